Source: an optimization exercise on an open RTL-to-GDS flow (aim: small area and a short achievable clock period). Production flows keep margins and buffers that such runs may drop.
At most, simulation tests tie the RTL to the original design; equivalence was not proved.
Order is by start time. A run may have started before the one above it ended, and the first run may already hold edits.
The series may have gaps, and a smaller design here may also do less where the tests do not look.
No functional check of the RTL was part of runs 2 to 4.
Power and IR drop assume default switching activity.

`flow/constraint.sdc`:
```
create_clock -name core_clock -period 8.0 [get_ports {clk}]
set_input_delay 1.6000 -clock core_clock [delete_from_list [all_inputs] [get_ports {clk}]]
set_output_delay 1.6000 -clock core_clock [all_outputs]
set_load 0.01 [all_outputs]
```
`flow/run.sh`:
```
#!/bin/bash
# synth_recipe.tcl (not shown) runs the flow's synth.tcl, then flattens the netlist and writes it again
# the make line also repeats each setting of config.mk as NAME=value (left out here)
make -C /OpenROAD-flow-scripts/flow DESIGN_CONFIG=/design/flow/config.mk WORK_HOME=/design/flow/orfs CLKGATE_MAP_FILE= SYNTH_SCRIPT=/design/flow/synth_recipe.tcl finish
```
`flow/config.mk`:
```
export PLATFORM = sky130hd
export DESIGN_NAME = gng_interp
export DESIGN_NICKNAME = gng_interp
export VERILOG_FILES = /design/flow/design.v
export SDC_FILE = /design/flow/constraint.sdc
export NUM_CORES = 4
export LEC_CHECK = 0
export CAP_MARGIN = 20
export CORE_MARGIN = 2
export CORE_UTILIZATION = 40
export SLEW_MARGIN = 20
export SYNTH_MEMORY_MAX_BITS = 16384
```
`flow/design.v`:
```
`timescale 1 ns / 1 ps
module gng_lzd (
    input [60:0] data_in,         
    output [5:0] data_out         
);
wire [63:0] d;
wire p1 [31:0];
wire [31:0] v1;
wire [1:0] p2 [15:0];
wire [15:0] v2;
wire [2:0] p3 [7:0];
wire [7:0] v3;
wire [3:0] p4 [3:0];
wire [3:0] v4;
wire [4:0] p5 [1:0];
wire [1:0] v5;
wire [5:0] p6;
assign d = {data_in, 3'b111};     
assign p1[0 ] = ~d[1 ];
assign p1[1 ] = ~d[3 ];
assign p1[2 ] = ~d[5 ];
assign p1[3 ] = ~d[7 ];
assign p1[4 ] = ~d[9 ];
assign p1[5 ] = ~d[11];
assign p1[6 ] = ~d[13];
assign p1[7 ] = ~d[15];
assign p1[8 ] = ~d[17];
assign p1[9 ] = ~d[19];
assign p1[10] = ~d[21];
assign p1[11] = ~d[23];
assign p1[12] = ~d[25];
assign p1[13] = ~d[27];
assign p1[14] = ~d[29];
assign p1[15] = ~d[31];
assign p1[16] = ~d[33];
assign p1[17] = ~d[35];
assign p1[18] = ~d[37];
assign p1[19] = ~d[39];
assign p1[20] = ~d[41];
assign p1[21] = ~d[43];
assign p1[22] = ~d[45];
assign p1[23] = ~d[47];
assign p1[24] = ~d[49];
assign p1[25] = ~d[51];
assign p1[26] = ~d[53];
assign p1[27] = ~d[55];
assign p1[28] = ~d[57];
assign p1[29] = ~d[59];
assign p1[30] = ~d[61];
assign p1[31] = ~d[63];
assign v1[0 ] = d[0 ] | d[1 ];
assign v1[1 ] = d[2 ] | d[3 ];
assign v1[2 ] = d[4 ] | d[5 ];
assign v1[3 ] = d[6 ] | d[7 ];
assign v1[4 ] = d[8 ] | d[9 ];
assign v1[5 ] = d[10] | d[11];
assign v1[6 ] = d[12] | d[13];
assign v1[7 ] = d[14] | d[15];
assign v1[8 ] = d[16] | d[17];
assign v1[9 ] = d[18] | d[19];
assign v1[10] = d[20] | d[21];
assign v1[11] = d[22] | d[23];
assign v1[12] = d[24] | d[25];
assign v1[13] = d[26] | d[27];
assign v1[14] = d[28] | d[29];
assign v1[15] = d[30] | d[31];
assign v1[16] = d[32] | d[33];
assign v1[17] = d[34] | d[35];
assign v1[18] = d[36] | d[37];
assign v1[19] = d[38] | d[39];
assign v1[20] = d[40] | d[41];
assign v1[21] = d[42] | d[43];
assign v1[22] = d[44] | d[45];
assign v1[23] = d[46] | d[47];
assign v1[24] = d[48] | d[49];
assign v1[25] = d[50] | d[51];
assign v1[26] = d[52] | d[53];
assign v1[27] = d[54] | d[55];
assign v1[28] = d[56] | d[57];
assign v1[29] = d[58] | d[59];
assign v1[30] = d[60] | d[61];
assign v1[31] = d[62] | d[63];
assign p2[0 ] = {~v1[1 ], (v1[1 ] ? p1[1 ] : p1[0 ])};
assign p2[1 ] = {~v1[3 ], (v1[3 ] ? p1[3 ] : p1[2 ])};
assign p2[2 ] = {~v1[5 ], (v1[5 ] ? p1[5 ] : p1[4 ])};
assign p2[3 ] = {~v1[7 ], (v1[7 ] ? p1[7 ] : p1[6 ])};
assign p2[4 ] = {~v1[9 ], (v1[9 ] ? p1[9 ] : p1[8 ])};
assign p2[5 ] = {~v1[11], (v1[11] ? p1[11] : p1[10])};
assign p2[6 ] = {~v1[13], (v1[13] ? p1[13] : p1[12])};
assign p2[7 ] = {~v1[15], (v1[15] ? p1[15] : p1[14])};
assign p2[8 ] = {~v1[17], (v1[17] ? p1[17] : p1[16])};
assign p2[9 ] = {~v1[19], (v1[19] ? p1[19] : p1[18])};
assign p2[10] = {~v1[21], (v1[21] ? p1[21] : p1[20])};
assign p2[11] = {~v1[23], (v1[23] ? p1[23] : p1[22])};
assign p2[12] = {~v1[25], (v1[25] ? p1[25] : p1[24])};
assign p2[13] = {~v1[27], (v1[27] ? p1[27] : p1[26])};
assign p2[14] = {~v1[29], (v1[29] ? p1[29] : p1[28])};
assign p2[15] = {~v1[31], (v1[31] ? p1[31] : p1[30])};
assign v2[0 ] = v1[1 ] | v1[0 ];
assign v2[1 ] = v1[3 ] | v1[2 ];
assign v2[2 ] = v1[5 ] | v1[4 ];
assign v2[3 ] = v1[7 ] | v1[6 ];
assign v2[4 ] = v1[9 ] | v1[8 ];
assign v2[5 ] = v1[11] | v1[10];
assign v2[6 ] = v1[13] | v1[12];
assign v2[7 ] = v1[15] | v1[14];
assign v2[8 ] = v1[17] | v1[16];
assign v2[9 ] = v1[19] | v1[18];
assign v2[10] = v1[21] | v1[20];
assign v2[11] = v1[23] | v1[22];
assign v2[12] = v1[25] | v1[24];
assign v2[13] = v1[27] | v1[26];
assign v2[14] = v1[29] | v1[28];
assign v2[15] = v1[31] | v1[30];
assign p3[0] = {~v2[1 ], (v2[1 ] ? p2[1 ] : p2[0 ])};
assign p3[1] = {~v2[3 ], (v2[3 ] ? p2[3 ] : p2[2 ])};
assign p3[2] = {~v2[5 ], (v2[5 ] ? p2[5 ] : p2[4 ])};
assign p3[3] = {~v2[7 ], (v2[7 ] ? p2[7 ] : p2[6 ])};
assign p3[4] = {~v2[9 ], (v2[9 ] ? p2[9 ] : p2[8 ])};
assign p3[5] = {~v2[11], (v2[11] ? p2[11] : p2[10])};
assign p3[6] = {~v2[13], (v2[13] ? p2[13] : p2[12])};
assign p3[7] = {~v2[15], (v2[15] ? p2[15] : p2[14])};
assign v3[0] = v2[1 ] | v2[0 ];
assign v3[1] = v2[3 ] | v2[2 ];
assign v3[2] = v2[5 ] | v2[4 ];
assign v3[3] = v2[7 ] | v2[6 ];
assign v3[4] = v2[9 ] | v2[8 ];
assign v3[5] = v2[11] | v2[10];
assign v3[6] = v2[13] | v2[12];
assign v3[7] = v2[15] | v2[14];
assign p4[0] = {~v3[1], (v3[1] ? p3[1] : p3[0])};
assign p4[1] = {~v3[3], (v3[3] ? p3[3] : p3[2])};
assign p4[2] = {~v3[5], (v3[5] ? p3[5] : p3[4])};
assign p4[3] = {~v3[7], (v3[7] ? p3[7] : p3[6])};
assign v4[0] = v3[1] | v3[0];
assign v4[1] = v3[3] | v3[2];
assign v4[2] = v3[5] | v3[4];
assign v4[3] = v3[7] | v3[6];
assign p5[0] = {~v4[1], (v4[1] ? p4[1] : p4[0])};
assign p5[1] = {~v4[3], (v4[3] ? p4[3] : p4[2])};
assign v5[0] = v4[1] | v4[0];
assign v5[1] = v4[3] | v4[2];
assign p6 = {~v5[1], (v5[1] ? p5[1] : p5[0])};
assign data_out = p6;
endmodule
`timescale 1 ns / 1 ps
module gng_coef (
    input clk,                     
    input [7:0] addr,              
    output reg [17:0] c0,          
    output reg [17:0] c1,          
    output reg [16:0] c2           
);
reg [52:0] d;     
always @ (*) begin
    case (addr)
        8'd0  : d = 53'b000010101100101001_100110111110001110_10100011110000000;
        8'd1  : d = 53'b000001111101000111_101001011111011001_01011111011110011;
        8'd2  : d = 53'b000001010001100100_101010111101101110_00110010101000000;
        8'd3  : d = 53'b000000101000010001_101011101111111001_00001111111010011;
        8'd4  : d = 53'b000100100110011110_101100101100100010_10101101110011100;
        8'd5  : d = 53'b000100000010100011_101111010111110111_01110101000001100;
        8'd6  : d = 53'b000011100011000111_110001001011101011_01010011011010011;
        8'd7  : d = 53'b000011000110110001_110010011110011100_00111101101011001;
        8'd8  : d = 53'b000110001000101110_101111110110101010_10100011001000110;
        8'd9  : d = 53'b000101101010111101_110010010111100001_01101111010111011;
        8'd10 : d = 53'b000101010001011010_110100000101110001_01010000111111000;
        8'd11 : d = 53'b000100111010110110_110101010110001001_00111101100100011;
        8'd12 : d = 53'b000111011100110110_110001111001100101_10010111001100011;
        8'd13 : d = 53'b000111000010111111_110100001110101001_01100111010010101;
        8'd14 : d = 53'b000110101101000010_110101110100111010_01001011010000101;
        8'd15 : d = 53'b000110011001110111_110110111111100110_00111001011001010;
        8'd16 : d = 53'b001000100111011000_110011010110100101_10001100100110110;
        8'd17 : d = 53'b001000010000010000_110101100001001100_01011111111010010;
        8'd18 : d = 53'b000111111100110010_110111000000001000_01000101110011111;
        8'd19 : d = 53'b000111101011110111_111000000101011011_00110101001101001;
        8'd20 : d = 53'b001001101010111000_110100011100101111_10000011100100011;
        8'd21 : d = 53'b001001010101110100_110110011110011100_01011001100101001;
        8'd22 : d = 53'b001001000100001010_110111110111000110_01000001000110100;
        8'd23 : d = 53'b001000110100111000_111000110111101101_00110001100011100;
        8'd24 : d = 53'b001010101000111110_110101010011111110_01111011110111110;
        8'd25 : d = 53'b001010010101100000_110111001110000100_01010100001100011;
        8'd26 : d = 53'b001010000101010000_111000100001011001_00111101000110010;
        8'd27 : d = 53'b001001110111001111_111001011110000001_00101110011100100;
        8'd28 : d = 53'b001011100010101101_110110000000110101_01110101010001000;
        8'd29 : d = 53'b001011010000100011_110111110100011001_01001111100101010;
        8'd30 : d = 53'b001011000001011011_111001000011001010_00111001101011010;
        8'd31 : d = 53'b001010110100011010_111001111100011001_00101011110010110;
        8'd32 : d = 53'b001100011000111001_110110100110001001_01101111100010101;
        8'd33 : d = 53'b001100000111110011_111000010100000101_01001011100110010;
        8'd34 : d = 53'b001011111001100110_111001011110111001_00110110101110100;
        8'd35 : d = 53'b001011101101011011_111010010101001100_00101001100000110;
        8'd36 : d = 53'b001101001100000100_110111000101110100_01101010100010001;
        8'd37 : d = 53'b001100111011111001_111000101110110010_01001000000111110;
        8'd38 : d = 53'b001100101110011110_111001110110001010_00110100001010001;
        8'd39 : d = 53'b001100100010111110_111010101001111011_00100111100001111;
        8'd40 : d = 53'b001101111100101100_110111100001000101_01100110000110111;
        8'd41 : d = 53'b001101101101010011_111001000101101101_01000101000011110;
        8'd42 : d = 53'b001101100000100011_111010001010000011_00110001111001101;
        8'd43 : d = 53'b001101010101101000_111010111011100011_00100101110010101;
        8'd44 : d = 53'b001110101011000101_110111111000111001_01100010001010110;
        8'd45 : d = 53'b001110011100011000_111001011001101000_01000010010101101;
        8'd46 : d = 53'b001110010000001101_111010011011010001_00101111111001101;
        8'd47 : d = 53'b001110000101110011_111011001010110011_00100100010000001;
        8'd48 : d = 53'b001111010111100001_111000001101111010_01011110101000100;
        8'd49 : d = 53'b001111001001011011_111001101011001001_00111111111001110;
        8'd50 : d = 53'b001110111101110000_111010101010011000_00101110000111001;
        8'd51 : d = 53'b001110110011110011_111011011000001000_00100010111000010;
        8'd52 : d = 53'b010000000010001111_111000100000100111_01011011011100010;
        8'd53 : d = 53'b001111110100101011_111001111010101101_00111101101101001;
        8'd54 : d = 53'b001111101001011101_111010110111110001_00101100100000001;
        8'd55 : d = 53'b001111011111111001_111011100011111010_00100001101001010;
        8'd56 : d = 53'b010000101011011010_111000110001011010_01011000100010101;
        8'd57 : d = 53'b010000011110010100_111010001000101001_00111011101101101;
        8'd58 : d = 53'b010000010011100000_111011000011101110_00101011000010110;
        8'd59 : d = 53'b010000001010010010_111011101110011011_00100000100001110;
        8'd60 : d = 53'b010001010011001011_111001000000100110_01010101111001000;
        8'd61 : d = 53'b010001000110100001_111010010101001110_00111001111001011;
        8'd62 : d = 53'b010000111100000101_111011001110100000_00101001101101110;
        8'd63 : d = 53'b010000110011001011_111011110111111001_00011111100000110;
        8'd64 : d = 53'b010001111001101011_111001001110011010_01010011011101011;
        8'd65 : d = 53'b010001101101011010_111010100000101000_00111000001110110;
        8'd66 : d = 53'b010001100011010011_111011011000010001_00101000011111111;
        8'd67 : d = 53'b010001011010101100_111100000000011100_00011110100101010;
        8'd68 : d = 53'b010010011111000010_111001011011000010_01010001001101111;
        8'd69 : d = 53'b010010010011001000_111010101011000011_00110110101100101;
        8'd70 : d = 53'b010010001001010100_111011100001001011_00100111011000011;
        8'd71 : d = 53'b010010000000111110_111100001000001111_00011101101110101;
        8'd72 : d = 53'b010011000011010100_111001100110101010_01001111001001001;
        8'd73 : d = 53'b010010110111110000_111010110100101000_00110101010001111;
        8'd74 : d = 53'b010010101110001110_111011101001010101_00100110010110010;
        8'd75 : d = 53'b010010100110000111_111100001111011000_00011100111100001;
        8'd76 : d = 53'b010011100110101001_111001110001011000_01001101001101110;
        8'd77 : d = 53'b010011011011011000_111010111101011100_00110011111101110;
        8'd78 : d = 53'b010011010010000110_111011110000110110_00100101011000111;
        8'd79 : d = 53'b010011001010001101_111100010101111100_00011100001101100;
        8'd80 : d = 53'b010100001001000100_111001111011010100_01001011011010110;
        8'd81 : d = 53'b010011111110000101_111011000101100111_00110010101111010;
        8'd82 : d = 53'b010011110101000010_111011110111110011_00100100011111111;
        8'd83 : d = 53'b010011101101010110_111100011100000001_00011011100010000;
        8'd84 : d = 53'b010100101010101001_111010000100100011_01001001101111010;
        8'd85 : d = 53'b010100011111111011_111011001101001100_00110001100110000;
        8'd86 : d = 53'b010100010111000110_111011111110010000_00100011101010101;
        8'd87 : d = 53'b010100001111100110_111100100001101001_00011010111001100;
        8'd88 : d = 53'b010101001011011100_111010001101001011_01001000001010100;
        8'd89 : d = 53'b010101000000111110_111011010100010000_00110000100001100;
        8'd90 : d = 53'b010100111000010110_111100000100010001_00100010111000110;
        8'd91 : d = 53'b010100110001000001_111100100110111000_00011010010011100;
        8'd92 : d = 53'b010101101011100000_111010010101001111_01000110101011110;
        8'd93 : d = 53'b010101100001010001_111011011010111000_00101111100001000;
        8'd94 : d = 53'b010101011000110110_111100001001111000_00100010001010000;
        8'd95 : d = 53'b010101010001101011_111100101011110001_00011001110000000;
        8'd96 : d = 53'b010110001010111001_111010011100110100_01000101010010101;
        8'd97 : d = 53'b010110000000110111_111011100001000100_00101110100100011;
        8'd98 : d = 53'b010101111000101000_111100001111001001_00100001011110000;
        8'd99 : d = 53'b010101110001100111_111100110000010110_00011001001110100;
        8'd100: d = 53'b010110101001101001_111010100011111100_01000011111110011;
        8'd101: d = 53'b010110011111110100_111011100110111001_00101101101011001;
        8'd102: d = 53'b010110010111101111_111100010100000101_00100000110100100;
        8'd103: d = 53'b010110010000111000_111100110100101001_00011000101111000;
        8'd104: d = 53'b010111000111110010_111010101010101010_01000010101110101;
        8'd105: d = 53'b010110111110001010_111011101100011001_00101100110101000;
        8'd106: d = 53'b010110110110001111_111100011000101111_00100000001101010;
        8'd107: d = 53'b010110101111100000_111100111000101100_00011000010001010;
        8'd108: d = 53'b010111100101010111_111010110001000000_01000001100011001;
        8'd109: d = 53'b010111011011111010_111011110001100101_00101100000001110;
        8'd110: d = 53'b010111010100001000_111100011101001000_00011111101000001;
        8'd111: d = 53'b010111001101100010_111100111100100000_00010111110101000;
        8'd112: d = 53'b011000000010011001_111010110111000001_01000000011011011;
        8'd113: d = 53'b010111111001000111_111011110110011111_00101011010001001;
        8'd114: d = 53'b010111110001011110_111100100001010011_00011111000100111;
        8'd115: d = 53'b010111101011000000_111101000000000111_00010111011010010;
        8'd116: d = 53'b011000011110111010_111010111100101110_00111111010111001;
        8'd117: d = 53'b011000010101110010_111011111011001001_00101010100010111;
        8'd118: d = 53'b011000001110010011_111100100101001111_00011110100011011;
        8'd119: d = 53'b011000000111111011_111101000011100010_00010111000000111;
        8'd120: d = 53'b011000111010111100_111011000010001010_00111110010110001;
        8'd121: d = 53'b011000110001111110_111011111111100100_00101001110110111;
        8'd122: d = 53'b011000101010100111_111100101000111110_00011110000011100;
        8'd123: d = 53'b011000100100010110_111101000110110010_00010110101000110;
        8'd124: d = 53'b011001010110100001_111011000111010100_00111101011000001;
        8'd125: d = 53'b011001001101101100_111100000011110001_00101001001100110;
        8'd126: d = 53'b011001000110011100_111100101100100010_00011101100101001;
        8'd127: d = 53'b011001000000010011_111101001001111000_00010110010001110;
        8'd128: d = 53'b011001110001101001_111011001100001111_00111100011100111;
        8'd129: d = 53'b011001101000111101_111100000111110010_00101000100100101;
        8'd130: d = 53'b011001100001110101_111100101111111011_00011101001000001;
        8'd131: d = 53'b011001011011110010_111101001100110100_00010101111011110;
        8'd132: d = 53'b011010001100010110_111011010000111100_00111011100100001;
        8'd133: d = 53'b011010000011110011_111100001011100111_00100111111110010;
        8'd134: d = 53'b011001111100110010_111100110011001001_00011100101100011;
        8'd135: d = 53'b011001110110110101_111101001111100111_00010101100110101;
        8'd136: d = 53'b011010100110101010_111011010101011011_00111010101101111;
        8'd137: d = 53'b011010011110001111_111100001111010001_00100111011001101;
        8'd138: d = 53'b011010010111010101_111100110110001111_00011100010001111;
        8'd139: d = 53'b011010010001011101_111101010010010010_00010101010010101;
        8'd140: d = 53'b011011000000100101_111011011001101110_00111001111001110;
        8'd141: d = 53'b011010111000010010_111100010010110001_00100110110110011;
        8'd142: d = 53'b011010110001011110_111100111001001100_00011011111000011;
        8'd143: d = 53'b011010101011101100_111101010100110110_00010100111111010;
        8'd144: d = 53'b011011011010001001_111011011101110110_00111001000111110;
        8'd145: d = 53'b011011010001111101_111100010110000111_00100110010100100;
        8'd146: d = 53'b011011001011001111_111100111100000001_00011011100000000;
        8'd147: d = 53'b011011000101100010_111101010111010011_00010100101100111;
        8'd148: d = 53'b011011110011010110_111011100001110011_00111000010111101;
        8'd149: d = 53'b011011101011010001_111100011001010101_00100101110100000;
        8'd150: d = 53'b011011100100101001_111100111110101111_00011011001000100;
        8'd151: d = 53'b011011011111000010_111101011001101010_00010100011011000;
        8'd152: d = 53'b011100001100001101_111011100101100111_00110111101001100;
        8'd153: d = 53'b011100000100001111_111100011100011011_00100101010100110;
        8'd154: d = 53'b011011111101101101_111101000001010110_00011010110001111;
        8'd155: d = 53'b011011111000001010_111101011011111010_00010100001010000;
        8'd156: d = 53'b011100100100110000_111011101001010001_00110110111100111;
        8'd157: d = 53'b011100011100111000_111100011111011001_00100100110110110;
        8'd158: d = 53'b011100010110011100_111101000011110110_00011010011100010;
        8'd159: d = 53'b011100010000111110_111101011110000101_00010011111001101;
        8'd160: d = 53'b011100111100111110_111011101100110010_00110110010010000;
        8'd161: d = 53'b011100110101001101_111100100010001111_00100100011001110;
        8'd162: d = 53'b011100101110110110_111101000110010000_00011010000111010;
        8'd163: d = 53'b011100101001011100_111101100000001010_00010011101001110;
        8'd164: d = 53'b011101010100111001_111011110000001011_00110101101000101;
        8'd165: d = 53'b011101001101001110_111100100101000000_00100011111101110;
        8'd166: d = 53'b011101000110111100_111101001000100101_00011001110011001;
        8'd167: d = 53'b011101000001100111_111101100010001010_00010011011010100;
        8'd168: d = 53'b011101101100100001_111011110011011100_00110101000000101;
        8'd169: d = 53'b011101100100111101_111100100111101001_00100011100010111;
        8'd170: d = 53'b011101011110101111_111101001010110100_00011001011111101;
        8'd171: d = 53'b011101011001011110_111101100100000110_00010011001011110;
        8'd172: d = 53'b011110000011111000_111011110110100110_00110100011010000;
        8'd173: d = 53'b011101111100011001_111100101010001101_00100011001000110;
        8'd174: d = 53'b011101110110010000_111101001100111110_00011001001100111;
        8'd175: d = 53'b011101110001000011_111101100101111110_00010010111101101;
        8'd176: d = 53'b011110011010111101_111011111001101001_00110011110100110;
        8'd177: d = 53'b011110010011100100_111100101100101011_00100010101111100;
        8'd178: d = 53'b011110001101011111_111101001111000011_00011000111010110;
        8'd179: d = 53'b011110001000010110_111101100111110001_00010010101111111;
        8'd180: d = 53'b011110110001110001_111011111100100101_00110011010000101;
        8'd181: d = 53'b011110101010011101_111100101111000100_00100010010111001;
        8'd182: d = 53'b011110100100011101_111101010001000100_00011000101001001;
        8'd183: d = 53'b011110011111011000_111101101001100000_00010010100010100;
        8'd184: d = 53'b011111001000010110_111011111111011011_00110010101101101;
        8'd185: d = 53'b011111000001000111_111100110001011000_00100001111111101;
        8'd186: d = 53'b011110111011001011_111101010011000000_00011000011000001;
        8'd187: d = 53'b011110110110001001_111101101011001100_00010010010101110;
        8'd188: d = 53'b011111011110101010_111100000010001100_00110010001011110;
        8'd189: d = 53'b011111010111100000_111100110011100111_00100001101000110;
        8'd190: d = 53'b011111010001101001_111101010100111001_00011000000111101;
        8'd191: d = 53'b011111001100101010_111101101100110100_00010010001001010;
        8'd192: d = 53'b011111110100101111_111100000100110111_00110001101011000;
        8'd193: d = 53'b011111101101101010_111100110101110010_00100001010010101;
        8'd194: d = 53'b011111100111110111_111101010110101101_00010111110111110;
        8'd195: d = 53'b011111100010111100_111101101110011001_00010001111101010;
        8'd196: d = 53'b100000001010100110_111100000111011101_00110001001011010;
        8'd197: d = 53'b100000000011100101_111100110111111000_00100000111101010;
        8'd198: d = 53'b011111111101110110_111101011000011110_00010111101000010;
        8'd199: d = 53'b011111111000111110_111101101111111010_00010001110001100;
        8'd200: d = 53'b100000100000001110_111100001001111101_00110000101100101;
        8'd201: d = 53'b100000011001010010_111100111001111010_00100000101000100;
        8'd202: d = 53'b100000010011100110_111101011010001100_00010111011001011;
        8'd203: d = 53'b100000001110110010_111101110001011001_00010001100110010;
        8'd204: d = 53'b100000110101101001_111100001100011001_00110000001111001;
        8'd205: d = 53'b100000101110110001_111100111011111000_00100000010100101;
        8'd206: d = 53'b100000101001001001_111101011011110110_00010111001011000;
        8'd207: d = 53'b100000100100011000_111101110010110101_00010001011011011;
        8'd208: d = 53'b100001001010110110_111100001110110000_00101111110011010;
        8'd209: d = 53'b100001000100000010_111100111101110011_00100000000001101;
        8'd210: d = 53'b100000111110011110_111101011101011101_00010110111101010;
        8'd211: d = 53'b100000111001101111_111101110100001110_00010001010001000;
        8'd212: d = 53'b100001011111110110_111100010001000010_00101111011001100;
        8'd213: d = 53'b100001011001000111_111100111111101001_00011111101111111;
        8'd214: d = 53'b100001010011100101_111101011111000001_00010110110000010;
        8'd215: d = 53'b100001001110111010_111101110101100100_00010001000111001;
        8'd216: d = 53'b100001110100101001_111100010011001110_00101111000011000;
        8'd217: d = 53'b100001101101111110_111101000001011100_00011111100000001;
        8'd218: d = 53'b100001101000100000_111101100000100010_00010110100100101;
        8'd219: d = 53'b100001100011110111_111101110110111000_00010000111110001;
        8'd220: d = 53'b100010001001010000_111100010101010100_00101110110010010;
        8'd221: d = 53'b100010000010101001_111101000011001010_00011111010011101;
        8'd222: d = 53'b100001111101001110_111101100001111111_00010110011011000;
        8'd223: d = 53'b100001111000101000_111101111000001001_00010000110110100;
        8'd224: d = 53'b100010011101101011_111100010111010010_00101110101100100;
        8'd225: d = 53'b100010010111000111_111101000100110010_00011111001101001;
        8'd226: d = 53'b100010010001110000_111101100011011000_00010110010101000;
        8'd227: d = 53'b100010001101001101_111101111001010110_00010000110001010;
        8'd228: d = 53'b100010110001111010_111100011001000101_00101110111011101;
        8'd229: d = 53'b100010101011011010_111101000110010011_00011111010010001;
        8'd230: d = 53'b100010100110000110_111101100100101100_00010110010110000;
        8'd231: d = 53'b100010100001100101_111101111010100000_00010000110000101;
        8'd232: d = 53'b100011000101111110_111100011010100111_00101111110100001;
        8'd233: d = 53'b100010111111100010_111101000111101011_00011111101101110;
        8'd234: d = 53'b100010111010010000_111101100101111001_00010110100100111;
        8'd235: d = 53'b100010110101110010_111101111011100101_00010000111001000;
        8'd236: d = 53'b100011011001110111_111100101000100000_00000000000000000;
        8'd237: d = 53'b100011010011011110_111101010001001010_00000000000000000;
        8'd238: d = 53'b100011001110010000_111101101100110110_00000000000000000;
        8'd239: d = 53'b100011001001110100_111110000000111011_00000000000000000;
        8'd240: d = 53'b100011101101100101_000000000000000000_00000000000000000;
        8'd241: d = 53'b100011100111010000_000000000000000000_00000000000000000;
        8'd242: d = 53'b100011100010000100_000000000000000000_00000000000000000;
        8'd243: d = 53'b100011011101101011_000000000000000000_00000000000000000;
        8'd244: d = 53'b100100100111110000_000000000000000000_00000000000000000;
        8'd245: d = 53'b100100010100100001_000000000000000000_00000000000000000;
        8'd246: d = 53'b100100000001001000_000000000000000000_00000000000000000;
        8'd247: d = 53'b100011110101101101_000000000000000000_00000000000000000;
        default: d = 53'd0;
    endcase
end
always @ (posedge clk) begin
    c0 <= d[52:35];
    c1 <= d[34:17];
    c2 <= d[16:0];
end
endmodule
`timescale 1 ns / 1 ps
module gng_smul_16_18_sadd_37 (
    input clk,                   
    input [15:0] a,              
    input [17:0] b,              
    input [36:0] c,              
    output [37:0] p              
);
reg signed [15:0] a_reg;
reg signed [17:0] b_reg;
reg signed [36:0] c_reg;
reg signed [33:0] prod;
wire signed [37:0] sum;
reg [37:0] result;
always @ (posedge clk) begin
    a_reg <= a;
    b_reg <= b;
    c_reg <= c;
end
always @ (posedge clk) begin
    prod <= a_reg * b_reg;
end
assign sum = c_reg + prod;
always @ (posedge clk) begin
    result <= sum;
end
assign p = result;
endmodule
`timescale 1 ns / 1 ps
module gng_smul_16_18 (
    input clk,                   
    input [15:0] a,              
    input [17:0] b,              
    output [33:0] p              
);
reg signed [15:0] a_reg;
reg signed [17:0] b_reg;
reg signed [33:0] prod;
always @ (posedge clk) begin
    a_reg <= a;
    b_reg <= b;
end
always @ (posedge clk) begin
    prod <= a_reg * b_reg;
end
assign p = prod;
endmodule
`timescale 1 ns / 1 ps
module gng_interp (
    input clk,                     
    input rstn,                    
    input valid_in,                
    input [63:0] data_in,          
    output reg valid_out,          
    output reg [15:0] data_out     
);
wire [5:0] num_lzd;
reg [5:0] num_lzd_r;
reg [14:0] mask;
reg [1:0] offset;
wire [7:0] addr;
wire [17:0] c0;     
wire [17:0] c1;     
wire [16:0] c2;     
reg [14:0] x;       
reg [14:0] x_r1, x_r2, x_r3, x_r4;    
reg [17:0] c1_r1;     
wire [37:0] sum1;     
wire [17:0] sum1_new;     
wire [33:0] mul1;     
wire signed [13:0] mul1_new;     
reg [17:0] c0_r1, c0_r2, c0_r3, c0_r4, c0_r5;    
reg signed [18:0] sum2;     
reg [14:0] sum2_rnd;     
reg [8:0] sign_r;
reg [8:0] valid_in_r;
gng_lzd u_gng_lzd (
    .data_in(data_in[63:3]),
    .data_out(num_lzd)
);
always @ (posedge clk) begin
    if (!rstn)
        num_lzd_r <= 6'd0;
    else
        num_lzd_r <= num_lzd;
end
always @ (posedge clk) begin
    if (!rstn)
        mask <= 15'b111111111111111;
    else begin
        case (num_lzd_r)
            6'd61:   mask <= 15'b111111111111111;
            6'd60:   mask <= 15'b011111111111111;
            6'd59:   mask <= 15'b101111111111111;
            6'd58:   mask <= 15'b110111111111111;
            6'd57:   mask <= 15'b111011111111111;
            6'd56:   mask <= 15'b111101111111111;
            6'd55:   mask <= 15'b111110111111111;
            6'd54:   mask <= 15'b111111011111111;
            6'd53:   mask <= 15'b111111101111111;
            6'd52:   mask <= 15'b111111110111111;
            6'd51:   mask <= 15'b111111111011111;
            6'd50:   mask <= 15'b111111111101111;
            6'd49:   mask <= 15'b111111111110111;
            6'd48:   mask <= 15'b111111111111011;
            6'd47:   mask <= 15'b111111111111101;
            6'd46:   mask <= 15'b111111111111110;
            default: mask <= 15'b111111111111111;
        endcase
    end
end
always @ (posedge clk) begin
    if (!rstn)
        offset <= 2'd0;
    else
        offset <= {data_in[1], data_in[2]};
end
assign addr = {num_lzd_r, offset};
gng_coef u_gng_coef (
    .clk(clk),
    .addr(addr),
    .c0(c0),
    .c1(c1),
    .c2(c2)
);
always @ (posedge clk) begin
    if (!rstn)
        x <= 15'd0;
    else
        x <= {data_in[3], data_in[4], data_in[5], data_in[6], data_in[7],
              data_in[8], data_in[9], data_in[10], data_in[11], data_in[12],
              data_in[13], data_in[14], data_in[15], data_in[16], data_in[17]};
end
always @ (posedge clk) begin
    x_r1 <= x & mask;
    x_r2 <= x_r1;
    x_r3 <= x_r2;
    x_r4 <= x_r3;
end
always @ (posedge clk) begin
    c1_r1 <= c1;
end
always @ (posedge clk) begin
    c0_r1 <= c0;
    c0_r2 <= c0_r1;
    c0_r3 <= c0_r2;
    c0_r4 <= c0_r3;
    c0_r5 <= c0_r4;
end
always @ (posedge clk) begin
    sign_r <= {sign_r[7:0], data_in[0]};
end
always @ (posedge clk) begin
    if (!rstn)
        valid_in_r <= 9'd0;
    else
        valid_in_r <= {valid_in_r[7:0], valid_in};
end
gng_smul_16_18_sadd_37 u_gng_smul_16_18_sadd_37 (
    .clk(clk),
    .a({1'b0, x_r1}),
    .b({1'b0, c2}),
    .c({c1_r1, 19'd0}),
    .p(sum1)
);
assign sum1_new = sum1[37:20];
gng_smul_16_18 u_gng_smul_16_18 (
    .clk(clk),
    .a({1'b0, x_r4}),
    .b(sum1_new),
    .p(mul1)
);
assign mul1_new = mul1[32:19];
always @ (posedge clk) begin
    sum2 <= $signed({1'b0, c0_r5}) + mul1_new;
end
always @ (posedge clk) begin
    sum2_rnd <= sum2[17:3] + sum2[2];
end
always @ (posedge clk) begin
    if (!rstn)
        valid_out <= 1'b0;
    else
        valid_out <= valid_in_r[8];
end
always @ (posedge clk) begin
    if (!rstn)
        data_out <= 16'd0;
    else if (sign_r[8])
        data_out <= {1'b1, ~sum2_rnd} + 1'b1;
    else
        data_out <= {1'b0, sum2_rnd};
end
endmodule
```
==> results of run 1 <==
-- where the power goes --
| part | switching (mW) | internal, mW | leakage [nW] |
|---|---|---|---|
| Sequential | 0.499 | 2.69 | 3.66 |
| Combinational | 6.65 | 4.73 | 14.7 |
| Clock | 0.949 | 1.40 | 0.812 |
| Total | 8.10 | 8.82 | 19.2 |
-- routing by layer --
layer  track usage  wire length, um  up-vias
met5       0.00236              129        -
met4         0.320            20700       16
met3         0.170            26100     1036
met2         0.592            87500     2946
met1         0.499            80100    19300
li1              -                -    16100
-- layout make-up --
class	count	area, sq um	share of cell area
Inverter	551	2070	0.0465
Antenna cell	29	72.6	0.00163
Sequential cell	438	8790	0.198
Clock buffer	55	1280	0.0287
Tap cell	1298	1620	0.0365
Timing Repair Buffer	228	2010	0.0452
Clock inverter	30	405	0.00911
Multi-Input combinational cell	3513	28200	0.635
-- Yosys cell counts, types with 91 or more instances --
cell	instances	area (sq um)
clkbuf_1	258	968
fa_1	460	9210
o21ai_0	291	1460
a21oi_1	294	1470
and2_1	340	2130
dfxtp_1	438	8770
nand2_1	563	2110
nand3_1	92	460
inv_1	545	2050
nor3_1	91	455
ha_1	226	2830
nor2_1	287	1080
-- kinds of logic after synthesis --
kind of cell	Yosys count	share of synthesized area
multiplexers	26	0.0108
AND/OR/NAND/NOR	1546	0.182
XOR/XNOR	96	0.0209
buffers and inverters	904	0.0857
adder cells (fa/ha/maj)	686	0.299
AO/OA/AOI/OAI	1159	0.184
flip-flops	438	0.217
-- worst max-delay path: cells and delay by family (launching register included) --
family                   cells  cell delay, ns
AO/OA/AOI/OAI                6            1.67
adder cells (fa/ha/maj)      7            3.37
AND/OR/NAND/NOR              2            0.28
XOR/XNOR                     1            0.14
flip-flops                   1            0.80
buffers and inverters        6            0.44
-- path summary, 6_finish.rpt --
| kind | start | endpoint | slack [ns] |
|---|---|---|---|
| hold reg to reg | c0_r1[7]$_DFF_P_ | c0_r2[7]$_DFF_P_ | 0.31 |
| setup reg to reg | u_gng_smul_16_18.a_reg[7]$_DFF_P_ | u_gng_smul_16_18.prod[32]$_DFF_P_ | 1.23 |
| hold / removal | c0_r1[7]$_DFF_P_ | c0_r2[7]$_DFF_P_ | 0.31 |
| setup / recovery | u_gng_smul_16_18.a_reg[7]$_DFF_P_ | u_gng_smul_16_18.prod[32]$_DFF_P_ | 1.23 |
-- stage by stage --
stage               worst slack (ns)  std cells  utilization
finish                          1.23       6142        0.445
global route                   0.812       6116        0.444
CTS                             1.20       6107        0.443
detailed placement              1.24       6022        0.426
global placement                1.22       6022        0.426
floorplan                       1.89       4855            -
==> impl_results.md, run 1 <==
- Status: timing/DRC/antenna clean
- Clock buffer count from CTS: 47
- Least-Margin Pin Slew: 1.29 ns
- Worst-path fanout max: 18
- Most frequent cells in the layout: nand2_1, inv_1, fa_1
- Number of port buffers: 83
- Fin Clk Skew: around 0.027 ns
- Synth async-reset ratio: 0
- MaxCap Viol Count: 0
- Starting density of the core: 0.403
- Max H-tree Level: 2
- RSZ-0062 raised after global routing: false
- Post-synth EDFFs: 0
- Worst min path class: reg2reg
- Routed WL per cell: roughly 35 um
- Synth Warn #: 5
- Min Hold Slack: about 0.31 ns
- Cell repeated most along the worst path: fa_1
- Overall Global Routing Usage: 0.416
- Setup TNS Final: 0 ns
- Fill count: roughly 10,000
- Tmin final: 6.77 ns
- Deepest clock path buffer count: 3
- Vias per inst: 6.42
- Commonest non-fill, non-tap cell in the layout: nand2_1
- Worst path required time: 8.52 ns
- Worst-skew pair later-pin latency: 0.60 ns
- Setup crit end kind: flip-flop
- Global-route wire length before repair: 302 mm
- Slew Viols, Final: 0
- Mapped Area: 40,300 sq um
- Vias in the first global route: 38,600
- Drt first pass iters: 7
- Top FF cell, synth: dfxtp_1
- Static leakage: 19.2 nW
- Max incr delay on CP: 0.80 ns
- CTS tree: done
- Post-synthesis sequential area ratio: 0.217
- Synth Register Bits: 438
- Largest net degree at the start of global routing: 114
- Setup violations, final: 0
- Routed WL: 215 mm
- Power consumption: ~17 mW
- Initial antenna violation count: 37
- Slew HR: 0.138
- PD cells: roughly 380 nW/um^2
- Synthesized net count: 5,608
- Crit share post-route: 0.846
- Core Region: approximately 100,000 sq um
- Chip height: 321 um
- Slowest stage cell on the critical path: dfxtp_1
- Drt drc: 0
- Worst reg-to-reg path cell count: 22
- Cts hold-fix bufs: 0
- Fraction of layout instances using a drive strength above 1: 0.0694
- Hold Fails Final Rpt: 0
- Worst setup SP type: flip-flop
- Setup bufs post-CTS: 0
- Cell Rows: 116
- P&R area growth vs syn: 10.4%
- Crit-path cells: nand2_1, fa_1, inv_1, fa_1, inv_1, fa_1, inv_1, fa_1, fa_1, inv_1, fa_1, inv_1, ha_1, nand3_1, o221ai_1, a2111oi_2, a211oi_1, buf_4, o31ai_2, o211ai_1, a21oi_1, xnor2_1
- Fin nets: 5,532
- Post-cts resize count: 0
- Worst vdd ir: 0.679 mV
- Root buf cell: clkbuf_16
- DR vias: 39,400
- Aggregate global routing overflow: 0
- Post-synth cell types: 83
- DRT antenna net count: 0
- Number of DRC markers in iteration 0: 5,291
- Crit Path Class: reg2reg
- Post-DP HPWL: ~150 mm
- Placer Congestion: 1.16
- Avg Cell Area, Syn: 8.30 sq um
- Boundary Pins: 84
- Worst Hold Depth: 0
- Die area: 103,000 sq um
- Fin area: 44,500 sq um
- Critical path arrival: 7.29 ns
- Syn Inst Count: 4,855
- Placed inst area: approximately 43,000 sq um
- Die W: 321 um
- Clk slew on worst S/H paths: 0.07 ns
- Max Fclk: 0.148 GHz
- Clock Sink Count: 438
==> inputs of run 2 (changes only) <==
==> flow/design.v (replaced) <==
`timescale 1 ns / 1 ps
module gng_lzd (
    input [60:0] data_in,         
    output [5:0] data_out         
);
wire [63:0] d;
wire p1 [31:0];
wire [31:0] v1;
wire [1:0] p2 [15:0];
wire [15:0] v2;
wire [2:0] p3 [7:0];
wire [7:0] v3;
wire [3:0] p4 [3:0];
wire [3:0] v4;
wire [4:0] p5 [1:0];
wire [1:0] v5;
wire [5:0] p6;
assign d = {data_in, 3'b111};     
assign p1[0 ] = ~d[1 ];
assign p1[1 ] = ~d[3 ];
assign p1[2 ] = ~d[5 ];
assign p1[3 ] = ~d[7 ];
assign p1[4 ] = ~d[9 ];
assign p1[5 ] = ~d[11];
assign p1[6 ] = ~d[13];
assign p1[7 ] = ~d[15];
assign p1[8 ] = ~d[17];
assign p1[9 ] = ~d[19];
assign p1[10] = ~d[21];
assign p1[11] = ~d[23];
assign p1[12] = ~d[25];
assign p1[13] = ~d[27];
assign p1[14] = ~d[29];
assign p1[15] = ~d[31];
assign p1[16] = ~d[33];
assign p1[17] = ~d[35];
assign p1[18] = ~d[37];
assign p1[19] = ~d[39];
assign p1[20] = ~d[41];
assign p1[21] = ~d[43];
assign p1[22] = ~d[45];
assign p1[23] = ~d[47];
assign p1[24] = ~d[49];
assign p1[25] = ~d[51];
assign p1[26] = ~d[53];
assign p1[27] = ~d[55];
assign p1[28] = ~d[57];
assign p1[29] = ~d[59];
assign p1[30] = ~d[61];
assign p1[31] = ~d[63];
assign v1[0 ] = d[0 ] | d[1 ];
assign v1[1 ] = d[2 ] | d[3 ];
assign v1[2 ] = d[4 ] | d[5 ];
assign v1[3 ] = d[6 ] | d[7 ];
assign v1[4 ] = d[8 ] | d[9 ];
assign v1[5 ] = d[10] | d[11];
assign v1[6 ] = d[12] | d[13];
assign v1[7 ] = d[14] | d[15];
assign v1[8 ] = d[16] | d[17];
assign v1[9 ] = d[18] | d[19];
assign v1[10] = d[20] | d[21];
assign v1[11] = d[22] | d[23];
assign v1[12] = d[24] | d[25];
assign v1[13] = d[26] | d[27];
assign v1[14] = d[28] | d[29];
assign v1[15] = d[30] | d[31];
assign v1[16] = d[32] | d[33];
assign v1[17] = d[34] | d[35];
assign v1[18] = d[36] | d[37];
assign v1[19] = d[38] | d[39];
assign v1[20] = d[40] | d[41];
assign v1[21] = d[42] | d[43];
assign v1[22] = d[44] | d[45];
assign v1[23] = d[46] | d[47];
assign v1[24] = d[48] | d[49];
assign v1[25] = d[50] | d[51];
assign v1[26] = d[52] | d[53];
assign v1[27] = d[54] | d[55];
assign v1[28] = d[56] | d[57];
assign v1[29] = d[58] | d[59];
assign v1[30] = d[60] | d[61];
assign v1[31] = d[62] | d[63];
assign p2[0 ] = {~v1[1 ], (v1[1 ] ? p1[1 ] : p1[0 ])};
assign p2[1 ] = {~v1[3 ], (v1[3 ] ? p1[3 ] : p1[2 ])};
assign p2[2 ] = {~v1[5 ], (v1[5 ] ? p1[5 ] : p1[4 ])};
assign p2[3 ] = {~v1[7 ], (v1[7 ] ? p1[7 ] : p1[6 ])};
assign p2[4 ] = {~v1[9 ], (v1[9 ] ? p1[9 ] : p1[8 ])};
assign p2[5 ] = {~v1[11], (v1[11] ? p1[11] : p1[10])};
assign p2[6 ] = {~v1[13], (v1[13] ? p1[13] : p1[12])};
assign p2[7 ] = {~v1[15], (v1[15] ? p1[15] : p1[14])};
assign p2[8 ] = {~v1[17], (v1[17] ? p1[17] : p1[16])};
assign p2[9 ] = {~v1[19], (v1[19] ? p1[19] : p1[18])};
assign p2[10] = {~v1[21], (v1[21] ? p1[21] : p1[20])};
assign p2[11] = {~v1[23], (v1[23] ? p1[23] : p1[22])};
assign p2[12] = {~v1[25], (v1[25] ? p1[25] : p1[24])};
assign p2[13] = {~v1[27], (v1[27] ? p1[27] : p1[26])};
assign p2[14] = {~v1[29], (v1[29] ? p1[29] : p1[28])};
assign p2[15] = {~v1[31], (v1[31] ? p1[31] : p1[30])};
assign v2[0 ] = v1[1 ] | v1[0 ];
assign v2[1 ] = v1[3 ] | v1[2 ];
assign v2[2 ] = v1[5 ] | v1[4 ];
assign v2[3 ] = v1[7 ] | v1[6 ];
assign v2[4 ] = v1[9 ] | v1[8 ];
assign v2[5 ] = v1[11] | v1[10];
assign v2[6 ] = v1[13] | v1[12];
assign v2[7 ] = v1[15] | v1[14];
assign v2[8 ] = v1[17] | v1[16];
assign v2[9 ] = v1[19] | v1[18];
assign v2[10] = v1[21] | v1[20];
assign v2[11] = v1[23] | v1[22];
assign v2[12] = v1[25] | v1[24];
assign v2[13] = v1[27] | v1[26];
assign v2[14] = v1[29] | v1[28];
assign v2[15] = v1[31] | v1[30];
assign p3[0] = {~v2[1 ], (v2[1 ] ? p2[1 ] : p2[0 ])};
assign p3[1] = {~v2[3 ], (v2[3 ] ? p2[3 ] : p2[2 ])};
assign p3[2] = {~v2[5 ], (v2[5 ] ? p2[5 ] : p2[4 ])};
assign p3[3] = {~v2[7 ], (v2[7 ] ? p2[7 ] : p2[6 ])};
assign p3[4] = {~v2[9 ], (v2[9 ] ? p2[9 ] : p2[8 ])};
assign p3[5] = {~v2[11], (v2[11] ? p2[11] : p2[10])};
assign p3[6] = {~v2[13], (v2[13] ? p2[13] : p2[12])};
assign p3[7] = {~v2[15], (v2[15] ? p2[15] : p2[14])};
assign v3[0] = v2[1 ] | v2[0 ];
assign v3[1] = v2[3 ] | v2[2 ];
assign v3[2] = v2[5 ] | v2[4 ];
assign v3[3] = v2[7 ] | v2[6 ];
assign v3[4] = v2[9 ] | v2[8 ];
assign v3[5] = v2[11] | v2[10];
assign v3[6] = v2[13] | v2[12];
assign v3[7] = v2[15] | v2[14];
assign p4[0] = {~v3[1], (v3[1] ? p3[1] : p3[0])};
assign p4[1] = {~v3[3], (v3[3] ? p3[3] : p3[2])};
assign p4[2] = {~v3[5], (v3[5] ? p3[5] : p3[4])};
assign p4[3] = {~v3[7], (v3[7] ? p3[7] : p3[6])};
assign v4[0] = v3[1] | v3[0];
assign v4[1] = v3[3] | v3[2];
assign v4[2] = v3[5] | v3[4];
assign v4[3] = v3[7] | v3[6];
assign p5[0] = {~v4[1], (v4[1] ? p4[1] : p4[0])};
assign p5[1] = {~v4[3], (v4[3] ? p4[3] : p4[2])};
assign v5[0] = v4[1] | v4[0];
assign v5[1] = v4[3] | v4[2];
assign p6 = {~v5[1], (v5[1] ? p5[1] : p5[0])};
assign data_out = p6;
endmodule
`timescale 1 ns / 1 ps
module gng_coef_c2 (
    input [7:0] addr,
    output reg [16:0] d
);
always @ (*) begin
    case (addr)
        8'd0: d = 17'd83840;
        8'd1: d = 17'd48883;
        8'd2: d = 17'd25920;
        8'd3: d = 17'd8147;
        8'd4: d = 17'd88988;
        8'd5: d = 17'd59916;
        8'd6: d = 17'd42707;
        8'd7: d = 17'd31577;
        8'd8: d = 17'd83526;
        8'd9: d = 17'd57019;
        8'd10: d = 17'd41464;
        8'd11: d = 17'd31523;
        8'd12: d = 17'd77411;
        8'd13: d = 17'd52885;
        8'd14: d = 17'd38533;
        8'd15: d = 17'd29386;
        8'd16: d = 17'd71990;
        8'd17: d = 17'd49106;
        8'd18: d = 17'd35743;
        8'd19: d = 17'd27241;
        8'd20: d = 17'd67363;
        8'd21: d = 17'd45865;
        8'd22: d = 17'd33332;
        8'd23: d = 17'd25372;
        8'd24: d = 17'd63422;
        8'd25: d = 17'd43107;
        8'd26: d = 17'd31282;
        8'd27: d = 17'd23780;
        8'd28: d = 17'd60040;
        8'd29: d = 17'd40746;
        8'd30: d = 17'd29530;
        8'd31: d = 17'd22422;
        8'd32: d = 17'd57109;
        8'd33: d = 17'd38706;
        8'd34: d = 17'd28020;
        8'd35: d = 17'd21254;
        8'd36: d = 17'd54545;
        8'd37: d = 17'd36926;
        8'd38: d = 17'd26705;
        8'd39: d = 17'd20239;
        8'd40: d = 17'd52279;
        8'd41: d = 17'd35358;
        8'd42: d = 17'd25549;
        8'd43: d = 17'd19349;
        8'd44: d = 17'd50262;
        8'd45: d = 17'd33965;
        8'd46: d = 17'd24525;
        8'd47: d = 17'd18561;
        8'd48: d = 17'd48452;
        8'd49: d = 17'd32718;
        8'd50: d = 17'd23609;
        8'd51: d = 17'd17858;
        8'd52: d = 17'd46818;
        8'd53: d = 17'd31593;
        8'd54: d = 17'd22785;
        8'd55: d = 17'd17226;
        8'd56: d = 17'd45333;
        8'd57: d = 17'd30573;
        8'd58: d = 17'd22038;
        8'd59: d = 17'd16654;
        8'd60: d = 17'd43976;
        8'd61: d = 17'd29643;
        8'd62: d = 17'd21358;
        8'd63: d = 17'd16134;
        8'd64: d = 17'd42731;
        8'd65: d = 17'd28790;
        8'd66: d = 17'd20735;
        8'd67: d = 17'd15658;
        8'd68: d = 17'd41583;
        8'd69: d = 17'd28005;
        8'd70: d = 17'd20163;
        8'd71: d = 17'd15221;
        8'd72: d = 17'd40521;
        8'd73: d = 17'd27279;
        8'd74: d = 17'd19634;
        8'd75: d = 17'd14817;
        8'd76: d = 17'd39534;
        8'd77: d = 17'd26606;
        8'd78: d = 17'd19143;
        8'd79: d = 17'd14444;
        8'd80: d = 17'd38614;
        8'd81: d = 17'd25978;
        8'd82: d = 17'd18687;
        8'd83: d = 17'd14096;
        8'd84: d = 17'd37754;
        8'd85: d = 17'd25392;
        8'd86: d = 17'd18261;
        8'd87: d = 17'd13772;
        8'd88: d = 17'd36948;
        8'd89: d = 17'd24844;
        8'd90: d = 17'd17862;
        8'd91: d = 17'd13468;
        8'd92: d = 17'd36190;
        8'd93: d = 17'd24328;
        8'd94: d = 17'd17488;
        8'd95: d = 17'd13184;
        8'd96: d = 17'd35477;
        8'd97: d = 17'd23843;
        8'd98: d = 17'd17136;
        8'd99: d = 17'd12916;
        8'd100: d = 17'd34803;
        8'd101: d = 17'd23385;
        8'd102: d = 17'd16804;
        8'd103: d = 17'd12664;
        8'd104: d = 17'd34165;
        8'd105: d = 17'd22952;
        8'd106: d = 17'd16490;
        8'd107: d = 17'd12426;
        8'd108: d = 17'd33561;
        8'd109: d = 17'd22542;
        8'd110: d = 17'd16193;
        8'd111: d = 17'd12200;
        8'd112: d = 17'd32987;
        8'd113: d = 17'd22153;
        8'd114: d = 17'd15911;
        8'd115: d = 17'd11986;
        8'd116: d = 17'd32441;
        8'd117: d = 17'd21783;
        8'd118: d = 17'd15643;
        8'd119: d = 17'd11783;
        8'd120: d = 17'd31921;
        8'd121: d = 17'd21431;
        8'd122: d = 17'd15388;
        8'd123: d = 17'd11590;
        8'd124: d = 17'd31425;
        8'd125: d = 17'd21094;
        8'd126: d = 17'd15145;
        8'd127: d = 17'd11406;
        8'd128: d = 17'd30951;
        8'd129: d = 17'd20773;
        8'd130: d = 17'd14913;
        8'd131: d = 17'd11230;
        8'd132: d = 17'd30497;
        8'd133: d = 17'd20466;
        8'd134: d = 17'd14691;
        8'd135: d = 17'd11061;
        8'd136: d = 17'd30063;
        8'd137: d = 17'd20173;
        8'd138: d = 17'd14479;
        8'd139: d = 17'd10901;
        8'd140: d = 17'd29646;
        8'd141: d = 17'd19891;
        8'd142: d = 17'd14275;
        8'd143: d = 17'd10746;
        8'd144: d = 17'd29246;
        8'd145: d = 17'd19620;
        8'd146: d = 17'd14080;
        8'd147: d = 17'd10599;
        8'd148: d = 17'd28861;
        8'd149: d = 17'd19360;
        8'd150: d = 17'd13892;
        8'd151: d = 17'd10456;
        8'd152: d = 17'd28492;
        8'd153: d = 17'd19110;
        8'd154: d = 17'd13711;
        8'd155: d = 17'd10320;
        8'd156: d = 17'd28135;
        8'd157: d = 17'd18870;
        8'd158: d = 17'd13538;
        8'd159: d = 17'd10189;
        8'd160: d = 17'd27792;
        8'd161: d = 17'd18638;
        8'd162: d = 17'd13370;
        8'd163: d = 17'd10062;
        8'd164: d = 17'd27461;
        8'd165: d = 17'd18414;
        8'd166: d = 17'd13209;
        8'd167: d = 17'd9940;
        8'd168: d = 17'd27141;
        8'd169: d = 17'd18199;
        8'd170: d = 17'd13053;
        8'd171: d = 17'd9822;
        8'd172: d = 17'd26832;
        8'd173: d = 17'd17990;
        8'd174: d = 17'd12903;
        8'd175: d = 17'd9709;
        8'd176: d = 17'd26534;
        8'd177: d = 17'd17788;
        8'd178: d = 17'd12758;
        8'd179: d = 17'd9599;
        8'd180: d = 17'd26245;
        8'd181: d = 17'd17593;
        8'd182: d = 17'd12617;
        8'd183: d = 17'd9492;
        8'd184: d = 17'd25965;
        8'd185: d = 17'd17405;
        8'd186: d = 17'd12481;
        8'd187: d = 17'd9390;
        8'd188: d = 17'd25694;
        8'd189: d = 17'd17222;
        8'd190: d = 17'd12349;
        8'd191: d = 17'd9290;
        8'd192: d = 17'd25432;
        8'd193: d = 17'd17045;
        8'd194: d = 17'd12222;
        8'd195: d = 17'd9194;
        8'd196: d = 17'd25178;
        8'd197: d = 17'd16874;
        8'd198: d = 17'd12098;
        8'd199: d = 17'd9100;
        8'd200: d = 17'd24933;
        8'd201: d = 17'd16708;
        8'd202: d = 17'd11979;
        8'd203: d = 17'd9010;
        8'd204: d = 17'd24697;
        8'd205: d = 17'd16549;
        8'd206: d = 17'd11864;
        8'd207: d = 17'd8923;
        8'd208: d = 17'd24474;
        8'd209: d = 17'd16397;
        8'd210: d = 17'd11754;
        8'd211: d = 17'd8840;
        8'd212: d = 17'd24268;
        8'd213: d = 17'd16255;
        8'd214: d = 17'd11650;
        8'd215: d = 17'd8761;
        8'd216: d = 17'd24088;
        8'd217: d = 17'd16129;
        8'd218: d = 17'd11557;
        8'd219: d = 17'd8689;
        8'd220: d = 17'd23954;
        8'd221: d = 17'd16029;
        8'd222: d = 17'd11480;
        8'd223: d = 17'd8628;
        8'd224: d = 17'd23908;
        8'd225: d = 17'd15977;
        8'd226: d = 17'd11432;
        8'd227: d = 17'd8586;
        8'd228: d = 17'd24029;
        8'd229: d = 17'd16017;
        8'd230: d = 17'd11440;
        8'd231: d = 17'd8581;
        8'd232: d = 17'd24481;
        8'd233: d = 17'd16238;
        8'd234: d = 17'd11559;
        8'd235: d = 17'd8648;
        8'd236: d = 17'd0;
        8'd237: d = 17'd0;
        8'd238: d = 17'd0;
        8'd239: d = 17'd0;
        8'd240: d = 17'd0;
        8'd241: d = 17'd0;
        8'd242: d = 17'd0;
        8'd243: d = 17'd0;
        8'd244: d = 17'd0;
        8'd245: d = 17'd0;
        8'd246: d = 17'd0;
        8'd247: d = 17'd0;
        default: d = 17'd0;
    endcase
end
endmodule
module gng_coef_k1 (
    input [7:0] addr,
    output reg [16:0] d
);
always @ (*) begin
    case (addr)
        8'd0: d = 17'd102514;
        8'd1: d = 17'd92199;
        8'd2: d = 17'd86162;
        8'd3: d = 17'd82951;
        8'd4: d = 17'd79070;
        8'd5: d = 17'd68105;
        8'd6: d = 17'd60693;
        8'd7: d = 17'd55396;
        8'd8: d = 17'd66134;
        8'd9: d = 17'd55839;
        8'd10: d = 17'd48783;
        8'd11: d = 17'd43639;
        8'd12: d = 17'd57755;
        8'd13: d = 17'd48215;
        8'd14: d = 17'd41670;
        8'd15: d = 17'd36890;
        8'd16: d = 17'd51803;
        8'd17: d = 17'd42932;
        8'd18: d = 17'd36856;
        8'd19: d = 17'd32421;
        8'd20: d = 17'd47313;
        8'd21: d = 17'd39012;
        8'd22: d = 17'd33338;
        8'd23: d = 17'd29203;
        8'd24: d = 17'd43778;
        8'd25: d = 17'd35964;
        8'd26: d = 17'd30631;
        8'd27: d = 17'd26751;
        8'd28: d = 17'd40907;
        8'd29: d = 17'd33511;
        8'd30: d = 17'd28470;
        8'd31: d = 17'd24807;
        8'd32: d = 17'd38519;
        8'd33: d = 17'd31483;
        8'd34: d = 17'd26695;
        8'd35: d = 17'd23220;
        8'd36: d = 17'd36492;
        8'd37: d = 17'd29774;
        8'd38: d = 17'd25206;
        8'd39: d = 17'd21893;
        8'd40: d = 17'd34747;
        8'd41: d = 17'd28307;
        8'd42: d = 17'd23933;
        8'd43: d = 17'd20765;
        8'd44: d = 17'd33223;
        8'd45: d = 17'd27032;
        8'd46: d = 17'd22831;
        8'd47: d = 17'd19789;
        8'd48: d = 17'd31878;
        8'd49: d = 17'd25911;
        8'd50: d = 17'd21864;
        8'd51: d = 17'd18936;
        8'd52: d = 17'd30681;
        8'd53: d = 17'd24915;
        8'd54: d = 17'd21007;
        8'd55: d = 17'd18182;
        8'd56: d = 17'd29606;
        8'd57: d = 17'd24023;
        8'd58: d = 17'd20242;
        8'd59: d = 17'd17509;
        8'd60: d = 17'd28634;
        8'd61: d = 17'd23218;
        8'd62: d = 17'd19552;
        8'd63: d = 17'd16903;
        8'd64: d = 17'd27750;
        8'd65: d = 17'd22488;
        8'd66: d = 17'd18927;
        8'd67: d = 17'd16356;
        8'd68: d = 17'd26942;
        8'd69: d = 17'd21821;
        8'd70: d = 17'd18357;
        8'd71: d = 17'd15857;
        8'd72: d = 17'd26198;
        8'd73: d = 17'd21208;
        8'd74: d = 17'd17835;
        8'd75: d = 17'd15400;
        8'd76: d = 17'd25512;
        8'd77: d = 17'd20644;
        8'd78: d = 17'd17354;
        8'd79: d = 17'd14980;
        8'd80: d = 17'd24876;
        8'd81: d = 17'd20121;
        8'd82: d = 17'd16909;
        8'd83: d = 17'd14591;
        8'd84: d = 17'd24285;
        8'd85: d = 17'd19636;
        8'd86: d = 17'd16496;
        8'd87: d = 17'd14231;
        8'd88: d = 17'd23733;
        8'd89: d = 17'd19184;
        8'd90: d = 17'd16111;
        8'd91: d = 17'd13896;
        8'd92: d = 17'd23217;
        8'd93: d = 17'd18760;
        8'd94: d = 17'd15752;
        8'd95: d = 17'd13583;
        8'd96: d = 17'd22732;
        8'd97: d = 17'd18364;
        8'd98: d = 17'd15415;
        8'd99: d = 17'd13290;
        8'd100: d = 17'd22276;
        8'd101: d = 17'd17991;
        8'd102: d = 17'd15099;
        8'd103: d = 17'd13015;
        8'd104: d = 17'd21846;
        8'd105: d = 17'd17639;
        8'd106: d = 17'd14801;
        8'd107: d = 17'd12756;
        8'd108: d = 17'd21440;
        8'd109: d = 17'd17307;
        8'd110: d = 17'd14520;
        8'd111: d = 17'd12512;
        8'd112: d = 17'd21055;
        8'd113: d = 17'd16993;
        8'd114: d = 17'd14253;
        8'd115: d = 17'd12281;
        8'd116: d = 17'd20690;
        8'd117: d = 17'd16695;
        8'd118: d = 17'd14001;
        8'd119: d = 17'd12062;
        8'd120: d = 17'd20342;
        8'd121: d = 17'd16412;
        8'd122: d = 17'd13762;
        8'd123: d = 17'd11854;
        8'd124: d = 17'd20012;
        8'd125: d = 17'd16143;
        8'd126: d = 17'd13534;
        8'd127: d = 17'd11656;
        8'd128: d = 17'd19697;
        8'd129: d = 17'd15886;
        8'd130: d = 17'd13317;
        8'd131: d = 17'd11468;
        8'd132: d = 17'd19396;
        8'd133: d = 17'd15641;
        8'd134: d = 17'd13111;
        8'd135: d = 17'd11289;
        8'd136: d = 17'd19109;
        8'd137: d = 17'd15407;
        8'd138: d = 17'd12913;
        8'd139: d = 17'd11118;
        8'd140: d = 17'd18834;
        8'd141: d = 17'd15183;
        8'd142: d = 17'd12724;
        8'd143: d = 17'd10954;
        8'd144: d = 17'd18570;
        8'd145: d = 17'd14969;
        8'd146: d = 17'd12543;
        8'd147: d = 17'd10797;
        8'd148: d = 17'd18317;
        8'd149: d = 17'd14763;
        8'd150: d = 17'd12369;
        8'd151: d = 17'd10646;
        8'd152: d = 17'd18073;
        8'd153: d = 17'd14565;
        8'd154: d = 17'd12202;
        8'd155: d = 17'd10502;
        8'd156: d = 17'd17839;
        8'd157: d = 17'd14375;
        8'd158: d = 17'd12042;
        8'd159: d = 17'd10363;
        8'd160: d = 17'd17614;
        8'd161: d = 17'd14193;
        8'd162: d = 17'd11888;
        8'd163: d = 17'd10230;
        8'd164: d = 17'd17397;
        8'd165: d = 17'd14016;
        8'd166: d = 17'd11739;
        8'd167: d = 17'd10102;
        8'd168: d = 17'd17188;
        8'd169: d = 17'd13847;
        8'd170: d = 17'd11596;
        8'd171: d = 17'd9978;
        8'd172: d = 17'd16986;
        8'd173: d = 17'd13683;
        8'd174: d = 17'd11458;
        8'd175: d = 17'd9858;
        8'd176: d = 17'd16791;
        8'd177: d = 17'd13525;
        8'd178: d = 17'd11325;
        8'd179: d = 17'd9743;
        8'd180: d = 17'd16603;
        8'd181: d = 17'd13372;
        8'd182: d = 17'd11196;
        8'd183: d = 17'd9632;
        8'd184: d = 17'd16421;
        8'd185: d = 17'd13224;
        8'd186: d = 17'd11072;
        8'd187: d = 17'd9524;
        8'd188: d = 17'd16244;
        8'd189: d = 17'd13081;
        8'd190: d = 17'd10951;
        8'd191: d = 17'd9420;
        8'd192: d = 17'd16073;
        8'd193: d = 17'd12942;
        8'd194: d = 17'd10835;
        8'd195: d = 17'd9319;
        8'd196: d = 17'd15907;
        8'd197: d = 17'd12808;
        8'd198: d = 17'd10722;
        8'd199: d = 17'd9222;
        8'd200: d = 17'd15747;
        8'd201: d = 17'd12678;
        8'd202: d = 17'd10612;
        8'd203: d = 17'd9127;
        8'd204: d = 17'd15591;
        8'd205: d = 17'd12552;
        8'd206: d = 17'd10506;
        8'd207: d = 17'd9035;
        8'd208: d = 17'd15440;
        8'd209: d = 17'd12429;
        8'd210: d = 17'd10403;
        8'd211: d = 17'd8946;
        8'd212: d = 17'd15294;
        8'd213: d = 17'd12311;
        8'd214: d = 17'd10303;
        8'd215: d = 17'd8860;
        8'd216: d = 17'd15154;
        8'd217: d = 17'd12196;
        8'd218: d = 17'd10206;
        8'd219: d = 17'd8776;
        8'd220: d = 17'd15020;
        8'd221: d = 17'd12086;
        8'd222: d = 17'd10113;
        8'd223: d = 17'd8695;
        8'd224: d = 17'd14894;
        8'd225: d = 17'd11982;
        8'd226: d = 17'd10024;
        8'd227: d = 17'd8618;
        8'd228: d = 17'd14779;
        8'd229: d = 17'd11885;
        8'd230: d = 17'd9940;
        8'd231: d = 17'd8544;
        8'd232: d = 17'd14681;
        8'd233: d = 17'd11797;
        8'd234: d = 17'd9863;
        8'd235: d = 17'd8475;
        8'd236: d = 17'd13792;
        8'd237: d = 17'd11190;
        8'd238: d = 17'd9418;
        8'd239: d = 17'd8133;
        8'd240: d = 17'd0;
        8'd241: d = 17'd0;
        8'd242: d = 17'd0;
        8'd243: d = 17'd0;
        8'd244: d = 17'd0;
        8'd245: d = 17'd0;
        8'd246: d = 17'd0;
        8'd247: d = 17'd0;
        default: d = 17'd0;
    endcase
end
endmodule
module gng_coef_c0 (
    input [7:0] addr,
    output reg [17:0] d
);
always @ (*) begin
    case (addr)
        8'd0: d = 18'd11053;
        8'd1: d = 18'd8011;
        8'd2: d = 18'd5224;
        8'd3: d = 18'd2581;
        8'd4: d = 18'd18850;
        8'd5: d = 18'd16551;
        8'd6: d = 18'd14539;
        8'd7: d = 18'd12725;
        8'd8: d = 18'd25138;
        8'd9: d = 18'd23233;
        8'd10: d = 18'd21598;
        8'd11: d = 18'd20154;
        8'd12: d = 18'd30522;
        8'd13: d = 18'd28867;
        8'd14: d = 18'd27462;
        8'd15: d = 18'd26235;
        8'd16: d = 18'd35292;
        8'd17: d = 18'd33812;
        8'd18: d = 18'd32566;
        8'd19: d = 18'd31483;
        8'd20: d = 18'd39612;
        8'd21: d = 18'd38264;
        8'd22: d = 18'd37134;
        8'd23: d = 18'd36156;
        8'd24: d = 18'd43586;
        8'd25: d = 18'd42340;
        8'd26: d = 18'd41300;
        8'd27: d = 18'd40403;
        8'd28: d = 18'd47281;
        8'd29: d = 18'd46119;
        8'd30: d = 18'd45151;
        8'd31: d = 18'd44318;
        8'd32: d = 18'd50749;
        8'd33: d = 18'd49655;
        8'd34: d = 18'd48746;
        8'd35: d = 18'd47967;
        8'd36: d = 18'd54024;
        8'd37: d = 18'd52989;
        8'd38: d = 18'd52130;
        8'd39: d = 18'd51394;
        8'd40: d = 18'd57136;
        8'd41: d = 18'd56151;
        8'd42: d = 18'd55335;
        8'd43: d = 18'd54636;
        8'd44: d = 18'd60105;
        8'd45: d = 18'd59164;
        8'd46: d = 18'd58385;
        8'd47: d = 18'd57719;
        8'd48: d = 18'd62949;
        8'd49: d = 18'd62047;
        8'd50: d = 18'd61300;
        8'd51: d = 18'd60663;
        8'd52: d = 18'd65683;
        8'd53: d = 18'd64815;
        8'd54: d = 18'd64097;
        8'd55: d = 18'd63485;
        8'd56: d = 18'd68318;
        8'd57: d = 18'd67480;
        8'd58: d = 18'd66788;
        8'd59: d = 18'd66198;
        8'd60: d = 18'd70863;
        8'd61: d = 18'd70053;
        8'd62: d = 18'd69385;
        8'd63: d = 18'd68815;
        8'd64: d = 18'd73327;
        8'd65: d = 18'd72542;
        8'd66: d = 18'd71895;
        8'd67: d = 18'd71344;
        8'd68: d = 18'd75718;
        8'd69: d = 18'd74956;
        8'd70: d = 18'd74328;
        8'd71: d = 18'd73794;
        8'd72: d = 18'd78040;
        8'd73: d = 18'd77300;
        8'd74: d = 18'd76690;
        8'd75: d = 18'd76171;
        8'd76: d = 18'd80301;
        8'd77: d = 18'd79580;
        8'd78: d = 18'd78986;
        8'd79: d = 18'd78481;
        8'd80: d = 18'd82504;
        8'd81: d = 18'd81801;
        8'd82: d = 18'd81222;
        8'd83: d = 18'd80730;
        8'd84: d = 18'd84653;
        8'd85: d = 18'd83967;
        8'd86: d = 18'd83402;
        8'd87: d = 18'd82922;
        8'd88: d = 18'd86752;
        8'd89: d = 18'd86082;
        8'd90: d = 18'd85530;
        8'd91: d = 18'd85061;
        8'd92: d = 18'd88804;
        8'd93: d = 18'd88149;
        8'd94: d = 18'd87610;
        8'd95: d = 18'd87151;
        8'd96: d = 18'd90813;
        8'd97: d = 18'd90171;
        8'd98: d = 18'd89644;
        8'd99: d = 18'd89195;
        8'd100: d = 18'd92781;
        8'd101: d = 18'd92152;
        8'd102: d = 18'd91635;
        8'd103: d = 18'd91196;
        8'd104: d = 18'd94710;
        8'd105: d = 18'd94094;
        8'd106: d = 18'd93587;
        8'd107: d = 18'd93156;
        8'd108: d = 18'd96603;
        8'd109: d = 18'd95998;
        8'd110: d = 18'd95500;
        8'd111: d = 18'd95078;
        8'd112: d = 18'd98461;
        8'd113: d = 18'd97867;
        8'd114: d = 18'd97378;
        8'd115: d = 18'd96964;
        8'd116: d = 18'd100286;
        8'd117: d = 18'd99702;
        8'd118: d = 18'd99223;
        8'd119: d = 18'd98815;
        8'd120: d = 18'd102080;
        8'd121: d = 18'd101506;
        8'd122: d = 18'd101035;
        8'd123: d = 18'd100634;
        8'd124: d = 18'd103845;
        8'd125: d = 18'd103280;
        8'd126: d = 18'd102816;
        8'd127: d = 18'd102423;
        8'd128: d = 18'd105581;
        8'd129: d = 18'd105025;
        8'd130: d = 18'd104569;
        8'd131: d = 18'd104182;
        8'd132: d = 18'd107290;
        8'd133: d = 18'd106743;
        8'd134: d = 18'd106294;
        8'd135: d = 18'd105913;
        8'd136: d = 18'd108974;
        8'd137: d = 18'd108435;
        8'd138: d = 18'd107993;
        8'd139: d = 18'd107617;
        8'd140: d = 18'd110633;
        8'd141: d = 18'd110102;
        8'd142: d = 18'd109666;
        8'd143: d = 18'd109296;
        8'd144: d = 18'd112269;
        8'd145: d = 18'd111745;
        8'd146: d = 18'd111315;
        8'd147: d = 18'd110950;
        8'd148: d = 18'd113882;
        8'd149: d = 18'd113365;
        8'd150: d = 18'd112941;
        8'd151: d = 18'd112582;
        8'd152: d = 18'd115473;
        8'd153: d = 18'd114963;
        8'd154: d = 18'd114545;
        8'd155: d = 18'd114190;
        8'd156: d = 18'd117044;
        8'd157: d = 18'd116540;
        8'd158: d = 18'd116128;
        8'd159: d = 18'd115778;
        8'd160: d = 18'd118594;
        8'd161: d = 18'd118097;
        8'd162: d = 18'd117690;
        8'd163: d = 18'd117344;
        8'd164: d = 18'd120125;
        8'd165: d = 18'd119634;
        8'd166: d = 18'd119232;
        8'd167: d = 18'd118891;
        8'd168: d = 18'd121637;
        8'd169: d = 18'd121153;
        8'd170: d = 18'd120755;
        8'd171: d = 18'd120418;
        8'd172: d = 18'd123132;
        8'd173: d = 18'd122653;
        8'd174: d = 18'd122260;
        8'd175: d = 18'd121927;
        8'd176: d = 18'd124609;
        8'd177: d = 18'd124136;
        8'd178: d = 18'd123747;
        8'd179: d = 18'd123418;
        8'd180: d = 18'd126069;
        8'd181: d = 18'd125601;
        8'd182: d = 18'd125217;
        8'd183: d = 18'd124892;
        8'd184: d = 18'd127514;
        8'd185: d = 18'd127051;
        8'd186: d = 18'd126671;
        8'd187: d = 18'd126349;
        8'd188: d = 18'd128942;
        8'd189: d = 18'd128484;
        8'd190: d = 18'd128109;
        8'd191: d = 18'd127790;
        8'd192: d = 18'd130355;
        8'd193: d = 18'd129902;
        8'd194: d = 18'd129531;
        8'd195: d = 18'd129216;
        8'd196: d = 18'd131754;
        8'd197: d = 18'd131305;
        8'd198: d = 18'd130938;
        8'd199: d = 18'd130626;
        8'd200: d = 18'd133138;
        8'd201: d = 18'd132694;
        8'd202: d = 18'd132330;
        8'd203: d = 18'd132022;
        8'd204: d = 18'd134509;
        8'd205: d = 18'd134069;
        8'd206: d = 18'd133709;
        8'd207: d = 18'd133404;
        8'd208: d = 18'd135866;
        8'd209: d = 18'd135430;
        8'd210: d = 18'd135074;
        8'd211: d = 18'd134771;
        8'd212: d = 18'd137210;
        8'd213: d = 18'd136779;
        8'd214: d = 18'd136425;
        8'd215: d = 18'd136126;
        8'd216: d = 18'd138541;
        8'd217: d = 18'd138114;
        8'd218: d = 18'd137764;
        8'd219: d = 18'd137467;
        8'd220: d = 18'd139860;
        8'd221: d = 18'd139437;
        8'd222: d = 18'd139090;
        8'd223: d = 18'd138796;
        8'd224: d = 18'd141167;
        8'd225: d = 18'd140747;
        8'd226: d = 18'd140404;
        8'd227: d = 18'd140113;
        8'd228: d = 18'd142462;
        8'd229: d = 18'd142046;
        8'd230: d = 18'd141706;
        8'd231: d = 18'd141417;
        8'd232: d = 18'd143746;
        8'd233: d = 18'd143334;
        8'd234: d = 18'd142996;
        8'd235: d = 18'd142710;
        8'd236: d = 18'd145019;
        8'd237: d = 18'd144610;
        8'd238: d = 18'd144276;
        8'd239: d = 18'd143992;
        8'd240: d = 18'd146281;
        8'd241: d = 18'd145876;
        8'd242: d = 18'd145544;
        8'd243: d = 18'd145263;
        8'd244: d = 18'd150004;
        8'd245: d = 18'd148773;
        8'd246: d = 18'd147532;
        8'd247: d = 18'd146801;
        default: d = 18'd0;
    endcase
end
endmodule
`timescale 1 ns / 1 ps
module gng_interp (
    input clk,
    input rstn,
    input valid_in,
    input [63:0] data_in,
    output reg valid_out,
    output reg [15:0] data_out
);
reg [63:0] d0;
reg v0, rf0;
always @ (posedge clk) begin
    d0 <= data_in;
    v0 <= valid_in & rstn;
    rf0 <= rstn;
end
wire [5:0] lzd0;
gng_lzd u_lzd (.data_in(d0[63:3]), .data_out(lzd0));
wire [14:0] x0 = {d0[3], d0[4], d0[5], d0[6], d0[7], d0[8], d0[9], d0[10],
                  d0[11], d0[12], d0[13], d0[14], d0[15], d0[16], d0[17]};
reg [5:0] lzd1;
reg [1:0] off1;
reg [14:0] x1;
reg s1, v1;
wire [14:0] clr1 = (lzd1 >= 6'd46 && lzd1 <= 6'd60) ? (15'd1 << (lzd1 - 6'd46)) : 15'd0;
always @ (posedge clk) begin
    lzd1 <= rf0 ? lzd0 : 6'd0;
    off1 <= {d0[1], d0[2]};
    x1 <= x0 & ~clr1;
    s1 <= d0[0];
    v1 <= rstn & v0;
end
wire [7:0] a1 = {lzd1, off1};
wire [16:0] c2_1;
gng_coef_c2 u_c2 (.addr(a1), .d(c2_1));
reg [16:0] c2_2;
reg [7:0] a2;
reg [14:0] x2;
reg s2, v2;
always @ (posedge clk) begin
    c2_2 <= c2_1; a2 <= a1; x2 <= x1; s2 <= s1; v2 <= rstn & v1;
end
wire [16:0] k1_2;
gng_coef_k1 u_k1 (.addr(a2), .d(k1_2));
wire [35:0] t1 = {k1_2, 19'h7ffff} + 36'h80000 - x2 * c2_2;
reg [15:0] u3;
reg [7:0] a3;
reg [14:0] x3;
reg s3, v3;
always @ (posedge clk) begin
    u3 <= t1[35:20]; a3 <= a2; x3 <= x2; s3 <= s2; v3 <= rstn & v2;
end
wire [17:0] c0_3;
gng_coef_c0 u_c0 (.addr(a3), .d(c0_3));
wire [36:0] t2 = {c0_3, 19'd0} - x3 * u3;
reg [14:0] r4;
reg s4, v4;
always @ (posedge clk) begin
    r4 <= t2[36:22]; s4 <= s3; v4 <= rstn & v3;
end
reg [15:0] o5, o6, o7, o8;
reg v5, v6, v7, v8;
always @ (posedge clk) begin
    o5 <= s4 ? -{1'b0, r4} : {1'b0, r4};
    o6 <= o5; o7 <= o6; o8 <= o7; data_out <= o8;
    v5 <= rstn & v4; v6 <= rstn & v5; v7 <= rstn & v6; v8 <= rstn & v7;
    valid_out <= rstn & v8;
end
endmodule
--- a/flow/config.mk
+++ b/flow/config.mk
@@ -5,6 +5,7 @@
 export SDC_FILE = /design/flow/constraint.sdc
 export NUM_CORES = 4
 export LEC_CHECK = 0
+export ABC_AREA = 1
 export CAP_MARGIN = 20
 export CORE_MARGIN = 2
 export CORE_UTILIZATION = 40
==> impl_results.md, run 2 <==
- Status: timing/DRC/antenna clean (unchanged)
- Number of port buffers: 83 (unchanged)
- DRT antenna net count: 0 (unchanged)
- Routed WL: 198 mm (was 215 mm)
- Clock buffer count from CTS: 37 (was 47)
- Top cells by area, synth: fa_1, dfxtp_1, nand2_1 (was fa_1, dfxtp_1, ha_1)
- Setup crit end kind: flip-flop (unchanged)
- Fin nets: 6,139 (was 5,532)
- Root buf cell: clkbuf_16 (unchanged)
- MaxCap Viol Count: 0 (unchanged)
- CTS tree: done (unchanged)
- Multi-input logic area: 26,300 sq um (was 28,200 sq um)
- Most frequent cells in the layout: nand2_1, inv_1, fa_1 (unchanged)
- Setup bufs post-CTS: 0 (unchanged)
- DP Cell Count: 6,605 (was 6,022)
- Critical path arrival: 6.33 ns (was 7.29 ns)
- Clock Sink Count: 303 (was 438)
- Die area: 96,000 sq um (was 103,000 sq um)
- Aggregate global routing overflow: 0 (unchanged)
- Min Hold Slack: 0.323 ns (was 0.307 ns)
- Deepest clock path buffer count: 3 (unchanged)
- Most common cell in the netlist: nand2_1 (unchanged)
- Vias in the first global route: 39,600 (was 38,600)
- Core Region: 93,000 sq um (was 100,000 sq um)
- Fraction of layout instances using a drive strength above 1: 0.0371 (was 0.0694)
- Synth async-reset ratio: 0 (unchanged)
- Drt drc: 0 (unchanged)
- Commonest cells post-synth: nand2_1, inv_1, fa_1 (unchanged)
- Crit share post-route: 0.730 (was 0.846)
- Placer Congestion: 1.15 (was 1.16)
- Overall Global Routing Usage: 0.412 (was 0.416)
- Worst-path fanout max: 18 (unchanged)
- Setup TNS Final: 0 ns (unchanged)
- Worst min path class: reg2reg (unchanged)
- Synth Warn #: 5 (unchanged)
- Register area: 6080 sq um (was 8790 sq um)
- Least-Margin Pin Slew: 1.19 ns (was 1.29 ns)
- Routed WL per cell: 29.7 um (was 34.9 um)
- Initial antenna violation count: 19 (was 37)
- Post-synth cell types: 58 (was 83)
- RSZ-0062 raised after global routing: false (unchanged)
- Slew Viols, Final: 0 (unchanged)
- Commonest non-fill, non-tap cell in the layout: nand2_1 (unchanged)
- Max Fclk: 0.171 GHz (was 0.148 GHz)
- Die W: 310 um (was 321 um)
- Avg Cell Area, Syn: 6.87 sq um (was 8.30 sq um)
- Number of DRC markers in iteration 0: 5,331 (was 5,291)
- Worst path required time: 8.49 ns (was 8.52 ns)
- Crit Path Class: reg2reg (unchanged)
- Placed inst area: 39,200 sq um (was 42,600 sq um)
- Cell Rows: 112 (was 116)
- Fin area: 40,600 sq um (was 44,500 sq um)
- Post-synthesis sequential area ratio: 0.162 (was 0.217)
- Post-synth EDFFs: 0 (unchanged)
- Largest net degree at the start of global routing: 93 (was 114)
- DR vias: 39,600 (was 39,400)
- Worst setup SP type: flip-flop (unchanged)
- Mapped Area: 37,400 sq um (was 40,300 sq um)
- Chip height: 310 um (was 321 um)
- Largest area contributor in the netlist: fa_1 (unchanged)
- Top cell type's share of synthesized area: 0.225 (was 0.228)
- Register bank with the most flops: d0
- Max H-tree Level: 2 (unchanged)
- Worst-skew pair later-pin latency: 0.62 ns (was 0.60 ns)
- Synth Register Bits: 303 (was 438)
- Syn Inst Count: 5,448 (was 4,855)
- Synthesized net count: 6,197 (was 5,608)
- Global-route wire length before repair: 282 mm (was 302 mm)
- Tmin final: 5.84 ns (was 6.77 ns)
- Post-DP HPWL: 150 mm (was 153 mm)
- Fill count: 9,867 (was 10,000)
- Hold Fails Final Rpt: 0 (unchanged)
- Number of flip-flops in the largest register: 64
- Fin Clk Skew: 0.0221 ns (was 0.0270 ns)
- Top FF cell, synth: dfxtp_1 (unchanged)
- Setup violations, final: 0 (unchanged)
- Clk slew on worst S/H paths: 0.06 ns (was 0.07 ns)
- Boundary Pins: 84 (unchanged)
- Cts hold-fix bufs: 0 (unchanged)
- Starting density of the core: 0.402 (was 0.403)
- P&R area growth vs syn: 8.55% (was 10.4%)
- Drt first pass iters: 7 (unchanged)
- Post-cts resize count: 0 (unchanged)
- Vias per inst: 5.93 (was 6.42)
- Slew HR: 0.200 (was 0.138)
- Non-Filler Instances: 6,688 (was 6,142)
==> run 2: critical path, stage by stage (launching register included) <==
cell	delay, ns
dfxtp_1	0.92
nand2_1	0.19
fa_1	0.57
inv_1	0.05
fa_1	0.50
inv_1	0.05
fa_1	0.56
fa_1	0.44
fa_1	0.52
fa_1	0.42
ha_1	0.36
a21oi_1	0.22
inv_1	0.06
a31oi_1	0.29
o21ai_0	0.14
inv_1	0.10
nor2_1	0.05
nor2_1	0.11
nand2_1	0.07
nand2_1	0.05
nand2_1	0.05
==> run 2: layout make-up <==
cell class                      count  share of cell area
Clock inverter                     25             0.00893
Timing Repair Buffer              140              0.0319
Sequential cell                   303               0.150
Antenna cell                       15            0.000924
Multi-Input combinational cell   3842               0.647
Inverter                         1066              0.0986
Clock buffer                       43              0.0241
Tap cell                         1254              0.0386
==> run 2: kinds of logic after synthesis <==
| logic type | share of synthesized area |
|---|---|
| AOI/OAI and AO/OA | 0.141 |
| and+or+nand+nor | 0.243 |
| buffers and inverters | 0.135 |
| DFF | 0.162 |
| adders and majority gates | 0.312 |
| xor gates and xnor gates | 0.00679 |
==> run 2: per-layer routing <==
layer,track usage,up-vias,wire length [um]
met3,0.139,705,23600
met2,0.617,2583,83500
met5,0,-,75
met1,0.508,19400,76400
met4,0.260,10,14800
li1,-,17000,-
==> run 2: through the flow <==
step / setup WS, ns / util
floorplan: 2.70 / -
global placement: 2.28 / 0.422
detailed placement: 2.21 / 0.422
CTS: 2.21 / 0.436
global route: 1.82 / 0.436
finish: 2.16 / 0.437
==> run 2: path summary, 6_finish.rpt <==
kind / cells after the start / from / slack [ns] / to
setup / recovery: 20 / x2[6]$_DFF_P_ / 2.16 / u3[14]$_DFF_P_
hold reg to reg: 0 / x1[11]$_DFF_P_ / 0.32 / x2[11]$_DFF_P_
setup reg to reg: 20 / x2[6]$_DFF_P_ / 2.16 / u3[14]$_DFF_P_
hold / removal: 0 / x1[11]$_DFF_P_ / 0.32 / x2[11]$_DFF_P_
Power of run 2 is left out: the tool's default activity adds up to more than one toggle a clock period on the data nets, which glitch-free logic cannot reach.
==> run 3: too many edits to list; what changed since run 2 <==
flow/design.v: 989 -> 7240 lines; modules unchanged: 1
  gng_coef: new, 5657 lines, shown in part
  gng_interp: edited, 68 -> 1436 lines, not shown
  removed: gng_coef_c2, gng_coef_k1, gng_coef_c0
==> module gng_coef as of run 3, first 116 of 5657 lines <==
module gng_coef(addr, c2, k1, c0);
  input [7:0] addr;
  wire [7:0] addr;
  output [16:0] c2;
  wire [16:0] c2;
  output [16:0] k1;
  wire [16:0] k1;
  output [17:0] c0;
  wire [17:0] c0;
  wire _3028_;
  wire _3029_;
  wire _3030_;
  wire _3031_;
  wire _3032_;
  wire _3033_;
  wire _3034_;
  wire _3035_;
  wire _3036_;
  wire _3037_;
  wire _3038_;
  wire _3039_;
  wire _3040_;
  wire _3041_;
  wire _3042_;
  wire _3043_;
  wire _3044_;
  wire _3045_;
  wire _3046_;
  wire _3047_;
  wire _3048_;
  wire _3049_;
  wire _3050_;
  wire _3051_;
  wire _3052_;
  wire _3053_;
  wire _3054_;
  wire _3055_;
  wire _3056_;
  wire _3057_;
  wire _3058_;
  wire _3059_;
  wire _3060_;
  wire _3061_;
  wire _3062_;
  wire _3063_;
  wire _3064_;
  wire _3065_;
  wire _3066_;
  wire _3067_;
  wire _3068_;
  wire _3069_;
  wire _3070_;
  wire _3071_;
  wire _3072_;
  wire _3073_;
  wire _3074_;
  wire _3075_;
  wire _3076_;
  wire _3077_;
  wire _3078_;
  wire _3079_;
  wire _3080_;
  wire _3081_;
  wire _3082_;
  wire _3083_;
  wire _3084_;
  wire _3085_;
  wire _3086_;
  wire _3087_;
  wire _3088_;
  wire _3089_;
  wire _3090_;
  wire _3091_;
  wire _3092_;
  wire _3093_;
  wire _3094_;
  wire _3095_;
  wire _3096_;
  wire _3097_;
  wire _3098_;
  wire _3099_;
  wire _3100_;
  wire _3101_;
  wire _3102_;
  wire _3103_;
  wire _3104_;
  wire _3105_;
  wire _3106_;
  wire _3107_;
  wire _3108_;
  wire _3109_;
  wire _3110_;
  wire _3111_;
  wire _3112_;
  wire _3113_;
  wire _3114_;
  wire _3115_;
  wire _3116_;
  wire _3117_;
  wire _3118_;
  wire _3119_;
  wire _3120_;
  wire _3121_;
  wire _3122_;
  wire _3123_;
  wire _3124_;
  wire _3125_;
  wire _3126_;
  wire _3127_;
  wire _3128_;
  wire _3129_;
  wire _3130_;
  wire _3131_;
  wire _3132_;
  wire _3133_;
  wire _3134_;
==> impl_results.md, run 3 <==
- Status: timing/DRC/antenna clean (unchanged)
- Worst-skew pair later-pin latency: 0.63 ns (was 0.62 ns)
- Post-synth cell types: 52 (was 58)
- Worst path required time: 8.54 ns (was 8.49 ns)
- Adder-cell share of the synthesized area: 0.186 (was 0.312)
- DRT antenna net count: 0 (unchanged)
- Post-synth EDFFs: 0 (unchanged)
- Cts hold-fix bufs: 0 (unchanged)
- Top cell type's share of synthesized area: 0.277 (was 0.225)
- Multiplexer share of the synthesized area: 0.000360 (was 0)
- Critical path arrival: 5.24 ns (was 6.33 ns)
- Syn Inst Count: 4,195 (was 5,448)
- Fin area: 35,000 sq um (was 40,600 sq um)
- Least-Margin Pin Slew: 1.31 ns (was 1.19 ns)
- Number of port buffers: 83 (unchanged)
- Boundary Pins: 84 (unchanged)
- Post-cts resize count: 0 (unchanged)
- Max Fclk: 0.212 GHz (was 0.171 GHz)
- Drt first pass iters: 10 (was 7)
- Final worst setup slack: 3.29 ns (was 2.16 ns)
- Initial antenna violation count: 28 (was 19)
- Clock Sink Count: 433 (was 303)
- Min Hold Slack: 0.299 ns (was 0.323 ns)
- Crit-path cells: clkinv_2, nor2_4, inv_1, nor2_1, nand3b_1, nand4_1, nand2_1, a21oi_1 (was nand2_1, fa_1, inv_1, fa_1, inv_1, fa_1, fa_1, fa_1, fa_1, ha_1, a21oi_1, inv_1, a31oi_1, o21ai_0, inv_1, nor2_1, nor2_1, nand2_1, nand2_1, nand2_1)
- Global-route wire length before repair: 273 mm (was 282 mm)
- Fin nets: 4,623 (was 6,139)
- Largest area contributor in the netlist: dfxtp_1 (was fa_1)
- Post-DP HPWL: 149 mm (was 150 mm)
- Synth Warn #: 2 (was 5)
- PD cells: 367 nW/um^2
- Synth Area in Simple Gates: 0.204 (was 0.243)
- Core Region: 77,500 sq um (was 93,000 sq um)
- Setup bufs post-CTS: 0 (unchanged)
- Slew Viols, Final: 0 (unchanged)
- Commonest cells post-synth: nand2_1, inv_1, dfxtp_1 (was nand2_1, inv_1, fa_1)
- Combinational fraction of design power: 0.559
- Synth async-reset ratio: 0 (unchanged)
- Synth Register Bits: 433 (was 303)
- Most frequent cells in the layout: nand2_1, inv_1, dfxtp_1 (was nand2_1, inv_1, fa_1)
- Vias per inst: 6.63 (was 5.93)
- Vias in the first global route: 34,000 (was 39,600)
- Clock power share: 0.186
- Tmin final: 4.71 ns (was 5.84 ns)
- Fin Clk Skew: 0.0297 ns (was 0.0221 ns)
- DR vias: 35,200 (was 39,600)
- NetSw: 5.78 mW
- Placement Setup Slack: 3.83 ns (was 2.21 ns)
- Post-synthesis sequential area ratio: 0.277 (was 0.162)
- Setup TNS Final: 0 ns (unchanged)
- Deepest clock path buffer count: 3 (unchanged)
- Overall Global Routing Usage: 0.488 (was 0.412)
- Clock buffer count from CTS: 49 (was 37)
- Most common cell in the netlist: nand2_1 (unchanged)
- Starting density of the core: 0.404 (was 0.402)
- Worst-path fanout max: 23 (was 18)
- Slowest stage cell on the critical path: dfxtp_2 (was dfxtp_1)
- Aggregate global routing overflow: 0 (unchanged)
- Placed inst area: 33,300 sq um (was 39,200 sq um)
- MaxCap Viol Count: 0 (unchanged)
- Drt drc: 0 (unchanged)
- Commonest non-fill, non-tap cell in the layout: nand2_1 (unchanged)
- Mapped Area: 31,300 sq um (was 37,400 sq um)
- Sw Ratio: 0.450
- Pint: 7.06 mW
- P&R area growth vs syn: 11.8% (was 8.55%)
- Largest family of logic cells by synthesized area: simple AND/OR/NAND/NOR gates (was adder cells)
- Max H-tree Level: 2 (unchanged)
- DP Cell Count: 5,204 (was 6,605)
- Max incr delay on CP: 0.84 ns (was 0.92 ns)
- RSZ-0062 raised after global routing: false (unchanged)
- Core Util, Final: 0.452 (was 0.437)
- Crit share post-route: 0.588 (was 0.730)
- CTS tree: done (unchanged)
- Largest net degree at the start of global routing: 83 (was 93)
- Clk slew on worst S/H paths: 0.06 ns (about the same)
- Number of DRC markers in iteration 0: 5,762 (was 5,331)
- Cell Rows: 102 (was 112)
- CP Launch Point: a0[5]$_SDFF_PN0_ (was x2[6]$_DFF_P_)
- Worst vdd ir: 0.255 mV
- Routed WL: 202 mm (was 198 mm)
- Xor-xnor portion of the synthesized cell area: 0.0752 (was 0.00679)
- Setup violations, final: 0 (unchanged)
- Die area: 80,500 sq um (was 96,000 sq um)
- Setup crit end kind: flip-flop (unchanged)
- Hold path start: bx2[7]$_DFF_P_ (was x1[11]$_DFF_P_)
- Hold Fails Final Rpt: 0 (unchanged)
- Chip height: 284 um (was 310 um)
- Routed WL per cell: 38.0 um (was 29.7 um)
- Slew HR: 0.119 (was 0.200)
- Power consumption: 12.8 mW
- Seq pwr share: 0.255
- Fraction of layout instances using a drive strength above 1: 0.0539 (was 0.0371)
- Die W: 284 um (was 310 um)
- Crit Path Class: reg2reg (unchanged)
- Worst min path class: reg2reg (unchanged)
- Synthesized net count: 4,603 (was 6,197)
- Non-Filler Instances: 5,306 (was 6,688)
- Static leakage: ~17 nW
- Top cells by area, synth: dfxtp_1, fa_1, nand2_1 (was fa_1, dfxtp_1, nand2_1)
- Top FF cell, synth: dfxtp_1 (unchanged)
- Reg2reg start: a0[5]$_SDFF_PN0_ (was x2[6]$_DFF_P_)
- Root buf cell: clkbuf_16 (unchanged)
- Placer Congestion: 1.18 (was 1.15)
- Avg Cell Area, Syn: 7.46 sq um (was 6.87 sq um)
- Worst setup SP type: flip-flop (unchanged)
- Synth Area in Compound Gates: 0.160 (was 0.141)
==> run 3: path summary, 6_finish.rpt <==
| path | endpoint | slack [ns] | cells past startpoint |
|---|---|---|---|
| setup reg to reg | c2_1[11]$_DFF_P_ | 3.29 | 8 |
| hold / removal | bx3[7]$_DFF_P_ | 0.30 | 0 |
| hold reg to reg | bx3[7]$_DFF_P_ | 0.30 | 0 |
| setup / recovery | c2_1[11]$_DFF_P_ | 3.29 | 8 |
==> run 3: cell families after synthesis <==
family	after synthesis
and+or+nand+nor	1524
AOI/OAI and AO/OA	842
buffers and inverters	785
DFF	433
adders and majority gates	341
xor gates and xnor gates	269
muxes	1
==> run 3: layer usage <==
metal	GRT usage	up-vias	wire length (um)
met3	0.268	933	33400
met4	0.294	30	15700
met1	0.603	17000	76100
met5	0.0173	-	315
li1	-	13900	-
met2	0.654	3340	76300
==> run 3: worst max-delay path: cells and delay by family (launching register included) <==
family                 cells  cell delay [ns]
AO/OA/AOI/OAI              1             0.18
buffers and inverters      2             1.38
flip-flops                 1             0.84
AND/OR/NAND/NOR            5             2.15
==> run 3: final cells by class <==
cell class	count	area, sq um
fillers	7728	42500
multi-input cells	2977	19600
flip-flops and latches	433	8670
inverters	588	2210
repair buffers	166	1480
clock buffers	60	1350
well taps	1040	1300
clock inverters	27	329
diodes	15	37.5
==> run 3: power groups by stage <==
stage	sequential, mW	clock (mW)	combinational, mW
CTS	3.26	2.40	7.03
global placement	3.25	0	6.55
detailed placement	3.28	0	6.87
floorplan	3.15	0	4.77
global route	3.31	2.48	8.01
finish	3.27	2.38	7.18
==> inputs of run 4 (changes only) <==
--- a/flow/design.v
+++ b/flow/design.v
@@ -6221,339 +6221,339 @@
 wire t1_c377 = (t1_b132 & t1_b149) | (t1_b132 & k1_1[10]) | (t1_b149 & k1_1[10]);
 wire t1_s378 = t1_b133 ^ t1_b150;
 wire t1_c379 = t1_b133 & t1_b150;
-wire t1_s380 = t1_b1 ^ bx1[2];
-wire t1_c381 = t1_b1 & bx1[2];
-wire t1_s382 = t1_b2 ^ 1'b1;
-wire t1_c383 = t1_b2 & 1'b1;
-wire t1_s384 = t1_s322 ^ bx1[5] ^ 1'b1;
-wire t1_c385 = (t1_s322 & bx1[5]) | (t1_s322 & 1'b1) | (bx1[5] & 1'b1);
-wire t1_s386 = t1_s324 ^ 1'b1 ^ t1_c323;
-wire t1_c387 = (t1_s324 & 1'b1) | (t1_s324 & t1_c323) | (1'b1 & t1_c323);
-wire t1_s388 = t1_s326 ^ 1'b1 ^ t1_c325;
-wire t1_c389 = (t1_s326 & 1'b1) | (t1_s326 & t1_c325) | (1'b1 & t1_c325);
-wire t1_s390 = t1_s328 ^ t1_c231 ^ t1_c327;
-wire t1_c391 = (t1_s328 & t1_c231) | (t1_s328 & t1_c327) | (t1_c231 & t1_c327);
-wire t1_s392 = t1_s330 ^ t1_c233 ^ t1_c329;
-wire t1_c393 = (t1_s330 & t1_c233) | (t1_s330 & t1_c329) | (t1_c233 & t1_c329);
-wire t1_s394 = t1_s332 ^ t1_c237 ^ t1_c331;
-wire t1_c395 = (t1_s332 & t1_c237) | (t1_s332 & t1_c331) | (t1_c237 & t1_c331);
-wire t1_s396 = t1_s334 ^ t1_c241 ^ t1_c333;
-wire t1_c397 = (t1_s334 & t1_c241) | (t1_s334 & t1_c333) | (t1_c241 & t1_c333);
-wire t1_s398 = t1_s336 ^ t1_c245 ^ t1_c335;
-wire t1_c399 = (t1_s336 & t1_c245) | (t1_s336 & t1_c335) | (t1_c245 & t1_c335);
-wire t1_s400 = t1_s338 ^ t1_c249 ^ t1_c337;
-wire t1_c401 = (t1_s338 & t1_c249) | (t1_s338 & t1_c337) | (t1_c249 & t1_c337);
-wire t1_s402 = t1_s340 ^ t1_c253 ^ t1_c339;
-wire t1_c403 = (t1_s340 & t1_c253) | (t1_s340 & t1_c339) | (t1_c253 & t1_c339);
-wire t1_s404 = t1_s342 ^ t1_c257 ^ t1_c341;
-wire t1_c405 = (t1_s342 & t1_c257) | (t1_s342 & t1_c341) | (t1_c257 & t1_c341);
-wire t1_s406 = t1_s344 ^ t1_c261 ^ t1_c343;
-wire t1_c407 = (t1_s344 & t1_c261) | (t1_s344 & t1_c343) | (t1_c261 & t1_c343);
-wire t1_s408 = t1_s346 ^ t1_c265 ^ t1_c345;
-wire t1_c409 = (t1_s346 & t1_c265) | (t1_s346 & t1_c345) | (t1_c265 & t1_c345);
-wire t1_s410 = t1_s348 ^ t1_c269 ^ t1_c347;
-wire t1_c411 = (t1_s348 & t1_c269) | (t1_s348 & t1_c347) | (t1_c269 & t1_c347);
-wire t1_s412 = t1_s350 ^ t1_c273 ^ t1_c349;
-wire t1_c413 = (t1_s350 & t1_c273) | (t1_s350 & t1_c349) | (t1_c273 & t1_c349);
-wire t1_s414 = t1_s352 ^ t1_c277 ^ t1_c351;
-wire t1_c415 = (t1_s352 & t1_c277) | (t1_s352 & t1_c351) | (t1_c277 & t1_c351);
-wire t1_s416 = t1_s354 ^ t1_c281 ^ t1_c353;
-wire t1_c417 = (t1_s354 & t1_c281) | (t1_s354 & t1_c353) | (t1_c281 & t1_c353);
-wire t1_s418 = t1_s356 ^ t1_c285 ^ t1_c355;
-wire t1_c419 = (t1_s356 & t1_c285) | (t1_s356 & t1_c355) | (t1_c285 & t1_c355);
-wire t1_s420 = t1_s358 ^ t1_c289 ^ t1_c357;
-wire t1_c421 = (t1_s358 & t1_c289) | (t1_s358 & t1_c357) | (t1_c289 & t1_c357);
-wire t1_s422 = t1_s360 ^ t1_c293 ^ t1_c359;
-wire t1_c423 = (t1_s360 & t1_c293) | (t1_s360 & t1_c359) | (t1_c293 & t1_c359);
-wire t1_s424 = t1_s362 ^ t1_c297 ^ t1_c361;
-wire t1_c425 = (t1_s362 & t1_c297) | (t1_s362 & t1_c361) | (t1_c297 & t1_c361);
-wire t1_s426 = t1_s364 ^ t1_c301 ^ t1_c363;
-wire t1_c427 = (t1_s364 & t1_c301) | (t1_s364 & t1_c363) | (t1_c301 & t1_c363);
-wire t1_s428 = t1_s366 ^ t1_c305 ^ t1_c365;
-wire t1_c429 = (t1_s366 & t1_c305) | (t1_s366 & t1_c365) | (t1_c305 & t1_c365);
-wire t1_s430 = t1_s368 ^ t1_c309 ^ t1_c367;
-wire t1_c431 = (t1_s368 & t1_c309) | (t1_s368 & t1_c367) | (t1_c309 & t1_c367);
-wire t1_s432 = t1_s370 ^ t1_c313 ^ t1_c369;
-wire t1_c433 = (t1_s370 & t1_c313) | (t1_s370 & t1_c369) | (t1_c313 & t1_c369);
-wire t1_s434 = t1_s372 ^ t1_c317 ^ t1_c371;
-wire t1_c435 = (t1_s372 & t1_c317) | (t1_s372 & t1_c371) | (t1_c317 & t1_c371);
-wire t1_s436 = t1_s374 ^ t1_c319 ^ t1_c373;
-wire t1_c437 = (t1_s374 & t1_c319) | (t1_s374 & t1_c373) | (t1_c319 & t1_c373);
-wire t1_s438 = t1_s376 ^ t1_c321 ^ t1_c375;
-wire t1_c439 = (t1_s376 & t1_c321) | (t1_s376 & t1_c375) | (t1_c321 & t1_c375);
-wire t1_s440 = t1_s378 ^ k1_1[11] ^ t1_c377;
-wire t1_c441 = (t1_s378 & k1_1[11]) | (t1_s378 & t1_c377) | (k1_1[11] & t1_c377);
-wire t1_s442 = t1_b151 ^ k1_1[12] ^ t1_c379;
-wire t1_c443 = (t1_b151 & k1_1[12]) | (t1_b151 & t1_c379) | (k1_1[12] & t1_c379);
-reg [67:0] cs1_2;
+reg [93:0] cs1_2;
 reg [17:0] c0_2;
 reg [22:0] bx2;
 reg s2, v2;
 always @ (posedge clk) begin
-    cs1_2 <= {k1_1[16], k1_1[15], k1_1[14], t1_c443, k1_1[13], t1_c441, t1_s442, t1_c439, t1_s440, t1_c437, t1_s438, t1_c435, t1_s436, t1_c433, t1_s434, t1_c431, t1_s432, t1_c429, t1_s430, t1_c427, t1_s428, t1_c425, t1_s426, t1_c423, t1_s424, t1_c421, t1_s422, t1_c419, t1_s420, t1_c417, t1_s418, t1_c415, t1_s416, t1_c413, t1_s414, t1_c411, t1_s412, t1_c409, t1_s410, t1_c407, t1_s408, t1_c405, t1_s406, t1_c403, t1_s404, t1_c401, t1_s402, t1_c399, t1_s400, t1_c397, t1_s398, t1_c395, t1_s396, t1_c393, t1_s394, t1_c391, t1_s392, t1_c389, t1_s390, t1_c387, t1_s388, t1_c385, t1_s386, t1_c383, t1_s384, t1_c381, t1_s382, t1_s380};
+    cs1_2 <= {k1_1[16], k1_1[15], k1_1[14], k1_1[13], t1_c379, k1_1[12], t1_b151, t1_c377, k1_1[11], t1_s378, t1_c375, t1_c321, t1_s376, t1_c373, t1_c319, t1_s374, t1_c371, t1_c317, t1_s372, t1_c369, t1_c313, t1_s370, t1_c367, t1_c309, t1_s368, t1_c365, t1_c305, t1_s366, t1_c363, t1_c301, t1_s364, t1_c361, t1_c297, t1_s362, t1_c359, t1_c293, t1_s360, t1_c357, t1_c289, t1_s358, t1_c355, t1_c285, t1_s356, t1_c353, t1_c281, t1_s354, t1_c351, t1_c277, t1_s352, t1_c349, t1_c273, t1_s350, t1_c347, t1_c269, t1_s348, t1_c345, t1_c265, t1_s346, t1_c343, t1_c261, t1_s344, t1_c341, t1_c257, t1_s342, t1_c339, t1_c253, t1_s340, t1_c337, t1_c249, t1_s338, t1_c335, t1_c245, t1_s336, t1_c333, t1_c241, t1_s334, t1_c331, t1_c237, t1_s332, t1_c329, t1_c233, t1_s330, t1_c327, t1_c231, t1_s328, t1_c325, t1_s326, t1_c323, t1_s324, bx1[5], t1_s322, t1_b2, bx1[2], t1_b1};
     c0_2 <= c0_1;
     bx2 <= bx1;
     s2 <= s1;
     v2 <= rstn & v1;
 end
-wire t1b_g1 = cs1_2[0] & 1'b1;
-wire t1b_p2 = cs1_2[0] ^ 1'b1;
-wire t1b_g3 = cs1_2[1] & cs1_2[2];
-wire t1b_p4 = cs1_2[1] ^ cs1_2[2];
-wire t1b_g5 = cs1_2[3] & cs1_2[4];
-wire t1b_p6 = cs1_2[3] ^ cs1_2[4];
-wire t1b_g7 = cs1_2[5] & cs1_2[6];
-wire t1b_p8 = cs1_2[5] ^ cs1_2[6];
-wire t1b_g9 = cs1_2[7] & cs1_2[8];
-wire t1b_p10 = cs1_2[7] ^ cs1_2[8];
-wire t1b_g11 = cs1_2[9] & cs1_2[10];
-wire t1b_p12 = cs1_2[9] ^ cs1_2[10];
-wire t1b_g13 = cs1_2[11] & cs1_2[12];
-wire t1b_p14 = cs1_2[11] ^ cs1_2[12];
-wire t1b_g15 = cs1_2[13] & cs1_2[14];
-wire t1b_p16 = cs1_2[13] ^ cs1_2[14];
-wire t1b_g17 = cs1_2[15] & cs1_2[16];
-wire t1b_p18 = cs1_2[15] ^ cs1_2[16];
-wire t1b_g19 = cs1_2[17] & cs1_2[18];
-wire t1b_p20 = cs1_2[17] ^ cs1_2[18];
-wire t1b_g21 = cs1_2[19] & cs1_2[20];
-wire t1b_p22 = cs1_2[19] ^ cs1_2[20];
-wire t1b_g23 = cs1_2[21] & cs1_2[22];
-wire t1b_p24 = cs1_2[21] ^ cs1_2[22];
-wire t1b_g25 = cs1_2[23] & cs1_2[24];
-wire t1b_p26 = cs1_2[23] ^ cs1_2[24];
-wire t1b_g27 = cs1_2[25] & cs1_2[26];
-wire t1b_p28 = cs1_2[25] ^ cs1_2[26];
-wire t1b_g29 = cs1_2[27] & cs1_2[28];
-wire t1b_p30 = cs1_2[27] ^ cs1_2[28];
-wire t1b_g31 = cs1_2[29] & cs1_2[30];
-wire t1b_p32 = cs1_2[29] ^ cs1_2[30];
-wire t1b_g33 = cs1_2[31] & cs1_2[32];
-wire t1b_p34 = cs1_2[31] ^ cs1_2[32];
-wire t1b_g35 = cs1_2[33] & cs1_2[34];
-wire t1b_p36 = cs1_2[33] ^ cs1_2[34];
-wire t1b_g37 = cs1_2[35] & cs1_2[36];
-wire t1b_p38 = cs1_2[35] ^ cs1_2[36];
-wire t1b_g39 = cs1_2[37] & cs1_2[38];
-wire t1b_p40 = cs1_2[37] ^ cs1_2[38];
-wire t1b_g41 = cs1_2[39] & cs1_2[40];
-wire t1b_p42 = cs1_2[39] ^ cs1_2[40];
-wire t1b_g43 = cs1_2[41] & cs1_2[42];
-wire t1b_p44 = cs1_2[41] ^ cs1_2[42];
-wire t1b_g45 = cs1_2[43] & cs1_2[44];
-wire t1b_p46 = cs1_2[43] ^ cs1_2[44];
-wire t1b_g47 = cs1_2[45] & cs1_2[46];
-wire t1b_p48 = cs1_2[45] ^ cs1_2[46];
-wire t1b_g49 = cs1_2[47] & cs1_2[48];
-wire t1b_p50 = cs1_2[47] ^ cs1_2[48];
-wire t1b_g51 = cs1_2[49] & cs1_2[50];
-wire t1b_p52 = cs1_2[49] ^ cs1_2[50];
-wire t1b_g53 = cs1_2[51] & cs1_2[52];
-wire t1b_p54 = cs1_2[51] ^ cs1_2[52];
-wire t1b_g55 = cs1_2[53] & cs1_2[54];
-wire t1b_p56 = cs1_2[53] ^ cs1_2[54];
-wire t1b_g57 = cs1_2[55] & cs1_2[56];
-wire t1b_p58 = cs1_2[55] ^ cs1_2[56];
-wire t1b_g59 = cs1_2[57] & cs1_2[58];
-wire t1b_p60 = cs1_2[57] ^ cs1_2[58];
-wire t1b_g61 = cs1_2[59] & cs1_2[60];
-wire t1b_p62 = cs1_2[59] ^ cs1_2[60];
-wire t1b_g63 = cs1_2[61] & cs1_2[62];
-wire t1b_p64 = cs1_2[61] ^ cs1_2[62];
-wire t1b_g65 = cs1_2[63] & cs1_2[64];
-wire t1b_p66 = cs1_2[63] ^ cs1_2[64];
-wire t1b_G67 = t1b_g3 | (t1b_p4 & t1b_g1);
-wire t1b_P68 = t1b_p4 & t1b_p2;
-wire t1b_G69 = t1b_g7 | (t1b_p8 & t1b_g5);
-wire t1b_P70 = t1b_p8 & t1b_p6;
-wire t1b_G71 = t1b_g11 | (t1b_p12 & t1b_g9);
-wire t1b_P72 = t1b_p12 & t1b_p10;
-wire t1b_G73 = t1b_g15 | (t1b_p16 & t1b_g13);
-wire t1b_P74 = t1b_p16 & t1b_p14;
-wire t1b_G75 = t1b_g19 | (t1b_p20 & t1b_g17);
-wire t1b_P76 = t1b_p20 & t1b_p18;
-wire t1b_G77 = t1b_g23 | (t1b_p24 & t1b_g21);
-wire t1b_P78 = t1b_p24 & t1b_p22;
-wire t1b_G79 = t1b_g27 | (t1b_p28 & t1b_g25);
-wire t1b_P80 = t1b_p28 & t1b_p26;
-wire t1b_G81 = t1b_g31 | (t1b_p32 & t1b_g29);
-wire t1b_P82 = t1b_p32 & t1b_p30;
-wire t1b_G83 = t1b_g35 | (t1b_p36 & t1b_g33);
-wire t1b_P84 = t1b_p36 & t1b_p34;
-wire t1b_G85 = t1b_g39 | (t1b_p40 & t1b_g37);
-wire t1b_P86 = t1b_p40 & t1b_p38;
-wire t1b_G87 = t1b_g43 | (t1b_p44 & t1b_g41);
-wire t1b_P88 = t1b_p44 & t1b_p42;
-wire t1b_G89 = t1b_g47 | (t1b_p48 & t1b_g45);
-wire t1b_P90 = t1b_p48 & t1b_p46;
-wire t1b_G91 = t1b_g51 | (t1b_p52 & t1b_g49);
-wire t1b_P92 = t1b_p52 & t1b_p50;
-wire t1b_G93 = t1b_g55 | (t1b_p56 & t1b_g53);
-wire t1b_P94 = t1b_p56 & t1b_p54;
-wire t1b_G95 = t1b_g59 | (t1b_p60 & t1b_g57);
-wire t1b_P96 = t1b_p60 & t1b_p58;
-wire t1b_G97 = t1b_g63 | (t1b_p64 & t1b_g61);
-wire t1b_P98 = t1b_p64 & t1b_p62;
-wire t1b_G99 = cs1_2[65] & t1b_g65;
-wire t1b_P100 = cs1_2[65] & t1b_p66;
-wire t1b_P101 = cs1_2[67] & cs1_2[66];
-wire t1b_G102 = t1b_g5 | (t1b_p6 & t1b_G67);
-wire t1b_P103 = t1b_p6 & t1b_P68;
-wire t1b_G104 = t1b_G69 | (t1b_P70 & t1b_G67);
-wire t1b_P105 = t1b_P70 & t1b_P68;
-wire t1b_G106 = t1b_g13 | (t1b_p14 & t1b_G71);
-wire t1b_P107 = t1b_p14 & t1b_P72;
-wire t1b_G108 = t1b_G73 | (t1b_P74 & t1b_G71);
-wire t1b_P109 = t1b_P74 & t1b_P72;
-wire t1b_G110 = t1b_g21 | (t1b_p22 & t1b_G75);
-wire t1b_P111 = t1b_p22 & t1b_P76;
-wire t1b_G112 = t1b_G77 | (t1b_P78 & t1b_G75);
-wire t1b_P113 = t1b_P78 & t1b_P76;
-wire t1b_G114 = t1b_g29 | (t1b_p30 & t1b_G79);
-wire t1b_P115 = t1b_p30 & t1b_P80;
-wire t1b_G116 = t1b_G81 | (t1b_P82 & t1b_G79);
-wire t1b_P117 = t1b_P82 & t1b_P80;
-wire t1b_G118 = t1b_g37 | (t1b_p38 & t1b_G83);
-wire t1b_P119 = t1b_p38 & t1b_P84;
-wire t1b_G120 = t1b_G85 | (t1b_P86 & t1b_G83);
-wire t1b_P121 = t1b_P86 & t1b_P84;
-wire t1b_G122 = t1b_g45 | (t1b_p46 & t1b_G87);
-wire t1b_P123 = t1b_p46 & t1b_P88;
-wire t1b_G124 = t1b_G89 | (t1b_P90 & t1b_G87);
-wire t1b_P125 = t1b_P90 & t1b_P88;
-wire t1b_G126 = t1b_g53 | (t1b_p54 & t1b_G91);
-wire t1b_P127 = t1b_p54 & t1b_P92;
-wire t1b_G128 = t1b_G93 | (t1b_P94 & t1b_G91);
-wire t1b_P129 = t1b_P94 & t1b_P92;
-wire t1b_G130 = t1b_g61 | (t1b_p62 & t1b_G95);
-wire t1b_P131 = t1b_p62 & t1b_P96;
-wire t1b_G132 = t1b_G97 | (t1b_P98 & t1b_G95);
-wire t1b_P133 = t1b_P98 & t1b_P96;
-wire t1b_G134 = cs1_2[66] & t1b_G99;
-wire t1b_P135 = cs1_2[66] & t1b_P100;
-wire t1b_G136 = t1b_P101 & t1b_G99;
-wire t1b_P137 = t1b_P101 & t1b_P100;
-wire t1b_G138 = t1b_g9 | (t1b_p10 & t1b_G104);
-wire t1b_P139 = t1b_p10 & t1b_P105;
-wire t1b_G140 = t1b_G71 | (t1b_P72 & t1b_G104);
-wire t1b_P141 = t1b_P72 & t1b_P105;
-wire t1b_G142 = t1b_G106 | (t1b_P107 & t1b_G104);
-wire t1b_P143 = t1b_P107 & t1b_P105;
-wire t1b_G144 = t1b_G108 | (t1b_P109 & t1b_G104);
-wire t1b_P145 = t1b_P109 & t1b_P105;
-wire t1b_G146 = t1b_g25 | (t1b_p26 & t1b_G112);
-wire t1b_P147 = t1b_p26 & t1b_P113;
-wire t1b_G148 = t1b_G79 | (t1b_P80 & t1b_G112);
-wire t1b_P149 = t1b_P80 & t1b_P113;
-wire t1b_G150 = t1b_G114 | (t1b_P115 & t1b_G112);
-wire t1b_P151 = t1b_P115 & t1b_P113;
-wire t1b_G152 = t1b_G116 | (t1b_P117 & t1b_G112);
-wire t1b_P153 = t1b_P117 & t1b_P113;
-wire t1b_G154 = t1b_g41 | (t1b_p42 & t1b_G120);
-wire t1b_P155 = t1b_p42 & t1b_P121;
-wire t1b_G156 = t1b_G87 | (t1b_P88 & t1b_G120);
-wire t1b_P157 = t1b_P88 & t1b_P121;
-wire t1b_G158 = t1b_G122 | (t1b_P123 & t1b_G120);
-wire t1b_P159 = t1b_P123 & t1b_P121;
-wire t1b_G160 = t1b_G124 | (t1b_P125 & t1b_G120);
-wire t1b_P161 = t1b_P125 & t1b_P121;
-wire t1b_G162 = t1b_g57 | (t1b_p58 & t1b_G128);
-wire t1b_P163 = t1b_p58 & t1b_P129;
-wire t1b_G164 = t1b_G95 | (t1b_P96 & t1b_G128);
-wire t1b_P165 = t1b_P96 & t1b_P129;
-wire t1b_G166 = t1b_G130 | (t1b_P131 & t1b_G128);
-wire t1b_P167 = t1b_P131 & t1b_P129;
-wire t1b_G168 = t1b_G132 | (t1b_P133 & t1b_G128);
-wire t1b_P169 = t1b_P133 & t1b_P129;
-wire t1b_G170 = t1b_g17 | (t1b_p18 & t1b_G144);
-wire t1b_P171 = t1b_p18 & t1b_P145;
-wire t1b_G172 = t1b_G75 | (t1b_P76 & t1b_G144);
-wire t1b_P173 = t1b_P76 & t1b_P145;
-wire t1b_G174 = t1b_G110 | (t1b_P111 & t1b_G144);
-wire t1b_P175 = t1b_P111 & t1b_P145;
-wire t1b_G176 = t1b_G112 | (t1b_P113 & t1b_G144);
-wire t1b_P177 = t1b_P113 & t1b_P145;
-wire t1b_G178 = t1b_G146 | (t1b_P147 & t1b_G144);
-wire t1b_P179 = t1b_P147 & t1b_P145;
-wire t1b_G180 = t1b_G148 | (t1b_P149 & t1b_G144);
-wire t1b_P181 = t1b_P149 & t1b_P145;
-wire t1b_G182 = t1b_G150 | (t1b_P151 & t1b_G144);
-wire t1b_P183 = t1b_P151 & t1b_P145;
-wire t1b_G184 = t1b_G152 | (t1b_P153 & t1b_G144);
-wire t1b_P185 = t1b_P153 & t1b_P145;
-wire t1b_G186 = t1b_g49 | (t1b_p50 & t1b_G160);
-wire t1b_P187 = t1b_p50 & t1b_P161;
-wire t1b_G188 = t1b_G91 | (t1b_P92 & t1b_G160);
-wire t1b_P189 = t1b_P92 & t1b_P161;
-wire t1b_G190 = t1b_G126 | (t1b_P127 & t1b_G160);
-wire t1b_P191 = t1b_P127 & t1b_P161;
-wire t1b_G192 = t1b_G128 | (t1b_P129 & t1b_G160);
-wire t1b_P193 = t1b_P129 & t1b_P161;
-wire t1b_G194 = t1b_G162 | (t1b_P163 & t1b_G160);
-wire t1b_P195 = t1b_P163 & t1b_P161;
-wire t1b_G196 = t1b_G164 | (t1b_P165 & t1b_G160);
-wire t1b_P197 = t1b_P165 & t1b_P161;
-wire t1b_G198 = t1b_G166 | (t1b_P167 & t1b_G160);
-wire t1b_P199 = t1b_P167 & t1b_P161;
-wire t1b_G200 = t1b_G168 | (t1b_P169 & t1b_G160);
-wire t1b_P201 = t1b_P169 & t1b_P161;
-wire t1b_G202 = t1b_g33 | (t1b_p34 & t1b_G184);
-wire t1b_P203 = t1b_p34 & t1b_P185;
-wire t1b_G204 = t1b_G83 | (t1b_P84 & t1b_G184);
-wire t1b_P205 = t1b_P84 & t1b_P185;
-wire t1b_G206 = t1b_G118 | (t1b_P119 & t1b_G184);
-wire t1b_P207 = t1b_P119 & t1b_P185;
-wire t1b_G208 = t1b_G120 | (t1b_P121 & t1b_G184);
-wire t1b_P209 = t1b_P121 & t1b_P185;
-wire t1b_G210 = t1b_G154 | (t1b_P155 & t1b_G184);
-wire t1b_P211 = t1b_P155 & t1b_P185;
-wire t1b_G212 = t1b_G156 | (t1b_P157 & t1b_G184);
-wire t1b_P213 = t1b_P157 & t1b_P185;
-wire t1b_G214 = t1b_G158 | (t1b_P159 & t1b_G184);
-wire t1b_P215 = t1b_P159 & t1b_P185;
-wire t1b_G216 = t1b_G160 | (t1b_P161 & t1b_G184);
-wire t1b_P217 = t1b_P161 & t1b_P185;
-wire t1b_G218 = t1b_G186 | (t1b_P187 & t1b_G184);
-wire t1b_P219 = t1b_P187 & t1b_P185;
-wire t1b_G220 = t1b_G188 | (t1b_P189 & t1b_G184);
-wire t1b_P221 = t1b_P189 & t1b_P185;
-wire t1b_G222 = t1b_G190 | (t1b_P191 & t1b_G184);
-wire t1b_P223 = t1b_P191 & t1b_P185;
-wire t1b_G224 = t1b_G192 | (t1b_P193 & t1b_G184);
-wire t1b_P225 = t1b_P193 & t1b_P185;
-wire t1b_G226 = t1b_G194 | (t1b_P195 & t1b_G184);
-wire t1b_P227 = t1b_P195 & t1b_P185;
-wire t1b_G228 = t1b_G196 | (t1b_P197 & t1b_G184);
-wire t1b_P229 = t1b_P197 & t1b_P185;
-wire t1b_G230 = t1b_G198 | (t1b_P199 & t1b_G184);
-wire t1b_P231 = t1b_P199 & t1b_P185;
-wire t1b_G232 = t1b_G200 | (t1b_P201 & t1b_G184);
-wire t1b_P233 = t1b_P201 & t1b_P185;
-wire t1b_G234 = t1b_g65 | (t1b_p66 & t1b_G232);
-wire t1b_P235 = t1b_p66 & t1b_P233;
-wire t1b_G236 = t1b_G99 | (t1b_P100 & t1b_G232);
-wire t1b_P237 = t1b_P100 & t1b_P233;
-wire t1b_G238 = t1b_G134 | (t1b_P135 & t1b_G232);
-wire t1b_P239 = t1b_P135 & t1b_P233;
-wire t1b_G240 = t1b_G136 | (t1b_P137 & t1b_G232);
-wire t1b_P241 = t1b_P137 & t1b_P233;
-wire t1b_S242 = t1b_p42 ^ t1b_G208;
-wire t1b_S243 = t1b_p44 ^ t1b_G210;
-wire t1b_S244 = t1b_p46 ^ t1b_G212;
-wire t1b_S245 = t1b_p48 ^ t1b_G214;
-wire t1b_S246 = t1b_p50 ^ t1b_G216;
-wire t1b_S247 = t1b_p52 ^ t1b_G218;
-wire t1b_S248 = t1b_p54 ^ t1b_G220;
-wire t1b_S249 = t1b_p56 ^ t1b_G222;
-wire t1b_S250 = t1b_p58 ^ t1b_G224;
-wire t1b_S251 = t1b_p60 ^ t1b_G226;
-wire t1b_S252 = t1b_p62 ^ t1b_G228;
-wire t1b_S253 = t1b_p64 ^ t1b_G230;
-wire t1b_S254 = t1b_p66 ^ t1b_G232;
-wire t1b_S255 = cs1_2[65] ^ t1b_G234;
-wire t1b_S256 = cs1_2[66] ^ t1b_G236;
-wire t1b_S257 = cs1_2[67] ^ t1b_G238;
-wire [15:0] u2 = {t1b_S257, t1b_S256, t1b_S255, t1b_S254, t1b_S253, t1b_S252, t1b_S251, t1b_S250, t1b_S249, t1b_S248, t1b_S247, t1b_S246, t1b_S245, t1b_S244, t1b_S243, t1b_S242};
+wire t1b_s1 = cs1_2[0] ^ cs1_2[1];
+wire t1b_c2 = cs1_2[0] & cs1_2[1];
+wire t1b_s3 = cs1_2[2] ^ 1'b1;
+wire t1b_c4 = cs1_2[2] & 1'b1;
+wire t1b_s5 = cs1_2[3] ^ cs1_2[4] ^ 1'b1;
+wire t1b_c6 = (cs1_2[3] & cs1_2[4]) | (cs1_2[3] & 1'b1) | (cs1_2[4] & 1'b1);
+wire t1b_s7 = cs1_2[5] ^ cs1_2[6] ^ 1'b1;
+wire t1b_c8 = (cs1_2[5] & cs1_2[6]) | (cs1_2[5] & 1'b1) | (cs1_2[6] & 1'b1);
+wire t1b_s9 = cs1_2[7] ^ cs1_2[8] ^ 1'b1;
+wire t1b_c10 = (cs1_2[7] & cs1_2[8]) | (cs1_2[7] & 1'b1) | (cs1_2[8] & 1'b1);
+wire t1b_s11 = cs1_2[9] ^ cs1_2[10] ^ cs1_2[11];
+wire t1b_c12 = (cs1_2[9] & cs1_2[10]) | (cs1_2[9] & cs1_2[11]) | (cs1_2[10] & cs1_2[11]);
+wire t1b_s13 = cs1_2[12] ^ cs1_2[13] ^ cs1_2[14];
+wire t1b_c14 = (cs1_2[12] & cs1_2[13]) | (cs1_2[12] & cs1_2[14]) | (cs1_2[13] & cs1_2[14]);
+wire t1b_s15 = cs1_2[15] ^ cs1_2[16] ^ cs1_2[17];
+wire t1b_c16 = (cs1_2[15] & cs1_2[16]) | (cs1_2[15] & cs1_2[17]) | (cs1_2[16] & cs1_2[17]);
+wire t1b_s17 = cs1_2[18] ^ cs1_2[19] ^ cs1_2[20];
+wire t1b_c18 = (cs1_2[18] & cs1_2[19]) | (cs1_2[18] & cs1_2[20]) | (cs1_2[19] & cs1_2[20]);
+wire t1b_s19 = cs1_2[21] ^ cs1_2[22] ^ cs1_2[23];
+wire t1b_c20 = (cs1_2[21] & cs1_2[22]) | (cs1_2[21] & cs1_2[23]) | (cs1_2[22] & cs1_2[23]);
+wire t1b_s21 = cs1_2[24] ^ cs1_2[25] ^ cs1_2[26];
+wire t1b_c22 = (cs1_2[24] & cs1_2[25]) | (cs1_2[24] & cs1_2[26]) | (cs1_2[25] & cs1_2[26]);
+wire t1b_s23 = cs1_2[27] ^ cs1_2[28] ^ cs1_2[29];
+wire t1b_c24 = (cs1_2[27] & cs1_2[28]) | (cs1_2[27] & cs1_2[29]) | (cs1_2[28] & cs1_2[29]);
+wire t1b_s25 = cs1_2[30] ^ cs1_2[31] ^ cs1_2[32];
+wire t1b_c26 = (cs1_2[30] & cs1_2[31]) | (cs1_2[30] & cs1_2[32]) | (cs1_2[31] & cs1_2[32]);
+wire t1b_s27 = cs1_2[33] ^ cs1_2[34] ^ cs1_2[35];
+wire t1b_c28 = (cs1_2[33] & cs1_2[34]) | (cs1_2[33] & cs1_2[35]) | (cs1_2[34] & cs1_2[35]);
+wire t1b_s29 = cs1_2[36] ^ cs1_2[37] ^ cs1_2[38];
+wire t1b_c30 = (cs1_2[36] & cs1_2[37]) | (cs1_2[36] & cs1_2[38]) | (cs1_2[37] & cs1_2[38]);
+wire t1b_s31 = cs1_2[39] ^ cs1_2[40] ^ cs1_2[41];
+wire t1b_c32 = (cs1_2[39] & cs1_2[40]) | (cs1_2[39] & cs1_2[41]) | (cs1_2[40] & cs1_2[41]);
+wire t1b_s33 = cs1_2[42] ^ cs1_2[43] ^ cs1_2[44];
+wire t1b_c34 = (cs1_2[42] & cs1_2[43]) | (cs1_2[42] & cs1_2[44]) | (cs1_2[43] & cs1_2[44]);
+wire t1b_s35 = cs1_2[45] ^ cs1_2[46] ^ cs1_2[47];
+wire t1b_c36 = (cs1_2[45] & cs1_2[46]) | (cs1_2[45] & cs1_2[47]) | (cs1_2[46] & cs1_2[47]);
+wire t1b_s37 = cs1_2[48] ^ cs1_2[49] ^ cs1_2[50];
+wire t1b_c38 = (cs1_2[48] & cs1_2[49]) | (cs1_2[48] & cs1_2[50]) | (cs1_2[49] & cs1_2[50]);
+wire t1b_s39 = cs1_2[51] ^ cs1_2[52] ^ cs1_2[53];
+wire t1b_c40 = (cs1_2[51] & cs1_2[52]) | (cs1_2[51] & cs1_2[53]) | (cs1_2[52] & cs1_2[53]);
+wire t1b_s41 = cs1_2[54] ^ cs1_2[55] ^ cs1_2[56];
+wire t1b_c42 = (cs1_2[54] & cs1_2[55]) | (cs1_2[54] & cs1_2[56]) | (cs1_2[55] & cs1_2[56]);
+wire t1b_s43 = cs1_2[57] ^ cs1_2[58] ^ cs1_2[59];
+wire t1b_c44 = (cs1_2[57] & cs1_2[58]) | (cs1_2[57] & cs1_2[59]) | (cs1_2[58] & cs1_2[59]);
+wire t1b_s45 = cs1_2[60] ^ cs1_2[61] ^ cs1_2[62];
+wire t1b_c46 = (cs1_2[60] & cs1_2[61]) | (cs1_2[60] & cs1_2[62]) | (cs1_2[61] & cs1_2[62]);
+wire t1b_s47 = cs1_2[63] ^ cs1_2[64] ^ cs1_2[65];
+wire t1b_c48 = (cs1_2[63] & cs1_2[64]) | (cs1_2[63] & cs1_2[65]) | (cs1_2[64] & cs1_2[65]);
+wire t1b_s49 = cs1_2[66] ^ cs1_2[67] ^ cs1_2[68];
+wire t1b_c50 = (cs1_2[66] & cs1_2[67]) | (cs1_2[66] & cs1_2[68]) | (cs1_2[67] & cs1_2[68]);
+wire t1b_s51 = cs1_2[69] ^ cs1_2[70] ^ cs1_2[71];
+wire t1b_c52 = (cs1_2[69] & cs1_2[70]) | (cs1_2[69] & cs1_2[71]) | (cs1_2[70] & cs1_2[71]);
+wire t1b_s53 = cs1_2[72] ^ cs1_2[73] ^ cs1_2[74];
+wire t1b_c54 = (cs1_2[72] & cs1_2[73]) | (cs1_2[72] & cs1_2[74]) | (cs1_2[73] & cs1_2[74]);
+wire t1b_s55 = cs1_2[75] ^ cs1_2[76] ^ cs1_2[77];
+wire t1b_c56 = (cs1_2[75] & cs1_2[76]) | (cs1_2[75] & cs1_2[77]) | (cs1_2[76] & cs1_2[77]);
+wire t1b_s57 = cs1_2[78] ^ cs1_2[79] ^ cs1_2[80];
+wire t1b_c58 = (cs1_2[78] & cs1_2[79]) | (cs1_2[78] & cs1_2[80]) | (cs1_2[79] & cs1_2[80]);
+wire t1b_s59 = cs1_2[81] ^ cs1_2[82] ^ cs1_2[83];
+wire t1b_c60 = (cs1_2[81] & cs1_2[82]) | (cs1_2[81] & cs1_2[83]) | (cs1_2[82] & cs1_2[83]);
+wire t1b_s61 = cs1_2[84] ^ cs1_2[85] ^ cs1_2[86];
+wire t1b_c62 = (cs1_2[84] & cs1_2[85]) | (cs1_2[84] & cs1_2[86]) | (cs1_2[85] & cs1_2[86]);
+wire t1b_s63 = cs1_2[87] ^ cs1_2[88] ^ cs1_2[89];
+wire t1b_c64 = (cs1_2[87] & cs1_2[88]) | (cs1_2[87] & cs1_2[89]) | (cs1_2[88] & cs1_2[89]);
+wire t1b_g65 = t1b_s1 & 1'b1;
+wire t1b_p66 = t1b_s1 ^ 1'b1;
+wire t1b_g67 = t1b_s3 & t1b_c2;
+wire t1b_p68 = t1b_s3 ^ t1b_c2;
+wire t1b_g69 = t1b_s5 & t1b_c4;
+wire t1b_p70 = t1b_s5 ^ t1b_c4;
+wire t1b_g71 = t1b_s7 & t1b_c6;
+wire t1b_p72 = t1b_s7 ^ t1b_c6;
+wire t1b_g73 = t1b_s9 & t1b_c8;
+wire t1b_p74 = t1b_s9 ^ t1b_c8;
+wire t1b_g75 = t1b_s11 & t1b_c10;
+wire t1b_p76 = t1b_s11 ^ t1b_c10;
+wire t1b_g77 = t1b_s13 & t1b_c12;
+wire t1b_p78 = t1b_s13 ^ t1b_c12;
+wire t1b_g79 = t1b_s15 & t1b_c14;
+wire t1b_p80 = t1b_s15 ^ t1b_c14;
+wire t1b_g81 = t1b_s17 & t1b_c16;
+wire t1b_p82 = t1b_s17 ^ t1b_c16;
+wire t1b_g83 = t1b_s19 & t1b_c18;
+wire t1b_p84 = t1b_s19 ^ t1b_c18;
+wire t1b_g85 = t1b_s21 & t1b_c20;
+wire t1b_p86 = t1b_s21 ^ t1b_c20;
+wire t1b_g87 = t1b_s23 & t1b_c22;
+wire t1b_p88 = t1b_s23 ^ t1b_c22;
+wire t1b_g89 = t1b_s25 & t1b_c24;
+wire t1b_p90 = t1b_s25 ^ t1b_c24;
+wire t1b_g91 = t1b_s27 & t1b_c26;
+wire t1b_p92 = t1b_s27 ^ t1b_c26;
+wire t1b_g93 = t1b_s29 & t1b_c28;
+wire t1b_p94 = t1b_s29 ^ t1b_c28;
+wire t1b_g95 = t1b_s31 & t1b_c30;
+wire t1b_p96 = t1b_s31 ^ t1b_c30;
+wire t1b_g97 = t1b_s33 & t1b_c32;
+wire t1b_p98 = t1b_s33 ^ t1b_c32;
+wire t1b_g99 = t1b_s35 & t1b_c34;
+wire t1b_p100 = t1b_s35 ^ t1b_c34;
+wire t1b_g101 = t1b_s37 & t1b_c36;
+wire t1b_p102 = t1b_s37 ^ t1b_c36;
+wire t1b_g103 = t1b_s39 & t1b_c38;
+wire t1b_p104 = t1b_s39 ^ t1b_c38;
+wire t1b_g105 = t1b_s41 & t1b_c40;
+wire t1b_p106 = t1b_s41 ^ t1b_c40;
+wire t1b_g107 = t1b_s43 & t1b_c42;
+wire t1b_p108 = t1b_s43 ^ t1b_c42;
+wire t1b_g109 = t1b_s45 & t1b_c44;
+wire t1b_p110 = t1b_s45 ^ t1b_c44;
+wire t1b_g111 = t1b_s47 & t1b_c46;
+wire t1b_p112 = t1b_s47 ^ t1b_c46;
+wire t1b_g113 = t1b_s49 & t1b_c48;
+wire t1b_p114 = t1b_s49 ^ t1b_c48;
+wire t1b_g115 = t1b_s51 & t1b_c50;
+wire t1b_p116 = t1b_s51 ^ t1b_c50;
+wire t1b_g117 = t1b_s53 & t1b_c52;
+wire t1b_p118 = t1b_s53 ^ t1b_c52;
+wire t1b_g119 = t1b_s55 & t1b_c54;
+wire t1b_p120 = t1b_s55 ^ t1b_c54;
+wire t1b_g121 = t1b_s57 & t1b_c56;
+wire t1b_p122 = t1b_s57 ^ t1b_c56;
+wire t1b_g123 = t1b_s59 & t1b_c58;
+wire t1b_p124 = t1b_s59 ^ t1b_c58;
+wire t1b_g125 = t1b_s61 & t1b_c60;
+wire t1b_p126 = t1b_s61 ^ t1b_c60;
+wire t1b_g127 = t1b_s63 & t1b_c62;
+wire t1b_p128 = t1b_s63 ^ t1b_c62;
+wire t1b_g129 = cs1_2[90] & t1b_c64;
+wire t1b_p130 = cs1_2[90] ^ t1b_c64;
+wire t1b_G131 = t1b_g67 | (t1b_p68 & t1b_g65);
+wire t1b_P132 = t1b_p68 & t1b_p66;
+wire t1b_G133 = t1b_g71 | (t1b_p72 & t1b_g69);
+wire t1b_P134 = t1b_p72 & t1b_p70;
+wire t1b_G135 = t1b_g75 | (t1b_p76 & t1b_g73);
+wire t1b_P136 = t1b_p76 & t1b_p74;
+wire t1b_G137 = t1b_g79 | (t1b_p80 & t1b_g77);
+wire t1b_P138 = t1b_p80 & t1b_p78;
+wire t1b_G139 = t1b_g83 | (t1b_p84 & t1b_g81);
+wire t1b_P140 = t1b_p84 & t1b_p82;
+wire t1b_G141 = t1b_g87 | (t1b_p88 & t1b_g85);
+wire t1b_P142 = t1b_p88 & t1b_p86;
+wire t1b_G143 = t1b_g91 | (t1b_p92 & t1b_g89);
+wire t1b_P144 = t1b_p92 & t1b_p90;
+wire t1b_G145 = t1b_g95 | (t1b_p96 & t1b_g93);
+wire t1b_P146 = t1b_p96 & t1b_p94;
+wire t1b_G147 = t1b_g99 | (t1b_p100 & t1b_g97);
+wire t1b_P148 = t1b_p100 & t1b_p98;
+wire t1b_G149 = t1b_g103 | (t1b_p104 & t1b_g101);
+wire t1b_P150 = t1b_p104 & t1b_p102;
+wire t1b_G151 = t1b_g107 | (t1b_p108 & t1b_g105);
+wire t1b_P152 = t1b_p108 & t1b_p106;
+wire t1b_G153 = t1b_g111 | (t1b_p112 & t1b_g109);
+wire t1b_P154 = t1b_p112 & t1b_p110;
+wire t1b_G155 = t1b_g115 | (t1b_p116 & t1b_g113);
+wire t1b_P156 = t1b_p116 & t1b_p114;
+wire t1b_G157 = t1b_g119 | (t1b_p120 & t1b_g117);
+wire t1b_P158 = t1b_p120 & t1b_p118;
+wire t1b_G159 = t1b_g123 | (t1b_p124 & t1b_g121);
+wire t1b_P160 = t1b_p124 & t1b_p122;
+wire t1b_G161 = t1b_g127 | (t1b_p128 & t1b_g125);
+wire t1b_P162 = t1b_p128 & t1b_p126;
+wire t1b_G163 = cs1_2[91] & t1b_g129;
+wire t1b_P164 = cs1_2[91] & t1b_p130;
+wire t1b_P165 = cs1_2[93] & cs1_2[92];
+wire t1b_G166 = t1b_g69 | (t1b_p70 & t1b_G131);
+wire t1b_P167 = t1b_p70 & t1b_P132;
+wire t1b_G168 = t1b_G133 | (t1b_P134 & t1b_G131);
+wire t1b_P169 = t1b_P134 & t1b_P132;
+wire t1b_G170 = t1b_g77 | (t1b_p78 & t1b_G135);
+wire t1b_P171 = t1b_p78 & t1b_P136;
+wire t1b_G172 = t1b_G137 | (t1b_P138 & t1b_G135);
+wire t1b_P173 = t1b_P138 & t1b_P136;
+wire t1b_G174 = t1b_g85 | (t1b_p86 & t1b_G139);
+wire t1b_P175 = t1b_p86 & t1b_P140;
+wire t1b_G176 = t1b_G141 | (t1b_P142 & t1b_G139);
+wire t1b_P177 = t1b_P142 & t1b_P140;
+wire t1b_G178 = t1b_g93 | (t1b_p94 & t1b_G143);
+wire t1b_P179 = t1b_p94 & t1b_P144;
+wire t1b_G180 = t1b_G145 | (t1b_P146 & t1b_G143);
+wire t1b_P181 = t1b_P146 & t1b_P144;
+wire t1b_G182 = t1b_g101 | (t1b_p102 & t1b_G147);
+wire t1b_P183 = t1b_p102 & t1b_P148;
+wire t1b_G184 = t1b_G149 | (t1b_P150 & t1b_G147);
+wire t1b_P185 = t1b_P150 & t1b_P148;
+wire t1b_G186 = t1b_g109 | (t1b_p110 & t1b_G151);
+wire t1b_P187 = t1b_p110 & t1b_P152;
+wire t1b_G188 = t1b_G153 | (t1b_P154 & t1b_G151);
+wire t1b_P189 = t1b_P154 & t1b_P152;
+wire t1b_G190 = t1b_g117 | (t1b_p118 & t1b_G155);
+wire t1b_P191 = t1b_p118 & t1b_P156;
+wire t1b_G192 = t1b_G157 | (t1b_P158 & t1b_G155);
+wire t1b_P193 = t1b_P158 & t1b_P156;
+wire t1b_G194 = t1b_g125 | (t1b_p126 & t1b_G159);
+wire t1b_P195 = t1b_p126 & t1b_P160;
+wire t1b_G196 = t1b_G161 | (t1b_P162 & t1b_G159);
+wire t1b_P197 = t1b_P162 & t1b_P160;
+wire t1b_G198 = cs1_2[92] & t1b_G163;
+wire t1b_P199 = cs1_2[92] & t1b_P164;
+wire t1b_G200 = t1b_P165 & t1b_G163;
+wire t1b_P201 = t1b_P165 & t1b_P164;
+wire t1b_G202 = t1b_g73 | (t1b_p74 & t1b_G168);
+wire t1b_P203 = t1b_p74 & t1b_P169;
+wire t1b_G204 = t1b_G135 | (t1b_P136 & t1b_G168);
+wire t1b_P205 = t1b_P136 & t1b_P169;
+wire t1b_G206 = t1b_G170 | (t1b_P171 & t1b_G168);
+wire t1b_P207 = t1b_P171 & t1b_P169;
+wire t1b_G208 = t1b_G172 | (t1b_P173 & t1b_G168);
+wire t1b_P209 = t1b_P173 & t1b_P169;
+wire t1b_G210 = t1b_g89 | (t1b_p90 & t1b_G176);
+wire t1b_P211 = t1b_p90 & t1b_P177;
+wire t1b_G212 = t1b_G143 | (t1b_P144 & t1b_G176);
+wire t1b_P213 = t1b_P144 & t1b_P177;
+wire t1b_G214 = t1b_G178 | (t1b_P179 & t1b_G176);
+wire t1b_P215 = t1b_P179 & t1b_P177;
+wire t1b_G216 = t1b_G180 | (t1b_P181 & t1b_G176);
+wire t1b_P217 = t1b_P181 & t1b_P177;
+wire t1b_G218 = t1b_g105 | (t1b_p106 & t1b_G184);
+wire t1b_P219 = t1b_p106 & t1b_P185;
+wire t1b_G220 = t1b_G151 | (t1b_P152 & t1b_G184);
+wire t1b_P221 = t1b_P152 & t1b_P185;
+wire t1b_G222 = t1b_G186 | (t1b_P187 & t1b_G184);
+wire t1b_P223 = t1b_P187 & t1b_P185;
+wire t1b_G224 = t1b_G188 | (t1b_P189 & t1b_G184);
+wire t1b_P225 = t1b_P189 & t1b_P185;
+wire t1b_G226 = t1b_g121 | (t1b_p122 & t1b_G192);
+wire t1b_P227 = t1b_p122 & t1b_P193;
+wire t1b_G228 = t1b_G159 | (t1b_P160 & t1b_G192);
+wire t1b_P229 = t1b_P160 & t1b_P193;
+wire t1b_G230 = t1b_G194 | (t1b_P195 & t1b_G192);
+wire t1b_P231 = t1b_P195 & t1b_P193;
+wire t1b_G232 = t1b_G196 | (t1b_P197 & t1b_G192);
+wire t1b_P233 = t1b_P197 & t1b_P193;
+wire t1b_G234 = t1b_g81 | (t1b_p82 & t1b_G208);
+wire t1b_P235 = t1b_p82 & t1b_P209;
+wire t1b_G236 = t1b_G139 | (t1b_P140 & t1b_G208);
+wire t1b_P237 = t1b_P140 & t1b_P209;
+wire t1b_G238 = t1b_G174 | (t1b_P175 & t1b_G208);
+wire t1b_P239 = t1b_P175 & t1b_P209;
+wire t1b_G240 = t1b_G176 | (t1b_P177 & t1b_G208);
+wire t1b_P241 = t1b_P177 & t1b_P209;
+wire t1b_G242 = t1b_G210 | (t1b_P211 & t1b_G208);
+wire t1b_P243 = t1b_P211 & t1b_P209;
+wire t1b_G244 = t1b_G212 | (t1b_P213 & t1b_G208);
+wire t1b_P245 = t1b_P213 & t1b_P209;
+wire t1b_G246 = t1b_G214 | (t1b_P215 & t1b_G208);
+wire t1b_P247 = t1b_P215 & t1b_P209;
+wire t1b_G248 = t1b_G216 | (t1b_P217 & t1b_G208);
+wire t1b_P249 = t1b_P217 & t1b_P209;
+wire t1b_G250 = t1b_g113 | (t1b_p114 & t1b_G224);
+wire t1b_P251 = t1b_p114 & t1b_P225;
+wire t1b_G252 = t1b_G155 | (t1b_P156 & t1b_G224);
+wire t1b_P253 = t1b_P156 & t1b_P225;
+wire t1b_G254 = t1b_G190 | (t1b_P191 & t1b_G224);
+wire t1b_P255 = t1b_P191 & t1b_P225;
+wire t1b_G256 = t1b_G192 | (t1b_P193 & t1b_G224);
+wire t1b_P257 = t1b_P193 & t1b_P225;
+wire t1b_G258 = t1b_G226 | (t1b_P227 & t1b_G224);
+wire t1b_P259 = t1b_P227 & t1b_P225;
+wire t1b_G260 = t1b_G228 | (t1b_P229 & t1b_G224);
+wire t1b_P261 = t1b_P229 & t1b_P225;
+wire t1b_G262 = t1b_G230 | (t1b_P231 & t1b_G224);
+wire t1b_P263 = t1b_P231 & t1b_P225;
+wire t1b_G264 = t1b_G232 | (t1b_P233 & t1b_G224);
+wire t1b_P265 = t1b_P233 & t1b_P225;
+wire t1b_G266 = t1b_g97 | (t1b_p98 & t1b_G248);
+wire t1b_P267 = t1b_p98 & t1b_P249;
+wire t1b_G268 = t1b_G147 | (t1b_P148 & t1b_G248);
+wire t1b_P269 = t1b_P148 & t1b_P249;
+wire t1b_G270 = t1b_G182 | (t1b_P183 & t1b_G248);
+wire t1b_P271 = t1b_P183 & t1b_P249;
+wire t1b_G272 = t1b_G184 | (t1b_P185 & t1b_G248);
+wire t1b_P273 = t1b_P185 & t1b_P249;
+wire t1b_G274 = t1b_G218 | (t1b_P219 & t1b_G248);
+wire t1b_P275 = t1b_P219 & t1b_P249;
+wire t1b_G276 = t1b_G220 | (t1b_P221 & t1b_G248);
+wire t1b_P277 = t1b_P221 & t1b_P249;
+wire t1b_G278 = t1b_G222 | (t1b_P223 & t1b_G248);
+wire t1b_P279 = t1b_P223 & t1b_P249;
+wire t1b_G280 = t1b_G224 | (t1b_P225 & t1b_G248);
+wire t1b_P281 = t1b_P225 & t1b_P249;
+wire t1b_G282 = t1b_G250 | (t1b_P251 & t1b_G248);
+wire t1b_P283 = t1b_P251 & t1b_P249;
+wire t1b_G284 = t1b_G252 | (t1b_P253 & t1b_G248);
+wire t1b_P285 = t1b_P253 & t1b_P249;
+wire t1b_G286 = t1b_G254 | (t1b_P255 & t1b_G248);
+wire t1b_P287 = t1b_P255 & t1b_P249;
+wire t1b_G288 = t1b_G256 | (t1b_P257 & t1b_G248);
+wire t1b_P289 = t1b_P257 & t1b_P249;
+wire t1b_G290 = t1b_G258 | (t1b_P259 & t1b_G248);
+wire t1b_P291 = t1b_P259 & t1b_P249;
+wire t1b_G292 = t1b_G260 | (t1b_P261 & t1b_G248);
+wire t1b_P293 = t1b_P261 & t1b_P249;
+wire t1b_G294 = t1b_G262 | (t1b_P263 & t1b_G248);
+wire t1b_P295 = t1b_P263 & t1b_P249;
+wire t1b_G296 = t1b_G264 | (t1b_P265 & t1b_G248);
+wire t1b_P297 = t1b_P265 & t1b_P249;
+wire t1b_G298 = t1b_g129 | (t1b_p130 & t1b_G296);
+wire t1b_P299 = t1b_p130 & t1b_P297;
+wire t1b_G300 = t1b_G163 | (t1b_P164 & t1b_G296);
+wire t1b_P301 = t1b_P164 & t1b_P297;
+wire t1b_G302 = t1b_G198 | (t1b_P199 & t1b_G296);
+wire t1b_P303 = t1b_P199 & t1b_P297;
+wire t1b_G304 = t1b_G200 | (t1b_P201 & t1b_G296);
+wire t1b_P305 = t1b_P201 & t1b_P297;
+wire t1b_S306 = t1b_p106 ^ t1b_G272;
+wire t1b_S307 = t1b_p108 ^ t1b_G274;
+wire t1b_S308 = t1b_p110 ^ t1b_G276;
+wire t1b_S309 = t1b_p112 ^ t1b_G278;
+wire t1b_S310 = t1b_p114 ^ t1b_G280;
+wire t1b_S311 = t1b_p116 ^ t1b_G282;
+wire t1b_S312 = t1b_p118 ^ t1b_G284;
+wire t1b_S313 = t1b_p120 ^ t1b_G286;
+wire t1b_S314 = t1b_p122 ^ t1b_G288;
+wire t1b_S315 = t1b_p124 ^ t1b_G290;
+wire t1b_S316 = t1b_p126 ^ t1b_G292;
+wire t1b_S317 = t1b_p128 ^ t1b_G294;
+wire t1b_S318 = t1b_p130 ^ t1b_G296;
+wire t1b_S319 = cs1_2[91] ^ t1b_G298;
+wire t1b_S320 = cs1_2[92] ^ t1b_G300;
+wire t1b_S321 = cs1_2[93] ^ t1b_G302;
+wire [15:0] u2 = {t1b_S321, t1b_S320, t1b_S319, t1b_S318, t1b_S317, t1b_S316, t1b_S315, t1b_S314, t1b_S313, t1b_S312, t1b_S311, t1b_S310, t1b_S309, t1b_S308, t1b_S307, t1b_S306};
 reg [15:0] u3;
 reg [17:0] c0_3;
 reg [22:0] bx3;
@@ -6900,324 +6900,324 @@
 wire t2_c333 = (t2_b125 & t2_b141) | (t2_b125 & c0_3[9]) | (t2_b141 & c0_3[9]);
 wire t2_s334 = t2_b126 ^ t2_b142;
 wire t2_c335 = t2_b126 & t2_b142;
-wire t2_s336 = t2_b3 ^ t2_b19;
-wire t2_c337 = t2_b3 & t2_b19;
-wire t2_s338 = t2_b4 ^ t2_b20;
-wire t2_c339 = t2_b4 & t2_b20;
-wire t2_s340 = t2_s284 ^ t2_b37 ^ bx3[8];
-wire t2_c341 = (t2_s284 & t2_b37) | (t2_s284 & bx3[8]) | (t2_b37 & bx3[8]);
-wire t2_s342 = t2_s286 ^ t2_b38 ^ t2_c285;
-wire t2_c343 = (t2_s286 & t2_b38) | (t2_s286 & t2_c285) | (t2_b38 & t2_c285);
-wire t2_s344 = t2_s288 ^ bx3[11] ^ t2_c287;
-wire t2_c345 = (t2_s288 & bx3[11]) | (t2_s288 & t2_c287) | (bx3[11] & t2_c287);
-wire t2_s346 = t2_s290 ^ t2_c205 ^ t2_c289;
-wire t2_c347 = (t2_s290 & t2_c205) | (t2_s290 & t2_c289) | (t2_c205 & t2_c289);
-wire t2_s348 = t2_s292 ^ t2_c207 ^ t2_c291;
-wire t2_c349 = (t2_s292 & t2_c207) | (t2_s292 & t2_c291) | (t2_c207 & t2_c291);
-wire t2_s350 = t2_s294 ^ t2_c211 ^ t2_c293;
-wire t2_c351 = (t2_s294 & t2_c211) | (t2_s294 & t2_c293) | (t2_c211 & t2_c293);
-wire t2_s352 = t2_s296 ^ t2_c215 ^ t2_c295;
-wire t2_c353 = (t2_s296 & t2_c215) | (t2_s296 & t2_c295) | (t2_c215 & t2_c295);
-wire t2_s354 = t2_s298 ^ t2_c219 ^ t2_c297;
-wire t2_c355 = (t2_s298 & t2_c219) | (t2_s298 & t2_c297) | (t2_c219 & t2_c297);
-wire t2_s356 = t2_s300 ^ t2_c223 ^ t2_c299;
-wire t2_c357 = (t2_s300 & t2_c223) | (t2_s300 & t2_c299) | (t2_c223 & t2_c299);
-wire t2_s358 = t2_s302 ^ t2_c227 ^ t2_c301;
-wire t2_c359 = (t2_s302 & t2_c227) | (t2_s302 & t2_c301) | (t2_c227 & t2_c301);
-wire t2_s360 = t2_s304 ^ t2_c231 ^ t2_c303;
-wire t2_c361 = (t2_s304 & t2_c231) | (t2_s304 & t2_c303) | (t2_c231 & t2_c303);
-wire t2_s362 = t2_s306 ^ t2_c235 ^ t2_c305;
-wire t2_c363 = (t2_s306 & t2_c235) | (t2_s306 & t2_c305) | (t2_c235 & t2_c305);
-wire t2_s364 = t2_s308 ^ t2_c239 ^ t2_c307;
-wire t2_c365 = (t2_s308 & t2_c239) | (t2_s308 & t2_c307) | (t2_c239 & t2_c307);
-wire t2_s366 = t2_s310 ^ t2_c243 ^ t2_c309;
-wire t2_c367 = (t2_s310 & t2_c243) | (t2_s310 & t2_c309) | (t2_c243 & t2_c309);
-wire t2_s368 = t2_s312 ^ t2_c247 ^ t2_c311;
-wire t2_c369 = (t2_s312 & t2_c247) | (t2_s312 & t2_c311) | (t2_c247 & t2_c311);
-wire t2_s370 = t2_s314 ^ t2_c251 ^ t2_c313;
-wire t2_c371 = (t2_s314 & t2_c251) | (t2_s314 & t2_c313) | (t2_c251 & t2_c313);
-wire t2_s372 = t2_s316 ^ t2_c255 ^ t2_c315;
-wire t2_c373 = (t2_s316 & t2_c255) | (t2_s316 & t2_c315) | (t2_c255 & t2_c315);
-wire t2_s374 = t2_s318 ^ t2_c259 ^ t2_c317;
-wire t2_c375 = (t2_s318 & t2_c259) | (t2_s318 & t2_c317) | (t2_c259 & t2_c317);
-wire t2_s376 = t2_s320 ^ t2_c263 ^ t2_c319;
-wire t2_c377 = (t2_s320 & t2_c263) | (t2_s320 & t2_c319) | (t2_c263 & t2_c319);
-wire t2_s378 = t2_s322 ^ t2_c267 ^ t2_c321;
-wire t2_c379 = (t2_s322 & t2_c267) | (t2_s322 & t2_c321) | (t2_c267 & t2_c321);
-wire t2_s380 = t2_s324 ^ t2_c271 ^ t2_c323;
-wire t2_c381 = (t2_s324 & t2_c271) | (t2_s324 & t2_c323) | (t2_c271 & t2_c323);
-wire t2_s382 = t2_s326 ^ t2_c275 ^ t2_c325;
-wire t2_c383 = (t2_s326 & t2_c275) | (t2_s326 & t2_c325) | (t2_c275 & t2_c325);
-wire t2_s384 = t2_s328 ^ t2_c279 ^ t2_c327;
-wire t2_c385 = (t2_s328 & t2_c279) | (t2_s328 & t2_c327) | (t2_c279 & t2_c327);
-wire t2_s386 = t2_s330 ^ t2_c281 ^ t2_c329;
-wire t2_c387 = (t2_s330 & t2_c281) | (t2_s330 & t2_c329) | (t2_c281 & t2_c329);
-wire t2_s388 = t2_s332 ^ t2_c283 ^ t2_c331;
-wire t2_c389 = (t2_s332 & t2_c283) | (t2_s332 & t2_c331) | (t2_c283 & t2_c331);
-wire t2_s390 = t2_s334 ^ c0_3[10] ^ t2_c333;
-wire t2_c391 = (t2_s334 & c0_3[10]) | (t2_s334 & t2_c333) | (c0_3[10] & t2_c333);
-wire t2_s392 = t2_b143 ^ c0_3[11] ^ t2_c335;
-wire t2_c393 = (t2_b143 & c0_3[11]) | (t2_b143 & t2_c335) | (c0_3[11] & t2_c335);
-reg [67:0] cs2_4;
+reg [94:0] cs2_4;
 reg s4, v4;
 always @ (posedge clk) begin
-    cs2_4 <= {c0_3[17], c0_3[16], c0_3[15], c0_3[14], c0_3[13], t2_c393, c0_3[12], t2_c391, t2_s392, t2_c389, t2_s390, t2_c387, t2_s388, t2_c385, t2_s386, t2_c383, t2_s384, t2_c381, t2_s382, t2_c379, t2_s380, t2_c377, t2_s378, t2_c375, t2_s376, t2_c373, t2_s374, t2_c371, t2_s372, t2_c369, t2_s370, t2_c367, t2_s368, t2_c365, t2_s366, t2_c363, t2_s364, t2_c361, t2_s362, t2_c359, t2_s360, t2_c357, t2_s358, t2_c355, t2_s356, t2_c353, t2_s354, t2_c351, t2_s352, t2_c349, t2_s350, t2_c347, t2_s348, t2_c345, t2_s346, t2_c343, t2_s344, t2_c341, t2_s342, t2_c339, t2_s340, t2_c337, t2_s338, bx3[5], t2_s336, t2_b2, bx3[2], t2_b1};
+    cs2_4 <= {c0_3[17], c0_3[16], c0_3[15], c0_3[14], c0_3[13], c0_3[12], t2_c335, c0_3[11], t2_b143, t2_c333, c0_3[10], t2_s334, t2_c331, t2_c283, t2_s332, t2_c329, t2_c281, t2_s330, t2_c327, t2_c279, t2_s328, t2_c325, t2_c275, t2_s326, t2_c323, t2_c271, t2_s324, t2_c321, t2_c267, t2_s322, t2_c319, t2_c263, t2_s320, t2_c317, t2_c259, t2_s318, t2_c315, t2_c255, t2_s316, t2_c313, t2_c251, t2_s314, t2_c311, t2_c247, t2_s312, t2_c309, t2_c243, t2_s310, t2_c307, t2_c239, t2_s308, t2_c305, t2_c235, t2_s306, t2_c303, t2_c231, t2_s304, t2_c301, t2_c227, t2_s302, t2_c299, t2_c223, t2_s300, t2_c297, t2_c219, t2_s298, t2_c295, t2_c215, t2_s296, t2_c293, t2_c211, t2_s294, t2_c291, t2_c207, t2_s292, t2_c289, t2_c205, t2_s290, t2_c287, bx3[11], t2_s288, t2_c285, t2_b38, t2_s286, bx3[8], t2_b37, t2_s284, t2_b20, t2_b4, bx3[5], t2_b19, t2_b3, t2_b2, bx3[2], t2_b1};
     s4 <= s3;
     v4 <= rstn & v3;
 end
-wire t2b_g1 = cs2_4[0] & cs2_4[1];
-wire t2b_p2 = cs2_4[0] ^ cs2_4[1];
-wire t2b_g3 = cs2_4[3] & cs2_4[4];
-wire t2b_p4 = cs2_4[3] ^ cs2_4[4];
-wire t2b_g5 = cs2_4[5] & cs2_4[6];
-wire t2b_p6 = cs2_4[5] ^ cs2_4[6];
-wire t2b_g7 = cs2_4[7] & cs2_4[8];
-wire t2b_p8 = cs2_4[7] ^ cs2_4[8];
-wire t2b_g9 = cs2_4[9] & cs2_4[10];
-wire t2b_p10 = cs2_4[9] ^ cs2_4[10];
-wire t2b_g11 = cs2_4[11] & cs2_4[12];
-wire t2b_p12 = cs2_4[11] ^ cs2_4[12];
-wire t2b_g13 = cs2_4[13] & cs2_4[14];
-wire t2b_p14 = cs2_4[13] ^ cs2_4[14];
-wire t2b_g15 = cs2_4[15] & cs2_4[16];
-wire t2b_p16 = cs2_4[15] ^ cs2_4[16];
-wire t2b_g17 = cs2_4[17] & cs2_4[18];
-wire t2b_p18 = cs2_4[17] ^ cs2_4[18];
-wire t2b_g19 = cs2_4[19] & cs2_4[20];
-wire t2b_p20 = cs2_4[19] ^ cs2_4[20];
-wire t2b_g21 = cs2_4[21] & cs2_4[22];
-wire t2b_p22 = cs2_4[21] ^ cs2_4[22];
-wire t2b_g23 = cs2_4[23] & cs2_4[24];
-wire t2b_p24 = cs2_4[23] ^ cs2_4[24];
-wire t2b_g25 = cs2_4[25] & cs2_4[26];
-wire t2b_p26 = cs2_4[25] ^ cs2_4[26];
-wire t2b_g27 = cs2_4[27] & cs2_4[28];
-wire t2b_p28 = cs2_4[27] ^ cs2_4[28];
-wire t2b_g29 = cs2_4[29] & cs2_4[30];
-wire t2b_p30 = cs2_4[29] ^ cs2_4[30];
-wire t2b_g31 = cs2_4[31] & cs2_4[32];
-wire t2b_p32 = cs2_4[31] ^ cs2_4[32];
-wire t2b_g33 = cs2_4[33] & cs2_4[34];
-wire t2b_p34 = cs2_4[33] ^ cs2_4[34];
-wire t2b_g35 = cs2_4[35] & cs2_4[36];
-wire t2b_p36 = cs2_4[35] ^ cs2_4[36];
-wire t2b_g37 = cs2_4[37] & cs2_4[38];
-wire t2b_p38 = cs2_4[37] ^ cs2_4[38];
-wire t2b_g39 = cs2_4[39] & cs2_4[40];
-wire t2b_p40 = cs2_4[39] ^ cs2_4[40];
-wire t2b_g41 = cs2_4[41] & cs2_4[42];
-wire t2b_p42 = cs2_4[41] ^ cs2_4[42];
-wire t2b_g43 = cs2_4[43] & cs2_4[44];
-wire t2b_p44 = cs2_4[43] ^ cs2_4[44];
-wire t2b_g45 = cs2_4[45] & cs2_4[46];
-wire t2b_p46 = cs2_4[45] ^ cs2_4[46];
-wire t2b_g47 = cs2_4[47] & cs2_4[48];
-wire t2b_p48 = cs2_4[47] ^ cs2_4[48];
-wire t2b_g49 = cs2_4[49] & cs2_4[50];
-wire t2b_p50 = cs2_4[49] ^ cs2_4[50];
-wire t2b_g51 = cs2_4[51] & cs2_4[52];
-wire t2b_p52 = cs2_4[51] ^ cs2_4[52];
-wire t2b_g53 = cs2_4[53] & cs2_4[54];
-wire t2b_p54 = cs2_4[53] ^ cs2_4[54];
-wire t2b_g55 = cs2_4[55] & cs2_4[56];
-wire t2b_p56 = cs2_4[55] ^ cs2_4[56];
-wire t2b_g57 = cs2_4[57] & cs2_4[58];
-wire t2b_p58 = cs2_4[57] ^ cs2_4[58];
-wire t2b_g59 = cs2_4[59] & cs2_4[60];
-wire t2b_p60 = cs2_4[59] ^ cs2_4[60];
-wire t2b_g61 = cs2_4[61] & cs2_4[62];
-wire t2b_p62 = cs2_4[61] ^ cs2_4[62];
-wire t2b_G63 = cs2_4[2] & t2b_g1;
-wire t2b_P64 = cs2_4[2] & t2b_p2;
-wire t2b_G65 = t2b_g5 | (t2b_p6 & t2b_g3);
-wire t2b_P66 = t2b_p6 & t2b_p4;
-wire t2b_G67 = t2b_g9 | (t2b_p10 & t2b_g7);
-wire t2b_P68 = t2b_p10 & t2b_p8;
-wire t2b_G69 = t2b_g13 | (t2b_p14 & t2b_g11);
-wire t2b_P70 = t2b_p14 & t2b_p12;
-wire t2b_G71 = t2b_g17 | (t2b_p18 & t2b_g15);
-wire t2b_P72 = t2b_p18 & t2b_p16;
-wire t2b_G73 = t2b_g21 | (t2b_p22 & t2b_g19);
-wire t2b_P74 = t2b_p22 & t2b_p20;
-wire t2b_G75 = t2b_g25 | (t2b_p26 & t2b_g23);
-wire t2b_P76 = t2b_p26 & t2b_p24;
-wire t2b_G77 = t2b_g29 | (t2b_p30 & t2b_g27);
-wire t2b_P78 = t2b_p30 & t2b_p28;
-wire t2b_G79 = t2b_g33 | (t2b_p34 & t2b_g31);
-wire t2b_P80 = t2b_p34 & t2b_p32;
-wire t2b_G81 = t2b_g37 | (t2b_p38 & t2b_g35);
-wire t2b_P82 = t2b_p38 & t2b_p36;
-wire t2b_G83 = t2b_g41 | (t2b_p42 & t2b_g39);
-wire t2b_P84 = t2b_p42 & t2b_p40;
-wire t2b_G85 = t2b_g45 | (t2b_p46 & t2b_g43);
-wire t2b_P86 = t2b_p46 & t2b_p44;
-wire t2b_G87 = t2b_g49 | (t2b_p50 & t2b_g47);
-wire t2b_P88 = t2b_p50 & t2b_p48;
-wire t2b_G89 = t2b_g53 | (t2b_p54 & t2b_g51);
-wire t2b_P90 = t2b_p54 & t2b_p52;
-wire t2b_G91 = t2b_g57 | (t2b_p58 & t2b_g55);
-wire t2b_P92 = t2b_p58 & t2b_p56;
-wire t2b_G93 = t2b_g61 | (t2b_p62 & t2b_g59);
-wire t2b_P94 = t2b_p62 & t2b_p60;
-wire t2b_P95 = cs2_4[64] & cs2_4[63];
-wire t2b_P96 = cs2_4[66] & cs2_4[65];
-wire t2b_G97 = t2b_g3 | (t2b_p4 & t2b_G63);
-wire t2b_P98 = t2b_p4 & t2b_P64;
-wire t2b_G99 = t2b_G65 | (t2b_P66 & t2b_G63);
-wire t2b_P100 = t2b_P66 & t2b_P64;
-wire t2b_G101 = t2b_g11 | (t2b_p12 & t2b_G67);
-wire t2b_P102 = t2b_p12 & t2b_P68;
-wire t2b_G103 = t2b_G69 | (t2b_P70 & t2b_G67);
-wire t2b_P104 = t2b_P70 & t2b_P68;
-wire t2b_G105 = t2b_g19 | (t2b_p20 & t2b_G71);
-wire t2b_P106 = t2b_p20 & t2b_P72;
-wire t2b_G107 = t2b_G73 | (t2b_P74 & t2b_G71);
-wire t2b_P108 = t2b_P74 & t2b_P72;
-wire t2b_G109 = t2b_g27 | (t2b_p28 & t2b_G75);
-wire t2b_P110 = t2b_p28 & t2b_P76;
-wire t2b_G111 = t2b_G77 | (t2b_P78 & t2b_G75);
-wire t2b_P112 = t2b_P78 & t2b_P76;
-wire t2b_G113 = t2b_g35 | (t2b_p36 & t2b_G79);
-wire t2b_P114 = t2b_p36 & t2b_P80;
-wire t2b_G115 = t2b_G81 | (t2b_P82 & t2b_G79);
-wire t2b_P116 = t2b_P82 & t2b_P80;
-wire t2b_G117 = t2b_g43 | (t2b_p44 & t2b_G83);
-wire t2b_P118 = t2b_p44 & t2b_P84;
-wire t2b_G119 = t2b_G85 | (t2b_P86 & t2b_G83);
-wire t2b_P120 = t2b_P86 & t2b_P84;
-wire t2b_G121 = t2b_g51 | (t2b_p52 & t2b_G87);
-wire t2b_P122 = t2b_p52 & t2b_P88;
-wire t2b_G123 = t2b_G89 | (t2b_P90 & t2b_G87);
-wire t2b_P124 = t2b_P90 & t2b_P88;
-wire t2b_G125 = t2b_g59 | (t2b_p60 & t2b_G91);
-wire t2b_P126 = t2b_p60 & t2b_P92;
-wire t2b_G127 = t2b_G93 | (t2b_P94 & t2b_G91);
-wire t2b_P128 = t2b_P94 & t2b_P92;
-wire t2b_P129 = cs2_4[65] & t2b_P95;
-wire t2b_P130 = t2b_P96 & t2b_P95;
-wire t2b_G131 = t2b_g7 | (t2b_p8 & t2b_G99);
-wire t2b_P132 = t2b_p8 & t2b_P100;
-wire t2b_G133 = t2b_G67 | (t2b_P68 & t2b_G99);
-wire t2b_P134 = t2b_P68 & t2b_P100;
-wire t2b_G135 = t2b_G101 | (t2b_P102 & t2b_G99);
-wire t2b_P136 = t2b_P102 & t2b_P100;
-wire t2b_G137 = t2b_G103 | (t2b_P104 & t2b_G99);
-wire t2b_P138 = t2b_P104 & t2b_P100;
-wire t2b_G139 = t2b_g23 | (t2b_p24 & t2b_G107);
-wire t2b_P140 = t2b_p24 & t2b_P108;
-wire t2b_G141 = t2b_G75 | (t2b_P76 & t2b_G107);
-wire t2b_P142 = t2b_P76 & t2b_P108;
-wire t2b_G143 = t2b_G109 | (t2b_P110 & t2b_G107);
-wire t2b_P144 = t2b_P110 & t2b_P108;
-wire t2b_G145 = t2b_G111 | (t2b_P112 & t2b_G107);
-wire t2b_P146 = t2b_P112 & t2b_P108;
-wire t2b_G147 = t2b_g39 | (t2b_p40 & t2b_G115);
-wire t2b_P148 = t2b_p40 & t2b_P116;
-wire t2b_G149 = t2b_G83 | (t2b_P84 & t2b_G115);
-wire t2b_P150 = t2b_P84 & t2b_P116;
-wire t2b_G151 = t2b_G117 | (t2b_P118 & t2b_G115);
-wire t2b_P152 = t2b_P118 & t2b_P116;
-wire t2b_G153 = t2b_G119 | (t2b_P120 & t2b_G115);
-wire t2b_P154 = t2b_P120 & t2b_P116;
-wire t2b_G155 = t2b_g55 | (t2b_p56 & t2b_G123);
-wire t2b_P156 = t2b_p56 & t2b_P124;
-wire t2b_G157 = t2b_G91 | (t2b_P92 & t2b_G123);
-wire t2b_P158 = t2b_P92 & t2b_P124;
-wire t2b_G159 = t2b_G125 | (t2b_P126 & t2b_G123);
-wire t2b_P160 = t2b_P126 & t2b_P124;
-wire t2b_G161 = t2b_G127 | (t2b_P128 & t2b_G123);
-wire t2b_P162 = t2b_P128 & t2b_P124;
-wire t2b_P163 = cs2_4[67] & t2b_P130;
-wire t2b_G164 = t2b_g15 | (t2b_p16 & t2b_G137);
-wire t2b_P165 = t2b_p16 & t2b_P138;
-wire t2b_G166 = t2b_G71 | (t2b_P72 & t2b_G137);
-wire t2b_P167 = t2b_P72 & t2b_P138;
-wire t2b_G168 = t2b_G105 | (t2b_P106 & t2b_G137);
-wire t2b_P169 = t2b_P106 & t2b_P138;
-wire t2b_G170 = t2b_G107 | (t2b_P108 & t2b_G137);
-wire t2b_P171 = t2b_P108 & t2b_P138;
-wire t2b_G172 = t2b_G139 | (t2b_P140 & t2b_G137);
-wire t2b_P173 = t2b_P140 & t2b_P138;
-wire t2b_G174 = t2b_G141 | (t2b_P142 & t2b_G137);
-wire t2b_P175 = t2b_P142 & t2b_P138;
-wire t2b_G176 = t2b_G143 | (t2b_P144 & t2b_G137);
-wire t2b_P177 = t2b_P144 & t2b_P138;
-wire t2b_G178 = t2b_G145 | (t2b_P146 & t2b_G137);
-wire t2b_P179 = t2b_P146 & t2b_P138;
-wire t2b_G180 = t2b_g47 | (t2b_p48 & t2b_G153);
-wire t2b_P181 = t2b_p48 & t2b_P154;
-wire t2b_G182 = t2b_G87 | (t2b_P88 & t2b_G153);
-wire t2b_P183 = t2b_P88 & t2b_P154;
-wire t2b_G184 = t2b_G121 | (t2b_P122 & t2b_G153);
-wire t2b_P185 = t2b_P122 & t2b_P154;
-wire t2b_G186 = t2b_G123 | (t2b_P124 & t2b_G153);
-wire t2b_P187 = t2b_P124 & t2b_P154;
-wire t2b_G188 = t2b_G155 | (t2b_P156 & t2b_G153);
-wire t2b_P189 = t2b_P156 & t2b_P154;
-wire t2b_G190 = t2b_G157 | (t2b_P158 & t2b_G153);
-wire t2b_P191 = t2b_P158 & t2b_P154;
-wire t2b_G192 = t2b_G159 | (t2b_P160 & t2b_G153);
-wire t2b_P193 = t2b_P160 & t2b_P154;
-wire t2b_G194 = t2b_G161 | (t2b_P162 & t2b_G153);
-wire t2b_P195 = t2b_P162 & t2b_P154;
-wire t2b_G196 = t2b_g31 | (t2b_p32 & t2b_G178);
-wire t2b_P197 = t2b_p32 & t2b_P179;
-wire t2b_G198 = t2b_G79 | (t2b_P80 & t2b_G178);
-wire t2b_P199 = t2b_P80 & t2b_P179;
-wire t2b_G200 = t2b_G113 | (t2b_P114 & t2b_G178);
-wire t2b_P201 = t2b_P114 & t2b_P179;
-wire t2b_G202 = t2b_G115 | (t2b_P116 & t2b_G178);
-wire t2b_P203 = t2b_P116 & t2b_P179;
-wire t2b_G204 = t2b_G147 | (t2b_P148 & t2b_G178);
-wire t2b_P205 = t2b_P148 & t2b_P179;
-wire t2b_G206 = t2b_G149 | (t2b_P150 & t2b_G178);
-wire t2b_P207 = t2b_P150 & t2b_P179;
-wire t2b_G208 = t2b_G151 | (t2b_P152 & t2b_G178);
-wire t2b_P209 = t2b_P152 & t2b_P179;
-wire t2b_G210 = t2b_G153 | (t2b_P154 & t2b_G178);
-wire t2b_P211 = t2b_P154 & t2b_P179;
-wire t2b_G212 = t2b_G180 | (t2b_P181 & t2b_G178);
-wire t2b_P213 = t2b_P181 & t2b_P179;
-wire t2b_G214 = t2b_G182 | (t2b_P183 & t2b_G178);
-wire t2b_P215 = t2b_P183 & t2b_P179;
-wire t2b_G216 = t2b_G184 | (t2b_P185 & t2b_G178);
-wire t2b_P217 = t2b_P185 & t2b_P179;
-wire t2b_G218 = t2b_G186 | (t2b_P187 & t2b_G178);
-wire t2b_P219 = t2b_P187 & t2b_P179;
-wire t2b_G220 = t2b_G188 | (t2b_P189 & t2b_G178);
-wire t2b_P221 = t2b_P189 & t2b_P179;
-wire t2b_G222 = t2b_G190 | (t2b_P191 & t2b_G178);
-wire t2b_P223 = t2b_P191 & t2b_P179;
-wire t2b_G224 = t2b_G192 | (t2b_P193 & t2b_G178);
-wire t2b_P225 = t2b_P193 & t2b_P179;
-wire t2b_G226 = t2b_G194 | (t2b_P195 & t2b_G178);
-wire t2b_P227 = t2b_P195 & t2b_P179;
-wire t2b_G228 = cs2_4[63] & t2b_G226;
-wire t2b_P229 = cs2_4[63] & t2b_P227;
-wire t2b_G230 = t2b_P95 & t2b_G226;
-wire t2b_P231 = t2b_P95 & t2b_P227;
-wire t2b_G232 = t2b_P129 & t2b_G226;
-wire t2b_P233 = t2b_P129 & t2b_P227;
-wire t2b_G234 = t2b_P130 & t2b_G226;
-wire t2b_P235 = t2b_P130 & t2b_P227;
-wire t2b_G236 = t2b_P163 & t2b_G226;
-wire t2b_P237 = t2b_P163 & t2b_P227;
-wire t2b_S238 = t2b_p44 ^ t2b_G206;
-wire t2b_S239 = t2b_p46 ^ t2b_G208;
-wire t2b_S240 = t2b_p48 ^ t2b_G210;
-wire t2b_S241 = t2b_p50 ^ t2b_G212;
-wire t2b_S242 = t2b_p52 ^ t2b_G214;
-wire t2b_S243 = t2b_p54 ^ t2b_G216;
-wire t2b_S244 = t2b_p56 ^ t2b_G218;
-wire t2b_S245 = t2b_p58 ^ t2b_G220;
-wire t2b_S246 = t2b_p60 ^ t2b_G222;
-wire t2b_S247 = t2b_p62 ^ t2b_G224;
-wire t2b_S248 = cs2_4[63] ^ t2b_G226;
-wire t2b_S249 = cs2_4[64] ^ t2b_G228;
-wire t2b_S250 = cs2_4[65] ^ t2b_G230;
-wire t2b_S251 = cs2_4[66] ^ t2b_G232;
-wire t2b_S252 = cs2_4[67] ^ t2b_G234;
-wire [14:0] r4 = {t2b_S252, t2b_S251, t2b_S250, t2b_S249, t2b_S248, t2b_S247, t2b_S246, t2b_S245, t2b_S244, t2b_S243, t2b_S242, t2b_S241, t2b_S240, t2b_S239, t2b_S238};
+wire t2b_s1 = cs2_4[3] ^ cs2_4[4];
+wire t2b_c2 = cs2_4[3] & cs2_4[4];
+wire t2b_s3 = cs2_4[6] ^ cs2_4[7];
+wire t2b_c4 = cs2_4[6] & cs2_4[7];
+wire t2b_s5 = cs2_4[8] ^ cs2_4[9] ^ cs2_4[10];
+wire t2b_c6 = (cs2_4[8] & cs2_4[9]) | (cs2_4[8] & cs2_4[10]) | (cs2_4[9] & cs2_4[10]);
+wire t2b_s7 = cs2_4[11] ^ cs2_4[12] ^ cs2_4[13];
+wire t2b_c8 = (cs2_4[11] & cs2_4[12]) | (cs2_4[11] & cs2_4[13]) | (cs2_4[12] & cs2_4[13]);
+wire t2b_s9 = cs2_4[14] ^ cs2_4[15] ^ cs2_4[16];
+wire t2b_c10 = (cs2_4[14] & cs2_4[15]) | (cs2_4[14] & cs2_4[16]) | (cs2_4[15] & cs2_4[16]);
+wire t2b_s11 = cs2_4[17] ^ cs2_4[18] ^ cs2_4[19];
+wire t2b_c12 = (cs2_4[17] & cs2_4[18]) | (cs2_4[17] & cs2_4[19]) | (cs2_4[18] & cs2_4[19]);
+wire t2b_s13 = cs2_4[20] ^ cs2_4[21] ^ cs2_4[22];
+wire t2b_c14 = (cs2_4[20] & cs2_4[21]) | (cs2_4[20] & cs2_4[22]) | (cs2_4[21] & cs2_4[22]);
+wire t2b_s15 = cs2_4[23] ^ cs2_4[24] ^ cs2_4[25];
+wire t2b_c16 = (cs2_4[23] & cs2_4[24]) | (cs2_4[23] & cs2_4[25]) | (cs2_4[24] & cs2_4[25]);
+wire t2b_s17 = cs2_4[26] ^ cs2_4[27] ^ cs2_4[28];
+wire t2b_c18 = (cs2_4[26] & cs2_4[27]) | (cs2_4[26] & cs2_4[28]) | (cs2_4[27] & cs2_4[28]);
+wire t2b_s19 = cs2_4[29] ^ cs2_4[30] ^ cs2_4[31];
+wire t2b_c20 = (cs2_4[29] & cs2_4[30]) | (cs2_4[29] & cs2_4[31]) | (cs2_4[30] & cs2_4[31]);
+wire t2b_s21 = cs2_4[32] ^ cs2_4[33] ^ cs2_4[34];
+wire t2b_c22 = (cs2_4[32] & cs2_4[33]) | (cs2_4[32] & cs2_4[34]) | (cs2_4[33] & cs2_4[34]);
+wire t2b_s23 = cs2_4[35] ^ cs2_4[36] ^ cs2_4[37];
+wire t2b_c24 = (cs2_4[35] & cs2_4[36]) | (cs2_4[35] & cs2_4[37]) | (cs2_4[36] & cs2_4[37]);
+wire t2b_s25 = cs2_4[38] ^ cs2_4[39] ^ cs2_4[40];
+wire t2b_c26 = (cs2_4[38] & cs2_4[39]) | (cs2_4[38] & cs2_4[40]) | (cs2_4[39] & cs2_4[40]);
+wire t2b_s27 = cs2_4[41] ^ cs2_4[42] ^ cs2_4[43];
+wire t2b_c28 = (cs2_4[41] & cs2_4[42]) | (cs2_4[41] & cs2_4[43]) | (cs2_4[42] & cs2_4[43]);
+wire t2b_s29 = cs2_4[44] ^ cs2_4[45] ^ cs2_4[46];
+wire t2b_c30 = (cs2_4[44] & cs2_4[45]) | (cs2_4[44] & cs2_4[46]) | (cs2_4[45] & cs2_4[46]);
+wire t2b_s31 = cs2_4[47] ^ cs2_4[48] ^ cs2_4[49];
+wire t2b_c32 = (cs2_4[47] & cs2_4[48]) | (cs2_4[47] & cs2_4[49]) | (cs2_4[48] & cs2_4[49]);
+wire t2b_s33 = cs2_4[50] ^ cs2_4[51] ^ cs2_4[52];
+wire t2b_c34 = (cs2_4[50] & cs2_4[51]) | (cs2_4[50] & cs2_4[52]) | (cs2_4[51] & cs2_4[52]);
+wire t2b_s35 = cs2_4[53] ^ cs2_4[54] ^ cs2_4[55];
+wire t2b_c36 = (cs2_4[53] & cs2_4[54]) | (cs2_4[53] & cs2_4[55]) | (cs2_4[54] & cs2_4[55]);
+wire t2b_s37 = cs2_4[56] ^ cs2_4[57] ^ cs2_4[58];
+wire t2b_c38 = (cs2_4[56] & cs2_4[57]) | (cs2_4[56] & cs2_4[58]) | (cs2_4[57] & cs2_4[58]);
+wire t2b_s39 = cs2_4[59] ^ cs2_4[60] ^ cs2_4[61];
+wire t2b_c40 = (cs2_4[59] & cs2_4[60]) | (cs2_4[59] & cs2_4[61]) | (cs2_4[60] & cs2_4[61]);
+wire t2b_s41 = cs2_4[62] ^ cs2_4[63] ^ cs2_4[64];
+wire t2b_c42 = (cs2_4[62] & cs2_4[63]) | (cs2_4[62] & cs2_4[64]) | (cs2_4[63] & cs2_4[64]);
+wire t2b_s43 = cs2_4[65] ^ cs2_4[66] ^ cs2_4[67];
+wire t2b_c44 = (cs2_4[65] & cs2_4[66]) | (cs2_4[65] & cs2_4[67]) | (cs2_4[66] & cs2_4[67]);
+wire t2b_s45 = cs2_4[68] ^ cs2_4[69] ^ cs2_4[70];
+wire t2b_c46 = (cs2_4[68] & cs2_4[69]) | (cs2_4[68] & cs2_4[70]) | (cs2_4[69] & cs2_4[70]);
+wire t2b_s47 = cs2_4[71] ^ cs2_4[72] ^ cs2_4[73];
+wire t2b_c48 = (cs2_4[71] & cs2_4[72]) | (cs2_4[71] & cs2_4[73]) | (cs2_4[72] & cs2_4[73]);
+wire t2b_s49 = cs2_4[74] ^ cs2_4[75] ^ cs2_4[76];
+wire t2b_c50 = (cs2_4[74] & cs2_4[75]) | (cs2_4[74] & cs2_4[76]) | (cs2_4[75] & cs2_4[76]);
+wire t2b_s51 = cs2_4[77] ^ cs2_4[78] ^ cs2_4[79];
+wire t2b_c52 = (cs2_4[77] & cs2_4[78]) | (cs2_4[77] & cs2_4[79]) | (cs2_4[78] & cs2_4[79]);
+wire t2b_s53 = cs2_4[80] ^ cs2_4[81] ^ cs2_4[82];
+wire t2b_c54 = (cs2_4[80] & cs2_4[81]) | (cs2_4[80] & cs2_4[82]) | (cs2_4[81] & cs2_4[82]);
+wire t2b_s55 = cs2_4[83] ^ cs2_4[84] ^ cs2_4[85];
+wire t2b_c56 = (cs2_4[83] & cs2_4[84]) | (cs2_4[83] & cs2_4[85]) | (cs2_4[84] & cs2_4[85]);
+wire t2b_s57 = cs2_4[86] ^ cs2_4[87] ^ cs2_4[88];
+wire t2b_c58 = (cs2_4[86] & cs2_4[87]) | (cs2_4[86] & cs2_4[88]) | (cs2_4[87] & cs2_4[88]);
+wire t2b_g59 = cs2_4[0] & cs2_4[1];
+wire t2b_p60 = cs2_4[0] ^ cs2_4[1];
+wire t2b_g61 = t2b_s1 & cs2_4[5];
+wire t2b_p62 = t2b_s1 ^ cs2_4[5];
+wire t2b_g63 = t2b_s3 & t2b_c2;
+wire t2b_p64 = t2b_s3 ^ t2b_c2;
+wire t2b_g65 = t2b_s5 & t2b_c4;
+wire t2b_p66 = t2b_s5 ^ t2b_c4;
+wire t2b_g67 = t2b_s7 & t2b_c6;
+wire t2b_p68 = t2b_s7 ^ t2b_c6;
+wire t2b_g69 = t2b_s9 & t2b_c8;
+wire t2b_p70 = t2b_s9 ^ t2b_c8;
+wire t2b_g71 = t2b_s11 & t2b_c10;
+wire t2b_p72 = t2b_s11 ^ t2b_c10;
+wire t2b_g73 = t2b_s13 & t2b_c12;
+wire t2b_p74 = t2b_s13 ^ t2b_c12;
+wire t2b_g75 = t2b_s15 & t2b_c14;
+wire t2b_p76 = t2b_s15 ^ t2b_c14;
+wire t2b_g77 = t2b_s17 & t2b_c16;
+wire t2b_p78 = t2b_s17 ^ t2b_c16;
+wire t2b_g79 = t2b_s19 & t2b_c18;
+wire t2b_p80 = t2b_s19 ^ t2b_c18;
+wire t2b_g81 = t2b_s21 & t2b_c20;
+wire t2b_p82 = t2b_s21 ^ t2b_c20;
+wire t2b_g83 = t2b_s23 & t2b_c22;
+wire t2b_p84 = t2b_s23 ^ t2b_c22;
+wire t2b_g85 = t2b_s25 & t2b_c24;
+wire t2b_p86 = t2b_s25 ^ t2b_c24;
+wire t2b_g87 = t2b_s27 & t2b_c26;
+wire t2b_p88 = t2b_s27 ^ t2b_c26;
+wire t2b_g89 = t2b_s29 & t2b_c28;
+wire t2b_p90 = t2b_s29 ^ t2b_c28;
+wire t2b_g91 = t2b_s31 & t2b_c30;
+wire t2b_p92 = t2b_s31 ^ t2b_c30;
+wire t2b_g93 = t2b_s33 & t2b_c32;
+wire t2b_p94 = t2b_s33 ^ t2b_c32;
+wire t2b_g95 = t2b_s35 & t2b_c34;
+wire t2b_p96 = t2b_s35 ^ t2b_c34;
+wire t2b_g97 = t2b_s37 & t2b_c36;
+wire t2b_p98 = t2b_s37 ^ t2b_c36;
+wire t2b_g99 = t2b_s39 & t2b_c38;
+wire t2b_p100 = t2b_s39 ^ t2b_c38;
+wire t2b_g101 = t2b_s41 & t2b_c40;
+wire t2b_p102 = t2b_s41 ^ t2b_c40;
+wire t2b_g103 = t2b_s43 & t2b_c42;
+wire t2b_p104 = t2b_s43 ^ t2b_c42;
+wire t2b_g105 = t2b_s45 & t2b_c44;
+wire t2b_p106 = t2b_s45 ^ t2b_c44;
+wire t2b_g107 = t2b_s47 & t2b_c46;
+wire t2b_p108 = t2b_s47 ^ t2b_c46;
+wire t2b_g109 = t2b_s49 & t2b_c48;
+wire t2b_p110 = t2b_s49 ^ t2b_c48;
+wire t2b_g111 = t2b_s51 & t2b_c50;
+wire t2b_p112 = t2b_s51 ^ t2b_c50;
+wire t2b_g113 = t2b_s53 & t2b_c52;
+wire t2b_p114 = t2b_s53 ^ t2b_c52;
+wire t2b_g115 = t2b_s55 & t2b_c54;
+wire t2b_p116 = t2b_s55 ^ t2b_c54;
+wire t2b_g117 = t2b_s57 & t2b_c56;
+wire t2b_p118 = t2b_s57 ^ t2b_c56;
+wire t2b_g119 = cs2_4[89] & t2b_c58;
+wire t2b_p120 = cs2_4[89] ^ t2b_c58;
+wire t2b_G121 = cs2_4[2] & t2b_g59;
+wire t2b_P122 = cs2_4[2] & t2b_p60;
+wire t2b_G123 = t2b_g63 | (t2b_p64 & t2b_g61);
+wire t2b_P124 = t2b_p64 & t2b_p62;
+wire t2b_G125 = t2b_g67 | (t2b_p68 & t2b_g65);
+wire t2b_P126 = t2b_p68 & t2b_p66;
+wire t2b_G127 = t2b_g71 | (t2b_p72 & t2b_g69);
+wire t2b_P128 = t2b_p72 & t2b_p70;
+wire t2b_G129 = t2b_g75 | (t2b_p76 & t2b_g73);
+wire t2b_P130 = t2b_p76 & t2b_p74;
+wire t2b_G131 = t2b_g79 | (t2b_p80 & t2b_g77);
+wire t2b_P132 = t2b_p80 & t2b_p78;
+wire t2b_G133 = t2b_g83 | (t2b_p84 & t2b_g81);
+wire t2b_P134 = t2b_p84 & t2b_p82;
+wire t2b_G135 = t2b_g87 | (t2b_p88 & t2b_g85);
+wire t2b_P136 = t2b_p88 & t2b_p86;
+wire t2b_G137 = t2b_g91 | (t2b_p92 & t2b_g89);
+wire t2b_P138 = t2b_p92 & t2b_p90;
+wire t2b_G139 = t2b_g95 | (t2b_p96 & t2b_g93);
+wire t2b_P140 = t2b_p96 & t2b_p94;
+wire t2b_G141 = t2b_g99 | (t2b_p100 & t2b_g97);
+wire t2b_P142 = t2b_p100 & t2b_p98;
+wire t2b_G143 = t2b_g103 | (t2b_p104 & t2b_g101);
+wire t2b_P144 = t2b_p104 & t2b_p102;
+wire t2b_G145 = t2b_g107 | (t2b_p108 & t2b_g105);
+wire t2b_P146 = t2b_p108 & t2b_p106;
+wire t2b_G147 = t2b_g111 | (t2b_p112 & t2b_g109);
+wire t2b_P148 = t2b_p112 & t2b_p110;
+wire t2b_G149 = t2b_g115 | (t2b_p116 & t2b_g113);
+wire t2b_P150 = t2b_p116 & t2b_p114;
+wire t2b_G151 = t2b_g119 | (t2b_p120 & t2b_g117);
+wire t2b_P152 = t2b_p120 & t2b_p118;
+wire t2b_P153 = cs2_4[91] & cs2_4[90];
+wire t2b_P154 = cs2_4[93] & cs2_4[92];
+wire t2b_G155 = t2b_g61 | (t2b_p62 & t2b_G121);
+wire t2b_P156 = t2b_p62 & t2b_P122;
+wire t2b_G157 = t2b_G123 | (t2b_P124 & t2b_G121);
+wire t2b_P158 = t2b_P124 & t2b_P122;
+wire t2b_G159 = t2b_g69 | (t2b_p70 & t2b_G125);
+wire t2b_P160 = t2b_p70 & t2b_P126;
+wire t2b_G161 = t2b_G127 | (t2b_P128 & t2b_G125);
+wire t2b_P162 = t2b_P128 & t2b_P126;
+wire t2b_G163 = t2b_g77 | (t2b_p78 & t2b_G129);
+wire t2b_P164 = t2b_p78 & t2b_P130;
+wire t2b_G165 = t2b_G131 | (t2b_P132 & t2b_G129);
+wire t2b_P166 = t2b_P132 & t2b_P130;
+wire t2b_G167 = t2b_g85 | (t2b_p86 & t2b_G133);
+wire t2b_P168 = t2b_p86 & t2b_P134;
+wire t2b_G169 = t2b_G135 | (t2b_P136 & t2b_G133);
+wire t2b_P170 = t2b_P136 & t2b_P134;
+wire t2b_G171 = t2b_g93 | (t2b_p94 & t2b_G137);
+wire t2b_P172 = t2b_p94 & t2b_P138;
+wire t2b_G173 = t2b_G139 | (t2b_P140 & t2b_G137);
+wire t2b_P174 = t2b_P140 & t2b_P138;
+wire t2b_G175 = t2b_g101 | (t2b_p102 & t2b_G141);
+wire t2b_P176 = t2b_p102 & t2b_P142;
+wire t2b_G177 = t2b_G143 | (t2b_P144 & t2b_G141);
+wire t2b_P178 = t2b_P144 & t2b_P142;
+wire t2b_G179 = t2b_g109 | (t2b_p110 & t2b_G145);
+wire t2b_P180 = t2b_p110 & t2b_P146;
+wire t2b_G181 = t2b_G147 | (t2b_P148 & t2b_G145);
+wire t2b_P182 = t2b_P148 & t2b_P146;
+wire t2b_G183 = t2b_g117 | (t2b_p118 & t2b_G149);
+wire t2b_P184 = t2b_p118 & t2b_P150;
+wire t2b_G185 = t2b_G151 | (t2b_P152 & t2b_G149);
+wire t2b_P186 = t2b_P152 & t2b_P150;
+wire t2b_P187 = cs2_4[92] & t2b_P153;
+wire t2b_P188 = t2b_P154 & t2b_P153;
+wire t2b_G189 = t2b_g65 | (t2b_p66 & t2b_G157);
+wire t2b_P190 = t2b_p66 & t2b_P158;
+wire t2b_G191 = t2b_G125 | (t2b_P126 & t2b_G157);
+wire t2b_P192 = t2b_P126 & t2b_P158;
+wire t2b_G193 = t2b_G159 | (t2b_P160 & t2b_G157);
+wire t2b_P194 = t2b_P160 & t2b_P158;
+wire t2b_G195 = t2b_G161 | (t2b_P162 & t2b_G157);
+wire t2b_P196 = t2b_P162 & t2b_P158;
+wire t2b_G197 = t2b_g81 | (t2b_p82 & t2b_G165);
+wire t2b_P198 = t2b_p82 & t2b_P166;
+wire t2b_G199 = t2b_G133 | (t2b_P134 & t2b_G165);
+wire t2b_P200 = t2b_P134 & t2b_P166;
+wire t2b_G201 = t2b_G167 | (t2b_P168 & t2b_G165);
+wire t2b_P202 = t2b_P168 & t2b_P166;
+wire t2b_G203 = t2b_G169 | (t2b_P170 & t2b_G165);
+wire t2b_P204 = t2b_P170 & t2b_P166;
+wire t2b_G205 = t2b_g97 | (t2b_p98 & t2b_G173);
+wire t2b_P206 = t2b_p98 & t2b_P174;
+wire t2b_G207 = t2b_G141 | (t2b_P142 & t2b_G173);
+wire t2b_P208 = t2b_P142 & t2b_P174;
+wire t2b_G209 = t2b_G175 | (t2b_P176 & t2b_G173);
+wire t2b_P210 = t2b_P176 & t2b_P174;
+wire t2b_G211 = t2b_G177 | (t2b_P178 & t2b_G173);
+wire t2b_P212 = t2b_P178 & t2b_P174;
+wire t2b_G213 = t2b_g113 | (t2b_p114 & t2b_G181);
+wire t2b_P214 = t2b_p114 & t2b_P182;
+wire t2b_G215 = t2b_G149 | (t2b_P150 & t2b_G181);
+wire t2b_P216 = t2b_P150 & t2b_P182;
+wire t2b_G217 = t2b_G183 | (t2b_P184 & t2b_G181);
+wire t2b_P218 = t2b_P184 & t2b_P182;
+wire t2b_G219 = t2b_G185 | (t2b_P186 & t2b_G181);
+wire t2b_P220 = t2b_P186 & t2b_P182;
+wire t2b_P221 = cs2_4[94] & t2b_P188;
+wire t2b_G222 = t2b_g73 | (t2b_p74 & t2b_G195);
+wire t2b_P223 = t2b_p74 & t2b_P196;
+wire t2b_G224 = t2b_G129 | (t2b_P130 & t2b_G195);
+wire t2b_P225 = t2b_P130 & t2b_P196;
+wire t2b_G226 = t2b_G163 | (t2b_P164 & t2b_G195);
+wire t2b_P227 = t2b_P164 & t2b_P196;
+wire t2b_G228 = t2b_G165 | (t2b_P166 & t2b_G195);
+wire t2b_P229 = t2b_P166 & t2b_P196;
+wire t2b_G230 = t2b_G197 | (t2b_P198 & t2b_G195);
+wire t2b_P231 = t2b_P198 & t2b_P196;
+wire t2b_G232 = t2b_G199 | (t2b_P200 & t2b_G195);
+wire t2b_P233 = t2b_P200 & t2b_P196;
+wire t2b_G234 = t2b_G201 | (t2b_P202 & t2b_G195);
+wire t2b_P235 = t2b_P202 & t2b_P196;
+wire t2b_G236 = t2b_G203 | (t2b_P204 & t2b_G195);
+wire t2b_P237 = t2b_P204 & t2b_P196;
+wire t2b_G238 = t2b_g105 | (t2b_p106 & t2b_G211);
+wire t2b_P239 = t2b_p106 & t2b_P212;
+wire t2b_G240 = t2b_G145 | (t2b_P146 & t2b_G211);
+wire t2b_P241 = t2b_P146 & t2b_P212;
+wire t2b_G242 = t2b_G179 | (t2b_P180 & t2b_G211);
+wire t2b_P243 = t2b_P180 & t2b_P212;
+wire t2b_G244 = t2b_G181 | (t2b_P182 & t2b_G211);
+wire t2b_P245 = t2b_P182 & t2b_P212;
+wire t2b_G246 = t2b_G213 | (t2b_P214 & t2b_G211);
+wire t2b_P247 = t2b_P214 & t2b_P212;
+wire t2b_G248 = t2b_G215 | (t2b_P216 & t2b_G211);
+wire t2b_P249 = t2b_P216 & t2b_P212;
+wire t2b_G250 = t2b_G217 | (t2b_P218 & t2b_G211);
+wire t2b_P251 = t2b_P218 & t2b_P212;
+wire t2b_G252 = t2b_G219 | (t2b_P220 & t2b_G211);
+wire t2b_P253 = t2b_P220 & t2b_P212;
+wire t2b_G254 = t2b_g89 | (t2b_p90 & t2b_G236);
+wire t2b_P255 = t2b_p90 & t2b_P237;
+wire t2b_G256 = t2b_G137 | (t2b_P138 & t2b_G236);
+wire t2b_P257 = t2b_P138 & t2b_P237;
+wire t2b_G258 = t2b_G171 | (t2b_P172 & t2b_G236);
+wire t2b_P259 = t2b_P172 & t2b_P237;
+wire t2b_G260 = t2b_G173 | (t2b_P174 & t2b_G236);
+wire t2b_P261 = t2b_P174 & t2b_P237;
+wire t2b_G262 = t2b_G205 | (t2b_P206 & t2b_G236);
+wire t2b_P263 = t2b_P206 & t2b_P237;
+wire t2b_G264 = t2b_G207 | (t2b_P208 & t2b_G236);
+wire t2b_P265 = t2b_P208 & t2b_P237;
+wire t2b_G266 = t2b_G209 | (t2b_P210 & t2b_G236);
+wire t2b_P267 = t2b_P210 & t2b_P237;
+wire t2b_G268 = t2b_G211 | (t2b_P212 & t2b_G236);
+wire t2b_P269 = t2b_P212 & t2b_P237;
+wire t2b_G270 = t2b_G238 | (t2b_P239 & t2b_G236);
+wire t2b_P271 = t2b_P239 & t2b_P237;
+wire t2b_G272 = t2b_G240 | (t2b_P241 & t2b_G236);
+wire t2b_P273 = t2b_P241 & t2b_P237;
+wire t2b_G274 = t2b_G242 | (t2b_P243 & t2b_G236);
+wire t2b_P275 = t2b_P243 & t2b_P237;
+wire t2b_G276 = t2b_G244 | (t2b_P245 & t2b_G236);
+wire t2b_P277 = t2b_P245 & t2b_P237;
+wire t2b_G278 = t2b_G246 | (t2b_P247 & t2b_G236);
+wire t2b_P279 = t2b_P247 & t2b_P237;
+wire t2b_G280 = t2b_G248 | (t2b_P249 & t2b_G236);
+wire t2b_P281 = t2b_P249 & t2b_P237;
+wire t2b_G282 = t2b_G250 | (t2b_P251 & t2b_G236);
+wire t2b_P283 = t2b_P251 & t2b_P237;
+wire t2b_G284 = t2b_G252 | (t2b_P253 & t2b_G236);
+wire t2b_P285 = t2b_P253 & t2b_P237;
+wire t2b_G286 = cs2_4[90] & t2b_G284;
+wire t2b_P287 = cs2_4[90] & t2b_P285;
+wire t2b_G288 = t2b_P153 & t2b_G284;
+wire t2b_P289 = t2b_P153 & t2b_P285;
+wire t2b_G290 = t2b_P187 & t2b_G284;
+wire t2b_P291 = t2b_P187 & t2b_P285;
+wire t2b_G292 = t2b_P188 & t2b_G284;
+wire t2b_P293 = t2b_P188 & t2b_P285;
+wire t2b_G294 = t2b_P221 & t2b_G284;
+wire t2b_P295 = t2b_P221 & t2b_P285;
+wire t2b_S296 = t2b_p102 ^ t2b_G264;
+wire t2b_S297 = t2b_p104 ^ t2b_G266;
+wire t2b_S298 = t2b_p106 ^ t2b_G268;
+wire t2b_S299 = t2b_p108 ^ t2b_G270;
+wire t2b_S300 = t2b_p110 ^ t2b_G272;
+wire t2b_S301 = t2b_p112 ^ t2b_G274;
+wire t2b_S302 = t2b_p114 ^ t2b_G276;
+wire t2b_S303 = t2b_p116 ^ t2b_G278;
+wire t2b_S304 = t2b_p118 ^ t2b_G280;
+wire t2b_S305 = t2b_p120 ^ t2b_G282;
+wire t2b_S306 = cs2_4[90] ^ t2b_G284;
+wire t2b_S307 = cs2_4[91] ^ t2b_G286;
+wire t2b_S308 = cs2_4[92] ^ t2b_G288;
+wire t2b_S309 = cs2_4[93] ^ t2b_G290;
+wire t2b_S310 = cs2_4[94] ^ t2b_G292;
+wire [14:0] r4 = {t2b_S310, t2b_S309, t2b_S308, t2b_S307, t2b_S306, t2b_S305, t2b_S304, t2b_S303, t2b_S302, t2b_S301, t2b_S300, t2b_S299, t2b_S298, t2b_S297, t2b_S296};
 reg [14:0] r5;
 reg s5, v5;
 always @ (posedge clk) begin
--- a/flow/config.mk
+++ b/flow/config.mk
@@ -9,5 +9,6 @@
 export CAP_MARGIN = 20
 export CORE_MARGIN = 2
 export CORE_UTILIZATION = 40
+export SETUP_SLACK_MARGIN = 5
 export SLEW_MARGIN = 20
 export SYNTH_MEMORY_MAX_BITS = 16384
==> impl_results.md, run 4 <==
- Status: timing/DRC/antenna clean (unchanged)
- Worst-path fanout max: 9 (was 23)
- Cts hold-fix bufs: 0 (unchanged)
- Static leakage: 18.4 nW (was 16.5 nW)
- Slew Viols, Final: 0 (unchanged)
- Placer Congestion: 1.24 (was 1.18)
- Synthesized net count: 4,754 (was 4,603)
- Vias in the first global route: 36,600 (was 34,000)
- Worst vdd ir: 0.462 mV (was 0.255 mV)
- Slew HR: 0.248 (was 0.119)
- Aggregate global routing overflow: 0 (unchanged)
- Hold worst-path end: c0_2[11]$_DFF_P_ (was bx3[7]$_DFF_P_)
- Post-synthesis sequential area ratio: 0.296 (was 0.277)
- Most frequent cells in the layout: nand2_1, inv_1, dfxtp_1 (unchanged)
- Mapped Area: 32,700 sq um (was 31,300 sq um)
- Min Hold Slack: 0.298 ns (was 0.299 ns)
- Multi-input logic area: 20,500 sq um (was 19,600 sq um)
- Routed WL: 230 mm (was 202 mm)
- Routed WL per cell: 40.7 um (was 38.0 um)
- Top cell type's share of synthesized area: 0.296 (was 0.277)
- PD cells: 365 nW/um^2 (was 367 nW/um^2)
- Fraction of layout instances using a drive strength above 1: 0.152 (was 0.0539)
- Drt first pass iters: 14 (was 10)
- Clock Sink Count: 484 (was 433)
- Largest area contributor in the netlist: dfxtp_1 (unchanged)
- Tmin final: 3.54 ns (was 4.71 ns)
- Synth Register Bits: 484 (was 433)
- Cell repeated most along the worst path: fa_1
- Worst reg-to-reg path cell count: 7 (was 8)
- Post-synth cell types: 54 (was 52)
- Worst path top cell family by delay: adder cells (was simple AND/OR/NAND/NOR gates)
- Drt drc: 0 (unchanged)
- Fin Clk Skew: 0.0542 ns (was 0.0297 ns)
- Deepest clock path buffer count: 3 (unchanged)
- Fill count: 7,326 (was 7,728)
- Worst path required time: 8.53 ns (was 8.54 ns)
- Post-DP HPWL: 158 mm (was 149 mm)
- MaxCap Viol Count: 0 (unchanged)
- Die area: 84,100 sq um (was 80,500 sq um)
- Initial antenna violation count: 32 (was 28)
- Setup violations, final: 0 (unchanged)
- Syn Inst Count: 4,340 (was 4,195)
- Root buf cell: clkbuf_16 (unchanged)
- Starting density of the core: 0.405 (was 0.404)
- CTS tree: done (unchanged)
- Top FF cell, synth: dfxtp_1 (unchanged)
- Overall Global Routing Usage: 0.514 (was 0.488)
- Core Region: 80,700 sq um (was 77,500 sq um)
- Max H-tree Level: 2 (unchanged)
- DR vias: 39,100 (was 35,200)
- Max Fclk: 0.283 GHz (was 0.212 GHz)
- Top cells by area, synth: dfxtp_1, fa_1, nand2_1 (unchanged)
- Die W: 290 um (was 284 um)
- Reg2reg start: bx1[8]$_DFF_P_ (was a0[5]$_SDFF_PN0_)
- Clk slew on worst S/H paths: 0.08 ns (was 0.06 ns)
- Crit Path Class: reg2reg (unchanged)
- Number of flip-flops in the largest register: 95
- Setup slack, reg-to-reg: 4.46 ns (was 3.29 ns)
- Cell Rows: 104 (was 102)
- Critical path arrival: 4.07 ns (was 5.24 ns)
- Worst setup SP type: flip-flop (unchanged)
- Power consumption: 14.4 mW (was 12.8 mW)
- Number of DRC markers in iteration 0: 7,630 (was 5,762)
- Post-synth EDFFs: 0 (unchanged)
- Max incr delay on CP: 0.68 ns (was 0.84 ns)
- Fin nets: 4,936 (was 4,623)
- Register bank with the most flops: cs2_4
- Largest net degree at the start of global routing: 96 (was 83)
- Setup TNS Final: 0 ns (unchanged)
- Worst-skew pair later-pin latency: 0.67 ns (was 0.63 ns)
- Crit-path cells: clkinvlp_4, buf_4, xor2_1, fa_1, inv_1, fa_1, fa_1 (was clkinv_2, nor2_4, inv_1, nor2_1, nand3b_1, nand4_1, nand2_1, a21oi_1)
- Slowest stage cell on the critical path: xor2_1 (was dfxtp_2)
- Worst min path class: reg2reg (unchanged)
- Chip height: 290 um (was 284 um)
- Synth async-reset ratio: 0 (unchanged)
- Boundary Pins: 84 (unchanged)
- Worst Path Buf+Inv: 3 (was 2)
- P&R area growth vs syn: 20.8% (was 11.8%)
- Least-Margin Pin Slew: 1.12 ns (was 1.31 ns)
- RSZ-0062 raised after global routing: true (was false)
- Setup crit end kind: flip-flop (unchanged)
- DRT antenna net count: 0 (unchanged)
- Hold Fails Final Rpt: 0 (unchanged)
- Commonest non-fill, non-tap cell in the layout: nand2_1 (unchanged)
- Number of port buffers: 83 (unchanged)
- Vias per inst: 6.92 (was 6.63)
- Clock buffer count from CTS: 52 (was 49)
- Global-route wire length before repair: 299 mm (was 273 mm)
- Crit share post-route: 0.442 (was 0.588)
- Synth Warn #: 2 (unchanged)
- Register area: 9750 sq um (was 8670 sq um)
- Worst Hold Depth: 0 (unchanged)
- Most common cell in the netlist: nand2_1 (unchanged)
- Commonest cells post-synth: nand2_1, inv_1, dfxtp_1 (unchanged)
- Avg Cell Area, Syn: 7.54 sq um (was 7.46 sq um)
- Reg2Reg Capture Point: cs1_2[39]$_DFF_P_ (was c2_1[11]$_DFF_P_)
- Hold path start: c0_1[11]$_DFF_P_ (was bx2[7]$_DFF_P_)
[run 4: cell count changes after synthesis, moves of 7 or more]
cell and delta:
nand4_1 +7, clkbuf_1 +16, nand2_1 -7, inv_1 +81, o211ai_1 +13, nand3_1 -15
a21boi_0 -7, dfxtp_1 +51
[run 4: where the power goes]
part	total, mW	internal, mW	switching, mW
Clock	2.64	1.44	1.20
Combinational	8.15	2.92	5.22
Sequential	3.62	3.22	0.406
[run 4: cell type report]
cell class,instances,share of cell area
timing repair inverter,2,0.000253
timing repair buffer,338,0.0807
sequential,484,0.247
antenna,25,0.00158
inverter,668,0.0708
clock inverter,40,0.0116
tap,1060,0.0336
clock buffer,58,0.0350
multi-input combinational,2976,0.519
[run 4: cells by family after synthesis]
logic type	Yosys count	share of synthesized area
xor+xnor	269	0.0720
flops	484	0.296
simple gates	1512	0.194
compound gates	847	0.153
mux	1	0.000344
buf+inv	880	0.104
fa+ha+maj	347	0.181
[run 4: timing repair]
action / CTS / global route
gates cloned: 0 / 2
endpoints found under the setup margin: 118 / 97
pin swaps: 3 / 18
buffers inserted: 85 / 74
gates resized for setup: 233 / 184
[run 4: layer usage]
layer  track usage  part of all wire  vias up
li1              -                 -    14600
met1         0.612              0.35    18500
met2         0.688              0.37     4414
met3         0.290              0.17     1560
met4         0.363             0.099       36
met5        0.0323            0.0030        -
[run 4: worst max-delay path by stage]
stage / from / end / slack, ns / cells past startpoint
after floorplan: bx1[11]$_DFF_P_ / cs1_2[39]$_DFF_P_ / 5.11 / 8
after global placement: a0[1]$_DFF_P_ / k1_1[5]$_DFF_P_ / 3.81 / 12
after detailed placement: a0[0]$_DFF_P_ / k1_1[9]$_DFF_P_ / 3.92 / 11
after CTS: a0[0]$_DFF_P_ / c2_1[3]$_DFF_P_ / 4.87 / 12
after global routing: c2_1[7]$_DFF_P_ / cs1_2[45]$_DFF_P_ / 4.57 / 9
final: bx1[8]$_DFF_P_ / cs1_2[39]$_DFF_P_ / 4.46 / 7
[run 4: per-stage QoR]
| stage | util | setup WS (ns) | cell area, sq um | instances |
|---|---|---|---|---|
| CTS | 0.472 | 4.87 | 38100 | 5550 |
| finish | 0.490 | 4.46 | 39500 | 5651 |
| floorplan | - | 5.11 | 32700 | 4340 |
| global route | 0.489 | 4.57 | 39500 | 5634 |
| detailed placement | 0.431 | 3.92 | 34800 | 5367 |
| global placement | 0.431 | 3.81 | 34700 | 5365 |
--- run 5: outline of the changes from run 4 ---
flow/design.v: 7240 -> 6946 lines; modules unchanged: 1
  gng_coef: edited, 5657 -> 3384 lines, shown in part
  gng_coef_c0: new, 1971 lines, not shown
  gng_interp: edited, 1436 -> 1444 lines, not shown
==> module gng_coef, changes in run 5, first 107 of 8305 lines <==
@@ -1,12 +1,1106 @@
-module gng_coef(addr, c2, k1, c0);
-  input [7:0] addr;
-  wire [7:0] addr;
+module gng_coef(h, l, o, c2, k1);
+  input [7:0] h;
+  wire [7:0] h;
+  input [7:0] l;
+  wire [7:0] l;
+  input [3:0] o;
+  wire [3:0] o;
   output [16:0] c2;
   wire [16:0] c2;
   output [16:0] k1;
   wire [16:0] k1;
-  output [17:0] c0;
-  wire [17:0] c0;
+  wire _1936_;
+  wire _1937_;
+  wire _1938_;
+  wire _1939_;
+  wire _1940_;
+  wire _1941_;
+  wire _1942_;
+  wire _1943_;
+  wire _1944_;
+  wire _1945_;
+  wire _1946_;
+  wire _1947_;
+  wire _1948_;
+  wire _1949_;
+  wire _1950_;
+  wire _1951_;
+  wire _1952_;
+  wire _1953_;
+  wire _1954_;
+  wire _1955_;
+  wire _1956_;
+  wire _1957_;
+  wire _1958_;
+  wire _1959_;
+  wire _1960_;
+  wire _1961_;
+  wire _1962_;
+  wire _1963_;
+  wire _1964_;
+  wire _1965_;
+  wire _1966_;
+  wire _1967_;
+  wire _1968_;
+  wire _1969_;
+  wire _1970_;
+  wire _1971_;
+  wire _1972_;
+  wire _1973_;
+  wire _1974_;
+  wire _1975_;
+  wire _1976_;
+  wire _1977_;
+  wire _1978_;
+  wire _1979_;
+  wire _1980_;
+  wire _1981_;
+  wire _1982_;
+  wire _1983_;
+  wire _1984_;
+  wire _1985_;
+  wire _1986_;
+  wire _1987_;
+  wire _1988_;
+  wire _1989_;
+  wire _1990_;
+  wire _1991_;
+  wire _1992_;
+  wire _1993_;
+  wire _1994_;
+  wire _1995_;
+  wire _1996_;
+  wire _1997_;
+  wire _1998_;
+  wire _1999_;
+  wire _2000_;
+  wire _2001_;
+  wire _2002_;
+  wire _2003_;
+  wire _2004_;
+  wire _2005_;
+  wire _2006_;
+  wire _2007_;
+  wire _2008_;
+  wire _2009_;
+  wire _2010_;
+  wire _2011_;
+  wire _2012_;
+  wire _2013_;
+  wire _2014_;
+  wire _2015_;
+  wire _2016_;
+  wire _2017_;
+  wire _2018_;
+  wire _2019_;
+  wire _2020_;
+  wire _2021_;
+  wire _2022_;
+  wire _2023_;
+  wire _2024_;
+  wire _2025_;
--- a/flow/config.mk
+++ b/flow/config.mk
@@ -8,7 +8,7 @@
 export ABC_AREA = 1
 export CAP_MARGIN = 20
 export CORE_MARGIN = 2
-export CORE_UTILIZATION = 40
-export SETUP_SLACK_MARGIN = 5
+export CORE_UTILIZATION = 45
+export SETUP_SLACK_MARGIN = 4.8
 export SLEW_MARGIN = 20
 export SYNTH_MEMORY_MAX_BITS = 16384
==> impl_results.md, run 5 <==
- Routed WL: 176 mm (was 230 mm)
- Static leakage: 19.0 nW (was 18.4 nW)
- Post-synth EDFFs: 0 (unchanged)
- DR vias: 34,900 (was 39,100)
- Worst min path class: reg2reg (unchanged)
- Top cell type's share of synthesized area: 0.297 (was 0.296)
- Synth Area in Simple Gates: 0.239 (was 0.194)
- Final worst setup slack: 4.49 ns (was 4.46 ns)
- Fin Clk Skew: 0.0746 ns (was 0.0542 ns)
- DP Cell Count: 5,279 (was 5,367)
- Hold path start: c0_3[15]$_DFF_P_ (was c0_1[11]$_DFF_P_)
- Multiplexer share of the synthesized area: 0 (was 0.000344)
- RSZ-0062 raised after global routing: true (unchanged)
- Deepest clock path buffer count: 3 (unchanged)
- Reg2Reg Capture Point: c2n_1[10]$_DFF_P_ (was cs1_2[39]$_DFF_P_)
- Setup crit end kind: flip-flop (unchanged)
- Post-DP HPWL: 130 mm (was 158 mm)
- Starting density of the core: 0.452 (was 0.405)
- Routed WL per cell: 32.8 um (was 40.7 um)
- Crit Path Class: reg2reg (unchanged)
- Post-synthesis sequential area ratio: 0.297 (was 0.296)
- Root buf cell: clkbuf_16 (unchanged)
- Xor-xnor portion of the synthesized cell area: 0.0753 (was 0.0720)
- Slew Viols, Final: 0 (unchanged)
- Die area: 75,100 sq um (was 84,100 sq um)
- Most frequent cells in the layout: nand2_1, inv_1, dfxtp_1 (unchanged)
- Largest family of logic cells by synthesized area: simple AND/OR/NAND/NOR gates (unchanged)
- Avg Cell Area, Syn: 7.45 sq um (was 7.54 sq um)
- P&R area growth vs syn: 10.3% (was 20.8%)
- Synth async-reset ratio: 0 (unchanged)
- Worst vdd ir: 0.515 mV (was 0.462 mV)
- Worst-skew pair later-pin latency: 0.67 ns (about the same)
- Fill count: 6,871 (was 7,326)
- Worst path required time: 8.60 ns (was 8.53 ns)
- Fin nets: 4,777 (was 4,936)
- Drt first pass iters: 12 (was 14)
- Top FF cell, synth: dfxtp_1 (unchanged)
- Worst Hold Depth: 0 (unchanged)
- Synth Register Bits: 486 (was 484)
- Hold Fails Final Rpt: 0 (unchanged)
- Worst setup SP type: flip-flop (unchanged)
- Cts hold-fix bufs: 0 (unchanged)
- Mapped Area: 32,800 sq um (was 32,700 sq um)
- Chip height: 274 um (was 290 um)
- Hold worst-path end: cs2_4[92]$_DFF_P_ (was c0_2[11]$_DFF_P_)
- Register bank with the most flops: cs2_4 (unchanged)
- Tmin final: 3.51 ns (was 3.54 ns)
- Initial antenna violation count: 9 (was 32)
- Post-synth cell types: 51 (was 54)
- Syn Inst Count: 4,404 (was 4,340)
- Drt drc: 0 (unchanged)
- Crit share post-route: 0.439 (was 0.442)
- Slew HR: 0.222 (was 0.248)
- Die W: 274 um (was 290 um)
- Synthesized net count: 4,802 (was 4,754)
- Commonest non-fill, non-tap cell in the layout: nand2_1 (unchanged)
- Max Fclk: 0.285 GHz (was 0.283 GHz)
- Vias per inst: 6.49 (was 6.92)
- Fraction of layout instances using a drive strength above 1: 0.0604 (was 0.152)
- Aggregate global routing overflow: 0 (unchanged)
- Overall Global Routing Usage: 0.461 (was 0.514)
- Setup slack, reg-to-reg: 4.49 ns (was 4.46 ns)
- Clock buffer count from CTS: 52 (unchanged)
- Core Region: 72,600 sq um (was 80,700 sq um)
- Number of DRC markers in iteration 0: 6,026 (was 7,630)
- Worst-path fanout max: 15 (was 9)
- Non-Filler Instances: 5,385 (was 5,651)
- Global-route wire length before repair: 248 mm (was 299 mm)
- Number of port buffers: 83 (unchanged)
- Most common cell in the netlist: nand2_1 (unchanged)
- Placement Setup Slack: 4.42 ns (was 3.92 ns)
- Number of flip-flops in the largest register: 95 (unchanged)
- Reg2reg start: l0[4]$_SDFF_PN0_ (was bx1[8]$_DFF_P_)
- Clk slew on worst S/H paths: 0.07 ns (was 0.08 ns)
- PD cells: 387 nW/um^2 (was 365 nW/um^2)
- Placer Congestion: 1.16 (was 1.24)
- Vias in the first global route: 34,500 (was 36,600)
- Boundary Pins: 84 (unchanged)
- Clock Sink Count: 486 (was 484)
- Synth Area in Compound Gates: 0.120 (was 0.153)
- Status: timing/DRC/antenna clean (unchanged)
- Largest net degree at the start of global routing: 26 (was 96)
- Synth Warn #: 2 (unchanged)
- Power consumption: 14.0 mW (was 14.4 mW)
- Commonest cells post-synth: nand2_1, inv_1, dfxtp_1 (unchanged)
- Adder-cell share of the synthesized area: 0.174 (was 0.181)
- Max H-tree Level: 2 (unchanged)
- DRT antenna net count: 0 (unchanged)
- CTS tree: done (unchanged)
- MaxCap Viol Count: 0 (unchanged)
- Top cells by area, synth: dfxtp_1, fa_1, nand2_1 (unchanged)
- Setup TNS Final: 0 ns (unchanged)
- Largest area contributor in the netlist: dfxtp_1 (unchanged)
- Setup violations, final: 0 (unchanged)
- Least-Margin Pin Slew: 1.16 ns (was 1.12 ns)
- Worst reg-to-reg path cell count: 7 (unchanged)
- Critical path arrival: 4.11 ns (was 4.07 ns)
- Cell Rows: 99 (was 104)
[run 5: cell types whose count changed after synthesis, sizes merged, moves of 22 or more]
cell    change
inv        -57
o22ai      -33
nand4      +54
buf        -52
nand3      -36
clkbuf     +37
o21ai      -22
nor3       +64
o211ai     -47
nor2      +132
nand2      +71
[run 5: power by group]
part           total, mW  leakage (nW)  internal, mW  switching (mW)
logic               7.39          14.0          2.84            4.55
registers           4.02          4.08          3.26           0.760
clock network       2.61         0.893          1.49            1.12
[run 5: per-stage QoR]
step | util | hold WS, ns | instance area, sq um
final | 0.499 | 0.325 | 36200
after global placement | 0.472 | 0.311 | 34200
after floorplan | - | 0.310 | 32800
after detailed placement | 0.472 | 0.312 | 34200
after CTS | 0.498 | 0.326 | 36100
after global routing | 0.498 | 0.329 | 36200
[run 5: repair_timing]
item                                   CTS  global route
setup endpoints to repair               44            45
buffers inserted                         5             0
endpoints found under the hold margin    0             0
gates resized for setup                 19            22
[run 5: kinds of logic after synthesis]
logic type               after synthesis
AND/OR/NAND/NOR                     1809
adder cells (fa/ha/maj)              331
flip-flops                           486
XOR/XNOR                             282
buffers and inverters                809
AO/OA/AOI/OAI                        687
[run 5: critical path, cell delays in order, from the launching register on]
cell     delay (ns)
dfxtp_1        0.61
nand2_2        0.51
nand2_1        0.62
nor2_1         0.35
nand2_1        0.07
o21ai_0        0.81
nand4_1        0.37
nor2_1         0.16
[run 5: worst max-delay path by stage]
| stage | end | from |
|---|---|---|
| after CTS | data_out[12] | data_out[12]$_DFF_P_ |
| after global placement | h0[7]$_SDFF_PP0_ | data_in[63] |
| after floorplan | cs1_2[39]$_DFF_P_ | bx1[11]$_DFF_P_ |
| final | c2n_1[10]$_DFF_P_ | l0[4]$_SDFF_PN0_ |
| after detailed placement | cs1_2[60]$_DFF_P_ | bx1[11]$_DFF_P_ |
| after global routing | c2n_1[10]$_DFF_P_ | o0[0]$_SDFF_PP0_ |
[run 5: cell type report]
class / instances / area, sq um / area share
clock buffers: 61 / 1390 / 0.0383
flip-flops and latches: 486 / 9740 / 0.269
multi-input cells: 3109 / 20000 / 0.552
clock inverters: 36 / 474 / 0.0131
well taps: 959 / 1200 / 0.0332
repair buffers: 118 / 1080 / 0.0299
inverters: 612 / 2310 / 0.0639
diodes: 4 / 10.0 / 0.000277
[run 5: routing by layer]
layer  wire [um]  vias to the layer above  GRT usage
met1       62600                    16400      0.545
met4       15100                        6      0.294
li1            -                    14200          -
met5         110                        -    0.00706
met3       27100                     1034      0.207
met2       71500                     3242      0.679
==> run 6: too many edits to list; what changed since run 5 <==
flow/design.v: 6946 -> 6776 lines; modules unchanged: 2
  gng_coef: edited, 3384 -> 3276 lines, shown in part
  gng_coef_c0: edited, 1971 -> 1909 lines, not shown
==> module gng_coef, changes in run 6, first 110 of 3979 lines <==
@@ -9,6 +9,70 @@
   wire [16:0] c2;
   output [16:0] k1;
   wire [16:0] k1;
+  wire _1872_;
+  wire _1873_;
+  wire _1874_;
+  wire _1875_;
+  wire _1876_;
+  wire _1877_;
+  wire _1878_;
+  wire _1879_;
+  wire _1880_;
+  wire _1881_;
+  wire _1882_;
+  wire _1883_;
+  wire _1884_;
+  wire _1885_;
+  wire _1886_;
+  wire _1887_;
+  wire _1888_;
+  wire _1889_;
+  wire _1890_;
+  wire _1891_;
+  wire _1892_;
+  wire _1893_;
+  wire _1894_;
+  wire _1895_;
+  wire _1896_;
+  wire _1897_;
+  wire _1898_;
+  wire _1899_;
+  wire _1900_;
+  wire _1901_;
+  wire _1902_;
+  wire _1903_;
+  wire _1904_;
+  wire _1905_;
+  wire _1906_;
+  wire _1907_;
+  wire _1908_;
+  wire _1909_;
+  wire _1910_;
+  wire _1911_;
+  wire _1912_;
+  wire _1913_;
+  wire _1914_;
+  wire _1915_;
+  wire _1916_;
+  wire _1917_;
+  wire _1918_;
+  wire _1919_;
+  wire _1920_;
+  wire _1921_;
+  wire _1922_;
+  wire _1923_;
+  wire _1924_;
+  wire _1925_;
+  wire _1926_;
+  wire _1927_;
+  wire _1928_;
+  wire _1929_;
+  wire _1930_;
+  wire _1931_;
+  wire _1932_;
+  wire _1933_;
+  wire _1934_;
+  wire _1935_;
   wire _1936_;
   wire _1937_;
   wire _1938_;
@@ -1331,2054 +1395,1882 @@
   wire _3255_;
   wire _3256_;
   wire _3257_;
-  wire _3258_;
-  wire _3259_;
-  wire _3260_;
-  wire _3261_;
-  wire _3262_;
-  wire _3263_;
-  wire _3264_;
-  wire _3265_;
-  wire _3266_;
-  wire _3267_;
-  wire _3268_;
-  wire _3269_;
-  wire _3270_;
-  wire _3271_;
-  wire _3272_;
-  wire _3273_;
-  wire _3274_;
-  wire _3275_;
-  wire _3276_;
-  wire _3277_;
-  wire _3278_;
-  wire _3279_;
-  wire _3280_;
-  wire _3281_;
-  wire _3282_;
-  wire _3283_;
-  wire _3284_;
-  wire _3285_;
-  wire _3286_;
-  wire _3287_;
-  wire _3288_;
-  wire _3289_;
-  wire _3290_;
-  wire _3291_;
-  wire _3292_;
--- a/flow/config.mk
+++ b/flow/config.mk
@@ -9,6 +9,6 @@
 export CAP_MARGIN = 20
 export CORE_MARGIN = 2
 export CORE_UTILIZATION = 45
-export SETUP_SLACK_MARGIN = 4.8
+export SETUP_SLACK_MARGIN = 5
 export SLEW_MARGIN = 20
 export SYNTH_MEMORY_MAX_BITS = 16384
==> impl_results.md, run 6 <==
- Fin nets: 4,589 (was 4,777)
- Crit-path cells: nand2_2, inv_1, nor2_1, nand3_1, o22ai_1, a21boi_0, nand3b_1 (was nand2_2, nand2_1, nor2_1, nand2_1, o21ai_0, nand4_1, nor2_1)
- Top cells by area, synth: dfxtp_1, fa_1, nand2_1 (unchanged)
- Largest net degree at the start of global routing: 21 (was 26)
- Aggregate global routing overflow: 0 (unchanged)
- Register bank with the most flops: cs2_4 (unchanged)
- Post-synthesis sequential area ratio: 0.303 (was 0.297)
- Clk slew on worst S/H paths: 0.07 ns (about the same)
- Post-DP HPWL: 119 mm (was 130 mm)
- Hold Fails Final Rpt: 0 (unchanged)
- Fin Clk Skew: 0.0559 ns (was 0.0746 ns)
- Commonest cells post-synth: nand2_1, inv_1, dfxtp_1 (unchanged)
- DP Cell Count: 5,067 (was 5,279)
- Max incr delay on CP: 1.05 ns (was 0.81 ns)
- Synth Register Bits: 486 (unchanged)
- Number of flip-flops in the largest register: 95 (unchanged)
- Drt drc: 0 (unchanged)
- MaxCap Viol Count: 0 (unchanged)
- Crit share post-route: 0.427 (was 0.439)
- Die W: 271 um (was 274 um)
- Register area: 9790 sq um (was 9740 sq um)
- Boundary Pins: 84 (unchanged)
- Clock Sink Count: 486 (unchanged)
- Vias in the first global route: 32,400 (was 34,500)
- Commonest non-fill, non-tap cell in the layout: nand2_1 (unchanged)
- Worst-skew pair later-pin latency: 0.64 ns (was 0.67 ns)
- Critical path arrival: 3.91 ns (was 4.11 ns)
- Crit Path Class: reg2reg (unchanged)
- Chip height: 271 um (was 274 um)
- PD cells: 372 nW/um^2 (was 387 nW/um^2)
- DR top layer: met5 (unchanged)
- Worst Path Buf+Inv: 1 (was 0)
- Setup violations, final: 0 (unchanged)
- Routed WL per cell: 30.3 um (was 32.8 um)
- Most common cell in the netlist: nand2_1 (unchanged)
- Least-Margin Pin Slew: 1.19 ns (was 1.16 ns)
- Cts hold-fix bufs: 0 (unchanged)
- Top FF cell, synth: dfxtp_1 (unchanged)
- Root buf cell: clkbuf_16 (unchanged)
- Syn Inst Count: 4,216 (was 4,404)
- Max Fclk: 0.293 GHz (was 0.285 GHz)
- CP Launch Point: o0[3]$_SDFF_PN0_ (was l0[4]$_SDFF_PN0_)
- Met2 WL: 63.2 mm (was 71.5 mm)
- Core Region: 70,300 sq um (was 72,600 sq um)
- Fill count: 6,839 (was 6,871)
- Met3 WL: 22.7 mm (was 27.1 mm)
- Top cell type's share of synthesized area: 0.303 (was 0.297)
- Core Util, Final: 0.507 (was 0.499)
- Number of DRC markers in iteration 0: 5,790 (was 6,026)
- Hold path start: c0_3[17]$_DFF_P_ (was c0_3[15]$_DFF_P_)
- Worst min path class: reg2reg (unchanged)
- Tmin final: 3.42 ns (was 3.51 ns)
- Placer Congestion: 1.20 (was 1.16)
- Cell Rows: 97 (was 99)
- Most frequent cells in the layout: nand2_1, inv_1, dfxtp_1 (unchanged)
- Slew Viols, Final: 0 (unchanged)
- Non-Filler Instances: 5,183 (was 5,385)
- Overall Global Routing Usage: 0.421 (was 0.461)
- Multi-input logic area: 19,300 sq um (was 20,000 sq um)
- Avg Cell Area, Syn: 7.61 sq um (was 7.45 sq um)
- Static leakage: 18.1 nW (was 19.0 nW)
- Synthesized net count: 4,614 (was 4,802)
- M1 wire length: 57.3 mm (was 62.6 mm)
- Die area: 73,400 sq um (was 75,100 sq um)
- Worst path top cell family by delay: flip-flops (was simple AND/OR/NAND/NOR gates)
- Worst vdd ir: 0.381 mV (was 0.515 mV)
- DRT antenna net count: 0 (unchanged)
- Global-route wire length before repair: 225 mm (was 248 mm)
- Post-synth cell types: 55 (was 51)
- Largest area contributor in the netlist: dfxtp_1 (unchanged)
- RSZ-0062 raised after global routing: true (unchanged)
- Synth Warn #: 2 (unchanged)
- Deepest clock path buffer count: 3 (unchanged)
- Max H-tree Level: 2 (unchanged)
- Vias per inst: 6.37 (was 6.49)
- Reg2reg start: o0[3]$_SDFF_PN0_ (was l0[4]$_SDFF_PN0_)
- Slowest stage cell on the critical path: dfxtp_1 (was o21ai_0)
- Post-synth EDFFs: 0 (unchanged)
- Worst-path fanout max: 14 (was 15)
- Slew HR: 0.202 (was 0.222)
- Mapped Area: 32,100 sq um (was 32,800 sq um)
- Worst setup SP type: flip-flop (unchanged)
- Routed WL: 157 mm (was 176 mm)
- Starting density of the core: 0.456 (was 0.452)
- P&R area growth vs syn: 11.0% (was 10.3%)
- Setup TNS Final: 0 ns (unchanged)
- Fraction of layout instances using a drive strength above 1: 0.0659 (was 0.0604)
- Drt first pass iters: 12 (unchanged)
- Initial antenna violation count: 12 (was 9)
- Status: timing/DRC/antenna clean (unchanged)
- Synth async-reset ratio: 0 (unchanged)
- Clock buffer count from CTS: 52 (unchanged)
- CTS tree: done (unchanged)
- Worst path required time: 8.49 ns (was 8.60 ns)
- Setup crit end kind: flip-flop (unchanged)
- Number of port buffers: 83 (unchanged)
- DR vias: 33,000 (was 34,900)
-- run 6: routing by layer --
layer,up-vias,GRT usage
li1,13700,-
met1,15500,0.509
met2,2916,0.612
met3,933,0.175
met4,9,0.270
met5,-,0.0178
-- run 6: repair_timing --
action	in CTS	in global routing
pin swaps	0	5
buffers inserted	6	4
endpoints found under the setup margin	74	82
resized for setup	44	73
-- run 6: through the flow --
stage	total power, mW	hold slack, ns	cell area [sq um]	setup WS [ns]
4_1_cts	13.2	0.321	35300	5.00
3_5_place_dp	10.5	0.312	33400	4.32
5_1_grt	14.4	0.330	35600	4.86
2_1_floorplan	8.54	0.310	32100	5.03
6_report	13.2	0.308	35600	4.58
3_3_place_gp	10.2	0.311	33400	4.36
-- run 6: report_power, final --
| part | internal [mW] | leakage [nW] | switching, mW |
|---|---|---|---|
| Clock | 1.51 | 0.902 | 1.07 |
| Sequential | 3.26 | 4.08 | 0.681 |
| Combinational | 2.71 | 13.1 | 4.01 |
-- run 6: final timing paths --
| path | to | slack [ns] | cells after the start |
|---|---|---|---|
| setup reg to reg | k1_1[9]$_DFF_P_ | 4.58 | 7 |
| setup / recovery | k1_1[9]$_DFF_P_ | 4.58 | 7 |
| hold reg to reg | cs2_4[94]$_DFF_P_ | 0.31 | 0 |
| hold / removal | cs2_4[94]$_DFF_P_ | 0.31 | 0 |
-- run 6: logic make-up (layout without fill, tap and decap cells) --
family | count (synthesis) | count (layout) | synth area share
other | 0 | 8 | 0
and+or+nand+nor | 1676 | 1676 | 0.229
DFF | 486 | 486 | 0.303
AOI/OAI and AO/OA | 616 | 616 | 0.113
buffers and inverters | 825 | 844 | 0.0995
adders and majority gates | 331 | 331 | 0.178
xor gates and xnor gates | 282 | 282 | 0.0770
-- run 6: final cells by class --
cell class              instances  share of cell area
diodes                          8            0.000562
well taps                     940              0.0330
clock buffers                  68              0.0402
multi-input cells            2905               0.543
clock inverters                30              0.0113
repair buffers                121              0.0308
inverters                     625              0.0665
flip-flops and latches        486               0.275
==> run 7: too many edits to list; what changed since run 6 <==
flow/design.v: 6776 -> 7226 lines; modules unchanged: 2
  gng_coef_c2: new, 1897 lines, shown in part
  gng_coef_k1: new, 1825 lines, not shown
  gng_interp: edited, 1444 -> 1448 lines
  removed: gng_coef
==> module gng_coef_c2 as of run 7, first 117 of 1897 lines <==
module gng_coef_c2(h, l, o, c2);
  input [7:0] h;
  wire [7:0] h;
  input [7:0] l;
  wire [7:0] l;
  input [3:0] o;
  wire [3:0] o;
  output [16:0] c2;
  wire [16:0] c2;
  wire _1039_;
  wire _1040_;
  wire _1041_;
  wire _1042_;
  wire _1043_;
  wire _1044_;
  wire _1045_;
  wire _1046_;
  wire _1047_;
  wire _1048_;
  wire _1049_;
  wire _1050_;
  wire _1051_;
  wire _1052_;
  wire _1053_;
  wire _1054_;
  wire _1055_;
  wire _1056_;
  wire _1057_;
  wire _1058_;
  wire _1059_;
  wire _1060_;
  wire _1061_;
  wire _1062_;
  wire _1063_;
  wire _1064_;
  wire _1065_;
  wire _1066_;
  wire _1067_;
  wire _1068_;
  wire _1069_;
  wire _1070_;
  wire _1071_;
  wire _1072_;
  wire _1073_;
  wire _1074_;
  wire _1075_;
  wire _1076_;
  wire _1077_;
  wire _1078_;
  wire _1079_;
  wire _1080_;
  wire _1081_;
  wire _1082_;
  wire _1083_;
  wire _1084_;
  wire _1085_;
  wire _1086_;
  wire _1087_;
  wire _1088_;
  wire _1089_;
  wire _1090_;
  wire _1091_;
  wire _1092_;
  wire _1093_;
  wire _1094_;
  wire _1095_;
  wire _1096_;
  wire _1097_;
  wire _1098_;
  wire _1099_;
  wire _1100_;
  wire _1101_;
  wire _1102_;
  wire _1103_;
  wire _1104_;
  wire _1105_;
  wire _1106_;
  wire _1107_;
  wire _1108_;
  wire _1109_;
  wire _1110_;
  wire _1111_;
  wire _1112_;
  wire _1113_;
  wire _1114_;
  wire _1115_;
  wire _1116_;
  wire _1117_;
  wire _1118_;
  wire _1119_;
  wire _1120_;
  wire _1121_;
  wire _1122_;
  wire _1123_;
  wire _1124_;
  wire _1125_;
  wire _1126_;
  wire _1127_;
  wire _1128_;
  wire _1129_;
  wire _1130_;
  wire _1131_;
  wire _1132_;
  wire _1133_;
  wire _1134_;
  wire _1135_;
  wire _1136_;
  wire _1137_;
  wire _1138_;
  wire _1139_;
  wire _1140_;
  wire _1141_;
  wire _1142_;
  wire _1143_;
  wire _1144_;
  wire _1145_;
  wire _1146_;
==> module gng_interp, changes in run 7 <==
@@ -8,14 +8,17 @@
 );
 wire [5:0] lzd_in;
 gng_lzd u_gng_lzd (.data_in(data_in[63:3]), .data_out(lzd_in));
-reg [7:0] h0, l0;
-reg [3:0] o0;
+reg [7:0] h0, l0, h0c, l0c;
+reg [3:0] o0, o0c;
 reg [14:0] x0;
 reg s0, v0;
 always @ (posedge clk) begin
     h0 <= rstn ? (8'd1 << lzd_in[5:3]) : 8'd1;
     l0 <= rstn ? (8'd1 << lzd_in[2:0]) : 8'd1;
-    o0 <= 4'd1 << {data_in[1], data_in[2]};
+    o0 <= rstn ? (4'd1 << {data_in[1], data_in[2]}) : 4'd1;
+    h0c <= 8'd1 << lzd_in[5:3];
+    l0c <= 8'd1 << lzd_in[2:0];
+    o0c <= 4'd1 << {data_in[1], data_in[2]};
     x0 <= {data_in[3], data_in[4], data_in[5], data_in[6], data_in[7],
            data_in[8], data_in[9], data_in[10], data_in[11], data_in[12],
            data_in[13], data_in[14], data_in[15], data_in[16], data_in[17]};
@@ -23,7 +26,8 @@
     v0 <= rstn & valid_in;
 end
 wire [16:0] c2_0, k1_0;
-gng_coef u_gng_coef (.h(h0), .l(l0), .o(o0), .c2(c2_0), .k1(k1_0));
+gng_coef_c2 u_gng_coef_c2 (.h(h0c), .l(l0c), .o(o0c), .c2(c2_0));
+gng_coef_k1 u_gng_coef_k1 (.h(h0), .l(l0), .o(o0), .k1(k1_0));
 reg [7:0] h1, l1;
 reg [3:0] o1;
 wire [14:0] clr0 = {h1[7] & l1[4], h1[7] & l1[3], h1[7] & l1[2], h1[7] & l1[1], h1[7] & l1[0],
==> impl_results.md, run 7 <==
- Routed WL: 154 mm (was 157 mm)
- Clk slew on worst S/H paths: 0.07 ns (about the same)
- Deepest clock path buffer count: 3 (unchanged)
- Top cells by area, synth: dfxtp_1, fa_1, nand2_1 (unchanged)
- Setup crit end kind: flip-flop (unchanged)
- Crit share post-route: 0.381 (was 0.427)
- Post-synth EDFFs: 0 (unchanged)
- DR vias: 33,400 (was 33,000)
- Drt first pass iters: 9 (was 12)
- Worst reg-to-reg path cell count: 10 (was 7)
- Crit path capture: c0_2[1]$_DFF_P_ (was k1_1[9]$_DFF_P_)
- Drt drc: 0 (unchanged)
- Top FF cell, synth: dfxtp_1 (unchanged)
- Combinational fraction of design power: 0.518 (was 0.508)
- Slowest stage cell on the critical path: dfxtp_1 (unchanged)
- Post-DP HPWL: 118 mm (was 119 mm)
- Worst-path fanout max: 12 (was 14)
- Top cell type's share of synthesized area: 0.303 (about the same)
- Overall Global Routing Usage: 0.393 (was 0.421)
- Commonest non-fill, non-tap cell in the layout: nand2_1 (unchanged)
- Min Hold Slack: 0.323 ns (was 0.308 ns)
- Register area: 10,200 sq um (was 9790 sq um)
- Sw Ratio: 0.441 (was 0.435)
- Boundary Pins: 84 (unchanged)
- Fin nets: 4,761 (was 4,589)
- Commonest cells post-synth: nand2_1, inv_1, dfxtp_1 (unchanged)
- Worst-skew pair later-pin latency: 0.61 ns (was 0.64 ns)
- Most frequent cells in the layout: nand2_1, inv_1, dfxtp_1 (unchanged)
- Reg2Reg Capture Point: c0_2[1]$_DFF_P_ (was k1_1[9]$_DFF_P_)
- Number of flip-flops in the largest register: 95 (unchanged)
- Avg Cell Area, Syn: 7.62 sq um (was 7.61 sq um)
- Worst vdd ir: 0.276 mV (was 0.381 mV)
- Synth async-reset ratio: 0 (unchanged)
- Clock power share: 0.185 (was 0.195)
- Clock Sink Count: 506 (was 486)
- Aggregate global routing overflow: 0 (unchanged)
- Clock buffer count from CTS: 52 (unchanged)
- Worst setup SP type: flip-flop (unchanged)
- Tmin final: 3.04 ns (was 3.42 ns)
- Critical path arrival: 3.48 ns (was 3.91 ns)
- Post-synth cell types: 58 (was 55)
- Stages on the worst setup path: 10 (was 7)
- Vias per inst: 6.22 (was 6.37)
- Number of port buffers: 83 (unchanged)
- Setup slack, reg-to-reg: 4.96 ns (was 4.58 ns)
- Slew HR: 0.232 (was 0.202)
- Crit-path cells: nand2_2, nand2_1, inv_1, nand2_1, nor2_1, nand2_1, o21ai_0, nand2_1, a21oi_1, nand2_1 (was nand2_2, inv_1, nor2_1, nand3_1, o22ai_1, a21boi_0, nand3b_1)
- Worst min path class: reg2reg (unchanged)
- Fill count: 6,990 (was 6,839)
- Slew Viols, Final: 0 (unchanged)
- Mapped Area: 33,500 sq um (was 32,100 sq um)
- RSZ-0062 raised after global routing: true (unchanged)
- Setup TNS Final: 0 ns (unchanged)
- Worst Path Buf+Inv: 1 (unchanged)
- Routed WL per cell: 28.7 um (was 30.3 um)
- Largest net degree at the start of global routing: 19 (was 21)
- Largest area contributor in the netlist: dfxtp_1 (unchanged)
- Multi-input logic area: 20,100 sq um (was 19,300 sq um)
- Root buf cell: clkbuf_16 (unchanged)
- Reg2reg start: o1[2]$_DFF_P_ (was o0[3]$_SDFF_PN0_)
- Chip height: 277 um (was 271 um)
- Synth Register Bits: 506 (was 486)
- Core Region: 74,100 sq um (was 70,300 sq um)
- Most common cell in the netlist: nand2_1 (unchanged)
- Hold Fails Final Rpt: 0 (unchanged)
- Status: timing/DRC/antenna clean (unchanged)
- PD cells: 376 nW/um^2 (was 372 nW/um^2)
- Pint: 7.73 mW (was 7.47 mW)
- Setup violations, final: 0 (unchanged)
- Vias in the first global route: 33,400 (was 32,400)
- Seq pwr share: 0.297 (was 0.298)
- Least-Margin Pin Slew: 1.14 ns (was 1.19 ns)
- Die area: 76,600 sq um (was 73,400 sq um)
- Initial antenna violation count: 3 (was 12)
- Worst path top cell family by delay: simple AND/OR/NAND/NOR gates (was flip-flops)
- Max Fclk: 0.328 GHz (was 0.293 GHz)
- Cell repeated most along the worst path: nand2_1
- Register bank with the most flops: cs2_4 (unchanged)
- Number of DRC markers in iteration 0: 4,714 (was 5,790)
- CTS tree: done (unchanged)
- Die W: 277 um (was 271 um)
- Static leakage: 18.8 nW (was 18.1 nW)
- Fraction of layout instances using a drive strength above 1: 0.0729 (was 0.0659)
- Max incr delay on CP: 0.61 ns (was 1.05 ns)
- Worst path required time: 8.44 ns (was 8.49 ns)
- Cell Rows: 100 (was 97)
- DRT antenna net count: 0 (unchanged)
- CP Launch Point: o1[2]$_DFF_P_ (was o0[3]$_SDFF_PN0_)
- Placer Congestion: 1.10 (was 1.20)
- Crit Path Class: reg2reg (unchanged)
- Synthesized net count: 4,791 (was 4,614)
- Starting density of the core: 0.452 (was 0.456)
- Global-route wire length before repair: 223 mm (was 225 mm)
- MaxCap Viol Count: 0 (unchanged)
- NetSw: 6.09 mW (was 5.76 mW)
- Max H-tree Level: 2 (unchanged)
- Syn Inst Count: 4,393 (was 4,216)
- Synth Warn #: 2 (unchanged)
- Post-synthesis sequential area ratio: 0.303 (about the same)
- P&R area growth vs syn: 9.77% (was 11.0%)
- Fin Clk Skew: 0.0340 ns (was 0.0559 ns)
[run 7: cell types whose count changed in the layout (fill, tap and decap cells not counted), moves of 8 or more]
| cell | previous run | this run |
|---|---|---|
| a21oi_1 | 118 | 155 |
| buf_4 | 38 | 28 |
| dfxtp_1 | 438 | 455 |
| inv_2 | 13 | 27 |
| nand2_1 | 695 | 762 |
| nand2_2 | 34 | 54 |
| nand3_1 | 251 | 264 |
| nand4_1 | 129 | 120 |
| nor2_2 | 13 | 21 |
| o21ai_0 | 152 | 133 |
| o21ai_1 | 6 | 22 |
[run 7: repair_timing]
item	4_1_cts	5_1_grt
setup buffers	5	0
gates resized for setup	33	52
setup endpoints to repair	60	54
hold endpoints to repair	0	0
hold buffers	0	0
[run 7: worst min-delay path by stage]
stage	startpoint	endpoint	slack [ns]	cells after the start
finish	o6[11]$_DFF_P_	o7[11]$_DFF_P_	0.32	0
global route	o7[9]$_DFF_P_	o8[9]$_DFF_P_	0.33	0
CTS	k1_1[12]$_DFF_P_	cs1_2[88]$_DFF_P_	0.33	0
detailed placement	k1_1[16]$_DFF_P_	cs1_2[93]$_DFF_P_	0.31	0
global placement	c0_3[11]$_DFF_P_	cs2_4[87]$_DFF_P_	0.31	0
floorplan	c0_2[0]$_DFF_P_	c0_3[0]$_DFF_P_	0.31	0
[run 7: cell type report]
type | instances | share of cell area
Antenna cell | 2 | 0.000136
Clock inverter | 28 | 0.0107
Timing Repair Buffer | 111 | 0.0278
Inverter | 641 | 0.0661
Sequential cell | 506 | 0.277
Multi-Input combinational cell | 3051 | 0.546
Clock buffer | 67 | 0.0389
Tap cell | 969 | 0.0330
[run 7: through the flow]
step,area (sq um),util,total power [mW],std cells,setup slack [ns]
6_report,36700,0.496,13.8,5375,4.96
5_1_grt,36700,0.496,14.9,5373,4.99
3_3_place_gp,34800,0.470,10.4,5273,4.61
3_5_place_dp,34800,0.470,10.8,5273,4.50
4_1_cts,36700,0.495,13.7,5373,4.98
2_1_floorplan,33500,-,8.80,4393,5.17
[run 7: cell families (layout without fill, tap and decap cells)]
logic type / after synthesis / after routing / synth area share
AO/OA/AOI/OAI: 657 / 657 / 0.116
adder cells (fa/ha/maj): 331 / 331 / 0.171
buffers and inverters: 836 / 847 / 0.0989
XOR/XNOR: 283 / 283 / 0.0740
AND/OR/NAND/NOR: 1780 / 1780 / 0.238
other: 0 / 2 / 0
flip-flops: 506 / 506 / 0.303
[run 7: worst register-to-register path, cell delays in order (launching register included)]
cell and delay (ns):
dfxtp_1 0.61, nand2_2 0.40, nand2_1 0.32, inv_1 0.19
nand2_1 0.19, nor2_1 0.28, nand2_1 0.10, o21ai_0 0.15
nand2_1 0.08, a21oi_1 0.32, nand2_1 0.23
[run 7: layer usage]
| metal | up-vias | routed length [um] | GRT usage |
|---|---|---|---|
| met5 | - | 86 | 0 |
| met4 | 4 | 9690 | 0.196 |
| met1 | 15900 | 60600 | 0.515 |
| li1 | 14300 | - | - |
| met2 | 2629 | 64100 | 0.589 |
| met3 | 668 | 19800 | 0.117 |
[run 7: power groups by stage]
stage,registers (mW),logic (mW),clock network (mW)
3_3_place_gp,4.05,6.32,0
2_1_floorplan,3.65,5.15,0
6_report,4.11,7.16,2.56
3_5_place_dp,4.09,6.75,0
4_1_cts,4.06,7.01,2.60
5_1_grt,4.16,8.03,2.69
==> inputs of run 8 (changes only) <==
--- a/flow/config.mk
+++ b/flow/config.mk
@@ -9,6 +9,8 @@
 export CAP_MARGIN = 20
 export CORE_MARGIN = 2
 export CORE_UTILIZATION = 45
+export CTS_CLUSTER_DIAMETER = 100
+export CTS_CLUSTER_SIZE = 30
 export SETUP_SLACK_MARGIN = 5
 export SLEW_MARGIN = 20
 export SYNTH_MEMORY_MAX_BITS = 16384
==> impl_results.md, run 8 <==
- Status: timing/DRC/antenna clean (unchanged)
- Worst-skew pair later-pin latency: 0.64 ns (was 0.61 ns)
- Clock buffer count from CTS: 24 (was 52)
- Post-synth cell types: 58 (unchanged)
- Commonest cells post-synth: nand2_1, inv_1, dfxtp_1 (unchanged)
- Clk slew on worst S/H paths: 0.12 ns (was 0.07 ns)
- Die W: 277 um (unchanged)
- PD cells: 348 nW/um^2 (was 376 nW/um^2)
- Worst min path class: reg2reg (unchanged)
- Min Hold Slack: 0.332 ns (was 0.323 ns)
- Worst path top cell family by delay: simple AND/OR/NAND/NOR gates (unchanged)
- Setup violations, final: 0 (unchanged)
- Fin Clk Skew: 0.0433 ns (was 0.0340 ns)
- Initial antenna violation count: 2 (was 3)
- Fraction of layout instances using a drive strength above 1: 0.0606 (was 0.0729)
- Worst vdd ir: 0.261 mV (was 0.276 mV)
- Slew Viols, Final: 0 (unchanged)
- Slew HR: 0.224 (was 0.232)
- Post-synthesis sequential area ratio: 0.303 (unchanged)
- Crit Path Class: reg2reg (unchanged)
- Worst-path fanout max: 11 (was 12)
- Top FF cell, synth: dfxtp_1 (unchanged)
- Vias in the first global route: 32,500 (was 33,400)
- Crit share post-route: 0.388 (was 0.381)
- Reg2Reg Capture Point: k1_1[5]$_DFF_P_ (was c0_2[1]$_DFF_P_)
- Placement Setup Slack: 4.50 ns (unchanged)
- Max H-tree Level: 1 (was 2)
- Global-route wire length before repair: 218 mm (was 223 mm)
- Met3 usage: 0.112 (was 0.117)
- Register bank with the most flops: cs2_4 (unchanged)
- Post-synth EDFFs: 0 (unchanged)
- Worst reg-to-reg path cell count: 8 (was 10)
- Avg Cell Area, Syn: 7.62 sq um (unchanged)
- Starting density of the core: 0.452 (unchanged)
- Aggregate global routing overflow: 0 (unchanged)
- Setup TNS Final: 0 ns (unchanged)
- Worst Path Buf+Inv: 0 (was 1)
- Slowest stage cell on the critical path: a21oi_1 (was dfxtp_1)
- Boundary Pins: 84 (unchanged)
- Most common cell in the netlist: nand2_1 (unchanged)
- Drt drc: 0 (unchanged)
- Most frequent cells in the layout: nand2_1, inv_1, dfxtp_1 (unchanged)
- Tmin final: 3.11 ns (was 3.04 ns)
- Crit path capture: k1_1[5]$_DFF_P_ (was c0_2[1]$_DFF_P_)
- Placer Congestion: 1.10 (unchanged)
- Max incr delay on CP: 0.61 ns (about the same)
- Core Region: 74,100 sq um (unchanged)
- Worst setup SP type: flip-flop (unchanged)
- CP Launch Point: l0[5]$_SDFF_PN0_ (was o1[2]$_DFF_P_)
- Die area: 76,600 sq um (unchanged)
- Top cells by area, synth: dfxtp_1, fa_1, nand2_1 (unchanged)
- Hold Fails Final Rpt: 0 (unchanged)
- Critical path arrival: 3.53 ns (was 3.48 ns)
- GR Layer Usage met1: 0.507 (was 0.515)
- Least-Margin Pin Slew: 1.15 ns (was 1.14 ns)
- CTS tree: done (unchanged)
- Overall Global Routing Usage: 0.383 (was 0.393)
- Routed WL per cell: 28.3 um (was 28.7 um)
- Number of DRC markers in iteration 0: 4,530 (was 4,714)
- Post-DP HPWL: 118 mm (unchanged)
- Syn Inst Count: 4,393 (unchanged)
- Power consumption: 12.4 mW (was 13.8 mW)
- Commonest non-fill, non-tap cell in the layout: nand2_1 (unchanged)
- DR vias: 32,700 (was 33,400)
- Crit-path cells: nand2_2, nand2_1, a21oi_1, nand3_1, o21ai_0, nand3_1, nor2_1, nand3_1 (was nand2_2, nand2_1, inv_1, nand2_1, nor2_1, nand2_1, o21ai_0, nand2_1, a21oi_1, nand2_1)
- Setup slack, reg-to-reg: 4.89 ns (was 4.96 ns)
- DRT antenna net count: 0 (unchanged)
- Cell repeated most along the worst path: nand3_1 (was nand2_1)
- Number of flip-flops in the largest register: 95 (unchanged)
- Synth Register Bits: 506 (unchanged)
- Reg2reg start: l0[5]$_SDFF_PN0_ (was o1[2]$_DFF_P_)
- Synth Warn #: 2 (unchanged)
- Worst path required time: 8.42 ns (was 8.44 ns)
- RSZ-0062 raised after global routing: true (unchanged)
- Max Fclk: 0.322 GHz (was 0.328 GHz)
- Routed WL: 150 mm (was 154 mm)
- Static leakage: 18.3 nW (was 18.8 nW)
- P&R area growth vs syn: 6.65% (was 9.77%)
- MaxCap Viol Count: 0 (unchanged)
- Largest area contributor in the netlist: dfxtp_1 (unchanged)
- Deepest clock path buffer count: 3 (unchanged)
- Fin nets: 4,733 (was 4,761)
- GRT busiest layer: met2 (unchanged)
- Cell Rows: 100 (unchanged)
- Clock Sink Count: 506 (unchanged)
- Drt first pass iters: 7 (was 9)
- Met2 GRT Util: 0.576 (was 0.589)
- Top cell type's share of synthesized area: 0.303 (unchanged)
- Synthesized net count: 4,791 (unchanged)
- Core Util, Final: 0.482 (was 0.496)
- Mapped Area: 33,500 sq um (unchanged)
- Number of port buffers: 83 (unchanged)
- Largest net degree at the start of global routing: 31 (was 19)
- Root buf cell: clkbuf_16 (unchanged)
- Final worst setup slack: 4.89 ns (was 4.96 ns)
- Setup crit end kind: flip-flop (unchanged)
- Chip height: 277 um (unchanged)
- Stages on the worst setup path: 8 (was 10)
- Vias per inst: 6.16 (was 6.22)
- Synth async-reset ratio: 0 (unchanged)
run 8: kinds of logic after synthesis:
| group | share of synthesized area |
|---|---|
| compound gates | 0.116 |
| xor+xnor | 0.0740 |
| buf+inv | 0.0989 |
| fa+ha+maj | 0.171 |
| simple gates | 0.238 |
| flops | 0.303 |
run 8: metrics by stage:
stage / cells / area [sq um]
after floorplan: 4393 / 33500
after global placement: 5273 / 34800
after detailed placement: 5273 / 34800
after CTS: 5311 / 35600
after global routing: 5311 / 35700
final: 5314 / 35700
run 8: routing by layer:
layer / vias to the layer above / wire length (um)
met5: - / 26
li1: 14200 / -
met2: 2369 / 62800
met4: 4 / 8790
met1: 15600 / 59800
met3: 563 / 18900
run 8: area by class of cell:
cell class	count	area [sq um]
Antenna cell	3	7.51
Timing Repair Buffer	111	1020
Sequential cell	506	10200
Fill cell	7172	38400
Inverter	641	2430
Multi-Input combinational cell	3051	20100
Clock buffer	25	614
Clock inverter	8	161
Tap cell	969	1210
run 8: how the worst min path moves through the flow:
stage | from | end | cells after the start | slack, ns
floorplan | c0_2[0]$_DFF_P_ | c0_3[0]$_DFF_P_ | 0 | 0.31
global placement | c0_3[11]$_DFF_P_ | cs2_4[87]$_DFF_P_ | 0 | 0.31
detailed placement | k1_1[16]$_DFF_P_ | cs1_2[93]$_DFF_P_ | 0 | 0.31
CTS | o7[13]$_DFF_P_ | o8[13]$_DFF_P_ | 0 | 0.34
global route | o8[7]$_DFF_P_ | data_out[7]$_DFF_P_ | 0 | 0.34
finish | k1_1[12]$_DFF_P_ | cs1_2[88]$_DFF_P_ | 0 | 0.33
run 8: repair_timing:
action / 4_1_cts / 5_1_grt
buffers inserted: 5 / 0
endpoints found under the setup margin: 61 / 54
pin swaps: 0 / 0
gates resized for setup: 33 / 50
hold buffers: 0 / 0
run 8: report_power, final:
group | internal, mW | switching, mW
logic | 2.79 | 4.08
clock network | 0.593 | 0.884
registers | 3.36 | 0.717
==> inputs of run 9 (changes only) <==
--- a/flow/config.mk
+++ b/flow/config.mk
@@ -9,8 +9,7 @@
 export CAP_MARGIN = 20
 export CORE_MARGIN = 2
 export CORE_UTILIZATION = 45
-export CTS_CLUSTER_DIAMETER = 100
-export CTS_CLUSTER_SIZE = 30
+export CTS_BUF_LIST = sky130_fd_sc_hd__clkbuf_8
 export SETUP_SLACK_MARGIN = 5
 export SLEW_MARGIN = 20
 export SYNTH_MEMORY_MAX_BITS = 16384
==> impl_results.md, run 9 <==
- Status: timing/DRC/antenna clean (unchanged)
- Post-synth EDFFs: 0 (unchanged)
- Chip height: 277 um (unchanged)
- Aggregate global routing overflow: 0 (unchanged)
- Root buf cell: clkbuf_8 (was clkbuf_16)
- Boundary Pins: 84 (unchanged)
- Fin Clk Skew: 0.0793 ns (was 0.0433 ns)
- Worst setup SP type: flip-flop (unchanged)
- Crit Path Class: reg2reg (unchanged)
- RSZ-0062 raised after global routing: true (unchanged)
- Worst-path fanout max: 12 (was 11)
- Top cell type's share of synthesized area: 0.303 (unchanged)
- Register bank with the most flops: cs2_4 (unchanged)
- Avg Cell Area, Syn: 7.62 sq um (unchanged)
- Routed WL: 153 mm (was 150 mm)
- Syn Inst Count: 4,393 (unchanged)
- Critical path arrival: 3.65 ns (was 3.53 ns)
- Synthesized net count: 4,791 (unchanged)
- Die W: 277 um (unchanged)
- Setup slack, reg-to-reg: 4.91 ns (was 4.89 ns)
- Overall Global Routing Usage: 0.392 (was 0.383)
- Placed inst area: 34,800 sq um (unchanged)
- Routed WL per cell: 28.3 um (about the same)
- CTS tree: done (unchanged)
- MaxCap Viol Count: 0 (unchanged)
- Min Hold Slack: 0.317 ns (was 0.332 ns)
- Clk slew on worst S/H paths: 0.06 ns (was 0.12 ns)
- Top FF cell, synth: dfxtp_1 (unchanged)
- Commonest non-fill, non-tap cell in the layout: nand2_1 (unchanged)
- Worst reg-to-reg path cell count: 10 (was 8)
- Worst path required time: 8.56 ns (was 8.42 ns)
- Fin nets: 4,794 (was 4,733)
- Fraction of layout instances using a drive strength above 1: 0.0823 (was 0.0606)
- Max Fclk: 0.324 GHz (was 0.322 GHz)
- Setup crit end kind: flip-flop (unchanged)
- DR vias: 33,500 (was 32,700)
- Tmin final: 3.09 ns (was 3.11 ns)
- Worst-skew pair later-pin latency: 0.73 ns (was 0.64 ns)
- Largest net degree at the start of global routing: 19 (was 31)
- Deepest clock path buffer count: 3 (unchanged)
- Slowest stage cell on the critical path: dfxtp_1 (was a21oi_1)
- Clock Sink Count: 506 (unchanged)
- Crit path capture: c0_2[1]$_DFF_P_ (was k1_1[5]$_DFF_P_)
- Synth Register Bits: 506 (unchanged)
- Slew Viols, Final: 0 (unchanged)
- PD cells: 369 nW/um^2 (was 348 nW/um^2)
- Commonest cells post-synth: nand2_1, inv_1, dfxtp_1 (unchanged)
- Top cells by area, synth: dfxtp_1, fa_1, nand2_1 (unchanged)
- Worst min path class: reg2reg (unchanged)
- Clock buffer count from CTS: 85 (was 24)
- Synth Warn #: 2 (unchanged)
- Post-synthesis sequential area ratio: 0.303 (unchanged)
- P&R area growth vs syn: 9.58% (was 6.65%)
- Reg2reg start: o1[2]$_DFF_P_ (was l0[5]$_SDFF_PN0_)
- Reg2Reg Capture Point: c0_2[1]$_DFF_P_ (was k1_1[5]$_DFF_P_)
- Cell Rows: 100 (unchanged)
- Slew HR: 0.239 (was 0.224)
- DRT antenna net count: 0 (unchanged)
- Vias in the first global route: 33,400 (was 32,500)
- Worst Hold Depth: 0 (unchanged)
- Least-Margin Pin Slew: 1.13 ns (was 1.15 ns)
- Most common cell in the netlist: nand2_1 (unchanged)
- Cell repeated most along the worst path: nand2_1 (was nand3_1)
- Global-route wire length before repair: 222 mm (was 218 mm)
- Max incr delay on CP: 0.61 ns (about the same)
- Static leakage: 18.9 nW (was 18.3 nW)
- Core Region: 74,100 sq um (unchanged)
- Max H-tree Level: 3 (was 1)
- Number of flip-flops in the largest register: 95 (unchanged)
- Number of port buffers: 83 (unchanged)
- CP Launch Point: o1[2]$_DFF_P_ (was l0[5]$_SDFF_PN0_)
- Mapped Area: 33,500 sq um (unchanged)
- Most frequent cells in the layout: nand2_1, inv_1, dfxtp_1 (unchanged)
- Setup violations, final: 0 (unchanged)
- Worst vdd ir: 0.272 mV (was 0.261 mV)
- Largest area contributor in the netlist: dfxtp_1 (unchanged)
- Placer Congestion: 1.10 (unchanged)
- Vias per inst: 6.17 (was 6.16)
- Crit-path cells: nand2_2, nand2_1, inv_1, nand2_1, nor2_1, nand2_1, o21ai_0, nand2_1, a21oi_1, nand2_1 (was nand2_2, nand2_1, a21oi_1, nand3_1, o21ai_0, nand3_1, nor2_1, nand3_1)
- Die area: 76,600 sq um (unchanged)
- Fin area: 36,700 sq um (was 35,700 sq um)
- Post-synth cell types: 58 (unchanged)
- Initial antenna violation count: 3 (was 2)
- Post-DP HPWL: 118 mm (unchanged)
- Synth async-reset ratio: 0 (unchanged)
- Hold Fails Final Rpt: 0 (unchanged)
- Cts hold-fix bufs: 0 (unchanged)
- Starting density of the core: 0.452 (unchanged)
- Crit share post-route: 0.386 (was 0.388)
- Number of DRC markers in iteration 0: 4,627 (was 4,530)
- Drt drc: 0 (unchanged)
- Drt first pass iters: 9 (was 7)
- Setup TNS Final: 0 ns (unchanged)
run 9: cell counts after synthesis:
No cell type changed its count.
run 9: kinds of logic (layout without fill, tap and decap cells):
kind of cell	Yosys count	after routing	share of synthesized area
XOR/XNOR	283	283	0.0740
buffers and inverters	836	903	0.0989
adder cells (fa/ha/maj)	331	331	0.171
flip-flops	506	506	0.303
AO/OA/AOI/OAI	657	657	0.116
other	0	1	0
AND/OR/NAND/NOR	1780	1780	0.238
run 9: final cells by class:
class,count,area (sq um)
antenna,1,2.50
clock buffer,102,1400
clock inverter,49,367
fill,7020,37400
inverter,641,2420
multi-input combinational,3051,20100
sequential,506,10200
tap,969,1210
timing repair buffer,111,1020
run 9: worst max-delay path: cells and delay by family (launching register included):
family | cells | cell delay (ns)
simple gates | 7 | 1.59
compound gates | 2 | 0.51
buf+inv | 1 | 0.18
flops | 1 | 0.61
run 9: worst min path at each step:
stage	start	end
after floorplan	c0_2[0]$_DFF_P_	c0_3[0]$_DFF_P_
after global placement	c0_3[11]$_DFF_P_	cs2_4[87]$_DFF_P_
after detailed placement	k1_1[16]$_DFF_P_	cs1_2[93]$_DFF_P_
after CTS	o6[11]$_DFF_P_	o7[11]$_DFF_P_
after global routing	c0_3[10]$_DFF_P_	cs2_4[84]$_DFF_P_
final	o6[11]$_DFF_P_	o7[11]$_DFF_P_
run 9: per-stage QoR:
stage | util | std cells | power, mW | worst slack [ns]
final | 0.495 | 5430 | 13.5 | 4.91
after CTS | 0.494 | 5427 | 13.4 | 5.00
after detailed placement | 0.470 | 5273 | 10.8 | 4.50
after global placement | 0.470 | 5273 | 10.4 | 4.61
after global routing | 0.495 | 5430 | 14.7 | 4.98
after floorplan | - | 4393 | 8.80 | 5.17
run 9: power breakdown:
group | total [mW] | internal (mW) | switching (mW)
logic | 7.05 | 2.83 | 4.21
registers | 4.10 | 3.37 | 0.730
clock network | 2.39 | 1.27 | 1.11
total | 13.5 | 7.48 | 6.06
run 9: layer usage:
| layer | wire (um) | global-route usage |
|---|---|---|
| met5 | 18 | 0 |
| met4 | 9870 | 0.201 |
| met3 | 20100 | 0.129 |
| met2 | 63300 | 0.582 |
| met1 | 60100 | 0.509 |
run 9: repair_timing:
| item | 4_1_cts | 5_1_grt |
|---|---|---|
| resized for setup | 37 | 53 |
| hold endpoints to repair | 0 | 0 |
| buffers inserted | 3 | 2 |
| endpoints found under the setup margin | 63 | 56 |
==> inputs of run 10 (changes only) <==
==> flow/flow/run.sh (new file) <==
#!/bin/bash
set -euo pipefail
MARGIN=$(cat flow/margin.txt)
sed -E "s/SETUP_SLACK_MARGIN=[-0-9.]+/SETUP_SLACK_MARGIN=${MARGIN}/" standard.sh > standard_margin.sh
grep -q "SETUP_SLACK_MARGIN=${MARGIN} " standard_margin.sh
bash standard_margin.sh > flow_make.log 2>&1
==> flow/flow/margin.txt (new file) <==
5.3
==> flow/standard.sh (new file) <==
#!/bin/bash
# synth_recipe.tcl (not shown) runs the flow's synth.tcl, then flattens the netlist and writes it again
# the make line also repeats each setting of config.mk as NAME=value (left out here)
make -C /OpenROAD-flow-scripts/flow DESIGN_CONFIG=/design/flow/config.mk WORK_HOME=/design/flow/orfs CLKGATE_MAP_FILE= SYNTH_SCRIPT=/design/flow/synth_recipe.tcl "${@:-finish}"
--- a/flow/config.mk
+++ b/flow/config.mk
@@ -9,7 +9,6 @@
 export CAP_MARGIN = 20
 export CORE_MARGIN = 2
 export CORE_UTILIZATION = 45
-export CTS_BUF_LIST = sky130_fd_sc_hd__clkbuf_8
 export SETUP_SLACK_MARGIN = 5
 export SLEW_MARGIN = 20
 export SYNTH_MEMORY_MAX_BITS = 16384
removed: flow/run.sh
==> impl_results.md, run 10 <==
- Status: timing/DRC/antenna clean (unchanged)
- Most common cell in the netlist: nand2_1 (unchanged)
- Critical path arrival: 3.22 ns (was 3.65 ns)
- DR vias: 33,000 (was 33,500)
- Number of flip-flops in the largest register: 95 (unchanged)
- Slew Viols, Final: 0 (unchanged)
- Routed WL per cell: 26.4 um (was 28.3 um)
- Slew HR: 0.337 (was 0.239)
- Worst Path Buf+Inv: 0 (was 1)
- Initial antenna violation count: 3 (unchanged)
- CTS tree: done (unchanged)
- GRT busiest layer: met2 (unchanged)
- Synth Area in Simple Gates: 0.238 (unchanged)
- RSZ-0062 raised after global routing: true (unchanged)
- Drt drc: 0 (unchanged)
- Worst setup SP type: flip-flop (unchanged)
- Overall Global Routing Usage: 0.361 (was 0.392)
- Post-synth EDFFs: 0 (unchanged)
- PD cells: 368 nW/um^2 (was 369 nW/um^2)
- Deepest clock path buffer count: 3 (unchanged)
- Max incr delay on CP: 0.76 ns (was 0.61 ns)
- Top FF cell, synth: dfxtp_1 (unchanged)
- Max Fclk: 0.361 GHz (was 0.324 GHz)
- Boundary Pins: 84 (unchanged)
- Vias per inst: 6.11 (was 6.17)
- Drt first pass iters: 9 (unchanged)
- Adder-cell share of the synthesized area: 0.171 (unchanged)
- Fin area: 37,700 sq um (was 36,700 sq um)
- Xor-xnor portion of the synthesized cell area: 0.0740 (unchanged)
- Tmin final: 2.77 ns (was 3.09 ns)
- Largest area contributor in the netlist: dfxtp_1 (unchanged)
- Setup violations, final: 0 (unchanged)
- Setup TNS Final: 0 ns (unchanged)
- Routed WL: 142 mm (was 153 mm)
- Crit share post-route: 0.346 (was 0.386)
- Top cells by area, synth: dfxtp_1, fa_1, nand2_1 (unchanged)
- Met3 usage: 0.119 (was 0.129)
- Avg Cell Area, Syn: 7.62 sq um (unchanged)
- Number of port buffers: 83 (unchanged)
- Worst min path class: reg2reg (unchanged)
- Clock Sink Count: 506 (unchanged)
- ANT cells: 0 (was 1)
- Cell Rows: 100 (unchanged)
- Worst-skew pair later-pin latency: 0.63 ns (was 0.73 ns)
- Synthesized net count: 4,791 (unchanged)
- Fin nets: 4,786 (was 4,794)
- GR Layer Usage met1: 0.463 (was 0.509)
- Worst path required time: 8.45 ns (was 8.56 ns)
- MaxCap Viol Count: 0 (unchanged)
- Crit-path cells: nand2_1, nand2_1, nor2_1, nand4_1, nand4_1, nor3_1 (was nand2_2, nand2_1, inv_1, nand2_1, nor2_1, nand2_1, o21ai_0, nand2_1, a21oi_1, nand2_1)
- Multiplexer share of the synthesized area: 0 (unchanged)
- Starting density of the core: 0.452 (unchanged)
- Largest family of logic cells by synthesized area: simple AND/OR/NAND/NOR gates (unchanged)
- Placer Congestion: 1.13 (was 1.10)
- P&R area growth vs syn: 12.6% (was 9.58%)
- Synth Register Bits: 506 (unchanged)
- Worst-path fanout max: 9 (was 12)
- Core Region: 74,100 sq um (unchanged)
- Vias in the first global route: 32,500 (was 33,400)
- Die area: 76,600 sq um (unchanged)
- Commonest cells post-synth: nand2_1, inv_1, dfxtp_1 (unchanged)
- Top cell type's share of synthesized area: 0.303 (unchanged)
- Synth Area in Compound Gates: 0.116 (unchanged)
- Post-synth cell types: 58 (unchanged)
- Least-Margin Pin Slew: 0.984 ns (was 1.13 ns)
- Placed inst area: 34,700 sq um (was 34,800 sq um)
- Clk slew on worst S/H paths: 0.06 ns (about the same)
- Synth async-reset ratio: 0 (unchanged)
- Most frequent cells in the layout: nand2_1, inv_1, dfxtp_1 (unchanged)
- Met2 GRT Util: 0.548 (was 0.582)
- Fin Clk Skew: 0.0351 ns (was 0.0793 ns)
- Chip height: 277 um (unchanged)
- Register bank with the most flops: cs2_4 (unchanged)
- Post-DP HPWL: 108 mm (was 118 mm)
- Commonest non-fill, non-tap cell in the layout: nand2_1 (unchanged)
- Synth Warn #: 2 (unchanged)
- Mapped Area: 33,500 sq um (unchanged)
- Fraction of layout instances using a drive strength above 1: 0.112 (was 0.0823)
- Max H-tree Level: 2 (was 3)
- Setup crit end kind: flip-flop (unchanged)
- Aggregate global routing overflow: 0 (unchanged)
- Static leakage: 19.3 nW (was 18.9 nW)
- Crit Path Class: reg2reg (unchanged)
- Worst path top cell family by delay: simple AND/OR/NAND/NOR gates (unchanged)
- Root buf cell: clkbuf_16 (was clkbuf_8)
- Placement Setup Slack: 4.54 ns (was 4.50 ns)
- Slowest stage cell on the critical path: dfxtp_1 (unchanged)
- Global-route wire length before repair: 209 mm (was 222 mm)
- Final worst setup slack: 5.23 ns (was 4.91 ns)
- Clock buffer count from CTS: 53 (was 85)
- Number of DRC markers in iteration 0: 4,505 (was 4,627)
- DRT antenna net count: 0 (unchanged)
- Largest net degree at the start of global routing: 19 (unchanged)
- Hold Fails Final Rpt: 0 (unchanged)
- Worst vdd ir: 0.244 mV (was 0.272 mV)
- Syn Inst Count: 4,393 (unchanged)
- Post-synthesis sequential area ratio: 0.303 (unchanged)
- Die W: 277 um (unchanged)
run 10: worst reg2reg max path, cell delays in order (launching register included):
cell and delay, ns:
dfxtp_1 0.76, nand2_1 0.48, nand2_1 0.41, nor2_1 0.21, nand4_1 0.15, nand4_1 0.22, nor3_1 0.39
run 10: kinds of logic (layout without fill, tap and decap cells):
| family | after synthesis | after routing |
|---|---|---|
| buffers and inverters | 836 | 875 |
| AOI/OAI and AO/OA | 657 | 657 |
| DFF | 506 | 506 |
| and+or+nand+nor | 1780 | 1780 |
| adders and majority gates | 331 | 331 |
| xor gates and xnor gates | 283 | 283 |
run 10: layout make-up:
class	instances	area, sq um
well taps	969	1210
clock buffers	69	1490
inverters	641	2450
flip-flops and latches	506	10400
fillers	7135	36400
repair buffers	135	1300
clock inverters	30	423
multi-input cells	3051	20500
run 10: worst paths after layout:
check / startpoint / cells past startpoint / slack (ns) / end
setup / recovery: l0c[4]$_DFF_P_ / 6 / 5.23 / c2n_1[9]$_DFF_P_
hold / removal: k1_1[13]$_DFF_P_ / 0 / 0.31 / cs1_2[90]$_DFF_P_
setup reg to reg: l0c[4]$_DFF_P_ / 6 / 5.23 / c2n_1[9]$_DFF_P_
hold reg to reg: k1_1[13]$_DFF_P_ / 0 / 0.31 / cs1_2[90]$_DFF_P_
run 10: power breakdown:
part / switching [mW] / internal, mW / total [mW]
logic: 4.12 / 3.01 / 7.13
registers: 0.719 / 3.39 / 4.11
clock network: 1.07 / 1.58 / 2.65
run 10: layer usage:
layer / wire length, um / up-vias
met1: 54900 / 15500
met4: 9000 / 4
met5: 27 / -
li1: - / 14300
met2: 59700 / 2487
met3: 18700 / 681
run 10: per-stage QoR:
stage / cells / total power [mW] / hold slack, ns / utilization
after detailed placement: 5263 / 10.7 / 0.312 / 0.469
after floorplan: 4393 / 8.81 / 0.310 / -
final: 5401 / 13.9 / 0.314 / 0.509
after global placement: 5263 / 10.4 / 0.311 / 0.469
after CTS: 5378 / 13.5 / 0.325 / 0.498
after global routing: 5401 / 15.2 / 0.322 / 0.509
run 10: what timing repair did:
action / 4_1_cts / 5_1_grt
resized for setup: 184 / 210
pin swaps: 11 / 59
hold buffers: 0 / 0
endpoints found under the setup margin: 100 / 118
setup buffers: 16 / 23
==> inputs of run 11 (changes only) <==
==> flow/run.sh (new file) <==
#!/bin/bash
# synth_recipe.tcl (not shown) runs the flow's synth.tcl, then flattens the netlist and writes it again
# the make line also repeats each setting of config.mk as NAME=value (left out here)
make -C /OpenROAD-flow-scripts/flow DESIGN_CONFIG=/design/flow/config.mk WORK_HOME=/design/flow/orfs CLKGATE_MAP_FILE= SYNTH_SCRIPT=/design/flow/synth_recipe.tcl finish
--- a/flow/config.mk
+++ b/flow/config.mk
@@ -8,7 +8,7 @@
 export ABC_AREA = 1
 export CAP_MARGIN = 20
 export CORE_MARGIN = 2
-export CORE_UTILIZATION = 45
+export CORE_UTILIZATION = 50
 export SETUP_SLACK_MARGIN = 5
 export SLEW_MARGIN = 20
 export SYNTH_MEMORY_MAX_BITS = 16384
removed: flow/flow/run.sh
removed: flow/flow/margin.txt
removed: flow/standard.sh
==> impl_results.md, run 11 <==
- Static leakage: 18.7 nW (was 19.3 nW)
- Root buf cell: clkbuf_16 (unchanged)
- Routed WL: 150 mm (was 142 mm)
- Crit Path Class: reg2reg (unchanged)
- Setup slack, reg-to-reg: 4.96 ns (was 5.23 ns)
- Synth Register Bits: 506 (unchanged)
- DP Cell Count: 5,168 (was 5,263)
- Synth async-reset ratio: 0 (unchanged)
- Least-Margin Pin Slew: 1.11 ns (was 0.984 ns)
- Worst Path Buf+Inv: 1 (was 0)
- Drt first pass iters: 9 (unchanged)
- Register area: 10,200 sq um (was 10,400 sq um)
- Slew Viols, Final: 0 (unchanged)
- Avg Cell Area, Syn: 7.62 sq um (unchanged)
- DR vias: 34,100 (was 33,000)
- Commonest cells post-synth: nand2_1, inv_1, dfxtp_1 (unchanged)
- Pint: 7.64 mW (was 7.98 mW)
- Deepest clock path buffer count: 3 (unchanged)
- Tmin final: 3.04 ns (was 2.77 ns)
- Clock Sink Count: 506 (unchanged)
- Placer Congestion: 1.15 (was 1.13)
- Core Region: 66,000 sq um (was 74,100 sq um)
- Aggregate global routing overflow: 0 (unchanged)
- Xor-xnor portion of the synthesized cell area: 0.0740 (unchanged)
- Worst path required time: 8.48 ns (was 8.45 ns)
- Syn Inst Count: 4,393 (unchanged)
- Cell Rows: 94 (was 100)
- Die area: 69,000 sq um (was 76,600 sq um)
- Slowest stage cell on the critical path: dfxtp_1 (unchanged)
- Top FF cell, synth: dfxtp_1 (unchanged)
- Worst setup SP type: flip-flop (unchanged)
- Post-synth cell types: 58 (unchanged)
- Fin Clk Skew: 0.0553 ns (was 0.0351 ns)
- Global-route wire length before repair: 221 mm (was 209 mm)
- Chip height: 263 um (was 277 um)
- Setup TNS Final: 0 ns (unchanged)
- Synth Area in Compound Gates: 0.116 (unchanged)
- Post-synth EDFFs: 0 (unchanged)
- Synth Warn #: 2 (unchanged)
- Max Fclk: 0.329 GHz (was 0.361 GHz)
- PD cells: 381 nW/um^2 (was 368 nW/um^2)
- Max incr delay on CP: 0.61 ns (was 0.76 ns)
- CTS tree: done (unchanged)
- Overall Global Routing Usage: 0.426 (was 0.361)
- Largest net degree at the start of global routing: 19 (unchanged)
- Adder-cell share of the synthesized area: 0.171 (unchanged)
- Worst vdd ir: 0.352 mV (was 0.244 mV)
- Slew HR: 0.253 (was 0.337)
- Synth Area in Simple Gates: 0.238 (unchanged)
- Post-DP HPWL: 110 mm (was 108 mm)
- Most common cell in the netlist: nand2_1 (unchanged)
- Clk slew on worst S/H paths: 0.07 ns (was 0.06 ns)
- Register bank with the most flops: cs2_4 (unchanged)
- Worst-path fanout max: 13 (was 9)
- Multi-input logic area: 20,100 sq um (was 20,500 sq um)
- Largest family of logic cells by synthesized area: simple AND/OR/NAND/NOR gates (unchanged)
- Most frequent cells in the layout: nand2_1, inv_1, dfxtp_1 (unchanged)
- Fraction of layout instances using a drive strength above 1: 0.0738 (was 0.112)
- Cell repeated most along the worst path: nand2_1
- Number of DRC markers in iteration 0: 5,817 (was 4,505)
- Cts hold-fix bufs: 0 (unchanged)
- Non-Filler Instances: 5,267 (was 5,401)
- Crit-path cells: inv_1, nand2_1, nand2_1, nand2_1, nor2_1, nand3_1, nor3_2, o21ai_0, nor2_1, nand2_1 (was nand2_1, nand2_1, nor2_1, nand4_1, nand4_1, nor3_1)
- Worst-skew pair later-pin latency: 0.64 ns (was 0.63 ns)
- Vias in the first global route: 34,600 (was 32,500)
- DRT antenna net count: 0 (unchanged)
- Critical path arrival: 3.52 ns (was 3.22 ns)
- Seq pwr share: 0.298 (was 0.296)
- Initial antenna violation count: 1 (was 3)
- Die W: 263 um (was 277 um)
- NetSw: 6.30 mW (was 5.90 mW)
- Commonest non-fill, non-tap cell in the layout: nand2_1 (unchanged)
- Worst min path class: reg2reg (unchanged)
- P&R area growth vs syn: 9.21% (was 12.6%)
- Min Hold Slack: 0.321 ns (was 0.314 ns)
- Post-synthesis sequential area ratio: 0.303 (unchanged)
- Number of flip-flops in the largest register: 95 (unchanged)
- MaxCap Viol Count: 0 (unchanged)
- Routed WL per cell: 28.6 um (was 26.4 um)
- Multiplexer share of the synthesized area: 0 (unchanged)
- RSZ-0062 raised after global routing: false (was true)
- Hold Fails Final Rpt: 0 (unchanged)
- Max H-tree Level: 2 (unchanged)
- Combinational fraction of design power: 0.524 (was 0.513)
- Fill count: 5,844 (was 7,135)
- Worst path top cell family by delay: simple AND/OR/NAND/NOR gates (unchanged)
- Status: timing/DRC/antenna clean (unchanged)
- Mapped Area: 33,500 sq um (unchanged)
- Crit share post-route: 0.380 (was 0.346)
- Sw Ratio: 0.452 (was 0.425)
- Drt drc: 0 (unchanged)
- Clock power share: 0.178 (was 0.191)
- Synthesized net count: 4,791 (unchanged)
- Top cell type's share of synthesized area: 0.303 (unchanged)
- Number of port buffers: 83 (unchanged)
- Setup violations, final: 0 (unchanged)
- Vias per inst: 6.48 (was 6.11)
- Largest area contributor in the netlist: dfxtp_1 (unchanged)
- Fin nets: 4,760 (was 4,786)
- Starting density of the core: 0.507 (was 0.452)
- Boundary Pins: 84 (unchanged)
- Clock buffer count from CTS: 50 (was 53)
- Setup crit end kind: flip-flop (unchanged)
- Top cells by area, synth: dfxtp_1, fa_1, nand2_1 (unchanged)
run 11: cell count changes in the layout (fill, tap and decap cells not counted), moves of 19 or more:
cell / before / now
dfxtp_1: 405 / 452
dfxtp_4: 47 / 0
nor2_1: 336 / 365
nand2_1: 737 / 765
buf_4: 51 / 29
clkdlybuf4s50_1: 46 / 66
dlymetal6s2s_1: 20 / 0
nor2_2: 40 / 21
run 11: metrics by stage:
| step | instance area [sq um] | utilization | power, mW | setup WS (ns) |
|---|---|---|---|---|
| 2_1_floorplan | 33500 | - | 8.80 | 5.17 |
| 3_3_place_gp | 34700 | 0.525 | 10.3 | 4.64 |
| 3_5_place_dp | 34700 | 0.525 | 11.0 | 4.43 |
| 4_1_cts | 36500 | 0.553 | 13.7 | 5.00 |
| 5_1_grt | 36600 | 0.554 | 14.9 | 4.97 |
| 6_report | 36600 | 0.554 | 13.9 | 4.96 |
run 11: power by group through the flow:
stage / Sequential [mW] / Combinational (mW) / Clock [mW]
after floorplan: 3.65 / 5.15 / 0
after global placement: 4.06 / 6.29 / 0
after detailed placement: 4.10 / 6.85 / 0
after CTS: 4.08 / 7.12 / 2.50
after global routing: 4.19 / 8.10 / 2.60
final: 4.15 / 7.31 / 2.48
run 11: area by class of cell:
type | count | area share
Antenna cell | 1 | 0.0000685
Sequential cell | 506 | 0.279
Clock inverter | 33 | 0.0115
Clock buffer | 59 | 0.0368
Multi-Input combinational cell | 3051 | 0.549
Inverter | 641 | 0.0664
Timing Repair Buffer | 112 | 0.0280
Tap cell | 864 | 0.0296
run 11: cells by family (layout without fill, tap and decap cells):
| group | Yosys count | count (layout) |
|---|---|---|
| compound gates | 657 | 657 |
| xor+xnor | 283 | 283 |
| flops | 506 | 506 |
| buf+inv | 836 | 845 |
| fa+ha+maj | 331 | 331 |
| other cells | 0 | 1 |
| simple gates | 1780 | 1780 |
run 11: per-layer routing:
layer	up-vias	routed length, um	GRT usage
met5	-	0	0
met2	3081	63000	0.641
met4	0	12100	0.263
li1	14300	-	-
met3	932	20700	0.146
met1	15900	54600	0.524
run 11: what timing repair did:
action                                  CTS  global route
buffers inserted                          6             0
hold endpoints to repair                  0             0
endpoints found under the setup margin   65            53
cloned                                    0             0
gates resized for setup                  34            54
run 11: final timing paths:
check	endpoint	startpoint	cells after the start
setup reg to reg	k1_1[7]$_DFF_P_	o0[2]$_SDFF_PN0_	10
hold / removal	o8[1]$_DFF_P_	o7[1]$_DFF_P_	0
hold reg to reg	o8[1]$_DFF_P_	o7[1]$_DFF_P_	0
setup / recovery	k1_1[7]$_DFF_P_	o0[2]$_SDFF_PN0_	10
==> inputs of run 12 (changes only) <==
==> flow/flow/run.sh (new file) <==
#!/bin/bash
set -euo pipefail
MARGIN=$(cat flow/margin.txt)
sed -E "s/SETUP_SLACK_MARGIN=[-0-9.]+/SETUP_SLACK_MARGIN=${MARGIN}/" standard.sh > standard_margin.sh
grep -q "SETUP_SLACK_MARGIN=${MARGIN} " standard_margin.sh
bash standard_margin.sh > flow_make.log 2>&1
==> flow/flow/margin.txt (new file) <==
5.45
==> flow/standard.sh (new file) <==
#!/bin/bash
# synth_recipe.tcl (not shown) runs the flow's synth.tcl, then flattens the netlist and writes it again
# the make line also repeats each setting of config.mk as NAME=value (left out here)
make -C /OpenROAD-flow-scripts/flow DESIGN_CONFIG=/design/flow/config.mk WORK_HOME=/design/flow/orfs CLKGATE_MAP_FILE= SYNTH_SCRIPT=/design/flow/synth_recipe.tcl "${@:-finish}"
--- a/flow/config.mk
+++ b/flow/config.mk
@@ -8,7 +8,7 @@
 export ABC_AREA = 1
 export CAP_MARGIN = 20
 export CORE_MARGIN = 2
-export CORE_UTILIZATION = 50
+export CORE_UTILIZATION = 45
 export SETUP_SLACK_MARGIN = 5
 export SLEW_MARGIN = 20
 export SYNTH_MEMORY_MAX_BITS = 16384
removed: flow/run.sh
==> impl_results.md, run 12 <==
- Status: timing/DRC/antenna clean (unchanged)
- Global-route wire length before repair: 220 mm (was 221 mm)
- Most common cell in the netlist: nand2_1 (unchanged)
- Largest area contributor in the netlist: dfxtp_1 (unchanged)
- Fin nets: 4,978 (was 4,760)
- Combinational fraction of design power: 0.559 (was 0.524)
- Fraction of layout instances using a drive strength above 1: 0.189 (was 0.0738)
- Least-Margin Pin Slew: 0.903 ns (was 1.11 ns)
- Worst setup SP type: flip-flop (unchanged)
- Core Util, Final: 0.547 (was 0.554)
- Initial antenna violation count: 6 (was 1)
- Register bank with the most flops: cs2_4 (unchanged)
- Setup crit end kind: flip-flop (unchanged)
- CTS tree: done (unchanged)
- Number of port buffers: 83 (unchanged)
- Non-Filler Instances: 5,594 (was 5,267)
- Seq pwr share: 0.265 (was 0.298)
- Vias in the first global route: 34,000 (was 34,600)
- Fin area: 40,500 sq um (was 36,600 sq um)
- Die W: 277 um (was 263 um)
- PD cells: 377 nW/um^2 (was 381 nW/um^2)
- Clk slew on worst S/H paths: 0.08 ns (was 0.07 ns)
- Met2 GRT Util: 0.616 (was 0.641)
- GR Layer Usage met1: 0.458 (was 0.524)
- Placer Congestion: 1.08 (was 1.15)
- MaxCap Viol Count: 0 (unchanged)
- Post-DP HPWL: 110 mm (about the same)
- Setup TNS Final: 0 ns (unchanged)
- Post-synth EDFFs: 0 (unchanged)
- Placed inst area: 34,900 sq um (was 34,700 sq um)
- Vias per inst: 6.26 (was 6.48)
- Boundary Pins: 84 (unchanged)
- Clock buffer count from CTS: 55 (was 50)
- Starting density of the core: 0.452 (was 0.507)
- Cell Rows: 100 (was 94)
- Drt drc: 0 (unchanged)
- Aggregate global routing overflow: 0 (unchanged)
- Sw Ratio: 0.445 (was 0.452)
- Deepest clock path buffer count: 3 (unchanged)
- DR vias: 35,000 (was 34,100)
- RSZ-0062 raised after global routing: true (was false)
- Largest net degree at the start of global routing: 19 (unchanged)
- Slew Viols, Final: 0 (unchanged)
- Top FF cell, synth: dfxtp_1 (unchanged)
- Clock power share: 0.177 (was 0.178)
- Overall Global Routing Usage: 0.386 (was 0.426)
- Worst vdd ir: 0.232 mV (was 0.352 mV)
- Min Hold Slack: 0.281 ns (was 0.321 ns)
- Setup violations, final: 0 (unchanged)
- Routed WL per cell: 28.8 um (was 28.6 um)
- Crit share post-route: 0.343 (was 0.380)
- Synth Register Bits: 506 (unchanged)
- Max H-tree Level: 2 (unchanged)
- Worst-skew pair later-pin latency: 0.67 ns (was 0.64 ns)
- Chip height: 277 um (was 263 um)
- Synthesized net count: 4,791 (unchanged)
- Post-synth cell types: 58 (unchanged)
- Core Region: 74,100 sq um (was 66,000 sq um)
- Synth Warn #: 2 (unchanged)
- Synth async-reset ratio: 0 (unchanged)
- GRT busiest layer: met2 (unchanged)
- Commonest cells post-synth: nand2_1, inv_1, dfxtp_1 (unchanged)
- Number of DRC markers in iteration 0: 4,444 (was 5,817)
- Drt first pass iters: 10 (was 9)
- Avg Cell Area, Syn: 7.62 sq um (unchanged)
- Syn Inst Count: 4,393 (unchanged)
- Commonest non-fill, non-tap cell in the layout: nand2_1 (unchanged)
- Met3 usage: 0.0867 (was 0.146)
- NetSw: 6.80 mW (was 6.30 mW)
- DP Cell Count: 5,278 (was 5,168)
- Max Fclk: 0.365 GHz (was 0.329 GHz)
- Top cells by area, synth: dfxtp_1, fa_1, nand2_1 (unchanged)
- DRT antenna net count: 0 (unchanged)
- Worst min path class: reg2reg (unchanged)
- Worst path required time: 8.52 ns (was 8.48 ns)
- Most frequent cells in the layout: nand2_1, inv_1, dfxtp_1 (unchanged)
- Clock Sink Count: 506 (unchanged)
- Number of flip-flops in the largest register: 95 (unchanged)
- Tmin final: 2.74 ns (was 3.04 ns)
- Slew HR: 0.397 (was 0.253)
- Top cell type's share of synthesized area: 0.303 (unchanged)
- Mapped Area: 33,500 sq um (unchanged)
- Post-synthesis sequential area ratio: 0.303 (unchanged)
- Worst-path fanout max: 3 (was 13)
- Root buf cell: clkbuf_16 (unchanged)
- Routed WL: 161 mm (was 150 mm)
- Die area: 76,600 sq um (was 69,000 sq um)
- Placement Setup Slack: 4.54 ns (was 4.43 ns)
- Fin Clk Skew: 0.0710 ns (was 0.0553 ns)
- Critical path arrival: 3.26 ns (was 3.52 ns)
- P&R area growth vs syn: 21.1% (was 9.21%)
- Hold Fails Final Rpt: 0 (unchanged)
- Cts hold-fix bufs: 0 (unchanged)
- Static leakage: 20.6 nW (was 18.7 nW)
- Final worst setup slack: 5.26 ns (was 4.96 ns)
- Power consumption: 15.3 mW (was 13.9 mW)
- Pint: 8.50 mW (was 7.64 mW)
- Crit Path Class: reg2reg (unchanged)
[run 12: changes by cell type in the layout (fill, tap and decap cells not counted), sizes merged, moves of 2 or more]
| cell | delta |
|---|---|
| diode | +2 |
| buf | +226 |
| clkdlybuf4s15 | +12 |
| dlymetal6s2s | +23 |
| bufinv | +2 |
| inv | +2 |
| clkbuf | +13 |
| clkdlybuf4s50 | -60 |
[run 12: area by class of cell]
| class | instances | area (sq um) |
|---|---|---|
| inverter | 641 | 2470 |
| timing repair buffer | 325 | 2920 |
| clock inverter | 38 | 522 |
| fill | 6573 | 33500 |
| antenna | 3 | 7.51 |
| multi-input combinational | 3051 | 21600 |
| tap | 969 | 1210 |
| sequential | 506 | 10400 |
| clock buffer | 61 | 1430 |
[run 12: critical path, cell delays in order, from the launching register on]
cell and delay, ns:
dfxtp_2 0.34, fa_2 0.67, ha_4 0.24, nand2_2 0.10
a21oi_1 0.07, nor2_2 0.19, nand2_4 0.15, a21oi_4 0.18
nand2_4 0.08, fa_2 0.51, inv_1 0.03
[run 12: worst paths after layout]
check | slack [ns] | depth (start not counted) | from | to
min | 0.28 | 0 | o7[15]$_DFF_P_ | o8[15]$_DFF_P_
max reg2reg | 5.26 | 10 | cs1_2[65]$_DFF_P_ | u3n[12]$_DFF_P_
max | 5.26 | 10 | cs1_2[65]$_DFF_P_ | u3n[12]$_DFF_P_
min reg2reg | 0.28 | 0 | o7[15]$_DFF_P_ | o8[15]$_DFF_P_
[run 12: timing repair]
action / 4_1_cts / 5_1_grt
hold endpoints to repair: 0 / 0
gates resized for setup: 368 / 361
setup endpoints to repair: 148 / 154
cloned: 0 / 1
setup buffers: 88 / 125
pin swaps: 60 / 193
[run 12: power groups by stage]
stage / clock (mW) / combinational [mW] / sequential [mW]
3_5_place_dp: 0 / 6.78 / 4.10
2_1_floorplan: 0 / 5.22 / 3.65
5_1_grt: 2.84 / 9.42 / 4.10
4_1_cts: 2.74 / 7.23 / 4.06
3_3_place_gp: 0 / 6.49 / 4.08
6_report: 2.71 / 8.55 / 4.05
[run 12: cell families (layout without fill, tap and decap cells)]
family | count (synthesis) | in the layout | synth area share
AO/OA/AOI/OAI | 657 | 657 | 0.116
XOR/XNOR | 283 | 283 | 0.0740
adder cells (fa/ha/maj) | 331 | 331 | 0.171
buffers and inverters | 836 | 1065 | 0.0989
flip-flops | 506 | 506 | 0.303
other | 0 | 3 | 0
AND/OR/NAND/NOR | 1780 | 1780 | 0.238
[run 12: layer usage]
metal | wire length (um) | vias to the layer above
li1 | - | 14700
met1 | 56300 | 16400
met2 | 70400 | 2894
met3 | 17700 | 1077
met4 | 16800 | 4
met5 | 29 | -

re-timing with driven ports:
How much do the figures lean on ideal ports? The routed layouts below were timed once more, with nothing changed but the port constraints.
Step 1: set_driving_cell puts a clkbuf_16 on clk and a buf_2 on each other input, an assumption about the parent block.
Step 2 also shifts input and output timing later by t, the mid clock arrival at the registers, as if the neighbouring blocks saw the same clock.
Slacks: ideal ports / drivers / drivers and shift; pairs: ideal ports / drivers.
| run | shift t [ns] | setup slack, ns | hold slack, ns | worst setup path at the end | worst data-port slew with drivers (ns) |
|---|---|---|---|---|---|
| run 1 | 0.651 | 1.230 / 1.230 / 1.230 | 0.307 / 0.307 / 0.307 | register to register | 0.04 |
| run 2 | 0.673 | 2.164 / 2.164 / 2.164 | 0.323 / 0.323 / 0.323 | register to register | 0.15 |
| run 3 | 0.695 | 3.293 / 3.293 / 3.293 | 0.299 / 0.299 / 0.299 | register to register | 0.05 |
| run 4 | 0.722 | 4.464 / 4.464 / 4.464 | 0.298 / 0.298 / 0.298 | register to register | 0.11 |
| run 5 | 0.690 | 4.487 / 4.487 / 4.395 | 0.325 / 0.325 / 0.325 | input to register | 0.06 |
| run 6 | 0.683 | 4.583 / 4.583 / 4.541 | 0.308 / 0.308 / 0.308 | input to register | 0.08 |
| run 7 | 0.664 | 4.955 / 4.955 / 4.550 | 0.323 / 0.323 / 0.323 | input to register | 0.06 |
| run 8 | 0.686 | 4.894 / 4.894 / 4.613 | 0.332 / 0.332 / 0.332 | input to register | 0.06 |
| run 9 | 0.756 | 4.909 / 4.909 / 4.545 | 0.317 / 0.317 / 0.317 | input to register | 0.06 |
| run 10 | 0.674 | 5.233 / 5.233 / 4.712 | 0.314 / 0.314 / 0.314 | input to register | 0.05 |
| run 11 | 0.676 | 4.961 / 4.954 / 4.546 | 0.321 / 0.321 / 0.321 | input to register | 0.05 |
| run 12 | 0.702 | 5.258 / 5.238 / 4.825 | 0.281 / 0.281 / 0.281 | input to register | 0.07 |
After both steps every run listed still meets setup and hold. The setup slack of run 10, which loses most, moves by 0.000 ns with the drivers and by -0.521 ns with both steps.
